Context: an optimization exercise on an open-source flow, tuned for small area and a short achievable clock period. The choices shown serve that exercise and are no tape-out recipe. The RTL was checked by simulation tests, not by an equivalence proof against the original design. Order is by start time. A run may have started before the one above it ended, and the first run may already hold edits. The series may have gaps, and a smaller design here may also do less where the tests do not look.

`flow/run.sh`:
```
#!/bin/bash
# synth_recipe.tcl (not shown) runs the flow's synth.tcl, then flattens the netlist and writes it again
# the make line also repeats each setting of config.mk as NAME=value (left out here)
make -C /OpenROAD-flow-scripts/flow DESIGN_CONFIG=/design/flow/config.mk WORK_HOME=/design/flow/orfs CLKGATE_MAP_FILE= SYNTH_SCRIPT=/design/flow/synth_recipe.tcl finish
```
`flow/constraint.sdc`:
```
create_clock -name core_clock -period 80.0 [get_ports {clock}]
set_input_delay 16.0000 -clock core_clock [delete_from_list [all_inputs] [get_ports {clock}]]
set_output_delay 16.0000 -clock core_clock [all_outputs]
set_load 0.01 [all_outputs]
```
`flow/design.v`:
```
module rgb2hsv(
        input clock,
        input reset_n,
        input in_valid,
        input [7:0] in_red,
        input [7:0] in_green,
        input [7:0] in_blue,
        input in_visual,
        input in_done,
        output out_valid,
        output [7:0] out_red,
        output [7:0] out_green,
        output [7:0] out_blue,
        output [7:0] out_hue,
        output [7:0] out_saturation,
        output [7:0] out_brightness,
        output out_visual,
        output out_done
    );
    reg valid1;
    reg [7:0] red1;
    reg [7:0] green1;
    reg [7:0] blue1;
    reg visual1;
    reg done1;
    reg [7:0] max_value1;
    reg [1:0] max_index1;
    reg [7:0] min_value1;
    reg [1:0] min_index1;
    always @(posedge clock)
    begin
        if (reset_n) begin
            valid1 <= in_valid;
            red1[7:0] <= in_red[7:0];
            green1[7:0] <= in_green[7:0];
            blue1[7:0] <= in_blue[7:0];
            visual1 <= in_visual;
            done1 <= in_done;
            if (in_red >= in_green) begin
                if (in_red >= in_blue) begin
                    max_value1[7:0] <= in_red[7:0];
                    max_index1[1:0] <= 1;
                end
                else begin
                    max_value1[7:0] <= in_blue[7:0];
                    max_index1[1:0] <= 3;
                end
            end
            else begin
                if (in_blue >= in_green) begin
                    max_value1[7:0] <= in_blue[7:0];
                    max_index1[1:0] <= 3;
                end
                else begin
                    max_value1[7:0] <= in_green[7:0];
                    max_index1[1:0] <= 2;
                end
            end
            if (in_red < in_green) begin
                if (in_red < in_blue) begin
                    min_value1[7:0] <= in_red[7:0];
                    min_index1[1:0] <= 1;
                end
                else begin
                    min_value1[7:0] <= in_blue[7:0];
                    min_index1[1:0] <= 3;
                end
            end
            else begin
                if (in_blue < in_green) begin
                    min_value1[7:0] <= in_blue[7:0];
                    min_index1[1:0] <= 3;
                end
                else begin
                    min_value1[7:0] <= in_green[7:0];
                    min_index1[1:0] <= 2;
                end
            end
        end 
        else begin
            valid1 <= 1'b0;
            red1[7:0] <= 8'b0;
            green1[7:0] <= 8'b0;
            blue1[7:0] <= 8'b0;
            visual1 <= 1'b0;
            done1 <= 1'b0;
            max_value1[7:0] <= 8'd0;
            max_index1[1:0] <= 2'd0; 
            min_value1[7:0] <= 8'd0; 
            min_index1[1:0] <= 2'd0;
        end
    end
    reg valid2;
    reg [7:0] red2;
    reg [7:0] green2;
    reg [7:0] blue2;
    reg visual2;
    reg done2;
    reg [7:0] dif2;
    reg [7:0] max_value2;
    reg [1:0] max_index2;
    reg [7:0] min_value2;
    reg [1:0] min_index2;
    always @(posedge clock)
    begin
        if (reset_n) begin
            valid2 <= valid1;
            red2[7:0] <= red1[7:0];
            green2[7:0] <= green1[7:0];
            blue2[7:0] <= blue1[7:0];
            visual2 <= visual1;
            done2 <= done1;
            dif2[7:0] <= max_value1[7:0] - min_value1[7:0];
            max_value2[7:0] <= max_value1[7:0];
            max_index2[1:0] <= max_index1[1:0];
            min_value2[7:0] <= min_value1[7:0];
            min_index2[1:0] <= min_index1[1:0];
        end 
        else begin
            valid2 <= 1'b0;
            red2[7:0] <= 8'b0;
            green2[7:0] <= 8'b0;
            blue2[7:0] <= 8'b0;
            visual2 <= 1'b0;
            done2 <= 1'b0;
            dif2[7:0] <= 8'd0;
            max_value2[7:0] <= 8'd0;
            max_index2[1:0] <= 2'd0;
            min_value2[7:0] <= 8'd0; 
            min_index2[1:0] <= 2'd0;
        end
    end
    reg valid3;
    reg [7:0] red3;
    reg [7:0] green3;
    reg [7:0] blue3;
    reg visual3;
    reg done3;
    reg [11:0] hue3;
    reg [7:0] dif3;
    reg [7:0] max_value3;
    reg [1:0] max_index3;
    reg [7:0] min_value3;
    reg [1:0] min_index3;
    always @(posedge clock)
    begin
        if (reset_n) begin
            valid3 <= valid2;
            red3[7:0] <= red2[7:0];
            green3[7:0] <= green2[7:0];
            blue3[7:0] <= blue2[7:0];
            visual3 <= visual2;
            done3 <= done2;
            dif3[7:0] <= dif2[7:0];
            max_value3[7:0] <= max_value2[7:0];
            max_index3[1:0] <= max_index2[1:0];
            min_value3[7:0] <= min_value2[7:0];
            min_index3[1:0] <= min_index2[1:0];
            if (dif2 > 0) begin
                if (max_index2 == 1) begin
                    if (green2 < blue2) begin
                        hue3[11:0] <= ((blue2 - green2) << 4);
                    end
                    else begin
                        hue3[11:0] <= ((green2 - blue2) << 4);
                    end
                end
                if (max_index2 == 2) begin
                    if (blue2 < red2) begin
                        hue3[11:0] <= ((red2 - blue2) << 4);
                    end
                    else begin
                        hue3[11:0] <= ((blue2 - red2) << 4);
                    end
                end
                if (max_index2 == 3) begin
                    if (red2 < green2) begin
                        hue3[11:0] <= ((green2 - red2) << 4);
                    end
                    else begin
                        hue3[11:0] <= ((red2 - green2) << 4);
                    end
                end
            end
            else begin
                hue3[11:0] <= 12'd0;             
            end
        end
        else begin
            valid3 <= 1'b0;
            red3[7:0] <= 8'b0;
            green3[7:0] <= 8'b0;
            blue3[7:0] <= 8'b0;
            visual3 <= 1'b0;
            done3 <= 1'b0;
            hue3[11:0] <= 12'd0;
            dif3[7:0] <= 8'd0;
            max_value3[7:0] <= 8'd0;
            max_index3[1:0] <= 2'd0;
            min_value3[7:0] <= 8'd0;
            min_index3[1:0] <= 2'd0;
        end
    end
    reg valid4;
    reg [7:0] red4;
    reg [7:0] green4;
    reg [7:0] blue4;
    reg visual4;
    reg done4;
    reg [11:0] hue4;
    reg [7:0] dif4;
    reg [7:0] max_value4;
    reg [1:0] max_index4;
    always @(posedge clock)
    begin
        if (reset_n) begin
            valid4 <= valid3;
            red4[7:0] <= red3[7:0];
            green4[7:0] <= green3[7:0];
            blue4[7:0] <= blue3[7:0];
            visual4 <= visual3;
            done4 <= done3;          
            dif4[7:0] <= dif3[7:0];
            max_value4[7:0] <= max_value3[7:0];
            max_index4 <= max_index3;
            hue4[11:0] <= (hue3 / dif3);
        end
        else begin
            valid4 <= 1'b0;
            red4[7:0] <= 8'b0;
            green4[7:0] <= 8'b0;
            blue4[7:0] <= 8'b0;
            visual4 <= 1'b0;
            done4 <= 1'b0;
            hue4[11:0] <= 12'd0;
            dif4[7:0] <= 8'd0;
            max_value4 <= 8'd0;
            max_index4[1:0] <= 2'd0;
        end
    end
    reg valid5;
    reg [7:0] red5;
    reg [7:0] green5;
    reg [7:0] blue5;
    reg visual5;
    reg done5;
    reg [11:0] hue5;
    reg [7:0] dif5;
    reg [7:0] max_value5;
    always @(posedge clock)
    begin
        if (reset_n) begin
            valid5 <= valid4;
            red5[7:0] <= red4[7:0];
            green5[7:0] <= green4[7:0];
            blue5[7:0] <= blue4[7:0];
            visual5 <= visual4;
            done5 <= done4;
            dif5[7:0] <= dif4[7:0];
            max_value5[7:0] <= max_value4[7:0];
            if (dif4 > 0) begin
                if (max_index4 == 1) begin
                    if (green4 < blue4) begin
                        hue5[11:0] <= 96 - hue4;
                    end
                    else begin
                        hue5[11:0] <= 0 + hue4;
                    end
                end
                if (max_index4 == 2) begin
                    if (blue4 < red4) begin
                        hue5[11:0] <= 32 - hue4;
                    end
                    else begin
                        hue5[11:0] <= 32 + hue4;
                    end
                end
                if (max_index4 == 3) begin
                    if (red4 < green4) begin
                        hue5[11:0] <= 64 - hue4;
                    end
                    else begin
                        hue5[11:0] <= 64 + hue4;
                    end
                end
            end
            else begin
                hue5[11:0] <= 12'd0;             
            end
        end
        else begin
            valid5 <= 1'b0;
            red5[7:0] <= 8'b0;
            green5[7:0] <= 8'b0;
            blue5[7:0] <= 8'b0;
            visual5 <= 1'b0;
            done5 <= 1'b0;
            dif5[7:0] <= 8'd0;
            max_value5[7:0] <= 8'd0;
            hue5[11:0] <= 12'd0;
        end
    end
    reg valid;
    reg [7:0] red;
    reg [7:0] green;
    reg [7:0] blue;
    reg visual;
    reg done;
    reg [18:0] hue;
    reg [7:0] saturation;
    reg [7:0] max_value;
    always @(posedge clock)
    begin
        if (reset_n) begin
            valid <= valid5;
            red[7:0] <= red5[7:0];
            green[7:0] <= green5[7:0];
            blue[7:0] <= blue5[7:0];
            visual <= visual5;
            done <= done5;
            max_value[7:0] <= max_value5[7:0];
            hue[18:0] <= (85 * hue5);
            if (max_value5 == 0) begin
                saturation[7:0] <= 8'd0;
            end
            else begin
                saturation[7:0] <= 255 * dif5 / max_value5;
            end
        end
        else begin 
            valid <= 1'b0;
            red[7:0] <= 8'b0;
            green[7:0] <= 8'b0;
            blue[7:0] <= 8'b0;
            visual <= 1'b0;
            done <= 1'b0;
            max_value[7:0] <= 8'd0;
            hue[18:0] <= 19'd0;
            saturation [7:0] <= 8'd0;
        end
    end
    assign out_valid = valid;
    assign out_red[7:0] = red[7:0];
    assign out_green[7:0] = green[7:0];  
    assign out_blue[7:0] = blue[7:0];
    assign out_hue[7:0] = hue[12:5];
    assign out_saturation[7:0] = saturation[7:0];
    assign out_brightness[7:0] = max_value[7:0];
    assign out_visual = visual;
    assign out_done = done;
endmodule
```
`flow/config.mk`:
```
export PLATFORM = sky130hd
export DESIGN_NAME = rgb2hsv
export DESIGN_NICKNAME = rgb2hsv
export VERILOG_FILES = /design/flow/design.v
export SDC_FILE = /design/flow/constraint.sdc
export NUM_CORES = 4
export LEC_CHECK = 0
export CAP_MARGIN = 20
export CORE_MARGIN = 2
export CORE_UTILIZATION = 40
export SLEW_MARGIN = 20
```
==> results of run 1 <==
per-stage QoR:
step	TNS (ns)	instance area, um2	utilization, %	std cells
6_report	0	40600	45.2	5989
2_1_floorplan	0	36300	-	4690
5_1_grt	-0.371	40600	45.2	5989
3_5_place_dp	-1.83	38600	42.9	5888
3_3_place_gp	0	38600	42.9	5888
4_1_cts	0	39900	44.4	5956
routing by layer:
layer / share of wire [%] / vias to the layer above / track usage (%) / wire length (um)
met1: 48 / 16136 / 29.9 / 50400
met4: 1.8 / 0 / 4.93 / 1920
met5: 0 / - / 0 / 0
li1: - / 17430 / - / -
met3: 4.4 / 129 / 2.33 / 4550
met2: 45 / 742 / 36.2 / 47100
area by class of cell:
cell class,count,share of cell area (%)
Clock inverter,16,0.450
Timing Repair Buffer,186,3.93
Clock buffer,48,2.50
Tap cell,1176,3.62
Sequential cell,306,15.1
Inverter,268,2.48
Multi-Input combinational cell,3989,71.9
critical path, delay by kind of cell, from the launching register on:
| kind | cells | cell delay (ns) |
|---|---|---|
| muxes | 10 | 3.12 |
| adders and majority gates | 30 | 8.83 |
| and+or+nand+nor | 124 | 24.11 |
| DFF | 1 | 0.41 |
| buffers and inverters | 17 | 2.28 |
| AOI/OAI and AO/OA | 196 | 35.72 |
timing repair:
item | in CTS | in global routing
setup buffers | 4 | 31
hold buffers | 0 | 0
setup endpoints to repair | 1 | 3
cloned | 0 | 2
gates resized for setup | 16 | 106
pin swaps | 2 | 19
cells in the final DEF, fill, tap and decap left out, types with 88 or more instances in the layout:
cell type / netlist / final
ha_1: 459 / 457
nor2_1: 455 / 442
nand2_1: 324 / 319
dfxtp_1: 306 / 306
nor3_1: 272 / 270
inv_1: 267 / 267
a21oi_1: 239 / 222
o21a_1: 215 / 215
and2_1: 198 / 197
o21ai_0: 186 / 180
xnor2_1: 135 / 135
buf_4: 2 / 105
o31ai_1: 91 / 89
a21o_1: 88 / 88
kinds of logic (layout without fill, tap and decap cells):
| logic type | after synthesis | after routing | synth area share [%] |
|---|---|---|---|
| buffers and inverters | 396 | 518 | 4.19 |
| AND/OR/NAND/NOR | 1848 | 1849 | 26.5 |
| multiplexers | 137 | 137 | 4.20 |
| adder cells (fa/ha/maj) | 502 | 502 | 18.2 |
| XOR/XNOR | 204 | 204 | 4.97 |
| flip-flops | 306 | 306 | 16.9 |
| AO/OA/AOI/OAI | 1281 | 1281 | 25.0 |
| other | 1 | 16 | 0.0104 |
worst min path at each step:
stage,endpoint,slack (ns),depth (start not counted)
after CTS,max_value4[4],0.41,1
after global placement,max_index2[1],0.41,1
after global routing,max_value4[4],0.42,1
after detailed placement,blue4[7],0.42,1
after floorplan,blue2[0],0.41,1
final,max_value4[4],0.42,1
==> reports/summary.txt, run 1 <==
worst path required time = 80.42 ns
synth warn = 1
fmax = 0.0134 GHz
CTS buffer count = 36
Reg area = 6130 um2
Reg clk slew, reported paths = 0.07 ns
top-count cell post-synth = ha_1
area grow syn2layout = 12.1%
R2R cell count = 377
total track usage = 21.7%
IO Count = 80
synth unique cells = 141
cell area after synthesis = 36200 um2
First-pass DRT Iterations = 6
final hold slack = 0.417 ns
Die ar. = 93000 um2
Synth Flop Type = dfxtp_1
Slew Limit Fails = 0
num rows = 110
filler cell count = 9040
routed length per instance = 17.4 um
Final ANT Viol Nets = 0
Port Buffers = 79
Final Hold Fails = 0
top cell type's share of synthesized area = 16.9%
clk_skew = 0.0376 ns
Yosys reg bits = 306
Skew-Pair Late Insertion Delay = 0.59 ns
GR Overflow Total = 0
1st-iter DRT viols = 2139
slowest CP cell = or4_4
clock tree buffer depth = 3
ant diodes = 0
area leader, netlist = dfxtp_1
die height = 305 um
reg2reg setup slack = 5.27 ns
largest cells by area after synthesis = dfxtp_1, ha_1, nor2_1
Setup WS pre-CTS = -1.83 ns
worst min-delay path startpoint = max_value3[4]
Worst-Margin Slew = 1.15 ns
HPWL Detailed = 81100 um
max capacitance violation total = 0
reg2reg end = saturation[0]
WL final = 104000 um
core area = 89900 um2
Critical Path Source Type = flip-flop
biggest regs = hue4: 12 flops, hue5: 12 flops
multi-input logic area = 29200 um2
most frequent cells after synthesis = ha_1, nor2_1, nand2_1
Syn Area/Cell = 7.75 um2
Final Wtd Congestion = 0.941
crit path launch = max_value5[7]
CP dominant cell by count = o21a_1
worst setup margin = 5.27 ns
vias in the first global route = 32853
nets = 5318
first-pass GRT wire length = 170000 um
via count = 34437
CP max FO = 16
Initial Util = 40.3%
Setup CP Type = reg -> reg
Die X = 305 um
clock sink total = 306
H-tree lvl count = 2
Crit. End Element = flip-flop
share of cells above drive strength 1 = 10.2%
post-synthesis sequential area ratio = 16.9%
Vias/cell = 5.75
worst min-delay path class = reg -> reg
largest net degree at the start of global routing = 90
fraction of registers with async set/reset = 0%
largest stage delay on the critical path = 0.66 ns
CTS root buffer = clkbuf_16
RR Startpoint = max_value5[7]
initial antenna violation count = 1
Post-synth EDFFs = 0
Syn Inst Count = 4675
CTS tree = yes
Setup-failing EPs final = 0
DRC = 0
end point of the critical path = saturation[0]
Final period util = 93.4%
Tmin final = 74.73 ns
crit path DAT = 75.15 ns
Worst slew margin = 23.4%
status = complete, no violations
Power of run 1 is left out: the tool's default activity adds up to more than one toggle a clock period on the data nets, which glitch-free logic cannot reach.
==> run 2: changes to the inputs <==
==> flow/design.v (replaced) <==
module rgb2hsv(
        input clock,
        input reset_n,
        input in_valid,
        input [7:0] in_red,
        input [7:0] in_green,
        input [7:0] in_blue,
        input in_visual,
        input in_done,
        output out_valid,
        output [7:0] out_red,
        output [7:0] out_green,
        output [7:0] out_blue,
        output [7:0] out_hue,
        output [7:0] out_saturation,
        output [7:0] out_brightness,
        output out_visual,
        output out_done
    );
    localparam SAT_A = 4;            
    reg [26:0] p1, p2, p3, p4, p5;
    always @(posedge clock) begin
        p1 <= {in_valid, in_visual, in_done, in_red, in_green, in_blue};
        p2 <= p1;
        p3 <= p2;
        p4 <= p3;
        p5 <= p4;
    end
    reg [2:0] rc;
    always @(posedge clock)
        rc <= {reset_n & (rc[1] | rc[2]), reset_n & rc[0], reset_n & ~rc[2]};
    wire live = reset_n & rc[2] & ~rc[1];
    wire [7:0] r4 = p4[23:16];
    wire [7:0] g4 = p4[15:8];
    wire [7:0] b4 = p4[7:0];
    wire r_ge_g = r4 >= g4;
    wire r_ge_b = r4 >= b4;
    wire g_lt_b = g4 < b4;
    wire rmax = r_ge_g & r_ge_b;
    wire bmax = ~rmax & g_lt_b;
    wire minus = rmax ? g_lt_b : (bmax ? ~r_ge_g : r_ge_b);
    reg [7:0] mx, lo, hi;
    always @* begin
        if (rmax) begin
            mx = r4;
            lo = minus ? g4 : b4;
            hi = minus ? b4 : g4;
        end else if (bmax) begin
            mx = b4;
            lo = minus ? r4 : g4;
            hi = minus ? g4 : r4;
        end else begin
            mx = g4;
            lo = minus ? b4 : r4;
            hi = minus ? r4 : b4;
        end
    end
    wire [7:0] e = mx + ~lo;
    wire zd = &e;
    wire [7:0] x = hi - lo;
    reg [4:0] q;
    reg [7:0] hr;
    reg [8:0] hv;
    reg [9:0] hs;
    integer i;
    always @* begin
        hs = {2'b0, x} + {2'b0, ~e};
        q[4] = hs[8];
        hr = q[4] ? 8'd0 : x;
        for (i = 3; i >= 0; i = i - 1) begin
            hv = {hr, 1'b0};
            hs = {1'b0, hv} + {2'b01, ~e};
            q[i] = hs[9];
            hr = q[i] ? hs[7:0] : hv[7:0];
        end
    end
    wire [2:0] sext = rmax ? (minus ? 3'd5 : 3'd0)
                    : bmax ? (minus ? 3'd3 : 3'd4)
                    :        (minus ? 3'd1 : 3'd2);
    wire [4:0] t = minus ? 5'd16 - q : q;
    wire [6:0] h5 = {sext + {2'b0, t[4]}, t[3:0]};
    reg [7:0] sr;
    reg [8:0] sv;
    reg [9:0] ss;
    reg [7:0] sq;
    integer j;
    always @* begin
        sr = e;
        sq = 8'd0;
        for (j = 7; j >= 8 - SAT_A; j = j - 1) begin
            sv = {sr, ~e[j]};
            ss = {1'b0, sv} + {2'b01, ~mx} + 10'd1;
            sq[j] = ss[9];
            sr = sq[j] ? ss[7:0] : sv[7:0];
        end
    end
    reg [7:0] mx5, sr5;
    reg [7:0] sd5;       
    reg [6:0] h55;
    reg zd5;
    always @(posedge clock) begin
        mx5 <= mx;
        sr5 <= sr;
        sd5 <= {sq[7:8-SAT_A], ~e[7-SAT_A:0]};
        h55 <= h5;
        zd5 <= zd;
    end
    reg [7:0] tr;
    reg [8:0] tv;
    reg [9:0] ts;
    reg [7:0] tq;
    integer k;
    always @* begin
        tr = sr5;
        tq = sd5;
        for (k = 7 - SAT_A; k >= 0; k = k - 1) begin
            tv = {tr, sd5[k]};
            ts = {1'b0, tv} + {2'b01, ~mx5} + 10'd1;
            tq[k] = ts[9];
            tr = tq[k] ? ts[7:0] : tv[7:0];
        end
    end
    wire [12:0] h85 = h55 * 7'd85;
    wire live_hs = live & ~zd5;
    reg [26:0] p6;
    reg [7:0] hue6, sat6, bri6;
    always @(posedge clock) begin
        p6 <= live ? p5 : 27'd0;
        bri6 <= live ? mx5 : 8'd0;
        sat6 <= live_hs ? tq : 8'd0;
        hue6 <= live_hs ? h85[12:5] : 8'd0;
    end
    assign out_valid = p6[26];
    assign out_visual = p6[25];
    assign out_done = p6[24];
    assign out_red = p6[23:16];
    assign out_green = p6[15:8];
    assign out_blue = p6[7:0];
    assign out_hue = hue6;
    assign out_saturation = sat6;
    assign out_brightness = bri6;
endmodule
==> reports/summary.txt, run 2 <==
RSZ-0062 raised after global routing = no
worst path required time = 64.00 ns (was 80.42 ns)
Syn Inst Count = 1197 (was 4675)
Critical Path Source Type = flip-flop (unchanged)
ant diodes = 0 (unchanged)
Initial Util = 40.6% (was 40.3%)
Port Buffers = 79 (unchanged)
Setup-failing EPs final = 0 (unchanged)
1st-iter DRT viols = 409 (was 2139)
buffer and inverter count on the worst path = 1 (was 17)
IO Count = 80 (unchanged)
most frequent cells after synthesis = dfxtp_1, ha_1, inv_1 (was ha_1, nor2_1, nand2_1)
Yosys reg bits = 221 (was 306)
worst min-delay path class = reg -> reg (unchanged)
Final Hold Fails = 0 (unchanged)
first-pass GRT wire length = 41300 um (was 170000 um)
Post-CTS Resized = 0 (was 16)
HPWL Detailed = 19500 um (was 81100 um)
top cell type's share of synthesized area = 38.0% (was 16.9%)
First-pass DRT Iterations = 6 (unchanged)
largest cells by area after synthesis = dfxtp_1, ha_1, xnor2_1 (was dfxtp_1, ha_1, nor2_1)
Post-synth EDFFs = 0 (unchanged)
top-count cell post-synth = dfxtp_1 (was ha_1)
Total Neg Setup Slack = 0 ns (unchanged)
status = complete, no violations (unchanged)
Crit. End Element = output port (was flip-flop)
fmax = 0.0575 GHz (was 0.0134 GHz)
Setup CP Type = reg -> out (was reg -> reg)
die height = 175 um (was 305 um)
area leader, netlist = dfxtp_1 (unchanged)
post-CTS setup buffers = 0 (was 4)
Syn Area/Cell = 9.73 um2 (was 7.75 um2)
delay-heaviest family, CP = buffers and inverters (was compound AO/OA/AOI/OAI gates)
GR Overflow Total = 0 (unchanged)
fraction of registers with async set/reset = 0% (unchanged)
initial antenna violation count = 1 (unchanged)
slowest CP cell = clkdlybuf4s50_1 (was or4_4)
Reg clk slew, reported paths = 0.06 ns (was 0.07 ns)
Final period util = 21.7% (was 93.4%)
Final Wtd Congestion = 0.908 (was 0.941)
DRC = 0 (unchanged)
crit-path cells = clkdlybuf4s50_1
CTS tree = yes (unchanged)
crit path DAT = 1.38 ns (was 75.15 ns)
CTS buffer count = 23 (was 36)
post-synthesis sequential area ratio = 38.0% (was 16.9%)
via count = 8310 (was 34437)
nets = 1490 (was 5318)
total track usage = 16.7% (was 21.7%)
clk_skew = 0.0112 ns (was 0.0376 ns)
largest net degree at the start of global routing = 38 (was 90)
CP max FO = 1 (was 16)
Slew Limit Fails = 0 (unchanged)
H-tree lvl count = 1 (was 2)
num rows = 62 (was 110)
Tmin final = 17.38 ns (was 74.73 ns)
share of cells above drive strength 1 = 7.00% (was 10.2%)
synth unique cells = 86 (was 141)
Post-CTS Hold Fix Bufs = 0 (unchanged)
cell area after synthesis = 11600 um2 (was 36200 um2)
max capacitance violation total = 0 (unchanged)
vias in the first global route = 8196 (was 32853)
Final ANT Viol Nets = 0 (unchanged)
largest stage delay on the critical path = 0.56 ns (was 0.66 ns)
synth warn = 1 (unchanged)
CTS root buffer = clkbuf_16 (unchanged)
WL final = 24900 um (was 104000 um)
filler cell count = 2684 (was 9040)
clock sink total = 221 (was 306)
Worst slew margin = 45.4% (was 23.4%)
Die X = 175 um (was 305 um)
core area = 28700 um2 (was 89900 um2)
Die ar. = 30500 um2 (was 93000 um2)
area grow syn2layout = 16.6% (was 12.1%)
routed length per instance = 14.8 um (was 17.4 um)
most common cell after layout, fill and taps aside = dfxtp_1 (was ha_1)
Skew-Pair Late Insertion Delay = 0.50 ns (was 0.59 ns)
clock tree buffer depth = 3 (unchanged)
Vias/cell = 4.93 (was 5.75)
Synth Flop Type = dfxtp_1 (unchanged)
Worst-Margin Slew = 0.816 ns (was 1.15 ns)
most frequent cells in the layout = dfxtp_1, ha_1, inv_1 (was ha_1, nor2_1, nand2_1)
run 2: cell count changes after synthesis, sizes merged, moves of 90 or more:
| cell | previous run | this run |
|---|---|---|
| nor2 | 456 | 88 |
| nand2 | 326 | 58 |
| nor3 | 283 | 8 |
| a21oi | 246 | 76 |
| o21a | 216 | 10 |
| and2 | 202 | 49 |
| ha | 459 | 159 |
| o21ai | 211 | 63 |
| clkbuf | 101 | 11 |
| inv | 268 | 107 |
run 2: routing by layer:
metal / global-route usage (%) / part of all wire [%] / up-vias
met5: 0 / 0.052 / -
met4: 3.99 / 1.9 / 2
met3: 2.22 / 4.5 / 27
met2: 28.9 / 47 / 146
met1: 22.0 / 47 / 3820
li1: - / - / 4315
run 2: logic make-up after synthesis:
group,after synthesis,synth area share [%]
compound gates,274,16.1
xor+xnor,67,5.04
fa+ha+maj,180,20.4
buf+inv,127,4.22
flops,221,38.0
mux,33,3.13
simple gates,295,13.1
run 2: cell type report:
cell class / count / area [um2] / area share (%)
Multi-Input combinational cell: 849 / 6730 / 49.6
Sequential cell: 221 / 4420 / 32.6
Timing Repair Buffer: 83 / 821 / 6.05
Clock buffer: 32 / 639 / 4.71
Tap cell: 384 / 480 / 3.54
Inverter: 107 / 402 / 2.96
Clock inverter: 8 / 78.8 / 0.581
run 2: path summary, 6_finish.rpt:
check | startpoint | end | slack [ns] | cells past startpoint
worst min-delay path | p2[23] | p3[23] | 0.32 | 0
worst min register to register | p2[23] | p3[23] | 0.32 | 0
worst max register to register | p4[2] | h55[6] | 64.27 | 73
worst max-delay path | hue6[7] | out_hue[7] | 62.62 | 1
run 2: per-stage QoR:
stage / hold slack (ns) / area [um2] / setup slack (ns) / utilization (%) / instances
after floorplan: 0.310 / 11600 / 63.14 / - / 1197
after global placement: 0.310 / 12900 / 62.36 / 44.8 / 1644
after detailed placement: 0.312 / 12900 / 62.28 / 44.8 / 1644
after CTS: 0.326 / 13600 / 62.57 / 47.3 / 1684
after global routing: 0.329 / 13600 / 62.54 / 47.3 / 1684
final: 0.323 / 13600 / 62.62 / 47.3 / 1684
Power of run 2 is left out for the same reason.
==> run 3: changes to the inputs <==
==> flow/design.v (replaced) <==
module rgb2hsv(
        input clock,
        input reset_n,
        input in_valid,
        input [7:0] in_red,
        input [7:0] in_green,
        input [7:0] in_blue,
        input in_visual,
        input in_done,
        output out_valid,
        output [7:0] out_red,
        output [7:0] out_green,
        output [7:0] out_blue,
        output [7:0] out_hue,
        output [7:0] out_saturation,
        output [7:0] out_brightness,
        output out_visual,
        output out_done
    );
    function ge8;
        input [7:0] a;
        input [7:0] b;
        integer i;
        reg c;
        begin
            c = 1'b1;
            for (i = 0; i < 8; i = i + 1)
                c = (a[i] & ~b[i]) | (a[i] & c) | (~b[i] & c);
            ge8 = c;
        end
    endfunction
    function [8:0] step_c;
        input [8:0] v;
        input [7:0] dn;
        integer i;
        reg c, q;
        reg [7:0] t;
        begin
            c = 1'b1;
            for (i = 0; i < 8; i = i + 1) begin
                t[i] = v[i] ^ dn[i] ^ c;
                c = (v[i] & dn[i]) | (v[i] & c) | (dn[i] & c);
            end
            q = v[8] | c;
            step_c = {q, ~(q ? t : v[7:0])};
        end
    endfunction
    function [8:0] step_b;
        input [8:0] vn;
        input [7:0] d;
        integer i;
        reg w, q;
        reg [7:0] tn;
        begin
            w = 1'b0;
            for (i = 0; i < 8; i = i + 1) begin
                tn[i] = vn[i] ^ d[i] ^ w;
                w = (vn[i] & d[i]) | (vn[i] & w) | (d[i] & w);
            end
            q = ~(vn[8] & w);
            step_b = {q, ~(q ? tn : vn[7:0])};
        end
    endfunction
    reg [26:0] p1, p2, p3, p4, p5;
    always @(posedge clock) begin
        p1 <= {in_valid, in_visual, in_done, in_red, in_green, in_blue};
        p2 <= p1;
        p3 <= p2;
        p4 <= p3;
        p5 <= p4;
    end
    reg [2:0] rc;
    always @(posedge clock)
        rc <= {reset_n & (rc[1] | rc[2]), reset_n & rc[0], reset_n & ~rc[2]};
    wire live = reset_n & rc[2] & ~rc[1];
    wire [7:0] r4 = p3[23:16];
    wire [7:0] g4 = p3[15:8];
    wire [7:0] b4 = p3[7:0];
    wire r_ge_g = ge8(r4, g4);
    wire r_ge_b = ge8(r4, b4);
    wire g_lt_b = ~ge8(g4, b4);
    wire rmax = r_ge_g & r_ge_b;
    wire bmax = ~rmax & g_lt_b;
    wire gmax = ~rmax & ~g_lt_b;
    wire minus = rmax ? g_lt_b : (bmax ? ~r_ge_g : r_ge_b);
    wire lo_r = (bmax & minus) | (gmax & ~minus);
    wire lo_g = (rmax & minus) | (bmax & ~minus);
    wire lo_b = (rmax & ~minus) | (gmax & minus);
    wire [7:0] mx = ({8{rmax}} & r4) | ({8{gmax}} & g4) | ({8{bmax}} & b4);
    wire [7:0] lo = ({8{lo_r}} & r4) | ({8{lo_g}} & g4) | ({8{lo_b}} & b4);
    wire [7:0] hi = ({8{~rmax & ~lo_r}} & r4) | ({8{~gmax & ~lo_g}} & g4)
                  | ({8{~bmax & ~lo_b}} & b4);
    reg [7:0] e, x;
    reg ce, cx;
    integer n;
    always @* begin
        ce = 1'b0;
        cx = 1'b1;
        for (n = 0; n < 8; n = n + 1) begin
            e[n] = mx[n] ^ ~lo[n] ^ ce;
            ce = (mx[n] & ~lo[n]) | (mx[n] & ce) | (~lo[n] & ce);
            x[n] = hi[n] ^ ~lo[n] ^ cx;
            cx = (hi[n] & ~lo[n]) | (hi[n] & cx) | (~lo[n] & cx);
        end
    end
    wire [1:0] hk = rmax ? {minus, minus} : (bmax ? 2'd2 : 2'd1);
    reg [7:0] mx4, e4, x4;
    reg [1:0] hk4;
    reg minus4, q44;
    always @(posedge clock) begin
        mx4 <= mx;
        e4 <= e;
        x4 <= x;
        hk4 <= hk;
        minus4 <= minus;
        q44 <= (hi == mx);       
    end
    wire zd = &e4;
    wire [7:0] en = ~e4;             
    wire [7:0] hr0 = q44 ? 8'd0 : x4;
    reg [8:0] hs3, hs2, hs1;
    reg q0h;
    always @* begin
        hs3 = hstep_c({hr0, 1'b0}, e4);
        hs2 = hstep_b({hs3[7:0], 1'b1}, en);
        hs1 = hstep_c({hs2[7:0], 1'b0}, e4);
        q0h = hlast_b({hs1[7:0], 1'b1}, en);
    end
    wire [4:0] q = {q44, hs3[8], hs2[8], hs1[8], q0h};
    function [8:0] hstep_c;
        input [8:0] v;
        input [7:0] ee;      
        integer i;
        reg c, qq;
        reg [7:0] t;
        begin
            c = 1'b0;
            for (i = 0; i < 8; i = i + 1) begin
                t[i] = v[i] ^ ~ee[i] ^ c;
                c = (v[i] & ~ee[i]) | (v[i] & c) | (~ee[i] & c);
            end
            qq = v[8] | c;
            hstep_c = {qq, ~(qq ? t : v[7:0])};
        end
    endfunction
    function [8:0] hstep_b;
        input [8:0] vn;
        input [7:0] een;     
        integer i;
        reg w, qq;
        reg [7:0] tn;
        begin
            w = 1'b1;
            for (i = 0; i < 8; i = i + 1) begin
                tn[i] = vn[i] ^ ~een[i] ^ w;
                w = (vn[i] & ~een[i]) | (vn[i] & w) | (~een[i] & w);
            end
            qq = ~(vn[8] & w);
            hstep_b = {qq, ~(qq ? tn : vn[7:0])};
        end
    endfunction
    function hlast_b;
        input [8:0] vn;
        input [7:0] een;
        integer i;
        reg w;
        begin
            w = 1'b1;
            for (i = 0; i < 8; i = i + 1)
                w = (vn[i] & ~een[i]) | (vn[i] & w) | (~een[i] & w);
            hlast_b = ~(vn[8] & w);
        end
    endfunction
    wire [7:0] mxn = ~mx4;
    wire [8:0] sa7 = step_c({e4, en[7]}, mxn);
    wire [8:0] sa6 = step_b({sa7[7:0], ~en[6]}, mx4);
    wire [8:0] sa5 = step_c({sa6[7:0], en[5]}, mxn);
    wire [8:0] sa4 = step_b({sa5[7:0], ~en[4]}, mx4);
    reg [7:0] mx5, sr5;
    reg [3:0] sq5, sd5;
    reg [4:0] q5;
    reg [1:0] hk5;
    reg minus5, zd5;
    always @(posedge clock) begin
        mx5 <= mx4;
        sr5 <= sa4[7:0];
        sq5 <= {sa7[8], sa6[8], sa5[8], sa4[8]};
        sd5 <= en[3:0];
        q5 <= q;
        hk5 <= hk4;
        minus5 <= minus4 & (q != 5'd0);
        zd5 <= zd;
    end
    wire [7:0] mx5n = ~mx5;
    wire [8:0] sb3 = step_c({sr5, sd5[3]}, mx5n);
    wire [8:0] sb2 = step_b({sb3[7:0], ~sd5[2]}, mx5);
    wire [8:0] sb1 = step_c({sb2[7:0], sd5[1]}, mx5n);
    wire [8:0] sb0 = step_b({sb1[7:0], ~sd5[0]}, mx5);
    wire [7:0] sat = {sq5, sb3[8], sb2[8], sb1[8], sb0[8]};
    reg [5:0] fp;
    always @* begin
        case (q5)
            5'd0: fp = 6'd0;
            5'd1: fp = 6'd2;
            5'd2: fp = 6'd5;
            5'd3: fp = 6'd7;
            5'd4: fp = 6'd10;
            5'd5: fp = 6'd13;
            5'd6: fp = 6'd15;
            5'd7: fp = 6'd18;
            5'd8: fp = 6'd21;
            5'd9: fp = 6'd23;
            5'd10: fp = 6'd26;
            5'd11: fp = 6'd29;
            5'd12: fp = 6'd31;
            5'd13: fp = 6'd34;
            5'd14: fp = 6'd37;
            5'd15: fp = 6'd39;
            default: fp = 6'd42;
        endcase
    end
    wire [7:0] hf = {minus5, minus5, fp ^ {6{minus5}}};
    wire [7:0] hue = {hk5[1], hk5[0], hk5[1], hk5[0], hk5[1], hk5[0], hk5[1], hk5[0]} + hf;
    wire live_hs = live & ~zd5;
    reg [26:0] p6;
    reg [7:0] hue6, sat6, bri6;
    always @(posedge clock) begin
        p6 <= live ? p5 : 27'd0;
        bri6 <= live ? mx5 : 8'd0;
        sat6 <= live_hs ? sat : 8'd0;
        hue6 <= live_hs ? hue : 8'd0;
    end
    assign out_valid = p6[26];
    assign out_visual = p6[25];
    assign out_done = p6[24];
    assign out_red = p6[23:16];
    assign out_green = p6[15:8];
    assign out_blue = p6[7:0];
    assign out_hue = hue6;
    assign out_saturation = sat6;
    assign out_brightness = bri6;
endmodule
==> flow/flow/run.sh (new file) <==
#!/bin/bash
# Standard layout (bash standard.sh), with two changes:
#  - every port gets the smallest plain buffer (buf_1) instead of the default;
#  - CTS without dummy loads and with larger sink clusters (flow/cts_args).
export BUFFER_PORTS_ARGS="-buffer_cell sky130_fd_sc_hd__buf_1"
export CTS_ARGS="$(cat flow/cts_args)"
bash standard.sh finish > standard.log 2>&1
==> flow/flow/cts_args (new file) <==
-sink_clustering_enable -repair_clock_nets -buf_list sky130_fd_sc_hd__clkbuf_8 -root_buf sky130_fd_sc_hd__clkbuf_16 -dont_use_dummy_load -sink_clustering_size 14 -sink_clustering_max_diameter 50
==> flow/standard.sh (new file) <==
#!/bin/bash
# synth_recipe.tcl (not shown) runs the flow's synth.tcl, then flattens the netlist and writes it again
# the make line also repeats each setting of config.mk as NAME=value (left out here)
make -C /OpenROAD-flow-scripts/flow DESIGN_CONFIG=/design/flow/config.mk WORK_HOME=/design/flow/orfs CLKGATE_MAP_FILE= SYNTH_SCRIPT=/design/flow/synth_recipe.tcl "${@:-finish}"
--- a/flow/config.mk
+++ b/flow/config.mk
@@ -10,2 +10,3 @@
 export CORE_UTILIZATION = 40
+export CTS_BUF_LIST = sky130_fd_sc_hd__clkbuf_4
 export SLEW_MARGIN = 20
removed: flow/run.sh
==> reports/summary.txt, run 3 <==
delay-heaviest family, CP = flip-flops (was buffers and inverters)
Post-CTS Hold Fix Bufs = 0 (unchanged)
Reg area = 5020 um2 (was 4420 um2)
via count = 6345 (was 8310)
Yosys reg bits = 251 (was 221)
Final Hold Fails = 0 (unchanged)
Final Wtd Congestion = 0.847 (was 0.908)
nets = 1141 (was 1490)
Final period util = 21.2% (was 21.7%)
Post-CTS Resized = 0 (unchanged)
CTS tree = yes (unchanged)
initial antenna violation count = 0 (was 1)
Setup-failing EPs final = 0 (unchanged)
Crit. End Element = output port (unchanged)
post-synthesis sequential area ratio = 49.5% (was 38.0%)
largest net degree at the start of global routing = 29 (was 38)
max capacitance violation total = 0 (unchanged)
area leader, netlist = dfxtp_1 (unchanged)
total track usage = 15.1% (was 16.7%)
post-CTS setup buffers = 0 (unchanged)
share of cells above drive strength 1 = 7.43% (was 7.00%)
CP max FO = 1 (unchanged)
first-pass GRT wire length = 32200 um (was 41300 um)
Slew Limit Fails = 0 (unchanged)
DRC = 0 (unchanged)
IO Count = 80 (unchanged)
Total Neg Setup Slack = 0 ns (unchanged)
largest stage delay on the critical path = 0.35 ns (was 0.56 ns)
CTS buffer count = 28 (was 23)
Post-synth EDFFs = 0 (unchanged)
die height = 163 um (was 175 um)
status = complete, no violations (unchanged)
First-pass DRT Iterations = 5 (was 6)
worst min-delay path class = reg -> reg (unchanged)
Tmin final = 16.99 ns (was 17.38 ns)
core area = 25000 um2 (was 28700 um2)
worst path required time = 64.00 ns (about the same)
clk_skew = 0.0549 ns (was 0.0112 ns)
1st-iter DRT viols = 361 (was 409)
Worst-Margin Slew = 0.690 ns (was 0.816 ns)
largest cells by area after synthesis = dfxtp_1, fa_1, nand2_1 (was dfxtp_1, ha_1, xnor2_1)
crit-path cells = buf_1 (was clkdlybuf4s50_1)
routed length per instance = 14.5 um (was 14.8 um)
Synth Flop Type = dfxtp_1 (unchanged)
num rows = 58 (was 62)
WL final = 19400 um (was 24900 um)
clock sink total = 251 (was 221)
Vias/cell = 4.74 (was 4.93)
most frequent cells after synthesis = dfxtp_1, nand2_1, inv_1 (was dfxtp_1, ha_1, inv_1)
clock tree buffer depth = 3 (unchanged)
Die ar. = 26700 um2 (was 30500 um2)
slowest CP cell = dfxtp_1 (was clkdlybuf4s50_1)
synth unique cells = 63 (was 86)
GR Overflow Total = 0 (unchanged)
Setup CP Type = reg -> out (unchanged)
most frequent cells in the layout = dfxtp_1, nand2_1, inv_1 (was dfxtp_1, ha_1, inv_1)
RSZ-0062 raised after global routing = no (unchanged)
crit path DAT = 0.99 ns (was 1.38 ns)
vias in the first global route = 6347 (was 8196)
Syn Area/Cell = 11.1 um2 (was 9.73 um2)
multi-input logic area = 4720 um2 (was 6730 um2)
Critical Path Source Type = flip-flop (unchanged)
area grow syn2layout = 10.8% (was 16.6%)
Final ANT Viol Nets = 0 (unchanged)
filler cell count = 2377 (was 2684)
top-count cell post-synth = dfxtp_1 (unchanged)
cell area after synthesis = 10100 um2 (was 11600 um2)
Worst slew margin = 53.5% (was 45.4%)
Skew-Pair Late Insertion Delay = 0.49 ns (was 0.50 ns)
Reg clk slew, reported paths = 0.08 ns (was 0.06 ns)
most common cell after layout, fill and taps aside = dfxtp_1 (unchanged)
buffer and inverter count on the worst path = 1 (unchanged)
ant diodes = 0 (unchanged)
HPWL Detailed = 15000 um (was 19500 um)
Die X = 163 um (was 175 um)
synth warn = 1 (unchanged)
fmax = 0.0589 GHz (was 0.0575 GHz)
H-tree lvl count = 1 (unchanged)
CTS root buffer = clkbuf_16 (unchanged)
fraction of registers with async set/reset = 0% (unchanged)
top cell type's share of synthesized area = 49.5% (was 38.0%)
Initial Util = 40.5% (was 40.6%)
Syn Inst Count = 916 (was 1197)
Port Buffers = 79 (unchanged)
run 3: changes by cell type after synthesis, moves of 11 or more:
cell / previous run / this run
ha_1: 159 / 24
a21oi_1: 76 / 35
nand2b_1: 24 / 12
a22oi_1: 1 / 16
xnor2_1: 50 / 24
nor2_1: 88 / 47
fa_1: 17 / 76
mux2i_1: 9 / 20
nand2_1: 56 / 92
dfxtp_1: 221 / 251
inv_1: 103 / 82
o21ai_0: 56 / 29
and2_1: 48 / 37
a21o_1: 42 / 7
run 3: path summary, 6_finish.rpt:
| check | cells after the start | slack [ns] | endpoint | start |
|---|---|---|---|---|
| max | 1 | 63.01 | out_blue[3] | p6[3] |
| min | 0 | 0.27 | p3[16] | p2[16] |
| max reg2reg | 43 | 65.43 | sr5[2] | e4[7] |
| min reg2reg | 0 | 0.27 | p3[16] | p2[16] |
run 3: area by class of cell:
type | instances | share of cell area (%)
Tap cell | 330 | 3.67
Sequential cell | 251 | 44.7
Inverter | 85 | 2.85
Timing Repair Buffer | 86 | 3.10
Multi-Input combinational cell | 560 | 42.0
Clock buffer | 28 | 3.73
run 3: through the flow:
| step | hold slack [ns] | cell area, um2 | setup slack [ns] | util, % | instances |
|---|---|---|---|---|---|
| 6_report | 0.272 | 11200 | 63.01 | 44.9 | 1340 |
| 5_1_grt | 0.283 | 11200 | 62.94 | 44.9 | 1340 |
| 4_1_cts | 0.277 | 11200 | 62.98 | 44.9 | 1340 |
| 3_5_place_dp | 0.312 | 10800 | 62.87 | 43.2 | 1312 |
| 3_3_place_gp | 0.310 | 10800 | 62.92 | 43.2 | 1312 |
| 2_1_floorplan | 0.310 | 10100 | 63.15 | - | 916 |
run 3: layer usage:
layer / part of all wire (%) / up-vias / GRT usage [%]
met5: 0 / - / 0
met4: 3.5 / 0 / 5.87
met3: 4.2 / 41 / 2.69
met2: 49 / 159 / 26.2
met1: 43 / 2966 / 18.7
li1: - / 3179 / -
run 3: cells by family (layout without fill, tap and decap cells):
family                     count (synthesis)  in the layout  share of synthesized area [%]
buffers and inverters                    105            199                           4.01
DFF                                      251            251                           49.5
AOI/OAI and AO/OA                        140            140                           9.27
muxes                                     46             46                           4.86
adders and majority gates                106            106                           18.6
and+or+nand+nor                          237            237                           11.1
xor gates and xnor gates                  31             31                           2.68
Power of run 3 is left out for the same reason.
==> run 4: changes to the inputs <==
==> flow/flow/cts_args (replaced) <==
-sink_clustering_enable -repair_clock_nets -buf_list sky130_fd_sc_hd__clkbuf_4 -dont_use_dummy_load -sink_clustering_size 10 -sink_clustering_max_diameter 40
==> reports/summary.txt, run 4 <==
Port Buffers = 79 (unchanged)
share of cells above drive strength 1 = 8.06% (was 7.43%)
IO Count = 80 (unchanged)
Worst path depth = 1 (unchanged)
RSZ-0062 raised after global routing = no (unchanged)
clock sink total = 251 (unchanged)
filler cell count = 2403 (was 2377)
via count = 6424 (was 6345)
area grow syn2layout = 9.27% (was 10.8%)
worst setup margin = 62.87 ns (was 63.01 ns)
initial antenna violation count = 1 (was 0)
first-pass GRT wire length = 32200 um (about the same)
synth warn = 1 (unchanged)
Crit. End Element = output port (unchanged)
Worst slew margin = 51.9% (was 53.5%)
First-pass DRT Iterations = 5 (unchanged)
crit path DAT = 1.13 ns (was 0.99 ns)
CP max FO = 1 (unchanged)
Tmin final = 17.13 ns (was 16.99 ns)
clock tree buffer depth = 3 (unchanged)
slowest CP cell = dfxtp_1 (unchanged)
reg2reg setup slack = 65.49 ns (was 65.43 ns)
clk_skew = 0.121 ns (was 0.0549 ns)
RR Startpoint = e4[7] (unchanged)
Skew-Pair Late Insertion Delay = 0.64 ns (was 0.49 ns)
Post-Synth XOR/XNOR Area = 2.68% (unchanged)
largest net degree at the start of global routing = 29 (unchanged)
Yosys reg bits = 251 (unchanged)
Critical Path Source Type = flip-flop (unchanged)
most common cell after layout, fill and taps aside = dfxtp_1 (unchanged)
vias in the first global route = 6414 (was 6347)
status = complete, no violations (unchanged)
DRC = 0 (unchanged)
WL final = 19500 um (was 19400 um)
H-tree lvl count = 2 (was 1)
Worst-Margin Slew = 0.714 ns (was 0.690 ns)
post-synthesis sequential area ratio = 49.5% (unchanged)
worst path required time = 64.00 ns (about the same)
Final Hold Fails = 0 (unchanged)
Synth Area in Compound Gates = 9.27% (unchanged)
Die ar. = 26700 um2 (unchanged)
Setup WS pre-CTS = 62.87 ns (unchanged)
max capacitance violation total = 0 (unchanged)
core area = 25000 um2 (unchanged)
CTS root buffer = clkbuf_4 (was clkbuf_16)
top cell type's share of synthesized area = 49.5% (unchanged)
worst min-delay path startpoint = p4[3] (was p2[16])
Setup-failing EPs final = 0 (unchanged)
post-CTS setup buffers = 0 (unchanged)
Die X = 163 um (unchanged)
Syn Area/Cell = 11.1 um2 (unchanged)
post-route non-filler standard cell count = 1348 (was 1340)
HPWL Detailed = 15000 um (unchanged)
CTS tree = yes (unchanged)
worst min-delay path class = reg -> reg (unchanged)
Final period util = 21.4% (was 21.2%)
fmax = 0.0584 GHz (was 0.0589 GHz)
Post-synth EDFFs = 0 (unchanged)
Reg clk slew, reported paths = 0.10 ns (was 0.08 ns)
CTS buffer count = 35 (was 28)
crit path launch = p6[5] (was p6[3])
Vias/cell = 4.77 (was 4.74)
Slew Limit Fails = 0 (unchanged)
delay-heaviest family, CP = flip-flops (unchanged)
Initial Util = 40.5% (unchanged)
area leader, netlist = dfxtp_1 (unchanged)
buffer and inverter count on the worst path = 1 (unchanged)
Post-CTS Resized = 0 (unchanged)
num rows = 58 (unchanged)
main combinational cell family by area after synthesis = adder cells (unchanged)
Synth Flop Type = dfxtp_1 (unchanged)
total track usage = 15.3% (was 15.1%)
end point of the critical path = out_blue[5] (was out_blue[3])
cell area after synthesis = 10100 um2 (unchanged)
placed cells = 1312 (unchanged)
Syn Inst Count = 916 (unchanged)
Total Neg Setup Slack = 0 ns (unchanged)
Reg area = 5020 um2 (unchanged)
most frequent cells after synthesis = dfxtp_1, nand2_1, inv_1 (unchanged)
1st-iter DRT viols = 333 (was 361)
simple-gate share of the synthesized area = 11.1% (unchanged)
Post-CTS Hold Fix Bufs = 0 (unchanged)
synth unique cells = 63 (unchanged)
top-count cell post-synth = dfxtp_1 (unchanged)
nets = 1148 (was 1141)
routed length per instance = 14.5 um (about the same)
fraction of registers with async set/reset = 0% (unchanged)
GR Overflow Total = 0 (unchanged)
Adder-Cell Fraction of Synth Area = 18.6% (unchanged)
die height = 163 um (unchanged)
mux cell area share after synthesis = 4.86% (unchanged)
Final ANT Viol Nets = 0 (unchanged)
R2R cell count = 43 (unchanged)
Final Wtd Congestion = 0.847 (unchanged)
Setup CP Type = reg -> out (unchanged)
largest cells by area after synthesis = dfxtp_1, fa_1, nand2_1 (unchanged)
crit-path cells = buf_1 (unchanged)
multi-input logic area = 4720 um2 (unchanged)
most frequent cells in the layout = dfxtp_1, nand2_1, inv_1 (unchanged)
reg2reg end = sr5[2] (unchanged)
largest stage delay on the critical path = 0.35 ns (about the same)
run 4: worst reg2reg max path, delay by kind of cell, from the launching register on:
| family | cells | cell delay [ns] |
|---|---|---|
| fa+ha+maj | 28 | 11.02 |
| simple gates | 4 | 1.13 |
| compound gates | 5 | 0.70 |
| buf+inv | 5 | 0.67 |
| flops | 1 | 0.51 |
| mux | 1 | 0.36 |
run 4: per-stage QoR:
| stage | hold slack [ns] | cell area (um2) | utilization [%] |
|---|---|---|---|
| floorplan | 0.310 | 10100 | - |
| global placement | 0.310 | 10800 | 43.2 |
| finish | 0.264 | 11100 | 44.3 |
| CTS | 0.258 | 11100 | 44.3 |
| global route | 0.263 | 11100 | 44.3 |
| detailed placement | 0.312 | 10800 | 43.2 |
run 4: kinds of logic (layout without fill, tap and decap cells):
| group | count (synthesis) | after routing |
|---|---|---|
| buf+inv | 105 | 206 |
| fa+ha+maj | 106 | 106 |
| mux | 46 | 46 |
| xor+xnor | 31 | 31 |
| flops | 251 | 251 |
| other cells | 0 | 1 |
| simple gates | 237 | 237 |
| compound gates | 140 | 140 |
run 4: final cells by class:
class,count,share of cell area [%]
clock buffers,35,2.37
inverters,85,2.89
flip-flops and latches,251,45.3
repair buffers,86,3.15
diodes,1,0.0226
multi-input cells,560,42.5
well taps,330,3.72
run 4: how the worst min path moves through the flow:
stage | end | cells after the start
floorplan | hk5[0] | 0
global placement | p5[26] | 0
detailed placement | p2[16] | 0
CTS | p5[3] | 0
global route | p5[3] | 0
finish | p5[3] | 0
run 4: layer usage:
layer  global-route usage [%]  vias to the layer above  part of all wire, %
li1                         -                     3204                    -
met1                     18.5                     3008                   43
met2                     26.2                      160                   49
met3                     3.17                       52                  4.7
met4                     6.68                        0                  4.1
met5                        0                        -                    0
Power of run 4 is left out for the same reason.
==> run 5: changes to the inputs <==
==> flow/flow/cts_args (replaced) <==
-sink_clustering_enable -repair_clock_nets -buf_list sky130_fd_sc_hd__clkbuf_8 -root_buf sky130_fd_sc_hd__clkbuf_16 -dont_use_dummy_load -sink_clustering_size 20 -sink_clustering_max_diameter 60
==> reports/summary.txt, run 5 <==
die height = 163 um (unchanged)
CTS root buffer = clkbuf_16 (was clkbuf_4)
Final Wtd Congestion = 0.847 (unchanged)
Skew-Pair Late Insertion Delay = 0.48 ns (was 0.64 ns)
core area = 25000 um2 (unchanged)
share of cells above drive strength 1 = 6.69% (was 8.06%)
multi-input logic area = 4720 um2 (unchanged)
worst min-delay path class = reg -> reg (unchanged)
crit-path cells = buf_1 (unchanged)
synth unique cells = 63 (unchanged)
post-synthesis sequential area ratio = 49.5% (unchanged)
total track usage = 15.0% (was 15.3%)
most frequent cells after synthesis = dfxtp_1, nand2_1, inv_1 (unchanged)
first-pass GRT wire length = 31900 um (was 32200 um)
most frequent cells in the layout = dfxtp_1, nand2_1, inv_1 (unchanged)
Setup-failing EPs final = 0 (unchanged)
1st-iter DRT viols = 354 (was 333)
Slew Limit Fails = 0 (unchanged)
routed length per instance = 14.5 um (about the same)
crit path DAT = 1.00 ns (was 1.13 ns)
H-tree lvl count = 1 (was 2)
Setup CP Type = reg -> out (unchanged)
Total Neg Setup Slack = 0 ns (unchanged)
Vias/cell = 4.74 (was 4.77)
Yosys reg bits = 251 (unchanged)
status = complete, no violations (unchanged)
post-route non-filler standard cell count = 1332 (was 1348)
Final ANT Viol Nets = 0 (unchanged)
fmax = 0.0588 GHz (was 0.0584 GHz)
filler cell count = 2382 (was 2403)
largest stage delay on the critical path = 0.37 ns (was 0.35 ns)
WL final = 19400 um (was 19500 um)
GR Overflow Total = 0 (unchanged)
Final Hold Fails = 0 (unchanged)
CTS buffer count = 20 (was 35)
buffer and inverter count on the worst path = 1 (unchanged)
clock tree buffer depth = 3 (unchanged)
clk_skew = 0.0612 ns (was 0.121 ns)
Worst-Margin Slew = 0.699 ns (was 0.714 ns)
Crit. End Element = output port (unchanged)
top cell type's share of synthesized area = 49.5% (unchanged)
vias in the first global route = 6261 (was 6414)
synth warn = 1 (unchanged)
Post-CTS Resized = 0 (unchanged)
Syn Inst Count = 916 (unchanged)
max capacitance violation total = 0 (unchanged)
Die X = 163 um (unchanged)
Synth Flop Type = dfxtp_1 (unchanged)
IO Count = 80 (unchanged)
most common cell after layout, fill and taps aside = dfxtp_1 (unchanged)
delay-heaviest family, CP = flip-flops (unchanged)
DRC = 0 (unchanged)
RSZ-0062 raised after global routing = no (unchanged)
First-pass DRT Iterations = 5 (unchanged)
via count = 6320 (was 6424)
ant diodes = 0 (was 1)
Critical Path Source Type = flip-flop (unchanged)
Tmin final = 17.00 ns (was 17.13 ns)
fraction of registers with async set/reset = 0% (unchanged)
largest cells by area after synthesis = dfxtp_1, fa_1, nand2_1 (unchanged)
area grow syn2layout = 9.70% (was 9.27%)
Syn Area/Cell = 11.1 um2 (unchanged)
HPWL Detailed = 15000 um (unchanged)
post-CTS setup buffers = 0 (unchanged)
largest net degree at the start of global routing = 29 (unchanged)
Die ar. = 26700 um2 (unchanged)
Post-CTS Hold Fix Bufs = 0 (unchanged)
placed cells = 1312 (unchanged)
worst path required time = 64.00 ns (about the same)
Post-synth EDFFs = 0 (unchanged)
top-count cell post-synth = dfxtp_1 (unchanged)
num rows = 58 (unchanged)
area leader, netlist = dfxtp_1 (unchanged)
Reg clk slew, reported paths = 0.10 ns (about the same)
Initial Util = 40.5% (unchanged)
Final period util = 21.2% (was 21.4%)
CP max FO = 1 (unchanged)
Reg area = 5020 um2 (unchanged)
Worst slew margin = 53.2% (was 51.9%)
nets = 1133 (was 1148)
cell area after synthesis = 10100 um2 (unchanged)
Port Buffers = 79 (unchanged)
initial antenna violation count = 0 (was 1)
slowest CP cell = dfxtp_1 (unchanged)
clock sink total = 251 (unchanged)
CTS tree = yes (unchanged)
[run 5: cell types whose count changed in the layout (fill, tap and decap cells not counted)]
cell       delta
clkbuf_16     +3
clkbuf_8     +17
clkbuf_4     -35
diode_2       -1
[run 5: routing by layer]
metal	vias to the layer above	GRT usage (%)	wire (um)
met1	2969	18.9	8440
li1	3164	-	-
met4	0	5.87	706
met3	42	2.29	682
met5	-	0	0
met2	145	26.0	9550
[run 5: logic make-up after synthesis]
| group | after synthesis | share of synthesized area, % |
|---|---|---|
| XOR/XNOR | 31 | 2.68 |
| buffers and inverters | 105 | 4.01 |
| AND/OR/NAND/NOR | 237 | 11.1 |
| multiplexers | 46 | 4.86 |
| adder cells (fa/ha/maj) | 106 | 18.6 |
| flip-flops | 251 | 49.5 |
| AO/OA/AOI/OAI | 140 | 9.27 |
[run 5: cell type report]
cell class | count | area share, %
sequential | 251 | 45.1
tap | 330 | 3.71
clock buffer | 20 | 2.78
multi-input combinational | 560 | 42.4
inverter | 85 | 2.88
timing repair buffer | 86 | 3.14
[run 5: metrics by stage]
stage | hold WS [ns] | utilization, % | setup WS (ns) | area (um2)
after floorplan | 0.310 | - | 63.15 | 10100
after global placement | 0.310 | 43.2 | 62.92 | 10800
after detailed placement | 0.312 | 43.2 | 62.87 | 10800
after CTS | 0.313 | 44.5 | 62.98 | 11100
after global routing | 0.322 | 44.5 | 62.94 | 11100
final | 0.316 | 44.5 | 63.00 | 11100
[run 5: path summary, 6_finish.rpt]
path / from / end / slack [ns] / depth (start not counted)
min reg2reg: p4[4] / p5[4] / 0.32 / 0
min: p4[4] / p5[4] / 0.32 / 0
max: p6[3] / out_blue[3] / 63.00 / 1
max reg2reg: e4[7] / sr5[5] / 65.45 / 43
Power of run 5 is left out for the same reason.
==> run 6: changes to the inputs <==
--- a/flow/config.mk
+++ b/flow/config.mk
@@ -9,4 +9,3 @@
 export CORE_MARGIN = 2
-export CORE_UTILIZATION = 40
-export CTS_BUF_LIST = sky130_fd_sc_hd__clkbuf_4
+export CORE_UTILIZATION = 55
 export SLEW_MARGIN = 20
==> reports/summary.txt, run 6 <==
status = complete, no violations (unchanged)
vias in the first global route = 6602 (was 6261)
hold depth = 0 (unchanged)
core area = 18000 um2 (was 25000 um2)
DRC = 0 (unchanged)
Final ANT Viol Nets = 0 (unchanged)
cell area after synthesis = 10100 um2 (unchanged)
CTS root buffer = clkbuf_16 (unchanged)
max capacitance violation total = 0 (unchanged)
die height = 140 um (was 163 um)
Setup CP Type = reg -> out (unchanged)
via count = 6548 (was 6320)
Skew-Pair Late Insertion Delay = 0.48 ns (about the same)
initial antenna violation count = 0 (unchanged)
Tmin final = 16.96 ns (was 17.00 ns)
num rows = 49 (was 58)
Worst slew margin = 30.5% (was 53.2%)
synth warn = 1 (unchanged)
Die X = 140 um (was 163 um)
largest cells by area after synthesis = dfxtp_1, fa_1, nand2_1 (unchanged)
crit path DAT = 0.96 ns (was 1.00 ns)
Crit. End Element = output port (unchanged)
Critical Path Source Type = flip-flop (unchanged)
post-synthesis sequential area ratio = 49.5% (unchanged)
synth unique cells = 63 (unchanged)
filler cell count = 1552 (was 2382)
Post-CTS Resized = 0 (unchanged)
clock sink total = 251 (unchanged)
most common cell after layout, fill and taps aside = dfxtp_1 (unchanged)
largest stage delay on the critical path = 0.33 ns (was 0.37 ns)
Vias/cell = 5.33 (was 4.74)
1st-iter DRT viols = 387 (was 354)
most frequent cells in the layout = dfxtp_1, nand2_1, inv_1 (unchanged)
Worst-Margin Slew = 1.04 ns (was 0.699 ns)
Setup-failing EPs final = 0 (unchanged)
RSZ-0062 raised after global routing = no (unchanged)
Final period util = 21.2% (about the same)
H-tree lvl count = 1 (unchanged)
CTS tree = yes (unchanged)
post-CTS setup buffers = 0 (unchanged)
slowest CP cell = dfxtp_1 (unchanged)
buffer and inverter count on the worst path = 1 (unchanged)
R2R cell count = 43 (unchanged)
ant diodes = 0 (unchanged)
area leader, netlist = dfxtp_1 (unchanged)
reg2reg setup slack = 65.70 ns (was 65.45 ns)
First-pass DRT Iterations = 5 (unchanged)
CP max FO = 1 (unchanged)
CTS buffer count = 19 (was 20)
worst path required time = 64.00 ns (about the same)
routed length per instance = 16.7 um (was 14.5 um)
WL final = 20500 um (was 19400 um)
Reg clk slew, reported paths = 0.11 ns (was 0.10 ns)
Endpoint, Worst Hold = p2[16] (was p5[4])
top cell type's share of synthesized area = 49.5% (unchanged)
HPWL Detailed = 15700 um (was 15000 um)
nets = 1130 (was 1133)
clock tree buffer depth = 3 (unchanged)
share of cells above drive strength 1 = 6.51% (was 6.69%)
Total Neg Setup Slack = 0 ns (unchanged)
area grow syn2layout = 8.20% (was 9.70%)
top-count cell post-synth = dfxtp_1 (unchanged)
most frequent cells after synthesis = dfxtp_1, nand2_1, inv_1 (unchanged)
clk_skew = 0.0548 ns (was 0.0612 ns)
crit path launch = hue6[0] (was p6[3])
total track usage = 21.4% (was 15.0%)
worst min-delay path class = reg -> reg (unchanged)
GR Overflow Total = 0 (unchanged)
crit-path cells = buf_1 (unchanged)
Final Hold Fails = 0 (unchanged)
Slew Limit Fails = 0 (unchanged)
Yosys reg bits = 251 (unchanged)
Post-synth EDFFs = 0 (unchanged)
fmax = 0.0589 GHz (was 0.0588 GHz)
largest net degree at the start of global routing = 29 (unchanged)
Final Wtd Congestion = 0.942 (was 0.847)
Syn Area/Cell = 11.1 um2 (unchanged)
Synth Flop Type = dfxtp_1 (unchanged)
fraction of registers with async set/reset = 0% (unchanged)
IO Count = 80 (unchanged)
worst min-delay path startpoint = p1[16] (was p4[4])
first-pass GRT wire length = 33800 um (was 31900 um)
RR Startpoint = e4[7] (unchanged)
reg2reg end = sr5[3] (was sr5[5])
delay-heaviest family, CP = flip-flops (unchanged)
Initial Util = 56.3% (was 40.5%)
Die ar. = 19600 um2 (was 26700 um2)
Post-CTS Hold Fix Bufs = 0 (unchanged)
Syn Inst Count = 916 (unchanged)
Port Buffers = 79 (unchanged)
## run 6: cell families (layout without fill, tap and decap cells)
family                     count (synthesis)  count (layout)  share of synthesized area [%]
and+or+nand+nor                          237             237                           11.1
buffers and inverters                    105             188                           4.01
muxes                                     46              46                           4.86
xor gates and xnor gates                  31              31                           2.68
AOI/OAI and AO/OA                        140             140                           9.27
DFF                                      251             251                           49.5
adders and majority gates                106             106                           18.6
## run 6: stage by stage
stage	util (%)	hold WS (ns)	instances	cell area [um2]	setup WS, ns
after global placement	59.3	0.310	1209	10700	62.38
after global routing	60.9	0.279	1228	11000	62.94
after floorplan	-	0.310	916	10100	63.15
after detailed placement	59.3	0.312	1209	10700	62.65
after CTS	60.9	0.281	1228	11000	63.01
final	60.9	0.279	1228	11000	63.04
## run 6: how the worst max path moves through the flow
stage | slack, ns | end | cells past startpoint
final | 63.04 | out_hue[0] | 1
after global routing | 62.94 | p6[19] | 4
after CTS | 63.01 | out_brightness[0] | 1
after detailed placement | 62.65 | p6[14] | 4
after global placement | 62.38 | p6[14] | 4
after floorplan | 63.15 | bri6[0] | 4
## run 6: routing by layer
layer  vias to the layer above  track usage (%)  part of all wire [%]
met5                         -                0                     0
met4                         0             6.47                   3.0
met3                        42             3.48                   5.3
met2                       203             34.5                    46
met1                      3143             30.0                    46
li1                       3160                -                     -
## run 6: final cells by class
type	count	area, um2	area share, %
inverter	85	320	2.92
multi-input combinational	560	4720	43.0
clock buffer	19	295	2.69
sequential	251	5020	45.8
timing repair buffer	84	334	3.04
tap	229	287	2.61
Power of run 6 is left out for the same reason.
==> run 7: changes to the inputs <==
--- a/flow/config.mk
+++ b/flow/config.mk
@@ -9,3 +9,4 @@
 export CORE_MARGIN = 2
-export CORE_UTILIZATION = 55
+export CORE_UTILIZATION = 65
+export PLACE_DENSITY = 0.8
 export SLEW_MARGIN = 20
==> reports/summary.txt, run 7 <==
share of cells above drive strength 1 = 6.50% (was 6.51%)
Post-CTS Hold Fix Bufs = 0 (unchanged)
area leader, netlist = dfxtp_1 (unchanged)
Worst path depth = 1 (unchanged)
placed standard-cell area = 10600 um2 (was 10700 um2)
DRC = 0 (unchanged)
CTS tree = yes (unchanged)
status = complete, no violations (unchanged)
die height = 129 um (was 140 um)
first-pass GRT wire length = 31400 um (was 33800 um)
worst path required time = 64.00 ns (about the same)
Port Buffers = 79 (unchanged)
Reg clk slew, reported paths = 0.11 ns (about the same)
Vias/cell = 5.48 (was 5.33)
WL final = 18800 um (was 20500 um)
nets = 1131 (was 1130)
clock sink total = 251 (unchanged)
Crit. End Element = output port (unchanged)
Setup CP Type = reg -> out (unchanged)
R2R cell count = 42 (was 43)
routed length per instance = 15.8 um (was 16.7 um)
worst min-delay path class = reg -> reg (unchanged)
delay-heaviest family, CP = flip-flops (unchanged)
largest stage delay on the critical path = 0.34 ns (was 0.33 ns)
largest net degree at the start of global routing = 29 (unchanged)
Post-synth EDFFs = 0 (unchanged)
Initial Util = 66.8% (was 56.3%)
area grow syn2layout = 7.68% (was 8.20%)
post-CTS setup buffers = 0 (unchanged)
crit path DAT = 0.98 ns (was 0.96 ns)
most common cell after layout, fill and taps aside = dfxtp_1 (unchanged)
Final Wtd Congestion = 0.950 (was 0.942)
HPWL Detailed = 14500 um (was 15700 um)
top cell type's share of synthesized area = 49.5% (unchanged)
Yosys reg bits = 251 (unchanged)
IO Count = 80 (unchanged)
GR Overflow Total = 0 (unchanged)
core area = 15200 um2 (was 18000 um2)
Critical Path Source Type = flip-flop (unchanged)
H-tree lvl count = 1 (unchanged)
Die X = 129 um (was 140 um)
Total Neg Setup Slack = 0 ns (unchanged)
Final ANT Viol Nets = 0 (unchanged)
Syn Inst Count = 916 (unchanged)
fraction of registers with async set/reset = 0% (unchanged)
RSZ-0062 raised after global routing = no (unchanged)
clock tree buffer depth = 3 (unchanged)
clk_skew = 0.0627 ns (was 0.0548 ns)
total track usage = 23.8% (was 21.4%)
Design Area, Final = 10900 um2 (was 11000 um2)
Final Hold Fails = 0 (unchanged)
hold depth = 0 (unchanged)
First-pass DRT Iterations = 5 (unchanged)
CTS buffer count = 18 (was 19)
ant diodes = 0 (unchanged)
most frequent cells in the layout = dfxtp_1, nand2_1, inv_1 (unchanged)
Post-CTS Resized = 0 (unchanged)
Tmin final = 16.98 ns (was 16.96 ns)
synth unique cells = 63 (unchanged)
cell area after synthesis = 10100 um2 (unchanged)
crit-path cells = buf_1 (unchanged)
num rows = 45 (was 49)
max capacitance violation total = 0 (unchanged)
Die ar. = 16600 um2 (was 19600 um2)
Worst-Margin Slew = 0.615 ns (was 1.04 ns)
CTS root buffer = clkbuf_16 (unchanged)
Final period util = 21.2% (about the same)
initial antenna violation count = 0 (unchanged)
post-synthesis sequential area ratio = 49.5% (unchanged)
Slew Limit Fails = 0 (unchanged)
fmax = 0.0589 GHz (about the same)
largest cells by area after synthesis = dfxtp_1, fa_1, nand2_1 (unchanged)
top-count cell post-synth = dfxtp_1 (unchanged)
vias in the first global route = 6602 (unchanged)
Syn Area/Cell = 11.1 um2 (unchanged)
most frequent cells after synthesis = dfxtp_1, nand2_1, inv_1 (unchanged)
via count = 6508 (was 6548)
Skew-Pair Late Insertion Delay = 0.48 ns (about the same)
synth warn = 1 (unchanged)
buffer and inverter count on the worst path = 1 (unchanged)
slowest CP cell = dfxtp_1 (unchanged)
1st-iter DRT viols = 382 (was 387)
CP max FO = 1 (unchanged)
Setup-failing EPs final = 0 (unchanged)
Worst slew margin = 58.6% (was 30.5%)
Synth Flop Type = dfxtp_1 (unchanged)
## run 7: cell counts after synthesis
No cell type changed its count.
## run 7: per-layer routing
metal / up-vias / track usage [%] / share of wire, %
met4: 0 / 9.08 / 3.2
met3: 49 / 3.41 / 6.0
li1: 3158 / - / -
met5: - / 0 / 0
met2: 237 / 42.8 / 51
met1: 3064 / 29.1 / 39
## run 7: cells by family after synthesis
family,Yosys count,synth area share [%]
buffers and inverters,105,4.01
adder cells (fa/ha/maj),106,18.6
flip-flops,251,49.5
XOR/XNOR,31,2.68
AND/OR/NAND/NOR,237,11.1
AO/OA/AOI/OAI,140,9.27
multiplexers,46,4.86
## run 7: final timing paths
path	start	slack [ns]	to
setup / recovery	p6[4]	63.02	out_blue[4]
hold / removal	p1[3]	0.29	p2[3]
setup reg to reg	mx4[1]	65.44	sr5[7]
hold reg to reg	p1[3]	0.29	p2[3]
## run 7: final cells by class
type / instances / area [um2]
Sequential cell: 251 / 5020
Multi-Input combinational cell: 560 / 4720
Fill cell: 1097 / 4270
Timing Repair Buffer: 86 / 349
Inverter: 85 / 320
Clock buffer: 18 / 282
Tap cell: 188 / 235
## run 7: stage by stage
stage	instances	hold WS, ns	worst slack, ns	util, %
after floorplan	916	0.310	63.15	-
after global placement	1170	0.310	62.93	70.0
after detailed placement	1170	0.312	62.85	70.0
after CTS	1188	0.292	62.99	71.9
after global routing	1188	0.285	62.96	71.9
final	1188	0.293	63.02	71.9
## run 7: worst register-to-register path: cells and delay by family, from the launching register on
kind | cells | cell delay [ns]
flops | 1 | 0.49
fa+ha+maj | 27 | 10.94
mux | 1 | 0.35
buf+inv | 5 | 0.83
simple gates | 4 | 1.08
compound gates | 5 | 0.71
Power of run 7 is left out for the same reason.
==> run 8: changes to the inputs <==
==> flow/flow/cts_args (replaced) <==
-sink_clustering_enable -repair_clock_nets -buf_list sky130_fd_sc_hd__clkbuf_4 -root_buf sky130_fd_sc_hd__clkbuf_16 -dont_use_dummy_load -sink_clustering_size 14 -sink_clustering_max_diameter 40
--- a/flow/config.mk
+++ b/flow/config.mk
@@ -9,4 +9,3 @@
 export CORE_MARGIN = 2
-export CORE_UTILIZATION = 65
-export PLACE_DENSITY = 0.8
+export CORE_UTILIZATION = 55
 export SLEW_MARGIN = 20
==> reports/summary.txt, run 8 <==
Post-synth EDFFs = 0 (unchanged)
worst min-delay path startpoint = p1[18] (was p1[3])
Final ANT Viol Nets = 0 (unchanged)
buffer and inverter count on the worst path = 1 (unchanged)
Die ar. = 19600 um2 (was 16600 um2)
H-tree lvl count = 1 (unchanged)
area grow syn2layout = 7.95% (was 7.68%)
initial antenna violation count = 0 (unchanged)
Initial Util = 56.3% (was 66.8%)
cell area after synthesis = 10100 um2 (unchanged)
filler cell count = 1579 (was 1097)
Tmin final = 16.99 ns (was 16.98 ns)
GR Overflow Total = 0 (unchanged)
crit path launch = hue6[0] (was p6[4])
CTS tree = yes (unchanged)
Syn Area/Cell = 11.1 um2 (unchanged)
post-CTS setup buffers = 0 (unchanged)
Reg clk slew, reported paths = 0.12 ns (was 0.11 ns)
CTS root buffer = clkbuf_16 (unchanged)
reg2reg setup slack = 65.70 ns (was 65.44 ns)
largest cells by area after synthesis = dfxtp_1, fa_1, nand2_1 (unchanged)
Slew Limit Fails = 0 (unchanged)
most frequent cells in the layout = dfxtp_1, nand2_1, inv_1 (unchanged)
post-synthesis sequential area ratio = 49.5% (unchanged)
Endpoint, Worst Hold = p2[18] (was p2[3])
clock sink total = 251 (unchanged)
Crit. End Element = output port (unchanged)
worst min-delay path class = reg -> reg (unchanged)
most frequent cells after synthesis = dfxtp_1, nand2_1, inv_1 (unchanged)
RR Startpoint = e4[7] (was mx4[1])
clock tree buffer depth = 3 (unchanged)
DRC = 0 (unchanged)
top cell type's share of synthesized area = 49.5% (unchanged)
Skew-Pair Late Insertion Delay = 0.50 ns (was 0.48 ns)
clk_skew = 0.0726 ns (was 0.0627 ns)
largest stage delay on the critical path = 0.34 ns (about the same)
Die X = 140 um (was 129 um)
synth warn = 1 (unchanged)
top-count cell post-synth = dfxtp_1 (unchanged)
met3 routed WL = 1120 um (was 1140 um)
RSZ-0062 raised after global routing = no (unchanged)
delay-heaviest family, CP = flip-flops (unchanged)
top routing layer in use = met4 (unchanged)
total track usage = 21.6% (was 23.8%)
crit-path cells = buf_1 (unchanged)
synth unique cells = 63 (unchanged)
nets = 1140 (was 1131)
ant diodes = 0 (unchanged)
wire length on met2 = 9370 um (was 9690 um)
Final Hold Fails = 0 (unchanged)
slowest CP cell = dfxtp_1 (unchanged)
area leader, netlist = dfxtp_1 (unchanged)
crit path DAT = 0.99 ns (was 0.98 ns)
Setup CP Type = reg -> out (unchanged)
Worst slew margin = 31.3% (was 58.6%)
fraction of registers with async set/reset = 0% (unchanged)
Post-CTS Resized = 0 (unchanged)
max capacitance violation total = 0 (unchanged)
vias in the first global route = 6697 (was 6602)
Yosys reg bits = 251 (unchanged)
Worst-Margin Slew = 1.03 ns (was 0.615 ns)
Synth Flop Type = dfxtp_1 (unchanged)
1st-iter DRT viols = 371 (was 382)
die height = 140 um (was 129 um)
status = complete, no violations (unchanged)
M1 wire length = 9390 um (was 7390 um)
most common cell after layout, fill and taps aside = dfxtp_1 (unchanged)
Vias/cell = 5.31 (was 5.48)
via count = 6570 (was 6508)
Reg area = 5020 um2 (unchanged)
Syn Inst Count = 916 (unchanged)
first-pass GRT wire length = 34000 um (was 31400 um)
Setup-failing EPs final = 0 (unchanged)
CTS buffer count = 29 (was 18)
fmax = 0.0589 GHz (about the same)
Critical Path Source Type = flip-flop (unchanged)
routed length per instance = 16.6 um (was 15.8 um)
hold depth = 0 (unchanged)
Final Wtd Congestion = 0.942 (was 0.950)
IO Count = 80 (unchanged)
R2R cell count = 43 (was 42)
worst path required time = 64.00 ns (about the same)
Port Buffers = 79 (unchanged)
reg2reg end = sr5[3] (was sr5[7])
WL final = 20500 um (was 18800 um)
multi-input logic area = 4720 um2 (about the same)
Post-CTS Hold Fix Bufs = 0 (unchanged)
largest net degree at the start of global routing = 29 (unchanged)
Final period util = 21.2% (about the same)
HPWL Detailed = 15700 um (was 14500 um)
Total Neg Setup Slack = 0 ns (unchanged)
num rows = 49 (was 45)
core area = 18000 um2 (was 15200 um2)
CP max FO = 1 (unchanged)
share of cells above drive strength 1 = 7.43% (was 6.50%)
First-pass DRT Iterations = 7 (was 5)
## run 8: changes by cell type in the layout (fill, tap and decap cells not counted), sizes merged
| cell | previous run | this run |
|---|---|---|
| buf | 86 | 84 |
| clkbuf | 18 | 29 |
## run 8: cells by family after synthesis
kind of cell,Yosys count,synth area share (%)
adder cells (fa/ha/maj),106,18.6
AO/OA/AOI/OAI,140,9.27
AND/OR/NAND/NOR,237,11.1
buffers and inverters,105,4.01
flip-flops,251,49.5
XOR/XNOR,31,2.68
multiplexers,46,4.86
## run 8: how the worst max path moves through the flow
stage,to,slack (ns),cells past startpoint
floorplan,bri6[0],63.15,4
global placement,p6[14],62.38,4
detailed placement,p6[14],62.65,4
CTS,out_green[6],62.97,1
global route,out_hue[0],62.92,1
finish,out_hue[0],63.01,1
## run 8: cell type report
cell class / count / share of cell area, %
sequential: 251 / 45.9
multi-input combinational: 560 / 43.1
timing repair buffer: 84 / 3.05
inverter: 85 / 2.92
tap: 229 / 2.62
clock buffer: 29 / 2.47
## run 8: routing by layer
metal,vias up,track usage [%]
met5,-,0
met4,0,7.32
met3,45,3.92
met2,197,34.7
met1,3146,29.6
li1,3182,-
## run 8: through the flow
stage          std cells  area [um2]  hold slack (ns)  utilization, %  setup WS (ns)
2_1_floorplan        916       10100            0.310               -          63.15
3_3_place_gp        1209       10700            0.310            59.3          62.38
3_5_place_dp        1209       10700            0.312            59.3          62.65
4_1_cts             1238       11000            0.318            60.8          62.97
5_1_grt             1238       11000            0.313            60.8          62.92
6_report            1238       11000            0.312            60.8          63.01
Power of run 8 is left out for the same reason.
==> run 9: changes to the inputs <==
==> flow/flow/cts_args (replaced) <==
-sink_clustering_enable -repair_clock_nets -buf_list sky130_fd_sc_hd__clkbuf_8 -root_buf sky130_fd_sc_hd__clkbuf_16 -dont_use_dummy_load -sink_clustering_size 16 -sink_clustering_max_diameter 45
==> reports/summary.txt, run 9 <==
HPWL Detailed = 15700 um (unchanged)
num rows = 49 (unchanged)
Total Neg Setup Slack = 0 ns (unchanged)
fraction of registers with async set/reset = 0% (unchanged)
post-synthesis sequential area ratio = 49.5% (unchanged)
Synth Flop Type = dfxtp_1 (unchanged)
GR Overflow Total = 0 (unchanged)
IO Count = 80 (unchanged)
max capacitance violation total = 0 (unchanged)
synth unique cells = 63 (unchanged)
RSZ-0062 raised after global routing = no (unchanged)
Worst slew margin = 31.2% (was 31.3%)
Port Buffers = 79 (unchanged)
core area = 18000 um2 (unchanged)
WL final = 20600 um (was 20500 um)
share of cells above drive strength 1 = 7.25% (was 7.43%)
Worst-Margin Slew = 1.03 ns (about the same)
CP max FO = 1 (unchanged)
synth warn = 1 (unchanged)
cell area after synthesis = 10100 um2 (unchanged)
Die X = 140 um (unchanged)
Syn Area/Cell = 11.1 um2 (unchanged)
largest stage delay on the critical path = 0.33 ns (was 0.34 ns)
Vias/cell = 5.32 (was 5.31)
Initial Util = 56.3% (unchanged)
Setup CP Type = reg -> out (unchanged)
final core occ = 61.5% (was 60.8%)
vias in the first global route = 6668 (was 6697)
Final Wtd Congestion = 0.942 (unchanged)
worst path required time = 64.00 ns (about the same)
Skew-Pair Late Insertion Delay = 0.49 ns (was 0.50 ns)
Tmin final = 16.97 ns (was 16.99 ns)
top cell type's share of synthesized area = 49.5% (unchanged)
Final Hold Fails = 0 (unchanged)
initial antenna violation count = 0 (unchanged)
nets = 1138 (was 1140)
largest net degree at the start of global routing = 29 (unchanged)
Crit. End Element = output port (unchanged)
CTS buffer count = 27 (was 29)
most frequent cells after synthesis = dfxtp_1, nand2_1, inv_1 (unchanged)
first-pass GRT wire length = 34100 um (was 34000 um)
First-pass DRT Iterations = 6 (was 7)
clk_skew = 0.0502 ns (was 0.0726 ns)
Die ar. = 19600 um2 (unchanged)
Slew Limit Fails = 0 (unchanged)
clock tree buffer depth = 3 (unchanged)
clock sink total = 251 (unchanged)
1st-iter DRT viols = 333 (was 371)
largest cells by area after synthesis = dfxtp_1, fa_1, nand2_1 (unchanged)
area grow syn2layout = 9.28% (was 7.95%)
H-tree lvl count = 1 (unchanged)
final hold slack = 0.294 ns (was 0.312 ns)
worst min-delay path class = reg -> reg (unchanged)
Syn Inst Count = 916 (unchanged)
post-CTS setup buffers = 0 (unchanged)
status = complete, no violations (unchanged)
slowest CP cell = dfxtp_1 (unchanged)
most frequent cells in the layout = dfxtp_1, nand2_1, inv_1 (unchanged)
fmax = 0.0589 GHz (about the same)
routed length per instance = 16.7 um (was 16.6 um)
via count = 6572 (was 6570)
buffer and inverter count on the worst path = 1 (unchanged)
ant diodes = 0 (unchanged)
top-count cell post-synth = dfxtp_1 (unchanged)
crit-path cells = buf_1 (unchanged)
area leader, netlist = dfxtp_1 (unchanged)
Reg clk slew, reported paths = 0.09 ns (was 0.12 ns)
Final period util = 21.2% (about the same)
CTS tree = yes (unchanged)
Setup-failing EPs final = 0 (unchanged)
die height = 140 um (unchanged)
crit path DAT = 0.97 ns (was 0.99 ns)
Yosys reg bits = 251 (unchanged)
Critical Path Source Type = flip-flop (unchanged)
filler cell count = 1542 (was 1579)
DRC = 0 (unchanged)
Final ANT Viol Nets = 0 (unchanged)
Post-CTS Hold Fix Bufs = 0 (unchanged)
most common cell after layout, fill and taps aside = dfxtp_1 (unchanged)
Post-synth EDFFs = 0 (unchanged)
Post-CTS Resized = 0 (unchanged)
delay-heaviest family, CP = flip-flops (unchanged)
total track usage = 21.7% (was 21.6%)
CTS root buffer = clkbuf_16 (unchanged)
-- run 9: cell counts after synthesis --
Identical to the previous run, type by type.
-- run 9: final timing paths --
kind                            startpoint      endpoint  slack [ns]  cells past startpoint
worst min-delay path                p1[18]        p2[18]        0.29                      0
worst max-delay path                p6[14]  out_green[6]       63.03                      1
worst max register to register       e4[7]        sr5[6]       65.72                     43
worst min register to register      p1[18]        p2[18]        0.29                      0
-- run 9: area by class of cell --
cell class                      count  area (um2)  area share, %
Clock buffer                       27         405           3.66
Multi-Input combinational cell    560        4720           42.6
Inverter                           85         320           2.89
Timing Repair Buffer               84         334           3.01
Sequential cell                   251        5020           45.3
Tap cell                          229         287           2.58
-- run 9: logic make-up after synthesis --
kind of cell	after synthesis	share of synthesized area [%]
buf+inv	105	4.01
mux	46	4.86
fa+ha+maj	106	18.6
simple gates	237	11.1
flops	251	49.5
xor+xnor	31	2.68
compound gates	140	9.27
-- run 9: stage by stage --
step / worst slack, ns / cell area (um2) / std cells
after floorplan: 63.15 / 10100 / 916
after global placement: 62.38 / 10700 / 1209
after detailed placement: 62.65 / 10700 / 1209
after CTS: 62.99 / 11100 / 1236
after global routing: 62.95 / 11100 / 1236
final: 63.03 / 11100 / 1236
-- run 9: per-layer routing --
layer  GRT usage, %  up-vias  share of wire [%]
met4           6.79        0                2.9
met1           29.9     3148                 46
met5              0        -                  0
li1               -     3172                  -
met2           35.0      207                 46
met3           3.85       45                5.5
Power of run 9 is left out for the same reason.
==> run 10: changes to the inputs <==
==> flow/flow/cts_args (replaced) <==
-sink_clustering_enable -repair_clock_nets -buf_list sky130_fd_sc_hd__clkbuf_16 -root_buf sky130_fd_sc_hd__clkbuf_16 -dont_use_dummy_load -sink_clustering_size 20 -sink_clustering_max_diameter 60
==> reports/summary.txt, run 10 <==
RSZ-0062 raised after global routing = no (unchanged)
largest cells by area after synthesis = dfxtp_1, fa_1, nand2_1 (unchanged)
Worst slew margin = 30.4% (was 31.2%)
worst path required time = 64.00 ns (about the same)
Setup-failing EPs final = 0 (unchanged)
largest stage delay on the critical path = 0.32 ns (was 0.33 ns)
num rows = 49 (unchanged)
largest net degree at the start of global routing = 29 (unchanged)
crit-path cells = buf_1 (unchanged)
Skew-Pair Late Insertion Delay = 0.48 ns (was 0.49 ns)
crit path DAT = 0.97 ns (about the same)
Post-synth EDFFs = 0 (unchanged)
via count = 6545 (was 6572)
most frequent cells after synthesis = dfxtp_1, nand2_1, inv_1 (unchanged)
initial antenna violation count = 0 (unchanged)
Vias/cell = 5.33 (was 5.32)
Post-CTS Resized = 0 (unchanged)
Yosys reg bits = 251 (unchanged)
RR Startpoint = e4[7] (unchanged)
Endpoint, Worst Hold = p2[18] (unchanged)
top cell type's share of synthesized area = 49.5% (unchanged)
Syn Inst Count = 916 (unchanged)
first-pass GRT wire length = 33900 um (was 34100 um)
H-tree lvl count = 1 (unchanged)
Port Buffers = 79 (unchanged)
clock sink total = 251 (unchanged)
Total Neg Setup Slack = 0 ns (unchanged)
total track usage = 21.5% (was 21.7%)
Syn Area/Cell = 11.1 um2 (unchanged)
DRC = 0 (unchanged)
max capacitance violation total = 0 (unchanged)
delay-heaviest family, CP = flip-flops (unchanged)
worst min-delay path class = reg -> reg (unchanged)
CTS root buffer = clkbuf_16 (unchanged)
reg2reg setup slack = 65.72 ns (about the same)
Final period util = 21.2% (about the same)
Critical Path Source Type = flip-flop (unchanged)
IO Count = 80 (unchanged)
most common cell after layout, fill and taps aside = dfxtp_1 (unchanged)
1st-iter DRT viols = 365 (was 333)
fraction of registers with async set/reset = 0% (unchanged)
First-pass DRT Iterations = 6 (unchanged)
GR Overflow Total = 0 (unchanged)
top-count cell post-synth = dfxtp_1 (unchanged)
most frequent cells in the layout = dfxtp_1, nand2_1, inv_1 (unchanged)
hold depth = 0 (unchanged)
buffer and inverter count on the worst path = 1 (unchanged)
Post-CTS Hold Fix Bufs = 0 (unchanged)
HPWL Detailed = 15700 um (unchanged)
core area = 18000 um2 (unchanged)
fmax = 0.0589 GHz (about the same)
CP max FO = 1 (unchanged)
worst min-delay path startpoint = p1[18] (unchanged)
Tmin final = 16.97 ns (about the same)
CTS buffer count = 19 (was 27)
R2R cell count = 43 (unchanged)
area leader, netlist = dfxtp_1 (unchanged)
synth unique cells = 63 (unchanged)
clock tree buffer depth = 3 (unchanged)
Crit. End Element = output port (unchanged)
die height = 140 um (unchanged)
Initial Util = 56.3% (unchanged)
reg2reg end = sr5[3] (was sr5[6])
Final ANT Viol Nets = 0 (unchanged)
post-synthesis sequential area ratio = 49.5% (unchanged)
area grow syn2layout = 9.97% (was 9.28%)
nets = 1130 (was 1138)
ant diodes = 0 (unchanged)
Setup CP Type = reg -> out (unchanged)
top routing layer in use = met4 (unchanged)
WL final = 20500 um (was 20600 um)
share of cells above drive strength 1 = 6.51% (was 7.25%)
Final Wtd Congestion = 0.942 (unchanged)
status = complete, no violations (unchanged)
cell area after synthesis = 10100 um2 (unchanged)
Die X = 140 um (unchanged)
routed length per instance = 16.7 um (about the same)
met3 routed WL = 1080 um (was 1140 um)
M1 wire length = 9430 um (was 9400 um)
synth warn = 1 (unchanged)
placed standard-cell area = 10700 um2 (unchanged)
Final Hold Fails = 0 (unchanged)
filler cell count = 1539 (was 1542)
Worst-Margin Slew = 1.04 ns (was 1.03 ns)
Slew Limit Fails = 0 (unchanged)
Die ar. = 19600 um2 (unchanged)
vias in the first global route = 6596 (was 6668)
Reg clk slew, reported paths = 0.07 ns (was 0.09 ns)
post-CTS setup buffers = 0 (unchanged)
Design Area, Final = 11200 um2 (was 11100 um2)
Synth Flop Type = dfxtp_1 (unchanged)
wire length on met2 = 9480 um (was 9500 um)
CTS tree = yes (unchanged)
slowest CP cell = dfxtp_1 (unchanged)
clk_skew = 0.0363 ns (was 0.0502 ns)
==> run 10: area by class of cell <==
cell class                      instances  area [um2]  area share, %
Sequential cell                       251        5020           45.0
Timing Repair Buffer                   84         334           2.99
Tap cell                              229         287           2.57
Clock buffer                           19         475           4.26
Multi-Input combinational cell        560        4720           42.3
Inverter                               85         320           2.87
==> run 10: worst max path at each step <==
stage | from | end | slack [ns] | cells past startpoint
after detailed placement | reset_n | p6[14] | 62.65 | 4
after global routing | reset_n | p6[13] | 62.95 | 4
after CTS | bri6[0] | out_brightness[0] | 63.01 | 1
after global placement | reset_n | p6[14] | 62.38 | 4
after floorplan | reset_n | bri6[0] | 63.15 | 4
final | hue6[0] | out_hue[0] | 63.03 | 1
==> run 10: per-stage QoR <==
step / instances / util, % / worst slack, ns / hold slack, ns
6_report: 1228 / 61.9 / 63.03 / 0.294
3_3_place_gp: 1209 / 59.3 / 62.38 / 0.310
2_1_floorplan: 916 / - / 63.15 / 0.310
4_1_cts: 1228 / 61.9 / 63.01 / 0.297
3_5_place_dp: 1209 / 59.3 / 62.65 / 0.312
5_1_grt: 1228 / 61.9 / 62.95 / 0.297
==> run 10: layer usage <==
metal / up-vias / track usage [%]
li1: 3160 / -
met1: 3145 / 30.0
met2: 198 / 35.0
met3: 42 / 3.58
met4: 0 / 5.79
met5: - / 0
==> run 10: cell families after synthesis <==
logic type / count (synthesis) / synth area share [%]
mux: 46 / 4.86
buf+inv: 105 / 4.01
fa+ha+maj: 106 / 18.6
compound gates: 140 / 9.27
simple gates: 237 / 11.1
flops: 251 / 49.5
xor+xnor: 31 / 2.68
Power of run 10 is left out for the same reason.
==> run 11: changes to the inputs <==
==> flow/flow/cts_args (replaced) <==
-sink_clustering_enable -repair_clock_nets -buf_list sky130_fd_sc_hd__clkbuf_4 -root_buf sky130_fd_sc_hd__clkbuf_4 -dont_use_dummy_load -sink_clustering_size 12 -sink_clustering_max_diameter 40
==> reports/summary.txt, run 11 <==
Worst-Margin Slew = 1.04 ns (about the same)
Final Wtd Congestion = 0.942 (unchanged)
num rows = 49 (unchanged)
status = complete, no violations (unchanged)
first-pass GRT wire length = 33900 um (about the same)
HPWL Detailed = 15700 um (unchanged)
WL final = 20500 um (about the same)
post-synthesis sequential area ratio = 49.5% (unchanged)
delay-heaviest family, CP = flip-flops (unchanged)
Worst path depth = 1 (unchanged)
core area = 18000 um2 (unchanged)
worst path required time = 64.00 ns (about the same)
synth unique cells = 63 (unchanged)
vias in the first global route = 6693 (was 6596)
cell area after synthesis = 10100 um2 (unchanged)
Tmin final = 17.16 ns (was 16.97 ns)
fraction of registers with async set/reset = 0% (unchanged)
CTS tree = yes (unchanged)
First-pass DRT Iterations = 5 (was 6)
post-CTS setup buffers = 0 (unchanged)
end point of the critical path = out_green[6] (was out_hue[0])
Yosys reg bits = 251 (unchanged)
Final ANT Viol Nets = 0 (unchanged)
routed length per instance = 16.5 um (was 16.7 um)
Slew Limit Fails = 0 (unchanged)
clock tree buffer depth = 3 (unchanged)
Setup-failing EPs final = 0 (unchanged)
GR Overflow Total = 0 (unchanged)
Syn Area/Cell = 11.1 um2 (unchanged)
reg2reg setup slack = 65.69 ns (was 65.72 ns)
die height = 140 um (unchanged)
worst min-delay path startpoint = p4[22] (was p1[18])
initial antenna violation count = 1 (was 0)
clock sink total = 251 (unchanged)
crit path launch = p6[14] (was hue6[0])
1st-iter DRT viols = 350 (was 365)
DRC = 0 (unchanged)
Vias/cell = 5.30 (was 5.33)
largest cells by area after synthesis = dfxtp_1, fa_1, nand2_1 (unchanged)
share of cells above drive strength 1 = 7.62% (was 6.51%)
Final period util = 21.5% (was 21.2%)
clk_skew = 0.0739 ns (was 0.0363 ns)
worst min-delay path class = reg -> reg (unchanged)
Synth Flop Type = dfxtp_1 (unchanged)
Die X = 140 um (unchanged)
Post-CTS Hold Fix Bufs = 0 (unchanged)
CP max FO = 1 (unchanged)
Reg clk slew, reported paths = 0.11 ns (was 0.07 ns)
Syn Inst Count = 916 (unchanged)
crit path DAT = 1.16 ns (was 0.97 ns)
Skew-Pair Late Insertion Delay = 0.66 ns (was 0.48 ns)
max capacitance violation total = 0 (unchanged)
Worst slew margin = 30.6% (was 30.4%)
area leader, netlist = dfxtp_1 (unchanged)
largest net degree at the start of global routing = 29 (unchanged)
Total Neg Setup Slack = 0 ns (unchanged)
H-tree lvl count = 1 (unchanged)
via count = 6583 (was 6545)
RSZ-0062 raised after global routing = no (unchanged)
nets = 1142 (was 1130)
IO Count = 80 (unchanged)
total track usage = 21.5% (about the same)
largest stage delay on the critical path = 0.33 ns (was 0.32 ns)
buffer and inverter count on the worst path = 1 (unchanged)
Setup CP Type = reg -> out (unchanged)
Final Hold Fails = 0 (unchanged)
crit-path cells = buf_1 (unchanged)
Port Buffers = 79 (unchanged)
synth warn = 1 (unchanged)
Post-CTS Resized = 0 (unchanged)
Critical Path Source Type = flip-flop (unchanged)
area grow syn2layout = 7.61% (was 9.97%)
most common cell after layout, fill and taps aside = dfxtp_1 (unchanged)
R2R cell count = 43 (unchanged)
Die ar. = 19600 um2 (unchanged)
slowest CP cell = dfxtp_1 (unchanged)
Initial Util = 56.3% (unchanged)
reg2reg end = sr5[3] (unchanged)
Crit. End Element = output port (unchanged)
Post-synth EDFFs = 0 (unchanged)
CTS buffer count = 31 (was 19)
most frequent cells after synthesis = dfxtp_1, nand2_1, inv_1 (unchanged)
RR Startpoint = e4[7] (unchanged)
top-count cell post-synth = dfxtp_1 (unchanged)
most frequent cells in the layout = dfxtp_1, nand2_1, inv_1 (unchanged)
fmax = 0.0583 GHz (was 0.0589 GHz)
CTS root buffer = clkbuf_4 (was clkbuf_16)
top cell type's share of synthesized area = 49.5% (unchanged)
[run 11: cell counts after synthesis]
Identical to the previous run, type by type.
[run 11: layer usage]
metal  vias up  share of wire, %  GRT usage [%]
li1       3193                 -              -
met1      3133                45           29.7
met2       214                46           34.6
met3        43               6.1           3.85
met4         0               2.9           7.00
met5         -                 0              0
[run 11: worst min path at each step]
stage / end / slack, ns / cells past startpoint
floorplan: hk5[0] / 0.31 / 0
global placement: p5[10] / 0.31 / 0
detailed placement: p2[13] / 0.31 / 0
CTS: p5[22] / 0.26 / 0
global route: p5[22] / 0.25 / 0
finish: p5[22] / 0.27 / 0
[run 11: per-stage QoR]
step	cells	hold WS [ns]	setup WS [ns]	util [%]	cell area, um2
floorplan	916	0.310	63.15	-	10100
global placement	1209	0.310	62.38	59.3	10700
detailed placement	1209	0.312	62.65	59.3	10700
CTS	1240	0.261	62.76	60.6	10900
global route	1241	0.254	62.72	60.6	10900
finish	1241	0.267	62.84	60.6	10900
[run 11: kinds of logic (layout without fill, tap and decap cells)]
kind of cell             after synthesis  after routing  synth area share (%)
AND/OR/NAND/NOR                      237            237                  11.1
other                                  0              1                     0
multiplexers                          46             46                  4.86
buffers and inverters                105            200                  4.01
flip-flops                           251            251                  49.5
adder cells (fa/ha/maj)              106            106                  18.6
XOR/XNOR                              31             31                  2.68
AO/OA/AOI/OAI                        140            140                  9.27
[run 11: final cells by class]
cell class | count | area (um2)
Fill cell | 1575 | 7100
Sequential cell | 251 | 5020
Multi-Input combinational cell | 560 | 4720
Timing Repair Buffer | 84 | 334
Inverter | 85 | 320
Tap cell | 229 | 287
Clock buffer | 31 | 233
Antenna cell | 1 | 2.50
Power of run 11 is left out for the same reason.
==> run 12: changes to the inputs <==
==> flow/flow/cts_args (replaced) <==
-sink_clustering_enable -repair_clock_nets -buf_list sky130_fd_sc_hd__clkbuf_4 -root_buf sky130_fd_sc_hd__clkbuf_8 -dont_use_dummy_load -sink_clustering_size 14 -sink_clustering_max_diameter 40
==> reports/summary.txt, run 12 <==
status = complete, no violations (unchanged)
placed cells = 1209 (unchanged)
first-pass GRT wire length = 33800 um (was 33900 um)
Yosys reg bits = 251 (unchanged)
largest stage delay on the critical path = 0.34 ns (was 0.33 ns)
Setup-failing EPs final = 0 (unchanged)
most common cell after layout, fill and taps aside = dfxtp_1 (unchanged)
cell area after synthesis = 10100 um2 (unchanged)
crit path DAT = 1.04 ns (was 1.16 ns)
CTS root buffer = clkbuf_8 (was clkbuf_4)
synth warn = 1 (unchanged)
worst path required time = 64.00 ns (about the same)
H-tree lvl count = 1 (unchanged)
reg2reg end = sr5[3] (unchanged)
HPWL Detailed = 15700 um (unchanged)
WL final = 20400 um (was 20500 um)
RSZ-0062 raised after global routing = no (unchanged)
Crit. End Element = output port (unchanged)
clock tree buffer depth = 3 (unchanged)
clock sink total = 251 (unchanged)
worst min-delay path startpoint = p1[16] (was p4[22])
fraction of registers with async set/reset = 0% (unchanged)
Final ANT Viol Nets = 0 (unchanged)
buffer and inverter count on the worst path = 1 (unchanged)
Syn Inst Count = 916 (unchanged)
CP max FO = 1 (unchanged)
most frequent cells in the layout = dfxtp_1, nand2_1, inv_1 (unchanged)
vias in the first global route = 6696 (was 6693)
Initial Util = 56.3% (unchanged)
Post-CTS Hold Fix Bufs = 0 (unchanged)
filler cell count = 1584 (was 1575)
Final Hold Fails = 0 (unchanged)
synth unique cells = 63 (unchanged)
largest cells by area after synthesis = dfxtp_1, fa_1, nand2_1 (unchanged)
R2R cell count = 43 (unchanged)
Critical Path Source Type = flip-flop (unchanged)
Post-CTS Resized = 0 (unchanged)
Slew Limit Fails = 0 (unchanged)
Setup CP Type = reg -> out (unchanged)
Vias/cell = 5.29 (was 5.30)
ant diodes = 0 (was 1)
GR Overflow Total = 0 (unchanged)
Skew-Pair Late Insertion Delay = 0.55 ns (was 0.66 ns)
IO Count = 80 (unchanged)
area grow syn2layout = 7.62% (was 7.61%)
largest net degree at the start of global routing = 29 (unchanged)
Setup WS pre-CTS = 62.65 ns (unchanged)
initial antenna violation count = 0 (was 1)
share of cells above drive strength 1 = 7.43% (was 7.62%)
Synth Flop Type = dfxtp_1 (unchanged)
Final period util = 21.3% (was 21.5%)
post-CTS setup buffers = 0 (unchanged)
area leader, netlist = dfxtp_1 (unchanged)
Post-synth EDFFs = 0 (unchanged)
RR Startpoint = e4[7] (unchanged)
Tmin final = 17.04 ns (was 17.16 ns)
crit-path cells = buf_1 (unchanged)
Die ar. = 19600 um2 (unchanged)
top-count cell post-synth = dfxtp_1 (unchanged)
Final Wtd Congestion = 0.942 (unchanged)
Die X = 140 um (unchanged)
fmax = 0.0587 GHz (was 0.0583 GHz)
DRC = 0 (unchanged)
post-route non-filler standard cell count = 1238 (was 1241)
Worst-Margin Slew = 1.03 ns (was 1.04 ns)
most frequent cells after synthesis = dfxtp_1, nand2_1, inv_1 (unchanged)
total track usage = 21.5% (about the same)
max capacitance violation total = 0 (unchanged)
reg2reg setup slack = 65.72 ns (was 65.69 ns)
Syn Area/Cell = 11.1 um2 (unchanged)
worst setup margin = 62.96 ns (was 62.84 ns)
via count = 6552 (was 6583)
post-synthesis sequential area ratio = 49.5% (unchanged)
hold depth = 0 (unchanged)
CTS buffer count = 29 (was 31)
1st-iter DRT viols = 363 (was 350)
top cell type's share of synthesized area = 49.5% (unchanged)
delay-heaviest family, CP = flip-flops (unchanged)
num rows = 49 (unchanged)
Worst slew margin = 31.5% (was 30.6%)
Port Buffers = 79 (unchanged)
CTS tree = yes (unchanged)
First-pass DRT Iterations = 5 (unchanged)
final hold slack = 0.312 ns (was 0.267 ns)
Total Neg Setup Slack = 0 ns (unchanged)
worst min-delay path class = reg -> reg (unchanged)
die height = 140 um (unchanged)
Endpoint, Worst Hold = p2[16] (was p5[22])
Reg clk slew, reported paths = 0.12 ns (was 0.11 ns)
clk_skew = 0.0729 ns (was 0.0739 ns)
core area = 18000 um2 (unchanged)
routed length per instance = 16.5 um (about the same)
slowest CP cell = dfxtp_1 (unchanged)
nets = 1140 (was 1142)
run 12: per-layer routing:
| layer | track usage [%] | share of wire, % | vias to the layer above |
|---|---|---|---|
| met5 | 0 | 0 | - |
| met3 | 3.85 | 5.7 | 44 |
| met2 | 34.5 | 46 | 208 |
| li1 | - | - | 3180 |
| met4 | 7.32 | 3.0 | 0 |
| met1 | 29.5 | 46 | 3120 |
run 12: worst max-delay path by stage:
stage	from	depth (start not counted)	endpoint
floorplan	reset_n	4	bri6[0]
global placement	reset_n	4	p6[14]
detailed placement	reset_n	4	p6[14]
CTS	p6[14]	1	out_green[6]
global route	hue6[0]	1	out_hue[0]
finish	p6[14]	1	out_green[6]
run 12: cell families (layout without fill, tap and decap cells):
| group | Yosys count | after routing | share of synthesized area [%] |
|---|---|---|---|
| buf+inv | 105 | 198 | 4.01 |
| flops | 251 | 251 | 49.5 |
| fa+ha+maj | 106 | 106 | 18.6 |
| compound gates | 140 | 140 | 9.27 |
| mux | 46 | 46 | 4.86 |
| simple gates | 237 | 237 | 11.1 |
| xor+xnor | 31 | 31 | 2.68 |
run 12: final cells by class:
| cell class | count | area (um2) | area share, % |
|---|---|---|---|
| Sequential cell | 251 | 5020 | 46.0 |
| Multi-Input combinational cell | 560 | 4720 | 43.2 |
| Timing Repair Buffer | 84 | 334 | 3.06 |
| Inverter | 85 | 320 | 2.93 |
| Tap cell | 229 | 287 | 2.62 |
| Clock buffer | 29 | 236 | 2.17 |
run 12: per-stage QoR:
stage               area [um2]  utilization, %
floorplan                10100               -
global placement         10700            59.3
detailed placement       10700            59.3
CTS                      10900            60.6
global route             10900            60.6
finish                   10900            60.6
Power of run 12 is left out for the same reason.
==> run 13: changes to the inputs <==
==> flow/flow/cts_args (replaced) <==
-sink_clustering_enable -repair_clock_nets -buf_list sky130_fd_sc_hd__clkbuf_4 -root_buf sky130_fd_sc_hd__clkbuf_8 -dont_use_dummy_load -sink_clustering_size 12 -sink_clustering_max_diameter 45
==> reports/summary.txt, run 13 <==
status = complete, no violations (unchanged)
initial antenna violation count = 0 (unchanged)
Synth Flop Type = dfxtp_1 (unchanged)
most frequent cells in the layout = dfxtp_1, nand2_1, inv_1 (unchanged)
most frequent cells after synthesis = dfxtp_1, nand2_1, inv_1 (unchanged)
clk_skew = 0.0425 ns (was 0.0729 ns)
most common cell after layout, fill and taps aside = dfxtp_1 (unchanged)
crit-path cells = buf_1 (unchanged)
top-count cell post-synth = dfxtp_1 (unchanged)
Syn Inst Count = 916 (unchanged)
via count = 6575 (was 6552)
max capacitance violation total = 0 (unchanged)
HPWL Detailed = 15700 um (unchanged)
Die X = 140 um (unchanged)
Final period util = 21.3% (about the same)
first-pass GRT wire length = 33900 um (was 33800 um)
reg2reg end = sr5[3] (unchanged)
post-synthesis sequential area ratio = 49.5% (unchanged)
ant diodes = 0 (unchanged)
CTS tree = yes (unchanged)
routed length per instance = 16.6 um (was 16.5 um)
Synth Area in Compound Gates = 9.27% (unchanged)
worst min-delay path startpoint = p1[22] (was p1[16])
WL final = 20500 um (was 20400 um)
Total Neg Setup Slack = 0 ns (unchanged)
Port Buffers = 79 (unchanged)
DRC = 0 (unchanged)
crit path DAT = 1.03 ns (was 1.04 ns)
cell area after synthesis = 10100 um2 (unchanged)
Vias/cell = 5.31 (was 5.29)
worst path required time = 64.00 ns (about the same)
Syn Area/Cell = 11.1 um2 (unchanged)
Setup CP Type = reg -> out (unchanged)
Die ar. = 19600 um2 (unchanged)
H-tree lvl count = 1 (unchanged)
clock sink total = 251 (unchanged)
Final Wtd Congestion = 0.942 (unchanged)
area leader, netlist = dfxtp_1 (unchanged)
reg2reg setup slack = 65.70 ns (was 65.72 ns)
GR Overflow Total = 0 (unchanged)
synth unique cells = 63 (unchanged)
area grow syn2layout = 7.62% (unchanged)
fmax = 0.0587 GHz (about the same)
R2R cell count = 43 (unchanged)
Skew-Pair Late Insertion Delay = 0.54 ns (was 0.55 ns)
Setup-failing EPs final = 0 (unchanged)
filler cell count = 1575 (was 1584)
core area = 18000 um2 (unchanged)
synth warn = 1 (unchanged)
largest net degree at the start of global routing = 29 (unchanged)
clock tree buffer depth = 3 (unchanged)
CTS root buffer = clkbuf_8 (unchanged)
Slew Limit Fails = 0 (unchanged)
RSZ-0062 raised after global routing = no (unchanged)
Initial Util = 56.3% (unchanged)
First-pass DRT Iterations = 5 (unchanged)
buffer and inverter count on the worst path = 1 (unchanged)
delay-heaviest family, CP = flip-flops (unchanged)
vias in the first global route = 6686 (was 6696)
worst min-delay path class = reg -> reg (unchanged)
Critical Path Source Type = flip-flop (unchanged)
CP max FO = 1 (unchanged)
Adder-Cell Fraction of Synth Area = 18.6% (unchanged)
multi-input logic area = 4720 um2 (unchanged)
Yosys reg bits = 251 (unchanged)
Worst-Margin Slew = 1.02 ns (was 1.03 ns)
Reg area = 5020 um2 (unchanged)
Final Hold Fails = 0 (unchanged)
share of cells above drive strength 1 = 7.43% (unchanged)
die height = 140 um (unchanged)
num rows = 49 (unchanged)
Reg clk slew, reported paths = 0.10 ns (was 0.12 ns)
Crit. End Element = output port (unchanged)
IO Count = 80 (unchanged)
1st-iter DRT viols = 372 (was 363)
Tmin final = 17.03 ns (was 17.04 ns)
mux cell area share after synthesis = 4.86% (unchanged)
Post-Synth XOR/XNOR Area = 2.68% (unchanged)
Post-CTS Resized = 0 (unchanged)
crit path launch = p6[14] (unchanged)
top cell type's share of synthesized area = 49.5% (unchanged)
post-CTS setup buffers = 0 (unchanged)
end point of the critical path = out_green[6] (unchanged)
slowest CP cell = dfxtp_1 (unchanged)
Worst slew margin = 31.9% (was 31.5%)
Final ANT Viol Nets = 0 (unchanged)
largest cells by area after synthesis = dfxtp_1, fa_1, nand2_1 (unchanged)
Post-CTS Hold Fix Bufs = 0 (unchanged)
total track usage = 21.5% (about the same)
Worst path depth = 1 (unchanged)
nets = 1140 (unchanged)
largest stage delay on the critical path = 0.34 ns (about the same)
CTS buffer count = 29 (unchanged)
main combinational cell family by area after synthesis = adder cells (unchanged)
RR Startpoint = e4[7] (unchanged)
simple-gate share of the synthesized area = 11.1% (unchanged)
fraction of registers with async set/reset = 0% (unchanged)
Post-synth EDFFs = 0 (unchanged)
-- run 13: cell counts after synthesis --
No cell type changed its count.
-- run 13: how the worst min path moves through the flow --
stage | end | slack (ns) | cells after the start
global route | p2[11] | 0.32 | 0
detailed placement | p2[13] | 0.31 | 0
floorplan | hk5[0] | 0.31 | 0
global placement | p5[10] | 0.31 | 0
CTS | p2[22] | 0.31 | 0
finish | p2[22] | 0.31 | 0
-- run 13: layer usage --
layer | vias up | track usage, % | share of wire (%)
li1 | 3184 | - | -
met1 | 3136 | 29.8 | 46
met2 | 201 | 34.4 | 45
met3 | 54 | 3.79 | 5.3
met4 | 0 | 7.42 | 3.5
met5 | - | 0 | 0
-- run 13: logic make-up (layout without fill, tap and decap cells) --
family          Yosys count  after routing
compound gates          140            140
xor+xnor                 31             31
fa+ha+maj               106            106
buf+inv                 105            198
flops                   251            251
mux                      46             46
simple gates            237            237
-- run 13: layout make-up --
class                           count  share of cell area, %
Clock buffer                       29                   2.17
Multi-Input combinational cell    560                   43.2
Sequential cell                   251                   46.0
Timing Repair Buffer               84                   3.06
Inverter                           85                   2.93
Tap cell                          229                   2.62
-- run 13: stage by stage --
step / hold WS (ns) / worst slack (ns) / std cells / utilization (%) / area, um2
global placement: 0.310 / 62.38 / 1209 / 59.3 / 10700
finish: 0.311 / 62.97 / 1238 / 60.6 / 10900
floorplan: 0.310 / 63.15 / 916 / - / 10100
CTS: 0.309 / 62.92 / 1238 / 60.6 / 10900
detailed placement: 0.312 / 62.65 / 1209 / 59.3 / 10700
global route: 0.325 / 62.87 / 1238 / 60.6 / 10900
Power of run 13 is left out for the same reason.
==> run 14: changes to the inputs <==
--- a/flow/design.v
+++ b/flow/design.v
@@ -222,3 +222,13 @@
     wire [7:0] hf = {minus5, minus5, fp ^ {6{minus5}}};
-    wire [7:0] hue = {hk5[1], hk5[0], hk5[1], hk5[0], hk5[1], hk5[0], hk5[1], hk5[0]} + hf;
+    wire [7:0] hk85 = {hk5[1], hk5[0], hk5[1], hk5[0], hk5[1], hk5[0], hk5[1], hk5[0]};
+    reg [7:0] hue;
+    reg ch;
+    integer m;
+    always @* begin
+        ch = 1'b0;
+        for (m = 0; m < 8; m = m + 1) begin
+            hue[m] = hk85[m] ^ hf[m] ^ ch;
+            ch = (hk85[m] & hf[m]) | (hk85[m] & ch) | (hf[m] & ch);
+        end
+    end
     wire live_hs = live & ~zd5;
==> reports/summary.txt, run 14 <==
Synth Flop Type = dfxtp_1 (unchanged)
GR Overflow Total = 0 (unchanged)
HPWL Detailed = 15100 um (was 15700 um)
Post-CTS Resized = 0 (unchanged)
Final ANT Viol Nets = 0 (unchanged)
Final Hold Fails = 0 (unchanged)
Yosys reg bits = 251 (unchanged)
Crit. End Element = output port (unchanged)
Worst slew margin = 39.7% (was 31.9%)
top-count cell post-synth = dfxtp_1 (unchanged)
first-pass GRT wire length = 32800 um (was 33900 um)
worst min-delay path class = reg -> reg (unchanged)
synth unique cells = 64 (was 63)
Die X = 140 um (about the same)
Port Buffers = 79 (unchanged)
nets = 1116 (was 1140)
Skew-Pair Late Insertion Delay = 0.55 ns (was 0.54 ns)
WL final = 19500 um (was 20500 um)
largest stage delay on the critical path = 0.34 ns (about the same)
clk_skew = 0.0872 ns (was 0.0425 ns)
Slew Limit Fails = 0 (unchanged)
most frequent cells in the layout = dfxtp_1, inv_1, fa_1 (was dfxtp_1, nand2_1, inv_1)
Syn Inst Count = 893 (was 916)
Total Neg Setup Slack = 0 ns (unchanged)
First-pass DRT Iterations = 4 (was 5)
fraction of registers with async set/reset = 0% (unchanged)
Post-CTS Hold Fix Bufs = 0 (unchanged)
Setup CP Type = reg -> out (unchanged)
post-synthesis sequential area ratio = 49.6% (was 49.5%)
RSZ-0062 raised after global routing = no (unchanged)
crit-path cells = buf_1 (unchanged)
die height = 140 um (about the same)
most frequent cells after synthesis = dfxtp_1, inv_1, fa_1 (was dfxtp_1, nand2_1, inv_1)
core area = 18000 um2 (unchanged)
Initial Util = 56.2% (was 56.3%)
H-tree lvl count = 1 (unchanged)
clock sink total = 251 (unchanged)
CTS buffer count = 31 (was 29)
Critical Path Source Type = flip-flop (unchanged)
crit path DAT = 1.04 ns (was 1.03 ns)
routed length per instance = 16.1 um (was 16.6 um)
Final period util = 21.3% (about the same)
post-CTS setup buffers = 0 (unchanged)
status = complete, no violations (unchanged)
fmax = 0.0587 GHz (about the same)
1st-iter DRT viols = 309 (was 372)
CTS root buffer = clkbuf_8 (unchanged)
max capacitance violation total = 0 (unchanged)
ant diodes = 0 (unchanged)
Final Wtd Congestion = 0.876 (was 0.942)
area leader, netlist = dfxtp_1 (unchanged)
Syn Area/Cell = 11.3 um2 (was 11.1 um2)
DRC = 0 (unchanged)
top cell type's share of synthesized area = 49.6% (was 49.5%)
Worst-Margin Slew = 0.898 ns (was 1.02 ns)
largest cells by area after synthesis = dfxtp_1, fa_1, inv_1 (was dfxtp_1, fa_1, nand2_1)
IO Count = 80 (unchanged)
Vias/cell = 5.27 (was 5.31)
Die ar. = 19500 um2 (was 19600 um2)
Tmin final = 17.04 ns (was 17.03 ns)
vias in the first global route = 6548 (was 6686)
synth warn = 1 (unchanged)
Post-synth EDFFs = 0 (unchanged)
largest net degree at the start of global routing = 29 (unchanged)
CTS tree = yes (unchanged)
CP max FO = 1 (unchanged)
most common cell after layout, fill and taps aside = dfxtp_1 (unchanged)
delay-heaviest family, CP = flip-flops (unchanged)
worst path required time = 64.00 ns (about the same)
clock tree buffer depth = 3 (unchanged)
total track usage = 20.7% (was 21.5%)
num rows = 49 (unchanged)
cell area after synthesis = 10100 um2 (about the same)
buffer and inverter count on the worst path = 1 (unchanged)
Setup-failing EPs final = 0 (unchanged)
slowest CP cell = dfxtp_1 (unchanged)
via count = 6401 (was 6575)
initial antenna violation count = 0 (unchanged)
Reg clk slew, reported paths = 0.11 ns (was 0.10 ns)
share of cells above drive strength 1 = 8.63% (was 7.43%)
area grow syn2layout = 7.53% (was 7.62%)
-- run 14: path summary, 6_finish.rpt --
path | startpoint | endpoint | slack (ns) | cells after the start
setup / recovery | p6[5] | out_blue[5] | 62.96 | 1
hold / removal | p4[5] | p5[5] | 0.25 | 0
setup reg to reg | e4[7] | sr5[3] | 65.63 | 42
hold reg to reg | p4[5] | p5[5] | 0.25 | 0
-- run 14: cell families (layout without fill, tap and decap cells) --
logic type / count (synthesis) / count (layout) / share of synthesized area, %
muxes: 45 / 45 / 4.93
and+or+nand+nor: 226 / 226 / 10.9
buffers and inverters: 113 / 205 / 4.39
adders and majority gates: 114 / 114 / 19.8
xor gates and xnor gates: 26 / 26 / 2.25
AOI/OAI and AO/OA: 118 / 118 / 8.13
DFF: 251 / 251 / 49.6
-- run 14: area by class of cell --
class | instances | area [um2]
Inverter | 91 | 342
Multi-Input combinational cell | 529 | 4660
Sequential cell | 251 | 5020
Fill cell | 1568 | 7140
Timing Repair Buffer | 83 | 327
Tap cell | 229 | 287
Clock buffer | 31 | 251
-- run 14: metrics by stage --
step	setup WS [ns]	cells	util (%)	hold slack, ns	instance area, um2
after floorplan	62.92	893	-	0.310	10100
after global placement	62.63	1183	59.0	0.310	10600
after detailed placement	62.59	1183	59.0	0.312	10600
after CTS	62.91	1214	60.4	0.248	10900
after global routing	62.88	1214	60.4	0.247	10900
final	62.96	1214	60.4	0.253	10900
-- run 14: routing by layer --
| layer | part of all wire [%] | track usage, % | routed length, um | vias to the layer above |
|---|---|---|---|---|
| met1 | 46 | 29.6 | 9030 | 3042 |
| met3 | 6.8 | 4.37 | 1320 | 41 |
| met5 | 0 | 0 | 0 | - |
| li1 | - | - | - | 3089 |
| met4 | 2.4 | 5.79 | 473 | 0 |
| met2 | 45 | 32.2 | 8680 | 229 |
Power of run 14 is left out for the same reason.
==> run 15: changes to the inputs <==
--- a/flow/config.mk
+++ b/flow/config.mk
@@ -7,5 +7,5 @@
 export LEC_CHECK = 0
-export CAP_MARGIN = 20
+export CAP_MARGIN = 0
 export CORE_MARGIN = 2
 export CORE_UTILIZATION = 55
-export SLEW_MARGIN = 20
+export SLEW_MARGIN = 0
==> reports/summary.txt, run 15 <==
status = complete, no violations (unchanged)
CTS root buffer = clkbuf_8 (unchanged)
area grow syn2layout = 7.53% (unchanged)
Final Wtd Congestion = 0.876 (unchanged)
Final Hold Fails = 0 (unchanged)
Port Buffers = 79 (unchanged)
Worst-Margin Slew = 0.898 ns (unchanged)
fraction of registers with async set/reset = 0% (unchanged)
slowest CP cell = dfxtp_1 (unchanged)
Syn Area/Cell = 11.3 um2 (unchanged)
synth warn = 1 (unchanged)
worst path required time = 64.00 ns (about the same)
GR Overflow Total = 0 (unchanged)
Reg clk slew, reported paths = 0.11 ns (about the same)
initial antenna violation count = 0 (unchanged)
top-count cell post-synth = dfxtp_1 (unchanged)
largest stage delay on the critical path = 0.34 ns (about the same)
1st-iter DRT viols = 309 (unchanged)
area leader, netlist = dfxtp_1 (unchanged)
Vias/cell = 5.27 (unchanged)
HPWL Detailed = 15100 um (unchanged)
nets = 1116 (unchanged)
First-pass DRT Iterations = 4 (unchanged)
Syn Inst Count = 893 (unchanged)
worst setup margin = 62.96 ns (unchanged)
largest cells by area after synthesis = dfxtp_1, fa_1, inv_1 (unchanged)
clock sink total = 251 (unchanged)
total track usage = 20.7% (unchanged)
Setup-failing EPs final = 0 (unchanged)
vias in the first global route = 6548 (unchanged)
Worst slew margin = 39.7% (unchanged)
Critical Path Source Type = flip-flop (unchanged)
Tmin final = 17.04 ns (unchanged)
Post-CTS Resized = 0 (unchanged)
Worst path depth = 1 (unchanged)
Setup CP Type = reg -> out (unchanged)
clock tree buffer depth = 3 (unchanged)
fmax = 0.0587 GHz (unchanged)
Crit. End Element = output port (unchanged)
largest net degree at the start of global routing = 29 (unchanged)
first-pass GRT wire length = 32800 um (unchanged)
CTS tree = yes (unchanged)
Post-synth EDFFs = 0 (unchanged)
IO Count = 80 (unchanged)
share of cells above drive strength 1 = 8.63% (unchanged)
Die ar. = 19500 um2 (unchanged)
crit path launch = p6[5] (unchanged)
Post-CTS Hold Fix Bufs = 0 (unchanged)
Setup WS pre-CTS = 62.59 ns (unchanged)
most common cell after layout, fill and taps aside = dfxtp_1 (unchanged)
cell area after synthesis = 10100 um2 (unchanged)
top cell type's share of synthesized area = 49.6% (unchanged)
num rows = 49 (unchanged)
DRC = 0 (unchanged)
die height = 140 um (unchanged)
crit path DAT = 1.04 ns (about the same)
RR Startpoint = e4[7] (unchanged)
R2R cell count = 42 (unchanged)
core area = 18000 um2 (unchanged)
hold depth = 0 (unchanged)
worst min-delay path startpoint = p4[5] (unchanged)
worst min-delay path class = reg -> reg (unchanged)
filler cell count = 1568 (unchanged)
multi-input logic area = 4660 um2 (unchanged)
RSZ-0062 raised after global routing = no (unchanged)
Die X = 140 um (unchanged)
Skew-Pair Late Insertion Delay = 0.55 ns (about the same)
Total Neg Setup Slack = 0 ns (unchanged)
most frequent cells after synthesis = dfxtp_1, inv_1, fa_1 (unchanged)
CTS buffer count = 31 (unchanged)
delay-heaviest family, CP = flip-flops (unchanged)
Reg area = 5020 um2 (unchanged)
post-CTS setup buffers = 0 (unchanged)
routed length per instance = 16.1 um (unchanged)
buffer and inverter count on the worst path = 1 (unchanged)
Slew Limit Fails = 0 (unchanged)
post-synthesis sequential area ratio = 49.6% (unchanged)
H-tree lvl count = 1 (unchanged)
clk_skew = 0.0872 ns (unchanged)
ant diodes = 0 (unchanged)
final hold slack = 0.253 ns (unchanged)
most frequent cells in the layout = dfxtp_1, inv_1, fa_1 (unchanged)
crit-path cells = buf_1 (unchanged)
WL final = 19500 um (unchanged)
Initial Util = 56.2% (unchanged)
synth unique cells = 64 (unchanged)
Synth Flop Type = dfxtp_1 (unchanged)
Final period util = 21.3% (unchanged)
CP max FO = 1 (unchanged)
max capacitance violation total = 0 (unchanged)
Yosys reg bits = 251 (unchanged)
via count = 6401 (unchanged)
Final ANT Viol Nets = 0 (unchanged)
[run 15: routing by layer]
metal / vias up / global-route usage (%) / share of wire (%)
met3: 41 / 4.37 / 6.8
met4: 0 / 5.79 / 2.4
met1: 3042 / 29.6 / 46
met5: - / 0 / 0
met2: 229 / 32.2 / 45
li1: 3089 / - / -
[run 15: final timing paths]
path | to | slack, ns
hold / removal | p5[5] | 0.25
setup / recovery | out_blue[5] | 62.96
hold reg to reg | p5[5] | 0.25
setup reg to reg | sr5[3] | 65.63
[run 15: cell type report]
cell class / count / share of cell area, %
tap: 229 / 2.63
timing repair buffer: 83 / 3.00
inverter: 91 / 3.14
multi-input combinational: 529 / 42.8
sequential: 251 / 46.2
clock buffer: 31 / 2.31
[run 15: kinds of logic (layout without fill, tap and decap cells)]
logic type                 count (synthesis)  after routing  share of synthesized area [%]
DFF                                      251            251                           49.6
xor gates and xnor gates                  26             26                           2.25
buffers and inverters                    113            205                           4.39
muxes                                     45             45                           4.93
adders and majority gates                114            114                           19.8
AOI/OAI and AO/OA                        118            118                           8.13
and+or+nand+nor                          226            226                           10.9
[run 15: through the flow]
step	area [um2]	cells	util, %
after floorplan	10100	893	-
after global placement	10600	1183	59.0
after detailed placement	10600	1183	59.0
after CTS	10900	1214	60.4
after global routing	10900	1214	60.4
final	10900	1214	60.4
Power of run 15 is left out for the same reason.
==> run 16: changes to the inputs <==
==> flow/flow/cts_args (replaced) <==
-sink_clustering_enable -repair_clock_nets -buf_list sky130_fd_sc_hd__clkbuf_4 sky130_fd_sc_hd__clkbuf_8 -root_buf sky130_fd_sc_hd__clkbuf_16 -dont_use_dummy_load -sink_clustering_size 12 -sink_clustering_max_diameter 45
--- a/flow/config.mk
+++ b/flow/config.mk
@@ -7,5 +7,5 @@
 export LEC_CHECK = 0
-export CAP_MARGIN = 0
+export CAP_MARGIN = 20
 export CORE_MARGIN = 2
 export CORE_UTILIZATION = 55
-export SLEW_MARGIN = 0
+export SLEW_MARGIN = 20
==> reports/summary.txt, run 16 <==
status = stopped before the end (was complete, no violations)
failing step = clock tree synthesis (4_1_cts)
Err = [ERROR STA-0564] clock_tree_synthesis positional arguments not supported.
Synth Flop Type = dfxtp_1 (unchanged)
Final Wtd Congestion = 0.876 (unchanged)
cell area after synthesis = 10100 um2 (unchanged)
IO Count = 80 (unchanged)
Yosys reg bits = 251 (unchanged)
top cell type's share of synthesized area = 49.6% (unchanged)
top-count cell post-synth = dfxtp_1 (unchanged)
Port Buffers = 79 (unchanged)
Syn Inst Count = 893 (unchanged)
area leader, netlist = dfxtp_1 (unchanged)
Die X = 140 um (unchanged)
most frequent cells after synthesis = dfxtp_1, inv_1, fa_1 (unchanged)
fraction of registers with async set/reset = 0% (unchanged)
num rows = 49 (unchanged)
synth unique cells = 64 (unchanged)
largest cells by area after synthesis = dfxtp_1, fa_1, inv_1 (unchanged)
Post-synth EDFFs = 0 (unchanged)
Syn Area/Cell = 11.3 um2 (unchanged)
synth warn = 1 (unchanged)
HPWL Detailed = 15100 um (unchanged)
die height = 140 um (unchanged)
post-synthesis sequential area ratio = 49.6% (unchanged)
Initial Util = 56.2% (unchanged)
## run 16: cell counts after synthesis
Identical to the previous run, type by type.
## run 16: cell families after synthesis
group                      share of synthesized area [%]
AOI/OAI and AO/OA                                   8.13
xor gates and xnor gates                            2.25
adders and majority gates                           19.8
buffers and inverters                               4.39
DFF                                                 49.6
muxes                                               4.93
and+or+nand+nor                                     10.9
## run 16: worst max path at each step
stage	from	to	slack [ns]	cells past startpoint
floorplan	reset_n	sat6[0]	62.92	5
global placement	reset_n	sat6[0]	62.63	5
detailed placement	reset_n	sat6[0]	62.59	5
## run 16: stage by stage
| stage | hold slack [ns] | util, % | area, um2 | std cells | setup slack, ns |
|---|---|---|---|---|---|
| after global placement | 0.310 | 59.0 | 10600 | 1183 | 62.63 |
| after detailed placement | 0.312 | 59.0 | 10600 | 1183 | 62.59 |
| after floorplan | 0.310 | - | 10100 | 893 | 62.92 |
==> run 17: changes to the inputs <==
==> flow/flow/cts_args (replaced) <==
-sink_clustering_enable -repair_clock_nets -buf_list sky130_fd_sc_hd__clkbuf_4 -root_buf sky130_fd_sc_hd__clkbuf_16 -dont_use_dummy_load -sink_clustering_size 12 -sink_clustering_max_diameter 45
==> reports/summary.txt, run 17 <==
status = complete, no violations (was stopped before the end)
crit path DAT = 0.99 ns
largest net degree at the start of global routing = 29
largest cells by area after synthesis = dfxtp_1, fa_1, inv_1 (unchanged)
Final ANT Viol Nets = 0
share of cells above drive strength 1 = 8.63%
initial antenna violation count = 0
Final period util = 21.2%
vias in the first global route = 6569
worst setup margin = 63.01 ns
top-count cell post-synth = dfxtp_1 (unchanged)
crit-path cells = buf_1
delay-heaviest family, CP = flip-flops
Setup WS pre-CTS = 62.59 ns (unchanged)
H-tree lvl count = 1
GR Overflow Total = 0
wire length on met2 = 8740 um
nets = 1116
buffer and inverter count on the worst path = 1
fmax = 0.0589 GHz
fraction of registers with async set/reset = 0% (unchanged)
clock tree buffer depth = 3
final core occ = 60.6%
Port Buffers = 79 (unchanged)
post-CTS setup buffers = 0
reg2reg setup slack = 65.66 ns
Synth Flop Type = dfxtp_1 (unchanged)
worst min-delay path class = reg -> reg
largest stage delay on the critical path = 0.33 ns
Crit. End Element = output port
worst min-delay path startpoint = p4[5]
Skew-Pair Late Insertion Delay = 0.50 ns
Post-synth EDFFs = 0 (unchanged)
IO Count = 80 (unchanged)
Die ar. = 19500 um2
Worst-Margin Slew = 0.888 ns
Vias/cell = 5.28
die height = 140 um (unchanged)
Critical Path Source Type = flip-flop
first-pass GRT wire length = 32900 um
Post-CTS Hold Fix Bufs = 0
synth warn = 1 (unchanged)
worst path required time = 64.00 ns
RR Startpoint = e4[7]
post-synthesis sequential area ratio = 49.6% (unchanged)
Initial Util = 56.2% (unchanged)
Setup CP Type = reg -> out
synth unique cells = 64 (unchanged)
num rows = 49 (unchanged)
M1 wire length = 9120 um
WL final = 19600 um
total track usage = 20.8%
cell area after synthesis = 10100 um2 (unchanged)
reg2reg end = sr5[3]
Final Hold Fails = 0
R2R cell count = 42
Die X = 140 um (unchanged)
Yosys reg bits = 251 (unchanged)
area leader, netlist = dfxtp_1 (unchanged)
top routing layer in use = met4
First-pass DRT Iterations = 5
Worst slew margin = 40.3%
DRC = 0
CP max FO = 1
clock sink total = 251
Final Wtd Congestion = 0.876 (unchanged)
area grow syn2layout = 7.86%
ant diodes = 0
core area = 18000 um2
top cell type's share of synthesized area = 49.6% (unchanged)
Slew Limit Fails = 0
hold depth = 0
routed length per instance = 16.2 um
most frequent cells in the layout = dfxtp_1, inv_1, fa_1
CTS tree = yes
Reg clk slew, reported paths = 0.11 ns
RSZ-0062 raised after global routing = no
Tmin final = 16.99 ns
via count = 6408
most frequent cells after synthesis = dfxtp_1, inv_1, fa_1 (unchanged)
Syn Inst Count = 893 (unchanged)
Post-CTS Resized = 0
slowest CP cell = dfxtp_1
Setup-failing EPs final = 0
CTS root buffer = clkbuf_16
1st-iter DRT viols = 316
HPWL Detailed = 15100 um (unchanged)
Endpoint, Worst Hold = p5[5]
max capacitance violation total = 0
met3 routed WL = 1260 um
clk_skew = 0.0823 ns
Total Neg Setup Slack = 0 ns
Syn Area/Cell = 11.3 um2 (unchanged)
CTS buffer count = 31
most common cell after layout, fill and taps aside = dfxtp_1
==> run 17: cell counts after synthesis <==
No cell type changed its count.
==> run 17: per-layer routing <==
| layer | global-route usage, % | vias up |
|---|---|---|
| li1 | - | 3089 |
| met1 | 29.6 | 3066 |
| met2 | 32.2 | 210 |
| met3 | 4.27 | 43 |
| met4 | 6.32 | 0 |
| met5 | 0 | - |
==> run 17: final cells by class <==
cell class                      count  area [um2]
Inverter                           91         342
Tap cell                          229         287
Fill cell                        1567        7100
Sequential cell                   251        5020
Clock buffer                       31         285
Multi-Input combinational cell    529        4660
Timing Repair Buffer               83         327
==> run 17: stage by stage <==
| step | hold slack, ns | cell area (um2) | cells |
|---|---|---|---|
| final | 0.254 | 10900 | 1214 |
| after global routing | 0.247 | 10900 | 1214 |
| after CTS | 0.248 | 10900 | 1214 |
| after detailed placement | 0.312 | 10600 | 1183 |
| after global placement | 0.310 | 10600 | 1183 |
| after floorplan | 0.310 | 10100 | 893 |
==> run 17: kinds of logic after synthesis <==
family	after synthesis	synth area share (%)
AO/OA/AOI/OAI	118	8.13
XOR/XNOR	26	2.25
adder cells (fa/ha/maj)	114	19.8
buffers and inverters	113	4.39
flip-flops	251	49.6
multiplexers	45	4.93
AND/OR/NAND/NOR	226	10.9
==> run 17: worst max-delay path by stage <==
stage,startpoint,to,slack [ns],depth (start not counted)
detailed placement,reset_n,sat6[0],62.59,5
global route,p6[8],out_green[0],62.94,1
CTS,p6[14],out_green[6],62.97,1
floorplan,reset_n,sat6[0],62.92,5
global placement,reset_n,sat6[0],62.63,5
finish,p6[14],out_green[6],63.01,1
Power of run 17 is left out for the same reason.
==> run 18: changes to the inputs <==
==> flow/flow/cts_args (replaced) <==
-sink_clustering_enable -repair_clock_nets -buf_list sky130_fd_sc_hd__clkbuf_4 -root_buf sky130_fd_sc_hd__clkbuf_8 -dont_use_dummy_load -sink_clustering_size 14 -sink_clustering_max_diameter 40
--- a/flow/config.mk
+++ b/flow/config.mk
@@ -9,3 +9,4 @@
 export CORE_MARGIN = 2
-export CORE_UTILIZATION = 55
+export CORE_UTILIZATION = 75
+export PLACE_DENSITY = 0.85
 export SLEW_MARGIN = 20
==> reports/summary.txt, run 18 <==
via count = 6667 (was 6408)
fmax = 0.0586 GHz (was 0.0589 GHz)
Final period util = 21.3% (was 21.2%)
Final ANT Viol Nets = 0 (unchanged)
First-pass DRT Iterations = 5 (unchanged)
crit path DAT = 1.06 ns (was 0.99 ns)
CTS tree = yes (unchanged)
CTS root buffer = clkbuf_8 (was clkbuf_16)
Final Wtd Congestion = 0.953 (was 0.876)
ant diodes = 0 (unchanged)
synth warn = 1 (unchanged)
crit path launch = sat6[6] (was p6[14])
largest cells by area after synthesis = dfxtp_1, fa_1, inv_1 (unchanged)
most common cell after layout, fill and taps aside = dfxtp_1 (unchanged)
buffer and inverter count on the worst path = 1 (unchanged)
1st-iter DRT viols = 578 (was 316)
Die X = 120 um (was 140 um)
Slew Limit Fails = 0 (unchanged)
top-count cell post-synth = dfxtp_1 (unchanged)
worst path required time = 64.00 ns (about the same)
CP max FO = 1 (unchanged)
placed standard-cell area = 10500 um2 (was 10600 um2)
Setup-failing EPs final = 0 (unchanged)
Skew-Pair Late Insertion Delay = 0.54 ns (was 0.50 ns)
clk_skew = 0.0770 ns (was 0.0823 ns)
Yosys reg bits = 251 (unchanged)
Post-CTS Resized = 0 (unchanged)
area grow syn2layout = 6.52% (was 7.86%)
worst min-delay path startpoint = p4[5] (unchanged)
total track usage = 29.9% (was 20.8%)
status = complete, no violations (unchanged)
most frequent cells in the layout = dfxtp_1, inv_1, fa_1 (unchanged)
CTS buffer count = 29 (was 31)
share of cells above drive strength 1 = 8.27% (was 8.63%)
WL final = 20400 um (was 19600 um)
nets = 1111 (was 1116)
Syn Inst Count = 893 (unchanged)
Worst-Margin Slew = 1.01 ns (was 0.888 ns)
Reg clk slew, reported paths = 0.12 ns (was 0.11 ns)
Final Hold Fails = 0 (unchanged)
Tmin final = 17.06 ns (was 16.99 ns)
Critical Path Source Type = flip-flop (unchanged)
worst min-delay path class = reg -> reg (unchanged)
top cell type's share of synthesized area = 49.6% (unchanged)
delay-heaviest family, CP = flip-flops (unchanged)
largest stage delay on the critical path = 0.35 ns (was 0.33 ns)
most frequent cells after synthesis = dfxtp_1, inv_1, fa_1 (unchanged)
Initial Util = 76.8% (was 56.2%)
fraction of registers with async set/reset = 0% (unchanged)
vias in the first global route = 6965 (was 6569)
area leader, netlist = dfxtp_1 (unchanged)
H-tree lvl count = 1 (unchanged)
RSZ-0062 raised after global routing = no (unchanged)
post-CTS setup buffers = 0 (unchanged)
DRC = 0 (unchanged)
HPWL Detailed = 15900 um (was 15100 um)
Post-CTS Hold Fix Bufs = 0 (unchanged)
crit-path cells = buf_1 (unchanged)
Worst slew margin = 32.1% (was 40.3%)
clock sink total = 251 (unchanged)
first-pass GRT wire length = 34000 um (was 32900 um)
RR Startpoint = e4[7] (unchanged)
IO Count = 80 (unchanged)
routed length per instance = 17.7 um (was 16.2 um)
clock tree buffer depth = 3 (unchanged)
Total Neg Setup Slack = 0 ns (unchanged)
Vias/cell = 5.77 (was 5.28)
Syn Area/Cell = 11.3 um2 (unchanged)
Design Area, Final = 10800 um2 (was 10900 um2)
Synth Flop Type = dfxtp_1 (unchanged)
core area = 13200 um2 (was 18000 um2)
largest net degree at the start of global routing = 29 (unchanged)
GR Overflow Total = 0 (unchanged)
max capacitance violation total = 0 (unchanged)
worst setup margin = 62.95 ns (was 63.01 ns)
Post-synth EDFFs = 0 (unchanged)
die height = 120 um (was 140 um)
Port Buffers = 79 (unchanged)
Setup WS pre-CTS = 62.33 ns (was 62.59 ns)
Crit. End Element = output port (unchanged)
cell area after synthesis = 10100 um2 (unchanged)
post-synthesis sequential area ratio = 49.6% (unchanged)
synth unique cells = 64 (unchanged)
num rows = 42 (was 49)
Setup CP Type = reg -> out (unchanged)
initial antenna violation count = 0 (unchanged)
slowest CP cell = dfxtp_1 (unchanged)
Die ar. = 14400 um2 (was 19500 um2)
==> run 18: changes by cell type in the layout (fill, tap and decap cells not counted), sizes merged <==
cell / before / now
clkbuf: 31 / 29
buf: 83 / 80
==> run 18: final timing paths <==
path                       endpoint  slack, ns  depth (start not counted)
setup / recovery  out_saturation[6]      62.95                          1
hold / removal                p5[5]       0.28                          0
setup reg to reg             sr5[4]      65.53                         42
hold reg to reg               p5[5]       0.28                          0
==> run 18: per-layer routing <==
| layer | global-route usage [%] | share of wire [%] | up-vias |
|---|---|---|---|
| li1 | - | - | 3080 |
| met1 | 39.3 | 41 | 3232 |
| met2 | 50.5 | 49 | 304 |
| met3 | 5.14 | 7.4 | 51 |
| met4 | 10.8 | 2.7 | 0 |
| met5 | 0 | 0 | - |
==> run 18: cell type report <==
cell class / instances / area (um2)
sequential: 251 / 5020
multi-input combinational: 529 / 4660
fill: 783 / 2400
inverter: 91 / 342
timing repair buffer: 80 / 304
clock buffer: 29 / 236
tap: 176 / 220
==> run 18: kinds of logic after synthesis <==
group | after synthesis | share of synthesized area (%)
compound gates | 118 | 8.13
mux | 45 | 4.93
simple gates | 226 | 10.9
flops | 251 | 49.6
xor+xnor | 26 | 2.25
buf+inv | 113 | 4.39
fa+ha+maj | 114 | 19.8
==> run 18: stage by stage <==
| step | std cells | hold WS (ns) | utilization [%] |
|---|---|---|---|
| 2_1_floorplan | 893 | 0.310 | - |
| 3_3_place_gp | 1127 | 0.310 | 80.0 |
| 3_5_place_dp | 1127 | 0.312 | 80.0 |
| 4_1_cts | 1156 | 0.274 | 81.7 |
| 5_1_grt | 1156 | 0.269 | 81.8 |
| 6_report | 1156 | 0.276 | 81.8 |
Power of run 18 is left out for the same reason.
==> run 19: changes to the inputs <==
==> flow/flow/cts_args (replaced) <==
-sink_clustering_enable -repair_clock_nets -buf_list sky130_fd_sc_hd__clkbuf_4 -root_buf sky130_fd_sc_hd__clkbuf_8 -dont_use_dummy_load -sink_clustering_size 12 -sink_clustering_max_diameter 45
--- a/flow/config.mk
+++ b/flow/config.mk
@@ -9,4 +9,4 @@
 export CORE_MARGIN = 2
-export CORE_UTILIZATION = 75
-export PLACE_DENSITY = 0.85
+export CORE_UTILIZATION = 70
+export PLACE_DENSITY = 0.8
 export SLEW_MARGIN = 20
==> reports/summary.txt, run 19 <==
Setup-failing EPs final = 0 (unchanged)
top cell type's share of synthesized area = 49.6% (unchanged)
Post-CTS Hold Fix Bufs = 0 (unchanged)
worst setup margin = 62.95 ns (about the same)
routed length per instance = 17.5 um (was 17.7 um)
worst min-delay path startpoint = mx4[5] (was p4[5])
Initial Util = 72.4% (was 76.8%)
HPWL Detailed = 15600 um (was 15900 um)
fraction of registers with async set/reset = 0% (unchanged)
R2R cell count = 42 (unchanged)
ant diodes = 0 (unchanged)
slowest CP cell = dfxtp_1 (unchanged)
largest cells by area after synthesis = dfxtp_1, fa_1, inv_1 (unchanged)
clock sink total = 251 (unchanged)
most common cell after layout, fill and taps aside = dfxtp_1 (unchanged)
CP max FO = 1 (unchanged)
delay-heaviest family, CP = flip-flops (unchanged)
Final ANT Viol Nets = 0 (unchanged)
Synth Flop Type = dfxtp_1 (unchanged)
Final Hold Fails = 0 (unchanged)
First-pass DRT Iterations = 6 (was 5)
clock tree buffer depth = 3 (unchanged)
first-pass GRT wire length = 34400 um (was 34000 um)
IO Count = 80 (unchanged)
Post-synth EDFFs = 0 (unchanged)
filler cell count = 907 (was 783)
Worst slew margin = 33.1% (was 32.1%)
max capacitance violation total = 0 (unchanged)
H-tree lvl count = 1 (unchanged)
num rows = 43 (was 42)
DRC = 0 (unchanged)
hold depth = 0 (unchanged)
RR Startpoint = e4[7] (unchanged)
post-synthesis sequential area ratio = 49.6% (unchanged)
GR Overflow Total = 0 (unchanged)
Crit. End Element = output port (unchanged)
Critical Path Source Type = flip-flop (unchanged)
Post-CTS Resized = 0 (unchanged)
initial antenna violation count = 1 (was 0)
synth unique cells = 64 (unchanged)
Tmin final = 17.05 ns (was 17.06 ns)
Syn Area/Cell = 11.3 um2 (unchanged)
clk_skew = 0.0512 ns (was 0.0770 ns)
Final Wtd Congestion = 0.948 (was 0.953)
Total Neg Setup Slack = 0 ns (unchanged)
core area = 14000 um2 (was 13200 um2)
RSZ-0062 raised after global routing = no (unchanged)
CTS buffer count = 28 (was 29)
crit path DAT = 1.05 ns (was 1.06 ns)
status = complete, no violations (unchanged)
Reg clk slew, reported paths = 0.11 ns (was 0.12 ns)
final hold slack = 0.299 ns (was 0.276 ns)
Die X = 124 um (was 120 um)
worst min-delay path class = reg -> reg (unchanged)
Worst-Margin Slew = 0.999 ns (was 1.01 ns)
Endpoint, Worst Hold = mx5[5] (was p5[5])
Design Area, Final = 10800 um2 (about the same)
reg2reg setup slack = 65.51 ns (was 65.53 ns)
Port Buffers = 79 (unchanged)
most frequent cells in the layout = dfxtp_1, inv_1, fa_1 (unchanged)
WL final = 20300 um (was 20400 um)
Final period util = 21.3% (about the same)
Die ar. = 15400 um2 (was 14400 um2)
largest stage delay on the critical path = 0.34 ns (was 0.35 ns)
cell area after synthesis = 10100 um2 (unchanged)
die height = 124 um (was 120 um)
Setup CP Type = reg -> out (unchanged)
1st-iter DRT viols = 448 (was 578)
vias in the first global route = 7000 (was 6965)
CTS root buffer = clkbuf_8 (unchanged)
synth warn = 1 (unchanged)
most frequent cells after synthesis = dfxtp_1, inv_1, fa_1 (unchanged)
fmax = 0.0587 GHz (was 0.0586 GHz)
Skew-Pair Late Insertion Delay = 0.54 ns (about the same)
post-CTS setup buffers = 0 (unchanged)
reg2reg end = sr5[6] (was sr5[4])
via count = 6608 (was 6667)
area grow syn2layout = 6.65% (was 6.52%)
worst path required time = 64.00 ns (about the same)
share of cells above drive strength 1 = 8.36% (was 8.27%)
Vias/cell = 5.69 (was 5.77)
CTS tree = yes (unchanged)
area leader, netlist = dfxtp_1 (unchanged)
nets = 1112 (was 1111)
Syn Inst Count = 893 (unchanged)
Setup WS pre-CTS = 62.18 ns (was 62.33 ns)
top-count cell post-synth = dfxtp_1 (unchanged)
crit-path cells = buf_1 (unchanged)
placed standard-cell area = 10600 um2 (was 10500 um2)
Slew Limit Fails = 0 (unchanged)
Yosys reg bits = 251 (unchanged)
total track usage = 27.4% (was 29.9%)
largest net degree at the start of global routing = 29 (unchanged)
buffer and inverter count on the worst path = 1 (unchanged)
==> run 19: cell type report <==
| cell class | count | area (um2) | area share [%] |
|---|---|---|---|
| clock buffer | 28 | 229 | 2.12 |
| inverter | 91 | 342 | 3.16 |
| multi-input combinational | 529 | 4660 | 43.1 |
| sequential | 251 | 5020 | 46.5 |
| tap | 180 | 225 | 2.09 |
| timing repair buffer | 82 | 319 | 2.95 |
==> run 19: cell families after synthesis <==
kind of cell               share of synthesized area, %
AOI/OAI and AO/OA                                  8.13
xor gates and xnor gates                           2.25
adders and majority gates                          19.8
buffers and inverters                              4.39
DFF                                                49.6
muxes                                              4.93
and+or+nand+nor                                    10.9
==> run 19: per-layer routing <==
metal	share of wire, %	global-route usage, %
met4	3.0	10.3
met3	7.9	5.67
met2	49	45.9
met5	0.074	0
met1	40	35.5
==> run 19: stage by stage <==
stage / instances / util [%]
global route: 1161 / 77.2
finish: 1161 / 77.2
floorplan: 893 / -
detailed placement: 1132 / 75.5
global placement: 1132 / 75.5
CTS: 1160 / 77.1
==> run 19: worst max-delay path by stage <==
stage | from | to | depth (start not counted)
floorplan | reset_n | sat6[0] | 5
global placement | reset_n | p6[4] | 4
detailed placement | reset_n | p6[7] | 4
CTS | reset_n | p6[7] | 4
global route | p6[9] | out_green[1] | 1
finish | p6[9] | out_green[1] | 1
Power of run 19 is left out for the same reason.

## re-timing with driven ports
Ports are ideal in the flow. The routed layouts listed here were re-timed in OpenROAD. Step 1: set_driving_cell puts a clkbuf_16 on clock and a buf_2 on each other input, an assumption about the parent block. Step 2 also shifts input and output timing later by t, the mid clock arrival at the registers, as if the neighbouring blocks saw the same clock. Slacks: ideal ports / drivers / drivers and shift; pairs: ideal ports / drivers.
| run | t, ns | setup slack, ns | latest minus earliest clock arrival (ns) | worst slew at a driven data input, ns | cell pins on the clock port's net |
|---|---|---|---|---|---|
| run 1 | 0.633 | 5.274 / 5.274 / 5.274 | 0.045 / 0.045 | 0.04 | 1 |
| run 2 | 0.542 | 62.622 / 62.572 / 62.319 | 0.011 / 0.012 | 0.04 | 1 |
| run 3 | 0.510 | 63.010 / 62.967 / 62.848 | 0.055 / 0.055 | 0.03 | 1 |
| run 4 | 0.618 | 62.867 / 62.824 / 62.877 | 0.121 / 0.121 | 0.03 | 1 |
| run 5 | 0.496 | 63.004 / 62.959 / 62.878 | 0.069 / 0.069 | 0.03 | 1 |
| run 6 | 0.494 | 63.036 / 62.991 / 62.714 | 0.055 / 0.055 | 0.03 | 1 |
| run 7 | 0.492 | 63.017 / 62.977 / 62.850 | 0.063 / 0.063 | 0.03 | 1 |
| run 8 | 0.510 | 63.011 / 62.968 / 62.722 | 0.073 / 0.073 | 0.03 | 1 |
| run 9 | 0.514 | 63.026 / 62.982 / 62.693 | 0.052 / 0.053 | 0.03 | 1 |
| run 10 | 0.510 | 63.032 / 62.988 / 62.704 | 0.037 / 0.037 | 0.03 | 1 |
| run 11 | 0.667 | 62.839 / 62.805 / 62.701 | 0.095 / 0.095 | 0.03 | 1 |
| run 12 | 0.556 | 62.961 / 62.922 / 62.718 | 0.073 / 0.073 | 0.03 | 1 |
| run 13 | 0.562 | 62.966 / 62.927 / 62.694 | 0.060 / 0.060 | 0.03 | 1 |
| run 14 | 0.544 | 62.963 / 62.925 / 62.596 | 0.088 / 0.088 | 0.03 | 1 |
| run 15 | 0.544 | 62.963 / 62.925 / 62.596 | 0.088 / 0.088 | 0.03 | 1 |
| run 17 | 0.507 | 63.008 / 62.965 / 62.593 | 0.085 / 0.085 | 0.03 | 1 |
| run 18 | 0.542 | 62.945 / 62.906 / 62.502 | 0.089 / 0.089 | 0.04 | 1 |
| run 19 | 0.550 | 62.953 / 62.913 / 62.468 | 0.052 / 0.051 | 0.04 | 1 |
After both steps setup and hold are still met in every run listed. The setup slack of run 19, which loses most, moves by -0.040 ns with the drivers and by -0.485 ns with both steps.
